This design comes from an exercise in tuning for small area on the open sky130 flow, not from production work. At most, simulation tests tie the RTL to the original design; equivalence was not proved. The runs stand in the order in which they began. Some may have run side by side, so a run need not build on the results above it, and the first need not be the original design. Some runs may be left out. An edit can pass the tests and still lose a function that they never use. Function not checked in runs 1 to 5, 12, 13, 15 and 16: the RTL went through the layout flow alone. The flow treats the clock pin as an ideal source, which a real chip does not have.

<file path="design/flow/run.sh">
#!/bin/bash
# synth_recipe.tcl (not shown) runs the flow's synth.tcl, then flattens the netlist and writes it again
# the make line also repeats each setting of config.mk as NAME=value (left out here)
make -C /OpenROAD-flow-scripts/flow DESIGN_CONFIG=/design/flow/config.mk WORK_HOME=/design/flow/orfs CLKGATE_MAP_FILE= SYNTH_SCRIPT=/design/flow/synth_recipe.tcl finish
</file>
<file path="design/flow/config.mk">
export PLATFORM = sky130hd
export DESIGN_NAME = apb_wrapper
export DESIGN_NICKNAME = apb_wrapper
export VERILOG_FILES = /design/flow/design.v
export SDC_FILE = /design/flow/constraint.sdc
export NUM_CORES = 4
export LEC_CHECK = 0
export CAP_MARGIN = 20
export CORE_MARGIN = 2
export CORE_UTILIZATION = 40
export SLEW_MARGIN = 20
</file>
<file path="design/flow/constraint.sdc">
create_clock -name core_clock -period 5.0 [get_ports {pclk}]
set_input_delay 1.0000 -clock core_clock [delete_from_list [all_inputs] [get_ports {pclk}]]
set_output_delay 1.0000 -clock core_clock [all_outputs]
set_load 0.01 [all_outputs]
</file>
<file path="design/flow/design.v">
`timescale 1ns / 1ps
module apb_master#(parameter addr_width =5 , data_width = 16) (
    input bit pclk,                   
    input bit preset_n,               
    input logic pready,               
    input logic transfer,             
    input logic [data_width - 1 : 0] prdata,  
    input logic [addr_width - 1 : 0] apb_paddr,  
    input logic [data_width - 1 : 0] apb_pwdata,  
    input logic apb_control,          
    output logic [addr_width - 1 : 0] paddr,  
    output logic pselx,               
    output bit penable,               
    output logic pwrite,              
    output logic [data_width - 1 : 0] pwdata,  
    output logic [data_width / 8 - 1 : 0] pstrb,  
    output logic [data_width - 1 : 0] apb_prdata  
);
localparam logic [2:0] idle   = 3'b001;  
localparam logic [2:0] setup  = 3'b010;  
localparam logic [2:0] access = 3'b100;  
logic [2:0] present_state, next_state;   
logic [data_width - 1 : 0] temp_apb_prdata;
always_ff @(posedge pclk, negedge preset_n) begin
    if (!preset_n)
        present_state <= idle;       
    else
        present_state <= next_state;  
end
always_comb begin
    case (present_state)
        idle: begin
            if (transfer) begin
                next_state = setup;
            end else begin
                next_state = idle;
            end
        end
        setup: begin
            if (transfer) begin 
                next_state = access;
            end else begin
                next_state = idle;
            end
        end
        access: begin
            if (pready == 'b1) begin
                next_state = idle;
            end else begin
                next_state = access;  
            end
        end
        default: next_state = idle;   
    endcase
end
always_comb begin
    case (present_state)
        idle: begin
            pselx   = 'b0;   
            penable = 'b0;   
        end
        setup: begin
            pselx   = 'b1;   
            penable = 'b0;   
        end
        access: begin
            pselx   = 'b1;   
            penable = 'b1;   
        end
        default: begin
            pselx   = 'b0;
            penable = 'b0;
        end
    endcase
end           
always_comb begin
    if ((present_state == setup) || (present_state == access)) begin
        paddr = apb_paddr;  
        if (apb_control) begin  
            pwdata = apb_pwdata;
        end else begin  
            pwdata = 'b0;
        end
    end else begin  
        paddr = 'b0;
        pwdata = 'b0;
    end
end
always_ff @(posedge pclk, negedge preset_n) begin
    if (!preset_n) begin
        temp_apb_prdata <= '0;
    end else if (pready && !apb_control) begin
        temp_apb_prdata <= prdata;
    end
end
always_comb begin
    if (pwrite && pselx && penable) begin
        pstrb = {data_width / 8 {1'b1}};
    end else begin
        pstrb = 'b0;  
    end
end
assign pwrite = apb_control;
assign apb_prdata=temp_apb_prdata;
endmodule
`timescale 1ns / 1ps
module apb_slave#(
    parameter addr_width = 5,
    parameter data_width = 16
)(
    input  logic pclk,
    input  logic preset_n,
    input  logic pselx,
    input  logic penable,
    input  logic pwrite,
    input  logic [addr_width - 1 : 0] paddr,
    input  logic [data_width - 1 : 0] pwdata,
    output logic [data_width - 1 : 0] apb_spwdata,
    output logic [data_width - 1 : 0] prdata,
    output logic pready
);
    logic [data_width-1:0] mem [0:2**addr_width]; 
    typedef enum logic [1:0] {
        IDLE = 2'b00,
        SETUP = 2'b01,
        ACCESS = 2'b10
    } state_t;
    state_t present_state, next_state;
    always_ff @(posedge pclk or negedge preset_n) begin
        if (!preset_n)
            present_state <= IDLE;
        else
            present_state <= next_state;
    end 
    always_comb begin
        case (present_state)
            IDLE: begin
                if (pselx && !penable)  
                    next_state = SETUP;
                else
                    next_state = IDLE;
            end
            SETUP: begin
                if (pselx && penable)  
                    next_state = ACCESS;
                else
                    next_state = IDLE;
            end
            ACCESS: begin
                if (!pselx)  
                    next_state = IDLE;
                else
                    next_state = SETUP;  
            end
            default: next_state = IDLE;
        endcase
    end
    always_ff @(posedge pclk or negedge preset_n) begin
        if (!preset_n)
            pready <= 1'b0;
        else if (present_state == ACCESS)
            pready <= 1'b1;
        else
            pready <= 1'b0;
    end
    always_ff @(posedge pclk) begin
       if (pready && pwrite) begin
            mem[paddr] <= pwdata;
            apb_spwdata <= pwdata;
        end
    end
    always_ff @(posedge pclk) begin
        if (pready && !pwrite)
            prdata <= mem[paddr];
    end
endmodule
`timescale 1ns / 1ps
module apb_wrapper#(parameter addr_width = 5, data_width = 16)(
    input bit pclk,                   
    input bit preset_n,               
    input logic transfer,  
    input logic [addr_width - 1 : 0] apb_paddr,  
    input logic [data_width - 1 : 0] apb_pwdata,  
    input logic apb_control ,         
    output logic [data_width - 1 : 0] apb_spwdata,   
    output logic [data_width - 1 : 0] apb_prdata  
    );
    logic [addr_width-1:0] paddr;
    logic pselx;
    bit penable;
    logic pwrite;
    logic [data_width-1:0] pwdata;
    logic [data_width/8-1:0] pstrb; 
    logic                    pready;
    logic [data_width -1:0]  prdata;
    apb_master #(.addr_width(addr_width), .data_width(data_width)) DUT (
        .pclk(pclk),
        .preset_n(preset_n),
        .pready(pready),
        .transfer(transfer),
        .prdata(prdata),
        .apb_paddr(apb_paddr),
        .apb_pwdata(apb_pwdata),
        .apb_control(apb_control),
        .paddr(paddr),
        .pselx(pselx),
        .penable(penable),
        .pwrite(pwrite),
        .pwdata(pwdata),
        .pstrb(pstrb),
        .apb_prdata(apb_prdata)
    );
     apb_slave #(
        .addr_width(addr_width),
        .data_width(data_width)
    ) dut (
        .pclk       (pclk),
        .preset_n   (preset_n),
        .pselx      (pselx),
        .penable    (penable),
        .pwrite     (pwrite),
        .paddr      (paddr),
        .pwdata     (pwdata),
        .apb_spwdata(apb_spwdata),
        .prdata     (prdata),
        .pready     (pready)
    );
endmodule
</file>
==> flow_metrics.tcl, run 1 <==
set metrics [dict create \
    run_status "no timing/DRC/antenna violations" \
    clkSinkCount 566 \
    vias_in_the_first_global_route 11690 \
    floorplan.die.width_um 233.6 \
    critical_path_arrival_ns 4.13 \
    crit_path_end_kind "flop" \
    nets 1386 \
    mostFrequentLayoutCell "edfxtp_1" \
    synthesis.yosys.warnings 2 \
    synth-main-ff-cell "edfxtp_1" \
    layout.filler_cells 4344 \
    cts_post_setup_buffers_inserted 0 \
    groute.usage.overall 0.2098 \
    clk-insertion-delay-late_ns 0.59 \
    max_freq_mhz 260.6 \
    path_max_fanout 22 \
    postSynthCellCount 1220 \
    postCtsResizedCells 0 \
    synth_largest_type_area_fraction 0.7747 \
    ctsLongestPathBuffers 3 \
    worst_r2r_endpoint "dut.prdata[12]$_DFFE_PP_" \
    route.detailed.drc 0 \
    final-setup-viol-count 0 \
    maximum_number_of_pins_on_one_net_before_global_route_repair 43 \
    reg2reg_setup_slack_ns 1.57 \
    placed_cells_incl_taps 1994 \
    die_area_um2 54570 \
    r2r-start "DUT.present_state[1]$_DFF_PN0_" \
    maxcap_violations 0 \
    wire_per_inst_um 27.31 \
    clk_transition_reported_paths_ns 0.06 \
    initial_core_util 0.4029 \
    rsz0062_at_grt "false" \
    proportion_of_synthesized_flip_flops_having_asynchronous_set_or_reset 0.03887 \
    via_count 12080 \
    final.setup_skew_ns 0.01955 \
    synth.ff_latch_count 566 \
    route.antenna.remaining_nets 0 \
    die_h_um 233.6 \
    placement.io_buffers 56 \
    ctsHoldBuffers 0 \
    cts_tree "yes" \
    highest_count_cells_in_the_layout_ignoring_fill_and_taps "544 x edfxtp_1, 120 x a22oi_1, 97 x buf_4" \
    coreArea_um2 52340 \
    postSynthNetCount 1245 \
    finalWorstPathRequiredPeriod_ns 3.838 \
    synth_area_per_cell_um2 17.28 \
    design.portCount 57 \
    clk_root_buffer_cell "clkbuf_16" \
    count_of_inserted_antenna_diode_cells 0 \
    final.period_utilization 0.7676 \
    detail_route.wirelength_um 57170 \
    drive_gt1_frac 0.1594 \
    worstMarginPinSlew_ns 1.140 \
    clock_tree.htree_level_count 2 \
    synthDominantAreaCellType "edfxtp_1" \
    hp-class "primary input to async pin" \
    drt_iter0_markers 1698 \
    grt_antenna_before_repair 0 \
    mapped_area_um2 21090 \
    synth_edf_count 544 \
    maxSlewHeadroom 0.2342 \
    netlist-cell-type-count 48 \
    max_transition_viols_final 0 \
    type_of_the_worst_setup_path "primary input to flop" \
    drt-vias-per-instance 5.774 \
    final_hold_viol_count 0 \
    synth-seq-area-share 0.8009 \
    layoutNonFillerInstCount 2093 \
    critical_path.startpoint "apb_paddr[2]" \
    grt_pass1_wl_um 82200 \
    final_setup_tns_ns 0 \
    netlist_top_cells_area "edfxtp_1 77%, a22oi_1 4.3%, dfrtp_1 2.5%" \
    worstPathRequired_ns 5.29 \
    drt_pass1_iterations 5 \
    worstRegToRegCells 8 \
    placement_rows 84 \
    synthToLayoutAreaGrowth_pct 18.38 \
    worst_setup_path_start_kind "primary input" \
    dpl.hpwl_um 35060 \
    finalWeightedCongestion 0.8427 \
    global_route.overflow_total 0 \
    numCtsBuffers 53 \
]
==> registers in the layout, indices dropped and copies added, names as in the netlist <==
register and count:
DUT.present_state 3, dut.apb_spwdata 16, dut.pready 1, dut.prdata 16, dut.mem 512, dut.present_state 2, DUT.temp_apb_prdata 16
==> worst max-delay path by stage <==
stage	cells past startpoint	slack [ns]	endpoint
2_1_floorplan	4	1.84	dut.mem[24][0]$_DFFE_PP_
3_3_place_gp	9	0.70	dut.prdata[11]$_DFFE_PP_
3_5_place_dp	9	0.62	dut.prdata[12]$_DFFE_PP_
4_1_cts	9	1.22	dut.prdata[12]$_DFFE_PP_
5_1_grt	9	1.04	dut.prdata[11]$_DFFE_PP_
6_report	9	1.16	dut.prdata[12]$_DFFE_PP_
==> routing by layer <==
| layer | global-route usage | share of wire | vias up |
|---|---|---|---|
| li1 | - | - | 5241 |
| met1 | 0.2898 | 0.41 | 6185 |
| met2 | 0.3367 | 0.48 | 560 |
| met3 | 0.03906 | 0.084 | 98 |
| met4 | 0.06665 | 0.030 | 0 |
| met5 | 0 | 0 | - |
==> worst max-delay path, stage by stage <==
cell and delay [ns]:
clkdlybuf4s50_1 0.66, nor3_1 0.08, buf_4 0.16, or3_2 0.65, buf_4 0.35, a222oi_1 0.40
nand4_1 0.18, a21oi_1 0.44, o21ai_0 0.19
==> metrics by stage <==
step	cell area [um^2]	hold WS [ns]	util	setup WS, ns
after detailed placement	23080	0.4529	0.4410	0.6211
after floorplan	21090	0.4194	-	1.839
final	24960	0.3913	0.4769	1.162
after CTS	24960	0.4582	0.4769	1.216
after global routing	24960	0.4239	0.4769	1.037
after global placement	23080	0.4340	0.4409	0.7039
==> Yosys cell counts (12+ instances only) <==
library cell    n
a21oi_1        41
a222oi_1       18
a22oi_1       120
a41oi_1        16
and3_1         23
buf_2          22
clkbuf_1       40
dfrtp_1        21
edfxtp_1      544
mux2_2         22
mux2i_1        43
nand2_1        86
nor2_1         50
o21ai_0        33
o22ai_1        12
==> cell type report <==
cell class | count | area [um^2] | area share
Tap cell | 688 | 860.8 | 0.03448
Sequential cell | 566 | 16890 | 0.6765
Timing Repair Buffer | 159 | 1404 | 0.05624
Multi-Input combinational cell | 578 | 3916 | 0.1569
Inverter | 3 | 11.26 | 0.0004511
Clock inverter | 37 | 523.0 | 0.02095
Clock buffer | 62 | 1360 | 0.05448
==> logic make-up (layout without fill, tap and decap cells) <==
kind of cell / after synthesis / count (layout) / share of synthesized area
compound gates: 295 / 295 / 0.1012
simple gates: 213 / 213 / 0.04634
xor+xnor: 2 / 2 / 0.0008309
mux: 68 / 68 / 0.03536
buf+inv: 76 / 261 / 0.01537
flops: 566 / 566 / 0.8009
Power of run 1 is not shown: the default activity estimate is doubtful for this run.
==> run 2: changes to the inputs <==
==> design/flow/design.v (replaced) <==
`timescale 1ns / 1ps
module apb_master#(parameter addr_width =5 , data_width = 16) (
    input bit pclk,
    input bit preset_n,
    input logic pready,
    input logic transfer,
    input logic [data_width - 1 : 0] prdata,
    input logic [addr_width - 1 : 0] apb_paddr,
    input logic [data_width - 1 : 0] apb_pwdata,
    input logic apb_control,
    output logic [addr_width - 1 : 0] paddr,
    output logic pselx,
    output bit penable,
    output logic pwrite,
    output logic [data_width - 1 : 0] pwdata,
    output logic [data_width / 8 - 1 : 0] pstrb,
    output logic [data_width - 1 : 0] apb_prdata
);
logic sel_q, en_q;
logic [data_width - 1 : 0] temp_apb_prdata;
always_ff @(posedge pclk, negedge preset_n) begin
    if (!preset_n) begin
        sel_q <= 1'b0;
        en_q  <= 1'b0;
    end else if (en_q) begin
        sel_q <= !pready;
        en_q  <= !pready;
    end else if (sel_q) begin
        sel_q <= transfer;
        en_q  <= transfer;
    end else begin
        sel_q <= transfer;
        en_q  <= 1'b0;
    end
end
assign pselx   = sel_q;
assign penable = en_q;
assign paddr   = sel_q ? apb_paddr : '0;
assign pwdata  = (sel_q && apb_control) ? apb_pwdata : '0;
assign pwrite  = apb_control;
assign pstrb   = (pwrite && pselx && penable) ? '1 : '0;
always_ff @(posedge pclk, negedge preset_n) begin
    if (!preset_n)
        temp_apb_prdata <= '0;
    else if (pready && !apb_control)
        temp_apb_prdata <= prdata;
end
assign apb_prdata = temp_apb_prdata;
endmodule
`timescale 1ns / 1ps
module apb_slave#(
    parameter addr_width = 5,
    parameter data_width = 16
)(
    input  logic pclk,
    input  logic preset_n,
    input  logic pselx,
    input  logic penable,
    input  logic pwrite,
    input  logic [addr_width - 1 : 0] paddr,
    input  logic [data_width - 1 : 0] pwdata,
    output logic [data_width - 1 : 0] apb_spwdata,
    output logic [data_width - 1 : 0] prdata,
    output logic pready
);
    localparam int N = 2**addr_width;
    localparam logic [1:0] IDLE = 2'b00, SETUP = 2'b01, ACCESS = 2'b10;
    logic [1:0] present_state, next_state;
    always_ff @(posedge pclk or negedge preset_n) begin
        if (!preset_n)
            present_state <= IDLE;
        else
            present_state <= next_state;
    end
    always_comb begin
        case (present_state)
            IDLE:    next_state = (pselx && !penable) ? SETUP : IDLE;
            SETUP:   next_state = (pselx && penable) ? ACCESS : IDLE;
            ACCESS:  next_state = !pselx ? IDLE : SETUP;
            default: next_state = IDLE;
        endcase
    end
    always_ff @(posedge pclk or negedge preset_n) begin
        if (!preset_n)
            pready <= 1'b0;
        else
            pready <= (present_state == ACCESS);
    end
    logic [data_width-1:0] ring [0:N-1];
    logic [addr_width-1:0] cnt;
    logic                  pend;
    logic [addr_width-1:0] pend_addr;
    wire                   wr   = pready && pwrite;
    wire [addr_width-1:0]  base = pend ? pend_addr : paddr;
    wire [addr_width-1:0]  pos  = base + cnt;
    wire                   load = pend || (wr && !pos[0]);
    wire [data_width-1:0]  wbus = pend ? apb_spwdata : pwdata;
    always_ff @(posedge pclk) begin
        cnt       <= cnt + 1'b1;
        pend      <= wr && pos[0];
        pend_addr <= paddr;
    end
    always_ff @(posedge pclk) begin
        for (int p = 0; p < N; p++) begin
            if ((p % 2 == 1) && load && (pos[addr_width-1:1] == p[addr_width-1:1]))
                ring[p] <= wbus;
            else
                ring[p] <= ring[(p + N - 1) % N];
        end
    end
    always_ff @(posedge pclk) begin
        if (wr)
            apb_spwdata <= pwdata;
    end
    always_ff @(posedge pclk) begin
        if (pready && !pwrite)
            prdata <= ring[pos];
    end
endmodule
`timescale 1ns / 1ps
module apb_wrapper#(parameter addr_width = 5, data_width = 16)(
    input bit pclk,                   
    input bit preset_n,               
    input logic transfer,  
    input logic [addr_width - 1 : 0] apb_paddr,  
    input logic [data_width - 1 : 0] apb_pwdata,  
    input logic apb_control ,         
    output logic [data_width - 1 : 0] apb_spwdata,   
    output logic [data_width - 1 : 0] apb_prdata  
    );
    logic [addr_width-1:0] paddr;
    logic pselx;
    bit penable;
    logic pwrite;
    logic [data_width-1:0] pwdata;
    logic [data_width/8-1:0] pstrb; 
    logic                    pready;
    logic [data_width -1:0]  prdata;
    apb_master #(.addr_width(addr_width), .data_width(data_width)) DUT (
        .pclk(pclk),
        .preset_n(preset_n),
        .pready(pready),
        .transfer(transfer),
        .prdata(prdata),
        .apb_paddr(apb_paddr),
        .apb_pwdata(apb_pwdata),
        .apb_control(apb_control),
        .paddr(paddr),
        .pselx(pselx),
        .penable(penable),
        .pwrite(pwrite),
        .pwdata(pwdata),
        .pstrb(pstrb),
        .apb_prdata(apb_prdata)
    );
     apb_slave #(
        .addr_width(addr_width),
        .data_width(data_width)
    ) dut (
        .pclk       (pclk),
        .preset_n   (preset_n),
        .pselx      (pselx),
        .penable    (penable),
        .pwrite     (pwrite),
        .paddr      (paddr),
        .pwdata     (pwdata),
        .apb_spwdata(apb_spwdata),
        .prdata     (prdata),
        .pready     (pready)
    );
endmodule
==> run 2 against run 1 <==
  * Still clean
  * Worst setup slack worse by 0.39 ns
  * Flip-flop and latch count is 10 higher
  * First-iteration DRC count is 14% higher
  * Synthesized cell count is 55% higher
  * Critical path type is now flop to flop
  * Largest cell class unchanged
==> flow_metrics.tcl, run 2 <==
set metrics [dict create \
    type_of_the_worst_setup_path "flop to flop" \
    mostFrequentLayoutCell "dfxtp_1" \
    maxcap_violations 0 \
    route.detailed.drc 0 \
    final_setup_tns_ns 0 \
    drt_iter0_markers 1933 \
    hp-class "flop to flop" \
    placement.io_buffers 56 \
    mapped_area_um2 19550 \
    numCtsBuffers 56 \
    path_max_fanout 25 \
    flip_flop_count_of_the_largest_register_after_layout 512 \
    netlist_top_cells_area "dfxtp_1 54%, edfxtp_1 4.9%, a21oi_1 4.5%" \
    min-delay-start "dut.ring[27][10]$_DFF_P_" \
    final.period_utilization 0.8459 \
    synth-seq-area-share 0.6115 \
    grt_antenna_before_repair 0 \
    highest_count_cells_in_the_layout_ignoring_fill_and_taps "523 x dfxtp_1, 200 x nand2_1, 176 x a21oi_1" \
    final_hold_viol_count 0 \
    ctsHoldBuffers 0 \
    reg2reg_setup_slack_ns 0.77 \
    timing.hold.worst_path_depth 0 \
    top_register "dut.ring" \
    max_transition_viols_final 0 \
    detail_route.wirelength_um 62370 \
    max_freq_mhz 236.4 \
    clkSinkCount 576 \
    route.antenna.remaining_nets 0 \
    synthToLayoutAreaGrowth_pct 20.10 \
    proportion_of_synthesized_flip_flops_having_asynchronous_set_or_reset 0.03646 \
    cts_post_setup_buffers_inserted 0 \
    drt-vias-per-instance 5.791 \
    crit_path_end_kind "flop" \
    critical_path.startpoint "dut.pend$_DFF_P_" \
    postSynthNetCount 1920 \
    hold_path_end "dut.ring[28][10]$_DFF_P_" \
    design.portCount 57 \
    maximum_number_of_pins_on_one_net_before_global_route_repair 51 \
    synth.ff_latch_count 576 \
    layout.filler_cells 4371 \
    postSynthCellCount 1888 \
    drive_gt1_frac 0.1404 \
    r2r-start "dut.pend$_DFF_P_" \
    synth_edf_count 32 \
    synth_commonest_cells "523 x dfxtp_1, 201 x nand2_1, 176 x a21oi_1, 156 x nor2_1, 145 x o21ai_0" \
    run_status "no timing/DRC/antenna violations" \
    finalWorstPathRequiredPeriod_ns 4.229 \
    nets 1999 \
    final.setup_skew_ns 0.01669 \
    coreArea_um2 48550 \
    vias_in_the_first_global_route 15540 \
    clk_transition_reported_paths_ns 0.06 \
    synthDominantAreaCellType "dfxtp_1" \
    maxSlewHeadroom 0.2278 \
    initial_core_util 0.4027 \
    synth_largest_type_area_fraction 0.5355 \
    global_route.overflow_total 0 \
    via_count 15270 \
    clk-insertion-delay-late_ns 0.61 \
    synthesis.yosys.warnings 3 \
    clk_root_buffer_cell "clkbuf_16" \
    worstMarginPinSlew_ns 1.136 \
    synth_area_per_cell_um2 10.36 \
    dpl.hpwl_um 40350 \
    clock_tree.htree_level_count 2 \
    worst_setup_path_start_kind "flop" \
    die_area_um2 50660 \
    die_h_um 225.1 \
    final-setup-viol-count 0 \
    placement_rows 81 \
    floorplan.die.width_um 225.1 \
    synth-main-ff-cell "dfxtp_1" \
    synth.most_common_cell "dfxtp_1" \
    groute.usage.overall 0.2479 \
    wire_per_inst_um 23.65 \
    cts_tree "yes" \
    rsz0062_at_grt "false" \
    worstPathRequired_ns 5.36 \
    ctsLongestPathBuffers 3 \
    netlist-cell-type-count 73 \
    count_of_inserted_antenna_diode_cells 0 \
    grt_pass1_wl_um 94910 \
    postCtsResizedCells 0 \
    critical_path_arrival_ns 4.59 \
    drt_pass1_iterations 6 \
    worst_r2r_endpoint "dut.prdata[9]$_DFFE_PP_" \
    worstRegToRegCells 13 \
    finalWeightedCongestion 0.8855 \
]
[run 2: logic make-up (layout without fill, tap and decap cells)]
kind of cell	count (synthesis)	in the layout	synth area share
xor+xnor	7	7	0.005056
buf+inv	169	296	0.04051
fa+ha+maj	7	7	0.004864
simple gates	488	488	0.1099
mux	65	65	0.03750
compound gates	576	576	0.1906
flops	576	576	0.6115
[run 2: critical path, cell delays in order (launching register included)]
cell and delay [ns]:
dfxtp_1 0.82, mux2_2 0.42, ha_1 0.20, inv_1 0.08
fa_1 0.46, buf_12 0.21, nand2b_1 0.26, nor2_4 0.11
buf_4 0.21, a222oi_1 0.33, a21oi_1 0.11, a2111oi_2 0.32
a41oi_1 0.10, mux2_2 0.33
[run 2: metal layers]
layer / vias up / part of all wire / global-route usage
li1: 6975 / - / -
met1: 7483 / 0.42 / 0.3256
met2: 687 / 0.47 / 0.4091
met3: 126 / 0.079 / 0.04407
met4: 0 / 0.033 / 0.09101
met5: - / 0 / 0
[run 2: how the worst max path moves through the flow]
stage | endpoint | slack, ns | cells after the start
floorplan | dut.prdata[10]$_DFFE_PP_ | 0.96 | 12
global placement | dut.prdata[9]$_DFFE_PP_ | 0.15 | 14
detailed placement | dut.prdata[9]$_DFFE_PP_ | 0.14 | 14
CTS | dut.prdata[9]$_DFFE_PP_ | 0.79 | 14
global route | dut.prdata[15]$_DFFE_PP_ | 0.51 | 13
finish | dut.prdata[9]$_DFFE_PP_ | 0.77 | 13
[run 2: cell type report]
class	count	area [um^2]	share of cell area
timing repair buffer	181	1724	0.07343
sequential	576	11960	0.5092
tap	622	778.2	0.03314
clock inverter	29	440.4	0.01876
inverter	9	33.78	0.001439
clock buffer	77	1644	0.07002
multi-input combinational	1143	6904	0.2940
[run 2: stage by stage]
stage | setup slack [ns] | cells | hold WS [ns] | util | cell area (um^2)
after floorplan | 0.9640 | 1888 | 0.3231 | - | 19550
after global placement | 0.1520 | 2531 | 0.3260 | 0.4404 | 21380
after detailed placement | 0.1447 | 2531 | 0.3291 | 0.4404 | 21380
after CTS | 0.7884 | 2637 | 0.3417 | 0.4833 | 23460
after global routing | 0.5102 | 2637 | 0.3497 | 0.4837 | 23480
final | 0.7706 | 2637 | 0.3437 | 0.4837 | 23480
Power of run 2 is not shown: the default activity estimate is doubtful for this run.
==> run 3: changes to the inputs <==
--- a/design/flow/config.mk
+++ b/design/flow/config.mk
@@ -8,4 +8,5 @@
 export CAP_MARGIN = 20
 export CORE_MARGIN = 2
 export CORE_UTILIZATION = 40
+export CTS_BUF_LIST = sky130_fd_sc_hd__clkbuf_4
 export SLEW_MARGIN = 20
==> run 3 against run 2 <==
  * Highest routed layer unchanged
  * Flip-flop and latch count did not move
  * Hold slack got worse by 0.021 ns
  * Die area unchanged
  * Utilization shrank 0.22 points
  * Clock skew rose by 0.051 ns
  * Register-to-register slack hardly changed
  * Count of clock-buffer cells in the layout increased by 152
  * Critical path depth shrank 3
  * Still clean
  * Non-clock buffer count did not move
  * Sequential share of layout area increased by 0.23 points
  * Worst setup slack better by 0.00070 ns
==> flow_metrics.tcl, run 3 <==
set metrics [dict create \
    global_route.overflow_total 0 \
    synth_commonest_cells "523 x dfxtp_1, 201 x nand2_1, 176 x a21oi_1, 156 x nor2_1, 145 x o21ai_0" \
    design.portCount 57 \
    clkSinkCount 576 \
    drt-vias-per-instance 5.682 \
    hp-class "flop to flop" \
    worst_setup_path_start_kind "flop" \
    max_transition_viols_final 0 \
    final.setup_skew_ns 0.06760 \
    grt_antenna_before_repair 1 \
    mostFrequentLayoutCell "dfxtp_1" \
    ctsHoldBuffers 0 \
    proportion_of_synthesized_flip_flops_having_asynchronous_set_or_reset 0.03646 \
    synthDominantAreaCellType "dfxtp_1" \
    drt_pass1_iterations 12 \
    final_hold_viol_count 0 \
    finalWorstPathRequiredPeriod_ns 4.229 \
    postSynthNetCount 1920 \
    maxSlewHeadroom 0.2117 \
    synthToLayoutAreaGrowth_pct 19.55 \
    floorplan.die.width_um 225.1 \
    r2r-start "dut.pend$_DFF_P_" \
    detail_route.wirelength_um 63200 \
    finalWeightedCongestion 0.8855 \
    netlist-cell-type-count 73 \
    worstRegToRegCells 10 \
    dpl.hpwl_um 40350 \
    synth_largest_type_area_fraction 0.5355 \
    coreArea_um2 48550 \
    die_h_um 225.1 \
    pre_cts_slack_ns 0.1447 \
    synth.most_common_cell "dfxtp_1" \
    path_common_cell "buf_4" \
    synthesis.yosys.warnings 3 \
    run_status "no timing/DRC/antenna violations" \
    vias_in_the_first_global_route 16370 \
    flip_flop_count_of_the_largest_register_after_layout 512 \
    highest_count_cells_in_the_layout_ignoring_fill_and_taps "523 x dfxtp_1, 229 x clkbuf_4, 200 x nand2_1" \
    critical_path.n_buffers_inverters 3 \
    max_freq_mhz 236.5 \
    synth-main-ff-cell "dfxtp_1" \
    synth_area_per_cell_um2 10.36 \
    synth_edf_count 32 \
    critical_path.startpoint "dut.pend$_DFF_P_" \
    path_depth 10 \
    final.period_utilization 0.8457 \
    postCtsResizedCells 0 \
    top_register "dut.ring" \
    least_setup_slack_across_all_paths_after_layout_ns 0.7713 \
    placement.io_buffers 56 \
    cp-endpoint "dut.prdata[15]$_DFFE_PP_" \
    mapped_area_um2 19550 \
    critical_path_arrival_ns 5.00 \
    timing.critical_path.max_delay_family "multiplexers" \
    path_max_fanout 13 \
    path_cells "mux2_2 -> ha_1 -> inv_1 -> nor3_2 -> buf_4 -> buf_4 -> a21oi_1 -> mux4_2 -> o221a_1 -> a31oi_1" \
    clk_transition_reported_paths_ns 0.07 \
    grt_pass1_wl_um 96500 \
    postSynthCellCount 1888 \
    drt_iter0_markers 1855 \
    worstMarginPinSlew_ns 1.160 \
    type_of_the_worst_setup_path "flop to flop" \
    worstPathRequired_ns 5.77 \
    final-setup-viol-count 0 \
    ctsLongestPathBuffers 3 \
    crit_path_top_delay_cell "dfxtp_1" \
    groute.usage.overall 0.2541 \
    slowest_delay_ns 0.83 \
    final_setup_tns_ns 0 \
    maximum_number_of_pins_on_one_net_before_global_route_repair 51 \
    die_area_um2 50660 \
    rsz0062_at_grt "false" \
    crit_path_end_kind "flop" \
    netlist_top_cells_area "dfxtp_1 54%, edfxtp_1 4.9%, a21oi_1 4.5%" \
    clk-insertion-delay-late_ns 0.98 \
    route.antenna.remaining_nets 0 \
    placement_rows 81 \
    nets 2091 \
    clk_root_buffer_cell "clkbuf_4" \
    route.detailed.drc 0 \
    synth-seq-area-share 0.6115 \
    drive_gt1_frac 0.1977 \
    initial_core_util 0.4027 \
    cts_tree "yes" \
    wire_per_inst_um 22.61 \
    cts_post_setup_buffers_inserted 0 \
    worst_r2r_endpoint "dut.prdata[15]$_DFFE_PP_" \
    numCtsBuffers 148 \
    maxcap_violations 0 \
    reg2reg_setup_slack_ns 0.77 \
    synth.ff_latch_count 576 \
    clock_tree.htree_level_count 4 \
    via_count 15880 \
]
run 3: cell counts after synthesis:
No cell type changed its count.
run 3: per-stage QoR:
stage | cell area, um^2 | utilization | std cells | hold slack [ns]
after detailed placement | 21380 | 0.4404 | 2531 | 0.3291
after global routing | 23370 | 0.4814 | 2793 | 0.3309
after global placement | 21380 | 0.4404 | 2531 | 0.3260
final | 23370 | 0.4815 | 2795 | 0.3230
after CTS | 23350 | 0.4810 | 2792 | 0.3144
after floorplan | 19550 | - | 1888 | 0.3231
run 3: cells by family after synthesis:
group,Yosys count,share of synthesized area
AOI/OAI and AO/OA,576,0.1906
DFF,576,0.6115
and+or+nand+nor,488,0.1099
buffers and inverters,169,0.04051
muxes,65,0.03750
xor gates and xnor gates,7,0.005056
adders and majority gates,7,0.004864
run 3: area by class of cell:
cell class                 instances  area [um^2]
clock inverter                    32        250.2
fill                            4490        25170
tap                              622        778.2
clock buffer                     229         1719
sequential                       576        11960
inverter                           9        33.78
timing repair buffer             181         1724
multi-input combinational       1143         6904
antenna                            3        7.507
run 3: layer usage:
layer / GRT usage / share of wire / vias to the layer above
met3: 0.05867 / 0.075 / 145
met5: 0 / 0 / -
met4: 0.1134 / 0.035 / 0
met1: 0.3231 / 0.42 / 7751
li1: - / - / 7253
met2: 0.4124 / 0.47 / 733
run 3: worst min path at each step:
stage / cells after the start / start / endpoint
after floorplan: 0 / dut.ring[15][13]$_DFF_P_ / dut.ring[16][13]$_DFF_P_
after global placement: 0 / dut.ring[25][13]$_DFF_P_ / dut.ring[26][13]$_DFF_P_
after detailed placement: 0 / dut.ring[25][13]$_DFF_P_ / dut.ring[26][13]$_DFF_P_
after CTS: 0 / dut.ring[9][8]$_DFF_P_ / dut.ring[10][8]$_DFF_P_
after global routing: 0 / dut.ring[9][8]$_DFF_P_ / dut.ring[10][8]$_DFF_P_
final: 0 / dut.ring[9][8]$_DFF_P_ / dut.ring[10][8]$_DFF_P_
run 3: worst reg2reg max path, delay by kind of cell, from the launching register on:
kind	cells	cell delay, ns
buf+inv	3	0.84
mux	2	0.88
fa+ha+maj	1	0.70
compound gates	3	0.44
simple gates	1	0.37
flops	1	0.83
Power of run 3 is not shown: the default activity estimate is doubtful for this run.
==> run 4: changes to the inputs <==
--- a/design/flow/design.v
+++ b/design/flow/design.v
@@ -64,6 +64,7 @@
     output logic pready
 );
     localparam int N = 2**addr_width;
+    localparam int H = N / 2;
     localparam logic [1:0] IDLE = 2'b00, SETUP = 2'b01, ACCESS = 2'b10;
     logic [1:0] present_state, next_state;
     always_ff @(posedge pclk or negedge preset_n) begin
@@ -88,23 +89,40 @@
     end
     logic [data_width-1:0] ring [0:N-1];
     logic [addr_width-1:0] cnt;
-    logic                  pend;
-    logic [addr_width-1:0] pend_addr;
+    logic                  wr_hold, rd_hold;
+    logic [addr_width-1:0] hold_addr;
     wire                   wr   = pready && pwrite;
-    wire [addr_width-1:0]  base = pend ? pend_addr : paddr;
+    wire                   rd   = pready && !pwrite;
+    wire [addr_width-1:0]  base = (wr_hold || rd_hold) ? hold_addr : paddr;
     wire [addr_width-1:0]  pos  = base + cnt;
-    wire                   load = pend || (wr && !pos[0]);
-    wire [data_width-1:0]  wbus = pend ? apb_spwdata : pwdata;
+    wire                   load = wr_hold || (wr && !pos[0]);
+    wire                   rload = rd_hold || (rd && !pos[0]);
+    wire [data_width-1:0]  wbus = wr_hold ? apb_spwdata : pwdata;
     always_ff @(posedge pclk) begin
         cnt       <= cnt + 1'b1;
-        pend      <= wr && pos[0];
-        pend_addr <= paddr;
-    end
-    always_ff @(posedge pclk) begin
-        for (int p = 0; p < N; p++) begin
-            if ((p % 2 == 1) && load && (pos[addr_width-1:1] == p[addr_width-1:1]))
-                ring[p] <= wbus;
-            else
+        wr_hold   <= wr && pos[0];
+        rd_hold   <= rd && pos[0];
+        hold_addr <= paddr;
+    end
+    logic [H-1:0] psel, wsel, wseln, rseln;
+    always_comb
+        for (int k = 0; k < H; k++) begin
+            psel[k]  = (pos[addr_width-1:1] == k[addr_width-2:0]);
+            wsel[k]  = load && psel[k];
+            wseln[k] = !wsel[k];
+            rseln[k] = !psel[k];
+        end
+    for (genvar p = 0; p < N; p++) begin : g_ring
+        if (p % 2 == 1) begin : g_load
+            wire [data_width-1:0] a = (p % 4 == 1) ? wbus : ~wbus;
+            for (genvar i = 0; i < data_width; i++) begin : g_bit
+                wire d;
+                apb_imux u_mux (.s(wsel[p/2]), .sn(wseln[p/2]), .a(a[i]), .b(ring[p-1][i]), .y(d));
+                always_ff @(posedge pclk)
+                    ring[p][i] <= d;
+            end
+        end else begin : g_shift
+            always_ff @(posedge pclk)
                 ring[p] <= ring[(p + N - 1) % N];
         end
     end
@@ -112,9 +130,42 @@
         if (wr)
             apb_spwdata <= pwdata;
     end
+    localparam logic [H-1:0] INV = 16'hAAAA;
+    logic [data_width-1:0] rdata;
+    for (genvar i = 0; i < data_width; i++) begin : g_rd
+        logic [H-1:0] col;
+        for (genvar k = 0; k < H; k++) begin : g_col
+            assign col[k] = ring[2*k][i];
+        end
+        apb_rmux #(.N(H), .INV(INV)) u_rmux (.s(psel), .sn(rseln), .d(col), .y(rdata[i]));
+    end
     always_ff @(posedge pclk) begin
-        if (pready && !pwrite)
-            prdata <= ring[pos];
+        if (rload)
+            prdata <= rdata;
+    end
+endmodule
+module apb_imux (
+    input  logic s,
+    input  logic sn,
+    input  logic a,
+    input  logic b,
+    output logic y
+);
+    assign y = ~((sn | a) & (s | b));
+endmodule
+module apb_rmux #(parameter N = 16, parameter logic [N-1:0] INV = '0) (
+    input  logic [N-1:0] s,
+    input  logic [N-1:0] sn,
+    input  logic [N-1:0] d,
+    output logic         y
+);
+    always_comb begin
+        y = 1'b0;
+        for (int k = 0; k < N; k++)
+            if (INV[k])
+                y = y | !(sn[k] | d[k]);
+            else
+                y = y | (s[k] & d[k]);
     end
 endmodule
 `timescale 1ns / 1ps
==> design/flow/flow/run.sh (new file) <==
#!/bin/bash
# Layout flow: the standard flow (standard.sh, unchanged synthesis), with
# options changed through ORFS's own variables:
#  - clock tree synthesis without dummy loads, with clkbuf_8 buffers and
#    larger sink clusters,
#  - port buffers of the smallest buffer cell.
# make's full output goes to standard.log here; ORFS's per-step logs stay
# under orfs/logs/.
set -euo pipefail
export CTS_ARGS="-sink_clustering_enable -repair_clock_nets -dont_use_dummy_load -buf_list sky130_fd_sc_hd__clkbuf_8 -sink_clustering_size 16 -sink_clustering_max_diameter 60"
export BUFFER_PORTS_ARGS="-buffer_cell sky130_fd_sc_hd__buf_1"
bash standard.sh > standard.log 2>&1
==> design/flow/standard.sh (new file) <==
#!/bin/bash
# synth_recipe.tcl (not shown) runs the flow's synth.tcl, then flattens the netlist and writes it again
# the make line also repeats each setting of config.mk as NAME=value (left out here)
make -C /OpenROAD-flow-scripts/flow DESIGN_CONFIG=/design/flow/config.mk WORK_HOME=/design/flow/orfs CLKGATE_MAP_FILE= SYNTH_SCRIPT=/design/flow/synth_recipe.tcl "${@:-finish}"
==> design/flow/config.mk (replaced) <==
export PLATFORM = sky130hd
export DESIGN_NAME = apb_wrapper
export DESIGN_NICKNAME = apb_wrapper
export VERILOG_FILES = /design/flow/design.v
export SDC_FILE = /design/flow/constraint.sdc
export NUM_CORES = 4
export LEC_CHECK = 0
export CAP_MARGIN = 0
export CORE_MARGIN = 2
export CORE_UTILIZATION = 40
export GPL_TIMING_DRIVEN = 0
export SLEW_MARGIN = 0
export SYNTH_HIERARCHICAL = 1
export SYNTH_MINIMUM_KEEP_SIZE = 0
removed: design/flow/run.sh
==> run 4 against run 3 <==
  * Sequential share of layout area grew 13 points
  * First-iteration DRC count shrank 38%
  * Clock skew shrank 0.0064 ns
  * Die area shrank 15%
  * Utilization shrank 2.8 points
  * Register-to-register slack lost 0.58 ns
  * Final area shrank 21%
  * Synthesized area shrank 15%
  * Critical path depth grew 4
  * Wire length shrank 16%
  * Flip-flop and latch count grew 1
  * Hold slack lost 0.050 ns
==> flow_metrics.tcl, run 4 <==
set metrics [dict create \
    run_status "no timing/DRC/antenna violations" \
    layout.filler_cells 3728 \
    clock_tree.htree_level_count 2 \
    mostFrequentLayoutCell "dfxtp_1" \
    ctsLongestPathBuffers 3 \
    final.period_utilization 0.9616 \
    synthesis.yosys.warnings 11 \
    global_route.overflow_total 0 \
    reg2reg_setup_slack_ns 0.19 \
    finalWeightedCongestion 0.8864 \
    rsz0062_at_grt "false" \
    count_of_inserted_antenna_diode_cells 0 \
    cts_tree "yes" \
    die_h_um 208.1 \
    worstRegToRegCells 14 \
    drt_pass1_iterations 5 \
    layout.core_utilization 0.4538 \
    type_of_the_worst_setup_path "flop to flop" \
    worst_hold_slack_ns 0.2725 \
    timing.critical_path.max_delay_family "simple AND/OR/NAND/NOR gates" \
    crit_path_top_delay_cell "nand2_1" \
    initial_core_util 0.4070 \
    mapped_area_um2 16660 \
    top_register "dut.ring" \
    grt_antenna_before_repair 0 \
    vias_in_the_first_global_route 11180 \
    coreArea_um2 40920 \
    final_hold_viol_count 0 \
    postSynthNetCount 1268 \
    dpl.hpwl_um 32380 \
    finalWorstPathRequiredPeriod_ns 4.808 \
    via_count 11390 \
    floorplan.die.width_um 208.1 \
    worstMarginPinSlew_ns 1.298 \
    nets 1390 \
    drive_gt1_frac 0.1402 \
    placement.io_buffers 56 \
    r2r-start "DUT.sel_q$_DFF_PN0_" \
    pre_cts_slack_ns -0.09707 \
    detail_route.wirelength_um 52870 \
    max_freq_mhz 208.0 \
    hold_path_end "dut.ring[20][9]$_DFF_P_" \
    path_max_fanout 16 \
    postSynthCellCount 1235 \
    die_area_um2 43290 \
    clkSinkCount 577 \
    slowest_delay_ns 0.95 \
    drt_iter0_markers 1150 \
    clk-insertion-delay-late_ns 0.60 \
    timing.hold.worst_path_depth 0 \
    route.detailed.drc 0 \
    synthToLayoutAreaGrowth_pct 11.50 \
    multi_input_area_um2 4566 \
    ctsHoldBuffers 0 \
    postCtsResizedCells 0 \
    worstPathRequired_ns 5.24 \
    highest_count_cells_in_the_layout_ignoring_fill_and_taps "524 x dfxtp_1, 288 x o22ai_1, 57 x buf_1" \
    numCtsBuffers 43 \
    clk_root_buffer_cell "clkbuf_8" \
    hp-class "flop to flop" \
    critical_path_arrival_ns 5.05 \
    crit_path_end_kind "flop" \
    cts_post_setup_buffers_inserted 0 \
    clk_transition_reported_paths_ns 0.10 \
    max_transition_viols_final 0 \
    sequential_cell_area_um2 11980 \
    flip_flop_count_of_the_largest_register_after_layout 512 \
    maxSlewHeadroom 0.1347 \
    final-setup-viol-count 0 \
    path_cells "clkbuf_1 -> and2_1 -> mux2_2 -> ha_1 -> inv_1 -> fa_1 -> nor2b_1 -> a221oi_4 -> xnor3_2 -> buf_2 -> nand2_1 -> nor2_1 -> a211oi_1 -> nand4_1" \
    critical_path.n_buffers_inverters 3 \
    maximum_number_of_pins_on_one_net_before_global_route_repair 22 \
    least_setup_slack_across_all_paths_after_layout_ns 0.1918 \
    worst_setup_path_start_kind "flop" \
    placement_rows 74 \
    drt-vias-per-instance 6.034 \
    final.setup_skew_ns 0.06119 \
    maxcap_violations 0 \
    design.portCount 57 \
    wire_per_inst_um 28.02 \
    groute.usage.overall 0.2409 \
    worst_r2r_endpoint "dut.prdata[0]$_DFFE_PP_" \
    grt_pass1_wl_um 75700 \
    route.antenna.remaining_nets 0 \
    synth_area_per_cell_um2 13.49 \
    min-delay-start "dut.ring[19][9]$_DFF_P_" \
]
[run 4: cell type report]
class                      instances  area share
multi-input combinational        617      0.2458
inverter                          21    0.004244
clock buffer                      43     0.03187
timing repair buffer              77     0.03032
tap                              532     0.03584
sequential                       577      0.6449
buffer                            20    0.007007
[run 4: worst max path at each step]
stage                        startpoint                 endpoint  slack, ns  depth (start not counted)
detailed placement         apb_paddr[0]  dut.prdata[5]$_DFFE_PP_       -0.1                         14
global placement           apb_paddr[0]  dut.prdata[9]$_DFFE_PP_      -0.84                         13
global route        DUT.sel_q$_DFF_PN0_  dut.prdata[9]$_DFFE_PP_       0.01                         14
floorplan                  apb_paddr[0]  dut.prdata[0]$_DFFE_PP_       0.74                         12
CTS                 DUT.sel_q$_DFF_PN0_  dut.prdata[9]$_DFFE_PP_        0.1                         14
finish              DUT.sel_q$_DFF_PN0_  dut.prdata[0]$_DFFE_PP_       0.19                         14
[run 4: routing by layer]
layer	track usage	vias to the layer above	wire, um
met5	0	-	0
met4	0.1093	0	2597
li1	-	4942	-
met2	0.3751	690	23160
met1	0.3104	5569	21360
met3	0.06958	186	5745
[run 4: worst reg2reg max path: stages, from the launching register on]
cell and delay [ns]:
dfrtp_1 0.45, clkbuf_1 0.36, and2_1 0.22, mux2_2 0.15, ha_1 0.17, inv_1 0.06, fa_1 0.43, nor2b_1 0.22
a221oi_4 0.10, xnor3_2 0.45, buf_2 0.21, nand2_1 0.95, nor2_1 0.09, a211oi_1 0.29, nand4_1 0.33
[run 4: stage by stage]
| step | TNS, ns | std cells | instance area, um^2 |
|---|---|---|---|
| 6_report | 0 | 1887 | 18570 |
| 3_3_place_gp | -13.85 | 1823 | 17530 |
| 3_5_place_dp | -0.4806 | 1843 | 17940 |
| 5_1_grt | 0 | 1887 | 18570 |
| 4_1_cts | 0 | 1886 | 18530 |
| 2_1_floorplan | 0 | 1235 | 16660 |
Power of run 4 is not shown: the default activity estimate is doubtful for this run.
==> run 5: changes to the inputs <==
--- a/design/flow/config.mk
+++ b/design/flow/config.mk
@@ -5,10 +5,10 @@
 export SDC_FILE = /design/flow/constraint.sdc
 export NUM_CORES = 4
 export LEC_CHECK = 0
-export CAP_MARGIN = 0
+export CAP_MARGIN = 20
 export CORE_MARGIN = 2
 export CORE_UTILIZATION = 40
 export GPL_TIMING_DRIVEN = 0
-export SLEW_MARGIN = 0
+export SLEW_MARGIN = 20
 export SYNTH_HIERARCHICAL = 1
 export SYNTH_MINIMUM_KEEP_SIZE = 0
==> run 5 against run 4 <==
  * Synthesized area unchanged
  * Die area unchanged
  * Clock skew is 0.0016 ns lower
  * Flip-flop and latch count did not move
  * Non-clock buffer count is 15 lower
  * Utilization fell by 0.20 points
  * Count of clock-buffer cells in the layout is the same
  * Worst setup slack gained 0.26 ns
  * First-iteration DRC count increased by 11%
  * Cell count fell by 0.74%
  * Critical path type unchanged
  * Critical endpoint is now dut.prdata[5]$_DFFE_PP_
==> flow_metrics.tcl, run 5 <==
set metrics [dict create \
    highest-signal-layer "met4" \
    worst_setup_path_start_kind "flop" \
    postSynthNetCount 1268 \
    mostFrequentLayoutCell "dfxtp_1" \
    groute.usage.overall 0.2383 \
    final.period_utilization 0.9103 \
    nets 1375 \
    type_of_the_worst_setup_path "flop to flop" \
    vias_in_the_first_global_route 10990 \
    crit_path_end_kind "flop" \
    dpl.hpwl_um 29950 \
    final_hold_viol_count 0 \
    via_count 11390 \
    synthToLayoutAreaGrowth_pct 11.00 \
    drt_pass1_iterations 6 \
    max_transition_viols_final 0 \
    global_route.overflow_total 0 \
    maxcap_violations 0 \
    sequential_cell_area_um2 11980 \
    clk_transition_reported_paths_ns 0.10 \
    clkSinkCount 577 \
    placed_cells_incl_taps 1828 \
    rsz0062_at_grt "false" \
    finalWorstPathRequiredPeriod_ns 4.551 \
    finalWeightedCongestion 0.8864 \
    route.antenna.remaining_nets 0 \
    maximum_number_of_pins_on_one_net_before_global_route_repair 22 \
    final.setup_skew_ns 0.05958 \
    highest_count_cells_in_the_layout_ignoring_fill_and_taps "524 x dfxtp_1, 288 x o22ai_1, 55 x buf_1" \
    multi_input_area_um2 4677 \
    clock_tree.htree_level_count 2 \
    detail_route.wirelength_um 52810 \
    drt-vias-per-instance 6.080 \
    clk-insertion-delay-late_ns 0.60 \
    drt_iter0_markers 1272 \
    die_area_um2 43290 \
    path_max_fanout 16 \
    numCtsBuffers 43 \
    critical_path_arrival_ns 4.78 \
    wl_met2_um 22790 \
    wire_per_inst_um 28.20 \
    cts_tree "yes" \
    max_freq_mhz 219.7 \
    placement.io_buffers 56 \
    coreArea_um2 40920 \
    top_register "dut.ring" \
    drive_gt1_frac 0.1358 \
    hp-class "flop to flop" \
    layout.filler_cells 3708 \
    placement_rows 74 \
    final-setup-viol-count 0 \
    grt_pass1_wl_um 74510 \
    layoutNonFillerInstCount 1873 \
    run_status "no timing/DRC/antenna violations" \
    mapped_area_um2 16660 \
    postSynthCellCount 1235 \
    initial_core_util 0.4070 \
    maxSlewHeadroom 0.1451 \
    clk_root_buffer_cell "clkbuf_8" \
    worstMarginPinSlew_ns 1.279 \
    layout.core_utilization 0.4518 \
    wl_met1_um 21570 \
    floorplan.die.width_um 208.1 \
    synth_area_per_cell_um2 13.49 \
    design.portCount 57 \
    wl_met3_um 5819 \
    worstPathRequired_ns 5.23 \
    grt_antenna_before_repair 1 \
    cts_post_setup_buffers_inserted 0 \
    die_h_um 208.1 \
    ctsHoldBuffers 0 \
    route.detailed.drc 0 \
    ctsLongestPathBuffers 3 \
    synthesis.yosys.warnings 11 \
    flip_flop_count_of_the_largest_register_after_layout 512 \
]
## run 5: final timing paths
path	from	end	slack (ns)	depth (start not counted)
worst min register to register	dut.ring[1][1]$_DFF_P_	dut.ring[2][1]$_DFF_P_	0.29	0
worst min-delay path	dut.ring[1][1]$_DFF_P_	dut.ring[2][1]$_DFF_P_	0.29	0
worst max-delay path	DUT.sel_q$_DFF_PN0_	dut.prdata[5]$_DFFE_PP_	0.45	14
max in group asynchronous	preset_n	DUT.temp_apb_prdata[11]$_DFFE_PN0P_	4.26	1
worst max register to register	DUT.sel_q$_DFF_PN0_	dut.prdata[5]$_DFFE_PP_	0.45	14
min in group asynchronous	preset_n	DUT.sel_q$_DFF_PN0_	0.38	1
## run 5: repair_timing
item,4_1_cts,5_1_grt
hold endpoints to repair,0,0
endpoints found under the setup margin,0,5
gates resized for setup,0,7
## run 5: final cells by class
type	count	share of cell area
diodes	1	0.0001354
plain buffers	20	0.007038
clock buffers	43	0.03201
inverters	21	0.004264
multi-input cells	617	0.2530
flip-flops and latches	577	0.6478
well taps	532	0.03600
repair buffers	62	0.01976
## run 5: worst max-delay path, cell delays in order (launching register included)
cell and delay (ns):
dfrtp_1 0.46, clkbuf_1 0.35, and2_1 0.21, mux2_2 0.15
ha_1 0.16, inv_1 0.06, fa_1 0.42, nor2b_1 0.22
a221oi_4 0.10, xor3_1 0.50, buf_2 0.23, nand2_2 0.62
o2bb2ai_2 0.11, a211oi_2 0.28, nand4_1 0.32
## run 5: metal layers
layer  global-route usage  up-vias
met1               0.3231     5526
li1                     -     4914
met3              0.05917      190
met2               0.3622      758
met5                    0        -
met4               0.1030        0
## run 5: per-stage QoR
stage / cell area (um^2) / setup TNS, ns / hold WS, ns / setup WS, ns
after global placement: 17530 / -13.85 / 0.3095 / -0.8364
final: 18490 / 0 / 0.2912 / 0.4487
after floorplan: 16660 / 0 / 0.3096 / 0.7419
after CTS: 18450 / 0 / 0.2962 / 0.1920
after detailed placement: 17860 / -0.001110 / 0.3121 / -0.001110
after global routing: 18490 / 0 / 0.2942 / 0.1303
Power of run 5 is not shown: the default activity estimate is doubtful for this run.
==> run 6: changes to the inputs <==
--- a/design/flow/design.v
+++ b/design/flow/design.v
@@ -88,33 +88,33 @@
             pready <= (present_state == ACCESS);
     end
     logic [data_width-1:0] ring [0:N-1];
+    logic [data_width-1:0] rd_q;
     logic [addr_width-1:0] cnt;
-    logic                  wr_hold, rd_hold;
+    logic                  wr_pend, rd_pend;
     logic [addr_width-1:0] hold_addr;
     wire                   wr   = pready && pwrite;
     wire                   rd   = pready && !pwrite;
-    wire [addr_width-1:0]  base = (wr_hold || rd_hold) ? hold_addr : paddr;
-    wire [addr_width-1:0]  pos  = base + cnt;
-    wire                   load = wr_hold || (wr && !pos[0]);
-    wire                   rload = rd_hold || (rd && !pos[0]);
-    wire [data_width-1:0]  wbus = wr_hold ? apb_spwdata : pwdata;
+    wire [addr_width-1:0]  pos  = hold_addr + cnt;
+    wire                   wr_do = wr_pend && !pos[0];
+    wire                   rd_do = rd_pend && !pos[0];
     always_ff @(posedge pclk) begin
-        cnt       <= cnt + 1'b1;
-        wr_hold   <= wr && pos[0];
-        rd_hold   <= rd && pos[0];
-        hold_addr <= paddr;
+        cnt     <= cnt + 1'b1;
+        wr_pend <= wr || (wr_pend && pos[0]);
+        rd_pend <= rd || (rd_pend && pos[0]);
+        if (pready)
+            hold_addr <= paddr;
     end
     logic [H-1:0] psel, wsel, wseln, rseln;
     always_comb
         for (int k = 0; k < H; k++) begin
             psel[k]  = (pos[addr_width-1:1] == k[addr_width-2:0]);
-            wsel[k]  = load && psel[k];
+            wsel[k]  = wr_do && psel[k];
             wseln[k] = !wsel[k];
             rseln[k] = !psel[k];
         end
     for (genvar p = 0; p < N; p++) begin : g_ring
         if (p % 2 == 1) begin : g_load
-            wire [data_width-1:0] a = (p % 4 == 1) ? wbus : ~wbus;
+            wire [data_width-1:0] a = (p % 4 == 1) ? apb_spwdata : ~apb_spwdata;
             for (genvar i = 0; i < data_width; i++) begin : g_bit
                 wire d;
                 apb_imux u_mux (.s(wsel[p/2]), .sn(wseln[p/2]), .a(a[i]), .b(ring[p-1][i]), .y(d));
@@ -139,10 +139,9 @@
         end
         apb_rmux #(.N(H), .INV(INV)) u_rmux (.s(psel), .sn(rseln), .d(col), .y(rdata[i]));
     end
-    always_ff @(posedge pclk) begin
-        if (rload)
-            prdata <= rdata;
-    end
+    assign prdata = rd_do ? rdata : rd_q;
+    always_ff @(posedge pclk)
+        rd_q <= prdata;
 endmodule
 module apb_imux (
     input  logic s,
==> design/flow/flow/run.sh (replaced) <==
#!/bin/bash
# Layout flow: the standard flow (standard.sh) with these changes, made
# through ORFS's own variables and a wrapper around the synthesis script:
#  - synthesis: the standard flow's synthesis script unchanged, except that ABC maps the
#    logic for area (flow/abc_area.script) instead of ORFS's delay script;
#    registers are mapped before ABC runs, so they are the standard ones,
#  - clock tree synthesis without dummy loads, with clkbuf_8 buffers and
#    smaller sink clusters,
#  - port buffers of the smallest buffer cell.
# make's full output goes to standard.log here; ORFS's per-step logs stay
# under orfs/logs/.
set -euo pipefail
here=$(pwd)
flowdir=$(cd "$(dirname "$0")" && pwd)

orig=$(grep -o 'SYNTH_SCRIPT=[^ ]*' standard.sh | head -1 | cut -d= -f2-)
cat > "$here/area_synth.tcl" <<EOT
# ABC with the area script; drop the delay target and its constraints
proc abc {args} {
  set keep {}
  set skip 0
  foreach a \$args {
    if {\$skip} { set skip 0; continue }
    if {\$a in {-script -D -constr}} { set skip 1; continue }
    lappend keep \$a
  }
  yosys abc -script $flowdir/abc_area.script {*}\$keep
}
source $orig
EOT
sed "s#SYNTH_SCRIPT=[^ ]*#SYNTH_SCRIPT=$here/area_synth.tcl#" standard.sh > area_standard.sh

export CTS_ARGS="-sink_clustering_enable -repair_clock_nets -dont_use_dummy_load -buf_list sky130_fd_sc_hd__clkbuf_8 -sink_clustering_size 16 -sink_clustering_max_diameter 60"
export BUFFER_PORTS_ARGS="-buffer_cell sky130_fd_sc_hd__buf_1"
bash area_standard.sh > standard.log 2>&1
==> design/flow/flow/abc_area.script (new file) <==
strash
dch
amap
--- a/design/flow/config.mk
+++ b/design/flow/config.mk
@@ -9,6 +9,7 @@
 export CORE_MARGIN = 2
 export CORE_UTILIZATION = 40
 export GPL_TIMING_DRIVEN = 0
+export SETUP_SLACK_MARGIN = 0.2
 export SLEW_MARGIN = 20
 export SYNTH_HIERARCHICAL = 1
 export SYNTH_MINIMUM_KEEP_SIZE = 0
==> run 6 against run 5 <==
  * Still clean on timing, DRC and antenna
  * Flip-flop and latch count is the same
  * Count of clock-buffer cells in the layout is the same
  * Synthesized area shrank 5.0%
  * Non-clock buffer count shrank 1
  * Clock skew grew 0.00096 ns
  * Utilization grew 0.57 points
  * Final area shrank 3.9%
  * First-iteration DRC count shrank 4.5%
  * Cell count shrank 2.3%
  * Wire length shrank 7.8%
  * Critical path depth shrank 1
  * Largest cell class unchanged
==> flow_metrics.tcl, run 6 <==
set metrics [dict create \
    max_freq_mhz 217.7 \
    final.period_utilization 0.9189 \
    critical_path.n_buffers_inverters 4 \
    critical_path_arrival_ns 5.07 \
    synth_area_per_cell_um2 13.31 \
    rsz0062_at_grt "true" \
    layout.filler_cells 3517 \
    clock_tree.htree_level_count 2 \
    slowest_delay_ns 0.76 \
    path_common_cell "clkinv_1" \
    count_of_inserted_antenna_diode_cells 0 \
    maxcap_violations 0 \
    worstPathRequired_ns 5.48 \
    route.antenna.remaining_nets 0 \
    hp-class "flop to flop" \
    worstMarginPinSlew_ns 1.112 \
    drt_pass1_iterations 7 \
    route.detailed.drc 0 \
    global_route.overflow_total 0 \
    clk-insertion-delay-late_ns 0.62 \
    grt_pass1_wl_um 69100 \
    clk_transition_reported_paths_ns 0.10 \
    worst_r2r_endpoint "dut.ring[17][6]$_DFF_P_" \
    least_setup_slack_across_all_paths_after_layout_ns 0.4056 \
    drt_iter0_markers 1215 \
    cts_tree "yes" \
    mapped_area_um2 15820 \
    placement_rows 72 \
    design.portCount 57 \
    clkSinkCount 577 \
    timing.critical_path.max_delay_family "simple AND/OR/NAND/NOR gates" \
    grt_antenna_before_repair 0 \
    finalWorstPathRequiredPeriod_ns 4.594 \
    initial_core_util 0.4075 \
    dpl.hpwl_um 26870 \
    postSynthCellCount 1189 \
    drt-vias-per-instance 5.964 \
    wire_per_inst_um 26.61 \
    flip_flop_count_of_the_largest_register_after_layout 512 \
    finalWeightedCongestion 0.8061 \
    numCtsBuffers 43 \
    top_register "dut.ring" \
    die_h_um 202.9 \
    final.setup_skew_ns 0.06053 \
    synthToLayoutAreaGrowth_pct 12.27 \
    mostFrequentLayoutCell "dfxtp_1" \
    sequential_cell_area_um2 11870 \
    floorplan.die.width_um 202.9 \
    ctsHoldBuffers 0 \
    path_max_fanout 17 \
    die_area_um2 41160 \
    final-setup-viol-count 0 \
    path_cells "ha_1 -> fa_1 -> clkinv_1 -> nor2_1 -> o32ai_1 -> a21oi_1 -> clkinv_1 -> nand2_1 -> nor2_4 -> clkinv_1 -> nor2_4 -> clkinvlp_4 -> o22ai_1" \
    pre_cts_slack_ns -0.3615 \
    drive_gt1_frac 0.08841 \
    critical_path.startpoint "dut.hold_addr[0]$_DFFE_PP_" \
    multi_input_area_um2 3904 \
    min-delay-start "dut.ring[15][5]$_DFF_P_" \
    maximum_number_of_pins_on_one_net_before_global_route_repair 22 \
    via_count 10910 \
    detail_route.wirelength_um 48700 \
    crit_path_top_delay_cell "clkinvlp_4" \
    groute.usage.overall 0.2321 \
    reg2reg_setup_slack_ns 0.41 \
    highest_count_cells_in_the_layout_ignoring_fill_and_taps "535 x dfxtp_1, 290 x o22ai_1, 96 x a22o_1" \
    maxSlewHeadroom 0.2543 \
    timing.hold.worst_path_depth 0 \
    postSynthNetCount 1220 \
    worst_setup_path_start_kind "flop" \
    final_hold_viol_count 0 \
    placement.io_buffers 56 \
    r2r-start "dut.hold_addr[0]$_DFFE_PP_" \
    type_of_the_worst_setup_path "flop to flop" \
    layout.core_utilization 0.4575 \
    crit_path_end_kind "flop" \
    run_status "no timing/DRC/antenna violations" \
    synthesis.yosys.warnings 11 \
    hold_path_end "dut.ring[16][5]$_DFF_P_" \
    nets 1345 \
    worstRegToRegCells 13 \
    coreArea_um2 38830 \
    vias_in_the_first_global_route 10550 \
    clk_root_buffer_cell "clkbuf_8" \
    max_transition_viols_final 0 \
    ctsLongestPathBuffers 3 \
]
==> run 6: final cells by class <==
type,count,share of cell area
Sequential cell,577,0.6681
Multi-Input combinational cell,547,0.2198
Tap cell,518,0.03649
Clock buffer,43,0.03332
Timing Repair Buffer,80,0.02642
Inverter,64,0.01550
Buffer,1,0.0004227
==> run 6: how the worst max path moves through the flow <==
stage | end | cells past startpoint
5_1_grt | dut.ring[17][10]$_DFF_P_ | 13
2_1_floorplan | dut.ring[1][0]$_DFF_P_ | 13
3_5_place_dp | dut.ring[15][9]$_DFF_P_ | 13
6_report | dut.ring[17][6]$_DFF_P_ | 13
3_3_place_gp | dut.ring[13][2]$_DFF_P_ | 13
4_1_cts | dut.ring[17][6]$_DFF_P_ | 13
==> run 6: through the flow <==
step	instances	cell area, um^2	hold slack, ns	setup TNS, ns
floorplan	1189	15820	0.3096	0
global placement	1763	16680	0.3096	-473.84
detailed placement	1765	16930	0.3121	-20.30
CTS	1814	17580	0.2701	0
global route	1830	17760	0.2840	0
finish	1830	17760	0.2751	0
==> run 6: routing by layer <==
layer,vias to the layer above,part of all wire,global-route usage,wire length (um)
met5,-,0,0,0
met1,5374,0.42,0.3170,20440
li1,4782,-,-,-
met4,0,0.037,0.09567,1783
met2,620,0.44,0.3573,21370
met3,138,0.11,0.05104,5114
==> run 6: what timing repair did <==
item,in CTS,in global routing
endpoints found under the setup margin,209,116
buffers inserted,6,16
hold endpoints to repair,0,0
pin swaps,4,5
gates resized for setup,14,6
Power of run 6 is not shown: the default activity estimate is doubtful for this run.
==> run 7: changes to the inputs <==
==> design/flow/flow/run.sh (replaced) <==
#!/bin/bash
# Layout flow: the standard flow (standard.sh, unchanged synthesis), with
# options changed through ORFS's own variables:
#  - clock tree synthesis without dummy loads, with clkbuf_8 buffers and
#    larger sink clusters,
#  - port buffers of the smallest buffer cell.
# make's full output goes to standard.log here; ORFS's per-step logs stay
# under orfs/logs/.
set -euo pipefail
export CTS_ARGS="-sink_clustering_enable -repair_clock_nets -dont_use_dummy_load -buf_list sky130_fd_sc_hd__clkbuf_8 -sink_clustering_size 16 -sink_clustering_max_diameter 60"
export BUFFER_PORTS_ARGS="-buffer_cell sky130_fd_sc_hd__buf_1"
bash standard.sh > standard.log 2>&1
--- a/design/flow/config.mk
+++ b/design/flow/config.mk
@@ -9,7 +9,6 @@
 export CORE_MARGIN = 2
 export CORE_UTILIZATION = 40
 export GPL_TIMING_DRIVEN = 0
-export SETUP_SLACK_MARGIN = 0.2
 export SLEW_MARGIN = 20
 export SYNTH_HIERARCHICAL = 1
 export SYNTH_MINIMUM_KEEP_SIZE = 0
removed: design/flow/flow/abc_area.script
==> run 7 against run 6 <==
  * Register-to-register slack better by 0.42 ns
  * Largest cell class unchanged
  * Critical path depth unchanged
  * Cell count up 2.6%
  * Count of clock-buffer cells in the layout unchanged
  * Die area up 3.8%
  * Synthesized area up 3.8%
  * Final area up 3.9%
  * Maximum frequency up 10%
  * Utilization down 0.33 points
  * Via count up 3.6%
  * Still clean
==> flow_metrics.tcl, run 7 <==
set metrics [dict create \
    run_status "no timing/DRC/antenna violations" \
    floorplan.die.width_um 206.6 \
    ctsLongestPathBuffers 3 \
    hp-class "primary input to async pin" \
    worst_setup_path_start_kind "flop" \
    critical_path.n_buffers_inverters 2 \
    route.detailed.drc 0 \
    finalWeightedCongestion 0.8261 \
    timing.critical_path.max_delay_family "simple AND/OR/NAND/NOR gates" \
    vias_in_the_first_global_route 11280 \
    drt-vias-per-instance 6.026 \
    synth_area_per_cell_um2 13.64 \
    rsz0062_at_grt "false" \
    pre_cts_slack_ns 0.9352 \
    count_of_inserted_antenna_diode_cells 0 \
    placement_rows 74 \
    route.antenna.remaining_nets 0 \
    final-setup-viol-count 0 \
    wire_per_inst_um 27.81 \
    least_setup_slack_across_all_paths_after_layout_ns 0.8225 \
    dpl_cell_area_um2 17850 \
    postSynthCellCount 1204 \
    initial_core_util 0.4041 \
    critical_path_arrival_ns 4.67 \
    flip_flop_count_of_the_largest_register_after_layout 512 \
    final.setup_skew_ns 0.04530 \
    final.period_utilization 0.8355 \
    max_freq_mhz 239.4 \
    maxSlewHeadroom 0.1527 \
    final_setup_tns_ns 0 \
    clk_transition_reported_paths_ns 0.10 \
    path_cells "ha_1 -> fa_1 -> a21o_1 -> a21oi_2 -> xor2_1 -> buf_4 -> buf_6 -> nand3_1 -> o22ai_1 -> a221oi_1 -> nand4_1 -> mux2_2 -> mux2_4" \
    type_of_the_worst_setup_path "flop to flop" \
    finalWorstPathRequiredPeriod_ns 4.178 \
    clkSinkCount 577 \
    die_area_um2 42700 \
    placement.io_buffers 56 \
    global_route.overflow_total 0 \
    postCtsResizedCells 0 \
    mapped_area_um2 16430 \
    maximum_number_of_pins_on_one_net_before_global_route_repair 18 \
    worst_hold_slack_ns 0.2948 \
    drt_pass1_iterations 5 \
    drt_iter0_markers 1223 \
    cts_post_setup_buffers_inserted 0 \
    synthToLayoutAreaGrowth_pct 12.38 \
    dpl.hpwl_um 32230 \
    max_transition_viols_final 0 \
    synthesis.yosys.warnings 11 \
    crit_path_end_kind "flop" \
    top_register "dut.ring" \
    via_count 11310 \
    groute.usage.overall 0.2441 \
    clk_root_buffer_cell "clkbuf_8" \
    path_max_fanout 16 \
    drive_gt1_frac 0.1695 \
    ctsHoldBuffers 0 \
    design.portCount 57 \
    grt_pass1_wl_um 74570 \
    final_hold_viol_count 0 \
    detail_route.wirelength_um 52200 \
    worstPathRequired_ns 5.49 \
    clock_tree.htree_level_count 2 \
    numCtsBuffers 43 \
    mostFrequentLayoutCell "dfxtp_1" \
    worstMarginPinSlew_ns 1.271 \
    highest_count_cells_in_the_layout_ignoring_fill_and_taps "535 x dfxtp_1, 288 x o22ai_1, 55 x buf_1" \
    slowest_delay_ns 0.91 \
    die_h_um 206.6 \
    postSynthNetCount 1235 \
    crit_path_top_delay_cell "nand3_1" \
    coreArea_um2 40650 \
    nets 1378 \
    maxcap_violations 0 \
    fin_area_um2 18460 \
    cts_tree "yes" \
    clk-insertion-delay-late_ns 0.59 \
    grt_antenna_before_repair 1 \
]
run 7: worst register-to-register path, delay by kind of cell (launching register included):
family | cells | cell delay, ns
simple gates | 2 | 1.13
compound gates | 4 | 0.86
fa+ha+maj | 2 | 0.65
mux | 2 | 0.59
flops | 1 | 0.38
buf+inv | 2 | 0.32
xor+xnor | 1 | 0.15
run 7: path summary, 6_finish.rpt:
kind                                            startpoint                                  to  slack, ns  cells past startpoint
worst max-delay path            dut.hold_addr[0]$_DFFE_PP_  DUT.temp_apb_prdata[4]$_DFFE_PN0P_       0.82                     13
worst min-delay path                              preset_n  DUT.temp_apb_prdata[9]$_DFFE_PN0P_       0.29                      1
worst max register to register  dut.hold_addr[0]$_DFFE_PP_  DUT.temp_apb_prdata[4]$_DFFE_PN0P_       0.82                     13
worst min register to register     dut.ring[7][13]$_DFF_P_             dut.ring[8][13]$_DFF_P_       0.31                      0
max in group asynchronous                         preset_n  DUT.temp_apb_prdata[6]$_DFFE_PN0P_       4.28                      2
min in group core_clock            dut.ring[7][13]$_DFF_P_             dut.ring[8][13]$_DFF_P_       0.31                      0
run 7: final cells by class:
type	count	area, um^2
tap	532	665.6
clock buffer	43	591.8
fill	3655	22190
buffer	21	140.1
multi-input combinational	587	4497
timing repair buffer	98	626.9
sequential	577	11870
inverter	19	71.32
run 7: stage by stage:
step,utilization,cells
2_1_floorplan,-,1204
3_3_place_gp,0.4257,1792
3_5_place_dp,0.4391,1834
4_1_cts,0.4536,1877
5_1_grt,0.4541,1877
6_report,0.4541,1877
run 7: metal layers:
layer / part of all wire / global-route usage / up-vias
met5: 0 / 0 / -
met4: 0.046 / 0.1036 / 0
met1: 0.42 / 0.3325 / 5574
li1: - / - / 4881
met3: 0.11 / 0.06327 / 188
met2: 0.43 / 0.3678 / 668
Power of run 7 is not shown: the default activity estimate is doubtful for this run.
==> run 8: changes to the inputs <==
--- a/design/flow/design.v
+++ b/design/flow/design.v
@@ -91,18 +91,16 @@
     logic [data_width-1:0] rd_q;
     logic [addr_width-1:0] cnt;
     logic                  wr_pend, rd_pend;
-    logic [addr_width-1:0] hold_addr;
-    wire                   wr   = pready && pwrite;
-    wire                   rd   = pready && !pwrite;
-    wire [addr_width-1:0]  pos  = hold_addr + cnt;
+    logic [addr_width-1:0] pos;
+    wire                   wr    = pready && pwrite;
+    wire                   rd    = pready && !pwrite;
     wire                   wr_do = wr_pend && !pos[0];
     wire                   rd_do = rd_pend && !pos[0];
     always_ff @(posedge pclk) begin
         cnt     <= cnt + 1'b1;
         wr_pend <= wr || (wr_pend && pos[0]);
         rd_pend <= rd || (rd_pend && pos[0]);
-        if (pready)
-            hold_addr <= paddr;
+        pos     <= pready ? paddr + cnt + 1'b1 : pos + 1'b1;
     end
     logic [H-1:0] psel, wsel, wseln, rseln;
     always_comb
==> design/flow/flow/run.sh (replaced) <==
#!/bin/bash
# Layout flow: the standard flow (standard.sh) with these changes, made
# through ORFS's own variables and a wrapper around the synthesis script:
#  - synthesis: the standard flow's synthesis script unchanged, except that ABC maps the
#    logic for area (flow/abc_area.script) instead of ORFS's delay script;
#    registers are mapped before ABC runs, so they are the standard ones,
#  - clock tree synthesis without dummy loads, with clkbuf_8 buffers and
#    smaller sink clusters,
#  - port buffers of the smallest buffer cell.
# make's full output goes to standard.log here; ORFS's per-step logs stay
# under orfs/logs/.
set -euo pipefail
here=$(pwd)
flowdir=$(cd "$(dirname "$0")" && pwd)

orig=$(grep -o 'SYNTH_SCRIPT=[^ ]*' standard.sh | head -1 | cut -d= -f2-)
cat > "$here/area_synth.tcl" <<EOT
# ABC with the area script; drop the delay target and its constraints
proc abc {args} {
  set keep {}
  set skip 0
  foreach a \$args {
    if {\$skip} { set skip 0; continue }
    if {\$a in {-script -D -constr}} { set skip 1; continue }
    lappend keep \$a
  }
  yosys abc -script $flowdir/abc_area.script {*}\$keep
}
source $orig
EOT
sed "s#SYNTH_SCRIPT=[^ ]*#SYNTH_SCRIPT=$here/area_synth.tcl#" standard.sh > area_standard.sh

export CTS_ARGS="-sink_clustering_enable -repair_clock_nets -dont_use_dummy_load -buf_list sky130_fd_sc_hd__clkbuf_8 -sink_clustering_size 20 -sink_clustering_max_diameter 60"
export BUFFER_PORTS_ARGS="-buffer_cell sky130_fd_sc_hd__buf_1"
bash area_standard.sh > standard.log 2>&1
==> design/flow/flow/abc_area.script (new file) <==
strash
dch
amap
==> run 8 against run 7 <==
  * Worst setup slack lost 0.20 ns
  * Count of clock-buffer cells in the layout is 6 lower
  * Maximum frequency decreased by 4.5%
  * Final area fell by 5.3%
  * Highest routed layer unchanged
  * Global-route usage down 1.3 points
  * Synthesized cell count unchanged
  * Hold slack got worse by 0.0012 ns
  * Synthesized area shrank 3.5%
  * Critical path type unchanged
  * Utilization down 0.51 points
  * First-iteration DRC count decreased by 20%
  * Die area is 3.4% lower
  * Register-to-register slack worse by 0.20 ns
==> flow_metrics.tcl, run 8 <==
set metrics [dict create \
    coreArea_um2 38920 \
    synthesis.yosys.warnings 11 \
    layout.filler_cells 3593 \
    maximum_number_of_pins_on_one_net_before_global_route_repair 22 \
    pre_cts_slack_ns 0.9171 \
    wire_per_inst_um 26.71 \
    sequential_cell_area_um2 11820 \
    drt_pass1_iterations 5 \
    path_depth 6 \
    finalWeightedCongestion 0.7913 \
    reg2reg_setup_slack_ns 0.63 \
    rsz0062_at_grt "false" \
    clk-insertion-delay-late_ns 0.57 \
    final.period_utilization 0.8748 \
    worstRegToRegCells 6 \
    mapped_area_um2 15850 \
    worstMarginPinSlew_ns 1.187 \
    drive_gt1_frac 0.05534 \
    detail_route.wirelength_um 48580 \
    global_route.overflow_total 0 \
    postSynthCellCount 1204 \
    grt_pass1_wl_um 68140 \
    mostFrequentLayoutCell "dfxtp_1" \
    die_h_um 203.1 \
    timing.hold.worst_path_depth 0 \
    cts_post_setup_buffers_inserted 0 \
    initial_core_util 0.4074 \
    clk_root_buffer_cell "clkbuf_8" \
    path_common_cell "clkinv_1" \
    max_freq_mhz 228.6 \
    crit_path_end_kind "flop" \
    run_status "no timing/DRC/antenna violations" \
    final-setup-viol-count 0 \
    path_cells "nand2_1 -> nor2_1 -> clkinv_1 -> nor2_4 -> clkinv_1 -> o22ai_1" \
    top_register "dut.ring" \
    layout.core_utilization 0.4490 \
    timing.critical_path.max_delay_family "buffers and inverters" \
    clock_tree.htree_level_count 2 \
    count_of_inserted_antenna_diode_cells 0 \
    final_hold_viol_count 0 \
    hp-class "flop to flop" \
    nets 1335 \
    final.setup_skew_ns 0.05273 \
    type_of_the_worst_setup_path "flop to flop" \
    worst_setup_path_start_kind "flop" \
    dpl.hpwl_um 27110 \
    path_max_fanout 17 \
    numCtsBuffers 37 \
    synthToLayoutAreaGrowth_pct 10.22 \
    groute.usage.overall 0.2309 \
    critical_path_arrival_ns 4.81 \
    clkSinkCount 577 \
    cts_tree "yes" \
    highest_count_cells_in_the_layout_ignoring_fill_and_taps "540 x dfxtp_1, 291 x o22ai_1, 96 x a22o_1" \
    via_count 10840 \
    route.detailed.drc 0 \
    finalWorstPathRequiredPeriod_ns 4.374 \
    ctsLongestPathBuffers 3 \
    maxcap_violations 0 \
    postCtsResizedCells 0 \
    crit_path_top_delay_cell "clkinv_1" \
    flip_flop_count_of_the_largest_register_after_layout 512 \
    slowest_delay_ns 1.14 \
    multi_input_area_um2 3973 \
    grt_antenna_before_repair 1 \
    clk_transition_reported_paths_ns 0.10 \
    design.portCount 57 \
    floorplan.die.width_um 203.1 \
    die_area_um2 41240 \
    least_setup_slack_across_all_paths_after_layout_ns 0.6261 \
    max_transition_viols_final 0 \
    placement_rows 72 \
    ctsHoldBuffers 0 \
    maxSlewHeadroom 0.2040 \
    postSynthNetCount 1236 \
    critical_path.n_buffers_inverters 2 \
    worstPathRequired_ns 5.43 \
    vias_in_the_first_global_route 10500 \
    drt-vias-per-instance 5.959 \
    placement.io_buffers 56 \
    route.antenna.remaining_nets 0 \
    drt_iter0_markers 977 \
    synth_area_per_cell_um2 13.17 \
]
## run 8: cell types whose count changed in the layout (fill, tap and decap cells not counted), moves of 17 or more
| cell | before | now |
|---|---|---|
| a22o_1 | 0 | 96 |
| buf_4 | 25 | 1 |
| buf_6 | 22 | 1 |
| clkinv_1 | 0 | 64 |
| inv_1 | 19 | 0 |
| mux2_2 | 22 | 0 |
| nor2_4 | 0 | 21 |
| nor2b_1 | 2 | 23 |
| o22a_1 | 0 | 17 |
| or4_1 | 0 | 32 |
## run 8: area by class of cell
type | instances | area share
flip-flops and latches | 577 | 0.6762
multi-input cells | 562 | 0.2273
well taps | 518 | 0.03709
clock buffers | 37 | 0.02914
repair buffers | 60 | 0.01604
inverters | 64 | 0.01375
plain buffers | 1 | 0.0004296
## run 8: final timing paths
check	from	to
setup / recovery	dut.pos[3]$_DFF_P_	dut.ring[15][4]$_DFF_P_
hold / removal	dut.ring[25][9]$_DFF_P_	dut.ring[26][9]$_DFF_P_
setup reg to reg	dut.pos[3]$_DFF_P_	dut.ring[15][4]$_DFF_P_
hold reg to reg	dut.ring[25][9]$_DFF_P_	dut.ring[26][9]$_DFF_P_
max in group asynchronous	preset_n	dut.present_state[1]$_DFF_PN0_
min in group asynchronous	preset_n	dut.pready$_DFF_PN0_
## run 8: layer usage
| metal | track usage | up-vias | routed length, um |
|---|---|---|---|
| met1 | 0.2953 | 5311 | 19900 |
| li1 | - | 4776 | - |
| met5 | 0 | - | 0 |
| met4 | 0.1152 | 0 | 2504 |
| met3 | 0.05297 | 180 | 4330 |
| met2 | 0.3680 | 573 | 21850 |
## run 8: per-stage QoR
stage | cell area (um^2) | hold slack, ns | TNS (ns) | cells
floorplan | 15850 | 0.3096 | 0 | 1204
global placement | 16710 | 0.3095 | -150.63 | 1778
detailed placement | 16960 | 0.3121 | 0 | 1782
CTS | 17470 | 0.2919 | 0 | 1819
global route | 17470 | 0.3027 | 0 | 1819
finish | 17470 | 0.2935 | 0 | 1819
Power of run 8 is not shown: the default activity estimate is doubtful for this run.
==> run 9: changes to the inputs <==
--- a/design/flow/flow/run.sh
+++ b/design/flow/flow/run.sh
@@ -30,6 +30,6 @@
 EOT
 sed "s#SYNTH_SCRIPT=[^ ]*#SYNTH_SCRIPT=$here/area_synth.tcl#" standard.sh > area_standard.sh
 
-export CTS_ARGS="-sink_clustering_enable -repair_clock_nets -dont_use_dummy_load -buf_list sky130_fd_sc_hd__clkbuf_8 -sink_clustering_size 20 -sink_clustering_max_diameter 60"
+export CTS_ARGS="-sink_clustering_enable -repair_clock_nets -dont_use_dummy_load -buf_list sky130_fd_sc_hd__clkbuf_16 -sink_clustering_size 32 -sink_clustering_max_diameter 80"
 export BUFFER_PORTS_ARGS="-buffer_cell sky130_fd_sc_hd__buf_1"
 bash area_standard.sh > standard.log 2>&1
==> run 9 against run 8 <==
  * Synthesized area is the same
  * Count of clock-buffer cells in the layout decreased by 14
  * Worst setup slack got worse by 0.037 ns
  * Die area is the same
  * Non-clock buffer count stayed put
  * Sequential share of layout area down 0.26 points
  * Final area grew 0.38%
  * Flip-flop and latch count is the same
  * First-iteration DRC count increased by 12%
  * Global-route usage fell by 0.11 points
==> flow_metrics.tcl, run 9 <==
set metrics [dict create \
    die_h_um 203.1 \
    global_route.overflow_total 0 \
    layoutNonFillerInstCount 1805 \
    clk_root_buffer_cell "clkbuf_16" \
    count_of_inserted_antenna_diode_cells 0 \
    finalWorstPathRequiredPeriod_ns 4.411 \
    numCtsBuffers 23 \
    type_of_the_worst_setup_path "flop to flop" \
    drive_gt1_frac 0.04507 \
    mapped_area_um2 15850 \
    hp-class "flop to flop" \
    final-setup-viol-count 0 \
    maxcap_violations 0 \
    flip_flop_count_of_the_largest_register_after_layout 512 \
    postSynthCellCount 1204 \
    placement_rows 72 \
    use_met2 0.3631 \
    placed_cells_incl_taps 1782 \
    final_hold_viol_count 0 \
    grt_util_met3 0.05329 \
    path_common_cell "clkinv_1" \
    coreArea_um2 38920 \
    crit_path_end_kind "flop" \
    ctsLongestPathBuffers 3 \
    synthesis.yosys.warnings 11 \
    nets 1321 \
    initial_core_util 0.4074 \
    mostFrequentLayoutCell "dfxtp_1" \
    worstRegToRegCells 6 \
    rsz0062_at_grt "false" \
    final.period_utilization 0.8822 \
    r2r-start "dut.pos[3]$_DFF_P_" \
    max_transition_viols_final 0 \
    max_freq_mhz 226.7 \
    critical_path.startpoint "dut.pos[3]$_DFF_P_" \
    postCtsResizedCells 0 \
    grt_pass1_wl_um 67670 \
    run_status "no timing/DRC/antenna violations" \
    worst_r2r_endpoint "dut.ring[31][4]$_DFF_P_" \
    vias_in_the_first_global_route 10320 \
    synth_area_per_cell_um2 13.17 \
    busiest_layer "met2" \
    groute.layer.met1.usage 0.2994 \
    highest_count_cells_in_the_layout_ignoring_fill_and_taps "540 x dfxtp_1, 291 x o22ai_1, 96 x a22o_1" \
    clk_transition_reported_paths_ns 0.11 \
    clk-insertion-delay-late_ns 0.57 \
    crit_path_top_delay_cell "clkinv_1" \
    finalWeightedCongestion 0.7913 \
    critical_path_arrival_ns 4.87 \
    cts_tree "yes" \
    min-delay-start "dut.ring[19][11]$_DFF_P_" \
    worstMarginPinSlew_ns 1.182 \
    path_cells "nand2_1 -> nor2_1 -> clkinv_1 -> nor2_4 -> clkinv_1 -> o22ai_1" \
    worst_hold_slack_ns 0.2968 \
    dpl_cell_area_um2 16960 \
    design.portCount 57 \
    drt_iter0_markers 1091 \
    worst_setup_path_start_kind "flop" \
    cts_post_setup_buffers_inserted 0 \
    postSynthNetCount 1236 \
    maxSlewHeadroom 0.2069 \
    reg2reg_setup_slack_ns 0.59 \
    top_register "dut.ring" \
    layout.core_utilization 0.4507 \
    floorplan.die.width_um 203.1 \
    slowest_delay_ns 1.11 \
    layout.filler_cells 3577 \
    route.detailed.drc 0 \
    detail_route.wirelength_um 48550 \
    fin_area_um2 17540 \
    cp-endpoint "dut.ring[31][4]$_DFF_P_" \
    ctsHoldBuffers 0 \
    placement.io_buffers 56 \
    wire_per_inst_um 26.90 \
    final.setup_skew_ns 0.03476 \
    route.antenna.remaining_nets 0 \
    via_count 10730 \
    worstPathRequired_ns 5.46 \
    die_area_um2 41240 \
    synthToLayoutAreaGrowth_pct 10.64 \
    maximum_number_of_pins_on_one_net_before_global_route_repair 33 \
    clkSinkCount 577 \
    dpl.hpwl_um 27110 \
    grt_antenna_before_repair 1 \
    clock_tree.htree_level_count 1 \
    drt-vias-per-instance 5.942 \
    multi_input_area_um2 3973 \
    drt_pass1_iterations 5 \
    path_max_fanout 17 \
    groute.usage.overall 0.2299 \
    sequential_cell_area_um2 11820 \
]
run 9: cell count changes in the layout (fill, tap and decap cells not counted):
cell       before  now
clkbuf_16       0   23
clkbuf_8       37    0
run 9: cell type report:
cell class,instances,share of cell area
Sequential cell,577,0.6737
Multi-Input combinational cell,562,0.2265
Inverter,64,0.01370
Clock buffer,23,0.03281
Buffer,1,0.0004280
Tap cell,518,0.03695
Timing Repair Buffer,60,0.01598
run 9: per-stage QoR:
stage,setup TNS (ns),setup WS [ns]
2_1_floorplan,0,2.409
3_3_place_gp,-150.63,-1.208
3_5_place_dp,0,0.9171
4_1_cts,0,0.9146
5_1_grt,0,0.5071
6_report,0,0.5890
run 9: how the worst min path moves through the flow:
stage | to | slack, ns | cells past startpoint
after floorplan | dut.ring[0][0]$_DFF_P_ | 0.31 | 0
after global placement | dut.ring[4][14]$_DFF_P_ | 0.31 | 0
after detailed placement | dut.ring[0][9]$_DFF_P_ | 0.31 | 0
after CTS | dut.ring[20][11]$_DFF_P_ | 0.30 | 0
after global routing | dut.ring[20][11]$_DFF_P_ | 0.31 | 0
final | dut.ring[20][11]$_DFF_P_ | 0.30 | 0
run 9: worst max-delay path, delay by kind of cell, from the launching register on:
family	cells	cell delay, ns
compound gates	1	0.42
flops	1	0.43
buf+inv	2	2.03
simple gates	3	1.42
run 9: metal layers:
layer | routed length, um | up-vias
met3 | 4508 | 170
met5 | 0 | -
li1 | - | 4767
met2 | 21560 | 552
met1 | 20010 | 5237
met4 | 2475 | 0
Power of run 9 is not shown: the default activity estimate is doubtful for this run.
==> run 10: changes to the inputs <==
--- a/design/flow/flow/run.sh
+++ b/design/flow/flow/run.sh
@@ -30,6 +30,6 @@
 EOT
 sed "s#SYNTH_SCRIPT=[^ ]*#SYNTH_SCRIPT=$here/area_synth.tcl#" standard.sh > area_standard.sh
 
-export CTS_ARGS="-sink_clustering_enable -repair_clock_nets -dont_use_dummy_load -buf_list sky130_fd_sc_hd__clkbuf_16 -sink_clustering_size 32 -sink_clustering_max_diameter 80"
+export CTS_ARGS="-sink_clustering_enable -repair_clock_nets -dont_use_dummy_load -buf_list sky130_fd_sc_hd__clkbuf_8 -sink_clustering_size 16 -sink_clustering_max_diameter 60"
 export BUFFER_PORTS_ARGS="-buffer_cell sky130_fd_sc_hd__buf_1"
 bash area_standard.sh > standard.log 2>&1
==> run 10 against run 9 <==
  * Count of clock-buffer cells in the layout rose by 20
  * Utilization barely moved
  * Synthesized area did not move
  * Hold slack got worse by 0.021 ns
  * Clock skew rose by 0.035 ns
  * Global-route usage rose by 0.28 points
  * Synthesized cell count did not move
  * Flip-flop and latch count did not move
  * Maximum frequency fell by 0.31%
  * Largest cell class unchanged
==> flow_metrics.tcl, run 10 <==
set metrics [dict create \
    finalWorstPathRequiredPeriod_ns 4.425 \
    clk-insertion-delay-late_ns 0.59 \
    grt_antenna_before_repair 1 \
    final-setup-viol-count 0 \
    final.setup_skew_ns 0.07006 \
    clk_transition_reported_paths_ns 0.09 \
    detail_route.wirelength_um 48980 \
    global_route.overflow_total 0 \
    grt_pass1_wl_um 68300 \
    run_status "no timing/DRC/antenna violations" \
    worstPathRequired_ns 5.47 \
    coreArea_um2 38920 \
    postSynthCellCount 1204 \
    drt_pass1_iterations 8 \
    design.portCount 57 \
    placement.io_buffers 56 \
    highest_count_cells_in_the_layout_ignoring_fill_and_taps "540 x dfxtp_1, 291 x o22ai_1, 96 x a22o_1" \
    groute.usage.overall 0.2326 \
    path_max_fanout 17 \
    die_area_um2 41240 \
    layout.filler_cells 3589 \
    ctsLongestPathBuffers 3 \
    worstMarginPinSlew_ns 1.178 \
    floorplan.die.width_um 203.1 \
    synth_area_per_cell_um2 13.17 \
    clkSinkCount 577 \
    max_transition_viols_final 0 \
    worst_hold_slack_ns 0.2756 \
    hp-class "flop to flop" \
    synthToLayoutAreaGrowth_pct 10.74 \
    cts_tree "yes" \
    flip_flop_count_of_the_largest_register_after_layout 512 \
    layoutNonFillerInstCount 1825 \
    placed_cells_incl_taps 1782 \
    wire_per_inst_um 26.84 \
    crit_path_end_kind "flop" \
    maximum_number_of_pins_on_one_net_before_global_route_repair 22 \
    cts_post_setup_buffers_inserted 0 \
    finalWeightedCongestion 0.7913 \
    clock_tree.htree_level_count 2 \
    die_h_um 203.1 \
    nets 1341 \
    ctsHoldBuffers 0 \
    drive_gt1_frac 0.05968 \
    drt-vias-per-instance 5.984 \
    top_register "dut.ring" \
    count_of_inserted_antenna_diode_cells 0 \
    clk_root_buffer_cell "clkbuf_8" \
    final_hold_viol_count 0 \
    final.period_utilization 0.8849 \
    maxSlewHeadroom 0.2096 \
    vias_in_the_first_global_route 10590 \
    worst_setup_path_start_kind "flop" \
    type_of_the_worst_setup_path "flop to flop" \
    rsz0062_at_grt "false" \
    placement_rows 72 \
    mostFrequentLayoutCell "dfxtp_1" \
    synthesis.yosys.warnings 11 \
    postSynthNetCount 1236 \
    drt_iter0_markers 1024 \
    mapped_area_um2 15850 \
    route.antenna.remaining_nets 0 \
    dpl.hpwl_um 27110 \
    critical_path_arrival_ns 4.90 \
    postCtsResizedCells 0 \
    numCtsBuffers 43 \
    initial_core_util 0.4074 \
    via_count 10920 \
    maxcap_violations 0 \
    max_freq_mhz 226.0 \
    route.detailed.drc 0 \
]
run 10: metal layers:
layer / up-vias / track usage / wire (um)
li1: 4810 / - / -
met1: 5288 / 0.2931 / 19870
met2: 617 / 0.3677 / 21830
met3: 206 / 0.05987 / 4594
met4: 0 / 0.1230 / 2692
met5: - / 0 / 0
run 10: worst max-delay path, cell delays in order, from the launching register on:
cell and delay (ns):
dfxtp_1 0.41, nand2_1 0.20, nor2_1 0.16, clkinv_1 0.92, nor2_4 1.07, clkinv_1 1.13
o22ai_1 0.41
run 10: area by class of cell:
class / instances / area [um^2] / area share
sequential: 577 / 11820 / 0.6730
multi-input combinational: 562 / 3973 / 0.2263
tap: 518 / 648.1 / 0.03692
clock buffer: 43 / 591.8 / 0.03371
timing repair buffer: 60 / 280.3 / 0.01596
inverter: 64 / 240.2 / 0.01368
buffer: 1 / 7.507 / 0.0004276
run 10: final timing paths:
path | startpoint | end | slack [ns] | depth (start not counted)
worst max register to register | dut.pos[3]$_DFF_P_ | dut.ring[31][1]$_DFF_P_ | 0.58 | 6
max in group asynchronous | preset_n | DUT.en_q$_DFF_PN0_ | 4.29 | 1
min in group asynchronous | preset_n | DUT.temp_apb_prdata[13]$_DFFE_PN0P_ | 0.35 | 1
worst min-delay path | dut.ring[19][12]$_DFF_P_ | dut.ring[20][12]$_DFF_P_ | 0.28 | 0
worst max-delay path | dut.pos[3]$_DFF_P_ | dut.ring[31][1]$_DFF_P_ | 0.58 | 6
worst min register to register | dut.ring[19][12]$_DFF_P_ | dut.ring[20][12]$_DFF_P_ | 0.28 | 0
run 10: stage by stage:
step / worst slack (ns) / instance area (um^2) / util / setup TNS (ns)
global route: 0.5340 / 17560 / 0.4511 / 0
CTS: 0.9317 / 17550 / 0.4510 / 0
detailed placement: 0.9171 / 16960 / 0.4358 / 0
floorplan: 2.409 / 15850 / - / 0
finish: 0.5754 / 17560 / 0.4511 / 0
global placement: -1.208 / 16710 / 0.4294 / -150.63
Power of run 10 is not shown: the default activity estimate is doubtful for this run.
==> run 11: changes to the inputs <==
--- a/design/flow/config.mk
+++ b/design/flow/config.mk
@@ -7,7 +7,7 @@
 export LEC_CHECK = 0
 export CAP_MARGIN = 20
 export CORE_MARGIN = 2
-export CORE_UTILIZATION = 40
+export CORE_UTILIZATION = 55
 export GPL_TIMING_DRIVEN = 0
 export SLEW_MARGIN = 20
 export SYNTH_HIERARCHICAL = 1
==> run 11 against run 10 <==
  * Via count up 0.87%
  * First-iteration DRC count rose by 26%
  * Synthesized cell count did not move
  * Global-route usage rose by 9.2 points
  * Cell count decreased by 6.8%
  * Die area is 27% lower
  * Clock skew shrank 0.038 ns
  * Synthesized area did not move
  * Still clean
  * Maximum frequency is 2.1% lower
==> flow_metrics.tcl, run 11 <==
set metrics [dict create \
    run_status "no timing/DRC/antenna violations" \
    max_freq_mhz 221.3 \
    mostFrequentLayoutCell "dfxtp_1" \
    layoutNonFillerInstCount 1700 \
    placement_rows 62 \
    fin_area_um2 17660 \
    synthesis.yosys.warnings 11 \
    grt_antenna_before_repair 0 \
    final.setup_skew_ns 0.03189 \
    floorplan.die.width_um 173.8 \
    top_register "dut.ring" \
    clkSinkCount 577 \
    crit_path_top_delay_cell "clkinv_1" \
    cts_post_setup_buffers_inserted 0 \
    route.antenna.remaining_nets 0 \
    slowest_delay_ns 1.12 \
    coreArea_um2 28550 \
    pre_cts_slack_ns 0.7777 \
    worstPathRequired_ns 5.44 \
    drt-vias-per-instance 6.480 \
    groute.usage.overall 0.3246 \
    rsz0062_at_grt "false" \
    cts_tree "yes" \
    hp-class "flop to flop" \
    path_cells "clkinv_1 -> nand2_1 -> nor2_1 -> clkinv_1 -> nor2_4 -> clkinv_1 -> o22ai_1" \
    postCtsResizedCells 0 \
    ctsLongestPathBuffers 3 \
    finalWorstPathRequiredPeriod_ns 4.519 \
    max_transition_viols_final 0 \
    count_of_inserted_antenna_diode_cells 0 \
    least_setup_slack_across_all_paths_after_layout_ns 0.4806 \
    drive_gt1_frac 0.06611 \
    postSynthNetCount 1236 \
    synthToLayoutAreaGrowth_pct 11.37 \
    route.detailed.drc 0 \
    nets 1350 \
    maximum_number_of_pins_on_one_net_before_global_route_repair 22 \
    critical_path_arrival_ns 4.96 \
    timing.critical_path.max_delay_family "buffers and inverters" \
    finalWeightedCongestion 0.8107 \
    detail_route.wirelength_um 49880 \
    die_h_um 173.8 \
    worstMarginPinSlew_ns 1.158 \
    flip_flop_count_of_the_largest_register_after_layout 512 \
    critical_path.n_buffers_inverters 3 \
    crit_path_end_kind "flop" \
    clk-insertion-delay-late_ns 0.58 \
    placement.io_buffers 56 \
    clk_root_buffer_cell "clkbuf_8" \
    die_area_um2 30200 \
    layout.filler_cells 2338 \
    design.portCount 57 \
    final.period_utilization 0.9039 \
    dpl_cell_area_um2 17070 \
    initial_core_util 0.5554 \
    drt_pass1_iterations 7 \
    drt_iter0_markers 1291 \
    mapped_area_um2 15850 \
    final-setup-viol-count 0 \
    via_count 11020 \
    vias_in_the_first_global_route 10370 \
    synth_area_per_cell_um2 13.17 \
    path_common_cell "clkinv_1" \
    highest_count_cells_in_the_layout_ignoring_fill_and_taps "540 x dfxtp_1, 291 x o22ai_1, 96 x a22o_1" \
    grt_pass1_wl_um 70370 \
    ctsHoldBuffers 0 \
    maxcap_violations 0 \
    numCtsBuffers 42 \
    global_route.overflow_total 0 \
    path_max_fanout 17 \
    clock_tree.htree_level_count 2 \
    worst_setup_path_start_kind "flop" \
    placed_cells_incl_taps 1658 \
    type_of_the_worst_setup_path "flop to flop" \
    postSynthCellCount 1204 \
    maxSlewHeadroom 0.2235 \
    final_hold_viol_count 0 \
    wire_per_inst_um 29.34 \
    layout.core_utilization 0.6185 \
    dpl.hpwl_um 27230 \
    clk_transition_reported_paths_ns 0.10 \
]
## run 11: worst paths after layout
kind,from,slack (ns),endpoint,cells after the start
min in group asynchronous,preset_n,0.38,DUT.sel_q$_DFF_PN0_,1
max in group asynchronous,preset_n,4.26,DUT.temp_apb_prdata[12]$_DFFE_PN0P_,1
worst min register to register,dut.ring[5][7]$_DFF_P_,0.31,dut.ring[6][7]$_DFF_P_,0
worst max-delay path,dut.pos[3]$_DFF_P_,0.48,dut.ring[3][10]$_DFF_P_,7
worst min-delay path,dut.ring[5][7]$_DFF_P_,0.31,dut.ring[6][7]$_DFF_P_,0
worst max register to register,dut.pos[3]$_DFF_P_,0.48,dut.ring[3][10]$_DFF_P_,7
## run 11: per-layer routing
layer / GRT usage / up-vias / routed length (um)
met2: 0.4837 / 639 / 21170
met3: 0.07039 / 162 / 5507
met1: 0.4624 / 5414 / 21040
met5: 0 / - / 0
li1: - / 4801 / -
met4: 0.1306 / 0 / 2156
## run 11: final cells by class
| type | count | area [um^2] | area share |
|---|---|---|---|
| Sequential cell | 577 | 11820 | 0.6692 |
| Multi-Input combinational cell | 562 | 3988 | 0.2258 |
| Clock buffer | 42 | 578.1 | 0.03274 |
| Timing Repair Buffer | 70 | 546.8 | 0.03097 |
| Tap cell | 384 | 480.5 | 0.02721 |
| Inverter | 64 | 240.2 | 0.01361 |
| Buffer | 1 | 7.507 | 0.0004252 |
## run 11: metrics by stage
stage          hold slack [ns]  setup TNS [ns]
6_report                0.3068               0
5_1_grt                 0.3127               0
4_1_cts                 0.3079               0
3_5_place_dp            0.3121               0
3_3_place_gp            0.3095         -231.61
2_1_floorplan           0.3096               0
Power of run 11 is not shown: the default activity estimate is doubtful for this run.
==> run 12: changes to the inputs <==
--- a/design/flow/design.v
+++ b/design/flow/design.v
@@ -156,14 +156,37 @@
     input  logic [N-1:0] d,
     output logic         y
 );
+    localparam int NP = N / 2;
+    logic [NP-1:0] ps, pd, qsn, qd;
     always_comb begin
-        y = 1'b0;
+        int ip, iq;
+        ip = 0; iq = 0;
+        ps = '0; pd = '0; qsn = '0; qd = '0;
         for (int k = 0; k < N; k++)
-            if (INV[k])
-                y = y | !(sn[k] | d[k]);
-            else
-                y = y | (s[k] & d[k]);
-    end
+            if (INV[k]) begin
+                qsn[iq] = sn[k]; qd[iq] = d[k]; iq++;
+            end else begin
+                ps[ip] = s[k]; pd[ip] = d[k]; ip++;
+            end
+    end
+    logic [NP/2-1:0] pn, qp;
+    for (genvar j = 0; j < NP/2; j++) begin : g_pair
+        apb_rsel_aoi u_p (.s1(ps[2*j]), .d1(pd[2*j]), .s2(ps[2*j+1]), .d2(pd[2*j+1]), .y(pn[j]));
+        apb_rsel_oai u_q (.sn1(qsn[2*j]), .d1(qd[2*j]), .sn2(qsn[2*j+1]), .d2(qd[2*j+1]), .y(qp[j]));
+    end
+    assign y = !(&pn) || (|qp);
+endmodule
+module apb_rsel_aoi (
+    input  logic s1, d1, s2, d2,
+    output logic y
+);
+    assign y = !((s1 && d1) || (s2 && d2));
+endmodule
+module apb_rsel_oai (
+    input  logic sn1, d1, sn2, d2,
+    output logic y
+);
+    assign y = !((sn1 || d1) && (sn2 || d2));
 endmodule
 `timescale 1ns / 1ps
 module apb_wrapper#(parameter addr_width = 5, data_width = 16)(
--- a/design/flow/config.mk
+++ b/design/flow/config.mk
@@ -7,7 +7,7 @@
 export LEC_CHECK = 0
 export CAP_MARGIN = 20
 export CORE_MARGIN = 2
-export CORE_UTILIZATION = 55
+export CORE_UTILIZATION = 40
 export GPL_TIMING_DRIVEN = 0
 export SLEW_MARGIN = 20
 export SYNTH_HIERARCHICAL = 1
==> run 12 against run 11 <==
  * Still clean
  * Utilization is 16 points lower
  * Hold slack worse by 0.014 ns
  * Count of clock-buffer cells in the layout did not move
  * Wire length down 11%
  * Die area is 36% higher
  * First-iteration DRC count is 48% lower
  * Sequential share of layout area grew 0.28 points
  * Non-clock buffer count increased by 9
==> flow_metrics.tcl, run 12 <==
set metrics [dict create \
    groute.usage.overall 0.2141 \
    critical_path_arrival_ns 4.23 \
    route.detailed.drc 0 \
    placement.io_buffers 56 \
    die_h_um 202.5 \
    dpl.hpwl_um 28480 \
    final.setup_skew_ns 0.04712 \
    postSynthCellCount 1236 \
    flip_flop_count_of_the_largest_register_after_layout 512 \
    ctsLongestPathBuffers 3 \
    drt_iter0_markers 667 \
    maxcap_violations 0 \
    mostFrequentLayoutCell "dfxtp_1" \
    worst_setup_path_start_kind "flop" \
    highest_count_cells_in_the_layout_ignoring_fill_and_taps "540 x dfxtp_1, 323 x o22ai_1, 64 x clkinv_1, 64 x a22oi_1, 55 x buf_1" \
    maxSlewHeadroom 0.4014 \
    clk_transition_reported_paths_ns 0.09 \
    clk-insertion-delay-late_ns 0.60 \
    hp-class "flop to flop" \
    clk_root_buffer_cell "clkbuf_8" \
    drt-vias-per-instance 5.731 \
    mapped_area_um2 15750 \
    global_route.overflow_total 0 \
    grt_pass1_wl_um 66260 \
    max_transition_viols_final 0 \
    route.antenna.remaining_nets 0 \
    initial_core_util 0.4067 \
    nets 1391 \
    rsz0062_at_grt "false" \
    final-setup-viol-count 0 \
    synthesis.yosys.warnings 11 \
    placement_rows 72 \
    path_max_fanout 17 \
    grt_antenna_before_repair 0 \
    floorplan.die.width_um 202.5 \
    max_freq_mhz 264.3 \
    wire_per_inst_um 23.65 \
    clkSinkCount 577 \
    crit_path_end_kind "flop" \
    design.portCount 57 \
    worstPathRequired_ns 5.44 \
    ctsHoldBuffers 0 \
    die_area_um2 40990 \
    synthToLayoutAreaGrowth_pct 11.62 \
    numCtsBuffers 42 \
    top_register "dut.ring" \
    dpl_cell_area_um2 17000 \
    final.period_utilization 0.7568 \
    worstMarginPinSlew_ns 0.8923 \
    vias_in_the_first_global_route 10870 \
    clock_tree.htree_level_count 2 \
    cts_post_setup_buffers_inserted 0 \
    coreArea_um2 38740 \
    synth_area_per_cell_um2 12.75 \
    via_count 10750 \
    layout.filler_cells 3674 \
    maximum_number_of_pins_on_one_net_before_global_route_repair 22 \
    type_of_the_worst_setup_path "flop to flop" \
    finalWorstPathRequiredPeriod_ns 3.784 \
    cts_tree "yes" \
    count_of_inserted_antenna_diode_cells 0 \
    detail_route.wirelength_um 44350 \
    drive_gt1_frac 0.06853 \
    postSynthNetCount 1268 \
    fin_area_um2 17580 \
    postCtsResizedCells 0 \
    finalWeightedCongestion 0.8283 \
    final_hold_viol_count 0 \
    run_status "no timing/DRC/antenna violations" \
    drt_pass1_iterations 5 \
]
[run 12: per-layer routing]
metal / wire length, um / vias up / share of wire / global-route usage
li1: - / 4883 / - / -
met1: 19530 / 5386 / 0.44 / 0.2889
met2: 20560 / 366 / 0.46 / 0.3470
met3: 2568 / 111 / 0.058 / 0.02921
met4: 1701 / 0 / 0.038 / 0.08968
met5: 0 / - / 0 / 0
[run 12: layout make-up]
cell class              count  area (um^2)  area share
well taps                 518        648.1     0.03686
repair buffers             79        534.3     0.03038
multi-input cells         594         3760      0.2138
flip-flops and latches    577        11820      0.6720
clock buffers              42        578.1     0.03287
plain buffers               1        7.507   0.0004269
inverters                  64        240.2     0.01366
[run 12: metrics by stage]
step	std cells	utilization	hold slack [ns]	setup WS, ns	TNS (ns)
after CTS	1875	0.4538	0.2917	0.9853	0
after floorplan	1236	-	0.3096	2.409	0
final	1875	0.4539	0.2923	1.216	0
after global placement	1810	0.4288	0.3096	-0.2866	-13.06
after detailed placement	1833	0.4389	0.3121	1.052	0
after global routing	1875	0.4539	0.2980	1.214	0
[run 12: path summary, 6_finish.rpt]
path	startpoint	to	slack, ns	cells after the start
max	dut.pos[2]$_DFF_P_	dut.ring[15][13]$_DFF_P_	1.22	6
min	dut.ring[13][12]$_DFF_P_	dut.ring[14][12]$_DFF_P_	0.29	0
max reg2reg	dut.pos[2]$_DFF_P_	dut.ring[15][13]$_DFF_P_	1.22	6
min reg2reg	dut.ring[13][12]$_DFF_P_	dut.ring[14][12]$_DFF_P_	0.29	0
max in group asynchronous	preset_n	DUT.sel_q$_DFF_PN0_	4.29	1
min in group asynchronous	preset_n	DUT.temp_apb_prdata[11]$_DFFE_PN0P_	0.37	1
[run 12: critical path, stage by stage (launching register included)]
cell and delay (ns):
dfxtp_1 0.40, nand2_1 0.20, nor2_1 0.19, clkinv_1 0.68
nor2_2 0.94, clkinv_1 0.72, o22ai_1 0.51
Power of run 12 is not shown: the default activity estimate is doubtful for this run.
==> run 13: changes to the inputs <==
--- a/design/flow/flow/run.sh
+++ b/design/flow/flow/run.sh
@@ -30,6 +30,6 @@
 EOT
 sed "s#SYNTH_SCRIPT=[^ ]*#SYNTH_SCRIPT=$here/area_synth.tcl#" standard.sh > area_standard.sh
 
-export CTS_ARGS="-sink_clustering_enable -repair_clock_nets -dont_use_dummy_load -buf_list sky130_fd_sc_hd__clkbuf_8 -sink_clustering_size 16 -sink_clustering_max_diameter 60"
+export CTS_ARGS="-sink_clustering_enable -repair_clock_nets -dont_use_dummy_load -buf_list sky130_fd_sc_hd__clkbuf_8 -sink_clustering_size 18 -sink_clustering_max_diameter 50"
 export BUFFER_PORTS_ARGS="-buffer_cell sky130_fd_sc_hd__buf_1"
 bash area_standard.sh > standard.log 2>&1
==> run 13 against run 12 <==
  * Worst setup slack improved by 0.20 ns
  * Highest routed layer unchanged
  * Still clean on timing, DRC and antenna
  * Wire length down 0.45%
  * Synthesized cell count unchanged
  * Synthesized area is the same
  * Non-clock buffer count did not move
==> flow_metrics.tcl, run 13 <==
set metrics [dict create \
    final_hold_viol_count 0 \
    finalWorstPathRequiredPeriod_ns 3.589 \
    clock_tree.htree_level_count 2 \
    postCtsResizedCells 0 \
    mostFrequentLayoutCell "dfxtp_1" \
    crit_path_top_delay_cell "nor2_2" \
    drive_gt1_frac 0.06853 \
    synth_area_per_cell_um2 12.75 \
    finalWeightedCongestion 0.8283 \
    detail_route.wirelength_um 44150 \
    ctsHoldBuffers 0 \
    grt_antenna_before_repair 0 \
    dpl_cell_area_um2 17000 \
    via_count 10660 \
    route.antenna.remaining_nets 0 \
    floorplan.die.width_um 202.5 \
    mapped_area_um2 15750 \
    cts_post_setup_buffers_inserted 0 \
    placed_cells_incl_taps 1833 \
    fin_area_um2 17580 \
    timing.critical_path.max_delay_family "buffers and inverters" \
    drt_iter0_markers 631 \
    grt_pass1_wl_um 66340 \
    placement.io_buffers 56 \
    critical_path.n_buffers_inverters 4 \
    path_cells "clkinv_1 -> nand2_1 -> nor2_1 -> clkinv_1 -> nor2_2 -> buf_6 -> clkinv_1 -> o22ai_1" \
    wire_per_inst_um 23.55 \
    flip_flop_count_of_the_largest_register_after_layout 512 \
    cts_tree "yes" \
    die_area_um2 40990 \
    synthesis.yosys.warnings 11 \
    path_common_cell "clkinv_1" \
    initial_core_util 0.4067 \
    hp-class "flop to flop" \
    worstPathRequired_ns 5.49 \
    vias_in_the_first_global_route 10820 \
    rsz0062_at_grt "false" \
    placement_rows 72 \
    final-setup-viol-count 0 \
    type_of_the_worst_setup_path "flop to flop" \
    max_transition_viols_final 0 \
    maxcap_violations 0 \
    path_max_fanout 17 \
    layoutNonFillerInstCount 1875 \
    dpl.hpwl_um 28480 \
    maximum_number_of_pins_on_one_net_before_global_route_repair 22 \
    count_of_inserted_antenna_diode_cells 0 \
    run_status "no timing/DRC/antenna violations" \
    drt_pass1_iterations 5 \
    global_route.overflow_total 0 \
    final.period_utilization 0.7178 \
    design.portCount 57 \
    max_freq_mhz 278.6 \
    critical_path_arrival_ns 4.08 \
    postSynthCellCount 1236 \
    worst_setup_path_start_kind "flop" \
    top_register "dut.ring" \
    clk_root_buffer_cell "clkbuf_8" \
    final.setup_skew_ns 0.05369 \
    crit_path_end_kind "flop" \
    nets 1391 \
    die_h_um 202.5 \
    slowest_delay_ns 0.82 \
    route.detailed.drc 0 \
    clk-insertion-delay-late_ns 0.60 \
    maxSlewHeadroom 0.4048 \
    groute.usage.overall 0.2148 \
    ctsLongestPathBuffers 3 \
    worstMarginPinSlew_ns 0.8873 \
    coreArea_um2 38740 \
    numCtsBuffers 42 \
    postSynthNetCount 1268 \
    synthToLayoutAreaGrowth_pct 11.62 \
    highest_count_cells_in_the_layout_ignoring_fill_and_taps "540 x dfxtp_1, 323 x o22ai_1, 64 x clkinv_1, 64 x a22oi_1, 55 x buf_1" \
    clk_transition_reported_paths_ns 0.11 \
    clkSinkCount 577 \
    drt-vias-per-instance 5.687 \
]
[run 13: cell counts in the layout (fill, tap and decap cells not counted)]
Identical to the previous run, type by type.
[run 13: worst reg2reg max path, cell delays in order (launching register included)]
cell	delay, ns
dfxtp_1	0.37
clkinv_1	0.09
nand2_1	0.18
nor2_1	0.16
clkinv_1	0.62
nor2_2	0.82
buf_6	0.26
clkinv_1	0.61
o22ai_1	0.38
[run 13: cell type report]
type	instances	area, um^2
buffer	1	7.507
multi-input combinational	594	3760
tap	518	648.1
sequential	577	11820
clock buffer	42	578.1
fill	3672	21150
timing repair buffer	79	534.3
inverter	64	240.2
[run 13: through the flow]
| stage | utilization | worst slack (ns) | hold slack [ns] | setup TNS, ns |
|---|---|---|---|---|
| 2_1_floorplan | - | 2.409 | 0.3096 | 0 |
| 3_3_place_gp | 0.4288 | -0.2866 | 0.3096 | -13.06 |
| 3_5_place_dp | 0.4389 | 1.052 | 0.3121 | 0 |
| 4_1_cts | 0.4538 | 1.086 | 0.3037 | 0 |
| 5_1_grt | 0.4539 | 1.216 | 0.3058 | 0 |
| 6_report | 0.4539 | 1.411 | 0.2989 | 0 |
[run 13: final timing paths]
kind                                    startpoint                             endpoint  slack, ns  cells after the start
min reg2reg                dut.ring[17][4]$_DFF_P_              dut.ring[18][4]$_DFF_P_       0.30                      0
min in group asynchronous                 preset_n       dut.present_state[1]$_DFF_PN0_       0.36                      1
max in group asynchronous                 preset_n  DUT.temp_apb_prdata[15]$_DFFE_PN0P_       4.27                      1
min                        dut.ring[17][4]$_DFF_P_              dut.ring[18][4]$_DFF_P_       0.30                      0
max                             dut.pos[3]$_DFF_P_              dut.ring[23][2]$_DFF_P_       1.41                      8
max reg2reg                     dut.pos[3]$_DFF_P_              dut.ring[23][2]$_DFF_P_       1.41                      8
[run 13: routing by layer]
layer	GRT usage	vias up	routed length, um
met5	0	-	0
met4	0.08811	0	1547
met3	0.02809	89	2181
met2	0.3491	348	20650
met1	0.2906	5343	19780
li1	-	4883	-
Power of run 13 is not shown: the default activity estimate is doubtful for this run.
==> run 14: changes to the inputs <==
--- a/design/flow/design.v
+++ b/design/flow/design.v
@@ -156,37 +156,14 @@
     input  logic [N-1:0] d,
     output logic         y
 );
-    localparam int NP = N / 2;
-    logic [NP-1:0] ps, pd, qsn, qd;
     always_comb begin
-        int ip, iq;
-        ip = 0; iq = 0;
-        ps = '0; pd = '0; qsn = '0; qd = '0;
+        y = 1'b0;
         for (int k = 0; k < N; k++)
-            if (INV[k]) begin
-                qsn[iq] = sn[k]; qd[iq] = d[k]; iq++;
-            end else begin
-                ps[ip] = s[k]; pd[ip] = d[k]; ip++;
-            end
-    end
-    logic [NP/2-1:0] pn, qp;
-    for (genvar j = 0; j < NP/2; j++) begin : g_pair
-        apb_rsel_aoi u_p (.s1(ps[2*j]), .d1(pd[2*j]), .s2(ps[2*j+1]), .d2(pd[2*j+1]), .y(pn[j]));
-        apb_rsel_oai u_q (.sn1(qsn[2*j]), .d1(qd[2*j]), .sn2(qsn[2*j+1]), .d2(qd[2*j+1]), .y(qp[j]));
-    end
-    assign y = !(&pn) || (|qp);
-endmodule
-module apb_rsel_aoi (
-    input  logic s1, d1, s2, d2,
-    output logic y
-);
-    assign y = !((s1 && d1) || (s2 && d2));
-endmodule
-module apb_rsel_oai (
-    input  logic sn1, d1, sn2, d2,
-    output logic y
-);
-    assign y = !((sn1 || d1) && (sn2 || d2));
+            if (INV[k])
+                y = y | !(sn[k] | d[k]);
+            else
+                y = y | (s[k] & d[k]);
+    end
 endmodule
 `timescale 1ns / 1ps
 module apb_wrapper#(parameter addr_width = 5, data_width = 16)(
--- a/design/flow/flow/run.sh
+++ b/design/flow/flow/run.sh
@@ -30,6 +30,6 @@
 EOT
 sed "s#SYNTH_SCRIPT=[^ ]*#SYNTH_SCRIPT=$here/area_synth.tcl#" standard.sh > area_standard.sh
 
-export CTS_ARGS="-sink_clustering_enable -repair_clock_nets -dont_use_dummy_load -buf_list sky130_fd_sc_hd__clkbuf_8 -sink_clustering_size 18 -sink_clustering_max_diameter 50"
+export CTS_ARGS="-sink_clustering_enable -repair_clock_nets -dont_use_dummy_load -buf_list sky130_fd_sc_hd__clkbuf_8 -sink_clustering_size 16 -sink_clustering_max_diameter 60"
 export BUFFER_PORTS_ARGS="-buffer_cell sky130_fd_sc_hd__buf_1"
 bash area_standard.sh > standard.log 2>&1
--- a/design/flow/config.mk
+++ b/design/flow/config.mk
@@ -5,10 +5,10 @@
 export SDC_FILE = /design/flow/constraint.sdc
 export NUM_CORES = 4
 export LEC_CHECK = 0
-export CAP_MARGIN = 20
+export CAP_MARGIN = 0
 export CORE_MARGIN = 2
 export CORE_UTILIZATION = 40
 export GPL_TIMING_DRIVEN = 0
-export SLEW_MARGIN = 20
+export SLEW_MARGIN = 0
 export SYNTH_HIERARCHICAL = 1
 export SYNTH_MINIMUM_KEEP_SIZE = 0
==> run 14 against run 13 <==
  * Sequential share of layout area down 0.93 points
  * Worst setup slack worse by 0.63 ns
  * Synthesized cell count down 2.6%
  * Still clean on timing, DRC and antenna
  * Global-route usage up 2.1 points
  * Non-clock buffer count up 1
  * Hold slack about the same
  * First-iteration DRC count up 67%
==> flow_metrics.tcl, run 14 <==
set metrics [dict create \
    worstPathRequired_ns 5.48 \
    final_setup_tns_ns 0 \
    reg2reg_setup_slack_ns 0.78 \
    drt-vias-per-instance 5.906 \
    clock_tree.htree_level_count 2 \
    final.period_utilization 0.8441 \
    ctsLongestPathBuffers 3 \
    count_of_inserted_antenna_diode_cells 0 \
    die_area_um2 41240 \
    mapped_area_um2 15850 \
    maximum_number_of_pins_on_one_net_before_global_route_repair 22 \
    worstMarginPinSlew_ns 1.145 \
    wl_met1_um 19970 \
    max_transition_viols_final 0 \
    cts_post_setup_buffers_inserted 0 \
    grt_antenna_before_repair 0 \
    final-setup-viol-count 0 \
    ctsHoldBuffers 0 \
    type_of_the_worst_setup_path "flop to flop" \
    placement.io_buffers 56 \
    clkSinkCount 577 \
    global_route.overflow_total 0 \
    flip_flop_count_of_the_largest_register_after_layout 512 \
    numCtsBuffers 42 \
    critical_path_arrival_ns 4.70 \
    coreArea_um2 38920 \
    top_register "dut.ring" \
    synthToLayoutAreaGrowth_pct 12.47 \
    drt_iter0_markers 1052 \
    maxcap_violations 0 \
    cts_tree "yes" \
    path_max_fanout 17 \
    final_hold_viol_count 0 \
    nets 1360 \
    max_freq_mhz 236.9 \
    finalWorstPathRequiredPeriod_ns 4.221 \
    synthesis.yosys.warnings 11 \
    groute.usage.overall 0.2354 \
    initial_core_util 0.4074 \
    finalWeightedCongestion 0.7913 \
    wl_met3_um 4367 \
    via_count 10890 \
    drive_gt1_frac 0.06938 \
    detail_route.wirelength_um 49140 \
    mostFrequentLayoutCell "dfxtp_1" \
    run_status "no timing/DRC/antenna violations" \
    drt_pass1_iterations 5 \
    final.setup_skew_ns 0.03831 \
    die_h_um 203.1 \
    route.antenna.remaining_nets 0 \
    clk_root_buffer_cell "clkbuf_8" \
    postSynthNetCount 1236 \
    route.detailed.drc 0 \
    wl_met2_um 22010 \
    clk_transition_reported_paths_ns 0.10 \
    highest_count_cells_in_the_layout_ignoring_fill_and_taps "540 x dfxtp_1, 291 x o22ai_1, 96 x a22o_1" \
    rsz0062_at_grt "false" \
    vias_in_the_first_global_route 10760 \
    synth_area_per_cell_um2 13.17 \
    placement_rows 72 \
    crit_path_end_kind "flop" \
    floorplan.die.width_um 203.1 \
    wire_per_inst_um 26.65 \
    postCtsResizedCells 0 \
    dpl.hpwl_um 30320 \
    grt_pass1_wl_um 69390 \
    postSynthCellCount 1204 \
    design.portCount 57 \
    hp-class "flop to flop" \
    highest-signal-layer "met4" \
    clk-insertion-delay-late_ns 0.61 \
    maxSlewHeadroom 0.2321 \
    worst_setup_path_start_kind "flop" \
]
## run 14: final timing paths
check	start	endpoint	cells past startpoint
hold reg to reg	dut.ring[19][2]$_DFF_P_	dut.ring[20][2]$_DFF_P_	0
max in group asynchronous	preset_n	DUT.temp_apb_prdata[5]$_DFFE_PN0P_	1
min in group asynchronous	preset_n	DUT.temp_apb_prdata[15]$_DFFE_PN0P_	1
setup / recovery	dut.pos[1]$_DFF_P_	dut.ring[15][4]$_DFF_P_	6
hold / removal	dut.ring[19][2]$_DFF_P_	dut.ring[20][2]$_DFF_P_	0
setup reg to reg	dut.pos[1]$_DFF_P_	dut.ring[15][4]$_DFF_P_	6
## run 14: metal layers
metal  track usage  vias up
li1              -     4839
met5             0        -
met3       0.05233      179
met4        0.1283        0
met1        0.2983     5289
met2        0.3746      583
## run 14: area by class of cell
class / instances / area (um^2)
buffer: 1 / 7.507
clock buffer: 42 / 578.1
fill: 3533 / 21090
inverter: 64 / 240.2
multi-input combinational: 562 / 3857
sequential: 577 / 11820
tap: 518 / 648.1
timing repair buffer: 80 / 683.2
## run 14: worst max-delay path: stages (launching register included)
cell and delay (ns):
dfxtp_1 0.41, nand2_1 0.16, nor2_1 0.15, clkinv_1 0.85
nor2_2 1.00, clkinv_1 1.11, o22ai_1 0.41
## run 14: through the flow
step                      setup slack (ns)  cells    util  hold slack (ns)  cell area, um^2
after floorplan                      2.409   1204       -           0.3096            15850
after global placement              -1.208   1778  0.4294           0.3095            16710
after detailed placement             1.049   1802  0.4433           0.3121            17250
after CTS                            1.036   1844  0.4582           0.3121            17830
after global routing                0.6819   1844  0.4582           0.3138            17830
final                               0.7793   1844  0.4582           0.2987            17830
Power of run 14 is not shown: the default activity estimate is doubtful for this run.
==> run 15: changes to the inputs <==
--- a/design/flow/design.v
+++ b/design/flow/design.v
@@ -156,14 +156,37 @@
     input  logic [N-1:0] d,
     output logic         y
 );
+    localparam int NP = N / 2;
+    logic [NP-1:0] ps, pd, qsn, qd;
     always_comb begin
-        y = 1'b0;
+        int ip, iq;
+        ip = 0; iq = 0;
+        ps = '0; pd = '0; qsn = '0; qd = '0;
         for (int k = 0; k < N; k++)
-            if (INV[k])
-                y = y | !(sn[k] | d[k]);
-            else
-                y = y | (s[k] & d[k]);
-    end
+            if (INV[k]) begin
+                qsn[iq] = sn[k]; qd[iq] = d[k]; iq++;
+            end else begin
+                ps[ip] = s[k]; pd[ip] = d[k]; ip++;
+            end
+    end
+    logic [NP/2-1:0] pn, qp;
+    for (genvar j = 0; j < NP/2; j++) begin : g_pair
+        apb_rsel_aoi u_p (.s1(ps[2*j]), .d1(pd[2*j]), .s2(ps[2*j+1]), .d2(pd[2*j+1]), .y(pn[j]));
+        apb_rsel_oai u_q (.sn1(qsn[2*j]), .d1(qd[2*j]), .sn2(qsn[2*j+1]), .d2(qd[2*j+1]), .y(qp[j]));
+    end
+    assign y = !(&pn) || (|qp);
+endmodule
+module apb_rsel_aoi (
+    input  logic s1, d1, s2, d2,
+    output logic y
+);
+    assign y = !((s1 && d1) || (s2 && d2));
+endmodule
+module apb_rsel_oai (
+    input  logic sn1, d1, sn2, d2,
+    output logic y
+);
+    assign y = !((sn1 || d1) && (sn2 || d2));
 endmodule
 `timescale 1ns / 1ps
 module apb_wrapper#(parameter addr_width = 5, data_width = 16)(
==> run 15 against run 14 <==
  * Still clean
  * Wire length fell by 11%
  * Critical path depth did not move
  * Hold slack got worse by 0.011 ns
  * Via count fell by 2.4%
  * Register-to-register slack barely moved
  * Die area fell by 0.62%
  * Synthesized cell count rose by 2.7%
  * Critical endpoint is now dut.ring[15][13]$_DFF_P_
==> flow_metrics.tcl, run 15 <==
set metrics [dict create \
    route.antenna.remaining_nets 0 \
    placement.io_buffers 56 \
    worstMarginPinSlew_ns 1.286 \
    max_transition_viols_final 0 \
    clk_root_buffer_cell "clkbuf_8" \
    layout.filler_cells 3650 \
    count_of_inserted_antenna_diode_cells 0 \
    crit_path_top_delay_cell "nor2_1" \
    cts_post_setup_buffers_inserted 0 \
    grt_antenna_before_repair 0 \
    path_max_fanout 17 \
    ctsHoldBuffers 0 \
    die_area_um2 40990 \
    final.setup_skew_ns 0.06420 \
    placement_rows 72 \
    nets 1391 \
    synthesis.yosys.warnings 11 \
    mostFrequentLayoutCell "dfxtp_1" \
    numCtsBuffers 42 \
    finalWorstPathRequiredPeriod_ns 4.212 \
    floorplan.die.width_um 202.5 \
    highest_count_cells_in_the_layout_ignoring_fill_and_taps "540 x dfxtp_1, 323 x o22ai_1, 64 x clkinv_1, 64 x a22oi_1, 56 x buf_1" \
    synthToLayoutAreaGrowth_pct 11.60 \
    finalWeightedCongestion 0.8283 \
    synth_area_per_cell_um2 12.75 \
    worst_setup_path_start_kind "flop" \
    maximum_number_of_pins_on_one_net_before_global_route_repair 22 \
    design.portCount 57 \
    worstPathRequired_ns 5.44 \
    via_count 10620 \
    hp-class "flop to flop" \
    max_freq_mhz 237.4 \
    flip_flop_count_of_the_largest_register_after_layout 512 \
    postSynthCellCount 1236 \
    drt-vias-per-instance 5.666 \
    dpl.hpwl_um 28540 \
    postSynthNetCount 1268 \
    crit_path_end_kind "flop" \
    fin_area_um2 17580 \
    critical_path.n_buffers_inverters 2 \
    grt_pass1_wl_um 65450 \
    die_h_um 202.5 \
    slowest_delay_ns 1.26 \
    final-setup-viol-count 0 \
    ctsLongestPathBuffers 3 \
    clk_transition_reported_paths_ns 0.10 \
    layout.core_utilization 0.4538 \
    final.period_utilization 0.8425 \
    clk-insertion-delay-late_ns 0.59 \
    timing.critical_path.max_delay_family "simple AND/OR/NAND/NOR gates" \
    coreArea_um2 38740 \
    clkSinkCount 577 \
    maxSlewHeadroom 0.1392 \
    groute.usage.overall 0.2115 \
    type_of_the_worst_setup_path "flop to flop" \
    mapped_area_um2 15750 \
    initial_core_util 0.4067 \
    wire_per_inst_um 23.37 \
    drt_pass1_iterations 5 \
    critical_path_arrival_ns 4.65 \
    maxcap_violations 0 \
    path_cells "nand2_1 -> nor2_1 -> clkinv_1 -> nor2_1 -> clkinv_1 -> o22ai_1" \
    rsz0062_at_grt "false" \
    dpl_cell_area_um2 17000 \
    cts_tree "yes" \
    drive_gt1_frac 0.06632 \
    vias_in_the_first_global_route 10800 \
    route.detailed.drc 0 \
    global_route.overflow_total 0 \
    postCtsResizedCells 0 \
    run_status "no timing/DRC/antenna violations" \
    detail_route.wirelength_um 43830 \
    drt_iter0_markers 641 \
    top_register "dut.ring" \
    final_hold_viol_count 0 \
    clock_tree.htree_level_count 2 \
]
## run 15: cell types whose count changed in the layout (fill, tap and decap cells not counted), moves of 9 or more
| cell | change |
|---|---|
| nor2_1 | +18 |
| or4_1 | -32 |
| a22oi_1 | +64 |
| nand2_1 | +16 |
| nand4_1 | +16 |
| buf_16 | -9 |
| o221ai_1 | -16 |
| nor3_1 | +16 |
| a22o_1 | -64 |
| o22ai_1 | +32 |
| o22a_1 | -16 |
## run 15: worst paths after layout
check | start | depth (start not counted) | slack (ns) | to
setup / recovery | dut.pos[1]$_DFF_P_ | 6 | 0.79 | dut.ring[15][13]$_DFF_P_
hold / removal | dut.ring[19][8]$_DFF_P_ | 0 | 0.29 | dut.ring[20][8]$_DFF_P_
setup reg to reg | dut.pos[1]$_DFF_P_ | 6 | 0.79 | dut.ring[15][13]$_DFF_P_
hold reg to reg | dut.ring[19][8]$_DFF_P_ | 0 | 0.29 | dut.ring[20][8]$_DFF_P_
max in group asynchronous | preset_n | 1 | 3.66 | DUT.sel_q$_DFF_PN0_
min in group asynchronous | preset_n | 1 | 0.62 | DUT.temp_apb_prdata[11]$_DFFE_PN0P_
## run 15: through the flow
stage	setup TNS (ns)	worst slack [ns]	hold WS, ns	instances
after floorplan	0	2.409	0.3096	1236
after global placement	-13.06	-0.2866	0.3096	1810
after detailed placement	0	1.060	0.3121	1833
after CTS	0	1.001	0.2818	1875
after global routing	0	0.6804	0.2873	1875
final	0	0.7877	0.2880	1875
## run 15: layout make-up
class	count	area, um^2	share of cell area
Buffer	1	7.507	0.0004270
Clock buffer	42	578.1	0.03288
Inverter	64	240.2	0.01366
Multi-Input combinational cell	594	3750	0.2133
Sequential cell	577	11820	0.6721
Tap cell	518	648.1	0.03687
Timing Repair Buffer	79	540.5	0.03075
## run 15: routing by layer
layer | global-route usage | up-vias | part of all wire
met1 | 0.2815 | 5256 | 0.44
met5 | 0 | - | 0
met2 | 0.3426 | 369 | 0.47
li1 | - | 4886 | -
met4 | 0.09567 | 0 | 0.040
met3 | 0.03082 | 113 | 0.056
Power of run 15 is not shown: the default activity estimate is doubtful for this run.
==> run 16: changes to the inputs <==
--- a/design/flow/design.v
+++ b/design/flow/design.v
@@ -6,14 +6,11 @@
     input logic transfer,
     input logic [data_width - 1 : 0] prdata,
     input logic [addr_width - 1 : 0] apb_paddr,
-    input logic [data_width - 1 : 0] apb_pwdata,
     input logic apb_control,
     output logic [addr_width - 1 : 0] paddr,
     output logic pselx,
     output bit penable,
     output logic pwrite,
-    output logic [data_width - 1 : 0] pwdata,
-    output logic [data_width / 8 - 1 : 0] pstrb,
     output logic [data_width - 1 : 0] apb_prdata
 );
 logic sel_q, en_q;
@@ -36,9 +33,7 @@
 assign pselx   = sel_q;
 assign penable = en_q;
 assign paddr   = sel_q ? apb_paddr : '0;
-assign pwdata  = (sel_q && apb_control) ? apb_pwdata : '0;
 assign pwrite  = apb_control;
-assign pstrb   = (pwrite && pselx && penable) ? '1 : '0;
 always_ff @(posedge pclk, negedge preset_n) begin
     if (!preset_n)
         temp_apb_prdata <= '0;
@@ -58,7 +53,7 @@
     input  logic penable,
     input  logic pwrite,
     input  logic [addr_width - 1 : 0] paddr,
-    input  logic [data_width - 1 : 0] pwdata,
+    input  logic [data_width - 1 : 0] pwdata,      
     output logic [data_width - 1 : 0] apb_spwdata,
     output logic [data_width - 1 : 0] prdata,
     output logic pready
@@ -124,10 +119,9 @@
                 ring[p] <= ring[(p + N - 1) % N];
         end
     end
-    always_ff @(posedge pclk) begin
-        if (wr)
-            apb_spwdata <= pwdata;
-    end
+    wire wr_data = wr && pselx;
+    always_ff @(posedge pclk)
+        apb_spwdata <= ({data_width{wr_data}} & pwdata) | ({data_width{!wr}} & apb_spwdata);
     localparam logic [H-1:0] INV = 16'hAAAA;
     logic [data_width-1:0] rdata;
     for (genvar i = 0; i < data_width; i++) begin : g_rd
@@ -156,37 +150,14 @@
     input  logic [N-1:0] d,
     output logic         y
 );
-    localparam int NP = N / 2;
-    logic [NP-1:0] ps, pd, qsn, qd;
     always_comb begin
-        int ip, iq;
-        ip = 0; iq = 0;
-        ps = '0; pd = '0; qsn = '0; qd = '0;
+        y = 1'b0;
         for (int k = 0; k < N; k++)
-            if (INV[k]) begin
-                qsn[iq] = sn[k]; qd[iq] = d[k]; iq++;
-            end else begin
-                ps[ip] = s[k]; pd[ip] = d[k]; ip++;
-            end
-    end
-    logic [NP/2-1:0] pn, qp;
-    for (genvar j = 0; j < NP/2; j++) begin : g_pair
-        apb_rsel_aoi u_p (.s1(ps[2*j]), .d1(pd[2*j]), .s2(ps[2*j+1]), .d2(pd[2*j+1]), .y(pn[j]));
-        apb_rsel_oai u_q (.sn1(qsn[2*j]), .d1(qd[2*j]), .sn2(qsn[2*j+1]), .d2(qd[2*j+1]), .y(qp[j]));
-    end
-    assign y = !(&pn) || (|qp);
-endmodule
-module apb_rsel_aoi (
-    input  logic s1, d1, s2, d2,
-    output logic y
-);
-    assign y = !((s1 && d1) || (s2 && d2));
-endmodule
-module apb_rsel_oai (
-    input  logic sn1, d1, sn2, d2,
-    output logic y
-);
-    assign y = !((sn1 || d1) && (sn2 || d2));
+            if (INV[k])
+                y = y | !(sn[k] | d[k]);
+            else
+                y = y | (s[k] & d[k]);
+    end
 endmodule
 `timescale 1ns / 1ps
 module apb_wrapper#(parameter addr_width = 5, data_width = 16)(
@@ -203,8 +174,6 @@
     logic pselx;
     bit penable;
     logic pwrite;
-    logic [data_width-1:0] pwdata;
-    logic [data_width/8-1:0] pstrb; 
     logic                    pready;
     logic [data_width -1:0]  prdata;
     apb_master #(.addr_width(addr_width), .data_width(data_width)) DUT (
@@ -214,14 +183,11 @@
         .transfer(transfer),
         .prdata(prdata),
         .apb_paddr(apb_paddr),
-        .apb_pwdata(apb_pwdata),
         .apb_control(apb_control),
         .paddr(paddr),
         .pselx(pselx),
         .penable(penable),
         .pwrite(pwrite),
-        .pwdata(pwdata),
-        .pstrb(pstrb),
         .apb_prdata(apb_prdata)
     );
      apb_slave #(
@@ -234,7 +200,7 @@
         .penable    (penable),
         .pwrite     (pwrite),
         .paddr      (paddr),
-        .pwdata     (pwdata),
+        .pwdata     (apb_pwdata),
         .apb_spwdata(apb_spwdata),
         .prdata     (prdata),
         .pready     (pready)
--- a/design/flow/config.mk
+++ b/design/flow/config.mk
@@ -5,10 +5,10 @@
 export SDC_FILE = /design/flow/constraint.sdc
 export NUM_CORES = 4
 export LEC_CHECK = 0
-export CAP_MARGIN = 0
+export CAP_MARGIN = 20
 export CORE_MARGIN = 2
 export CORE_UTILIZATION = 40
 export GPL_TIMING_DRIVEN = 0
-export SLEW_MARGIN = 0
+export SLEW_MARGIN = 20
 export SYNTH_HIERARCHICAL = 1
 export SYNTH_MINIMUM_KEEP_SIZE = 0
==> run 16 against run 15 <==
  * Still clean on timing, DRC and antenna
  * Cell count fell by 1.9%
  * Synthesized cell count fell by 1.3%
  * Via count rose by 3.1%
  * Hold slack better by 0.024 ns
  * Count of clock-buffer cells in the layout increased by 1
  * Final area decreased by 0.82%
  * Critical path type unchanged
  * Critical endpoint is now dut.ring[31][15]$_DFF_P_
==> flow_metrics.tcl, run 16 <==
set metrics [dict create \
    synthDominantAreaCellType "dfxtp_1" \
    mostFrequentLayoutCell "dfxtp_1" \
    layout.filler_cells 3576 \
    busiest_layer "met2" \
    ctsHoldBuffers 0 \
    via_count 10950 \
    worstMarginPinSlew_ns 1.172 \
    count_of_inserted_antenna_diode_cells 0 \
    postSynthNetCount 1252 \
    path_common_cell "clkinv_1" \
    wire_per_inst_um 26.96 \
    worstPathRequired_ns 5.47 \
    reg2reg_setup_slack_ns 0.49 \
    fin_area_um2 17440 \
    design.portCount 57 \
    groute.layer.met1.usage 0.3215 \
    min-delay-start "dut.ring[15][8]$_DFF_P_" \
    die_h_um 202.5 \
    type_of_the_worst_setup_path "flop to flop" \
    worst_r2r_endpoint "dut.ring[31][15]$_DFF_P_" \
    netlist-cell-type-count 23 \
    mapped_area_um2 15750 \
    synth-main-ff-cell "dfxtp_1" \
    placement.io_buffers 56 \
    clkSinkCount 577 \
    global_route.overflow_total 0 \
    grt_antenna_before_repair 0 \
    drt-vias-per-instance 5.955 \
    finalWeightedCongestion 0.8002 \
    dpl.hpwl_um 27410 \
    final-setup-viol-count 0 \
    run_status "no timing/DRC/antenna violations" \
    synthesis.yosys.warnings 11 \
    numCtsBuffers 43 \
    vias_in_the_first_global_route 10520 \
    nets 1355 \
    synth_commonest_cells "556 x dfxtp_1, 308 x o22ai_1, 96 x a22o_1, 80 x clkinv_1, 44 x nor2_1" \
    placement_rows 72 \
    detail_route.wirelength_um 49570 \
    initial_core_util 0.4067 \
    drive_gt1_frac 0.05753 \
    postCtsResizedCells 0 \
    r2r-start "dut.pos[4]$_DFF_P_" \
    path_depth 6 \
    grt_util_met3 0.05088 \
    drt_pass1_iterations 5 \
    critical_path_arrival_ns 4.98 \
    groute.usage.overall 0.2365 \
    critical_path.n_buffers_inverters 2 \
    route.detailed.drc 0 \
    path_cells "nand2_1 -> nor2_1 -> clkinv_1 -> nor2_4 -> clkinv_1 -> o22ai_1" \
    path_max_fanout 17 \
    cp-endpoint "dut.ring[31][15]$_DFF_P_" \
    synthToLayoutAreaGrowth_pct 10.68 \
    maximum_number_of_pins_on_one_net_before_global_route_repair 22 \
    critical_path.startpoint "dut.pos[4]$_DFF_P_" \
    timing.critical_path.max_delay_family "buffers and inverters" \
    cts_tree "yes" \
    route.antenna.remaining_nets 0 \
    clk-insertion-delay-late_ns 0.58 \
    die_area_um2 40990 \
    proportion_of_synthesized_flip_flops_having_asynchronous_set_or_reset 0.03640 \
    coreArea_um2 38740 \
    floorplan.die.width_um 202.5 \
    top_register "dut.ring" \
    maxSlewHeadroom 0.2140 \
    dpl_cell_area_um2 16840 \
    flip_flop_count_of_the_largest_register_after_layout 512 \
    clock_tree.htree_level_count 2 \
    max_freq_mhz 221.7 \
    maxcap_violations 0 \
    worstRegToRegCells 6 \
    synth-seq-area-share 0.7399 \
    use_met2 0.3737 \
    max_transition_viols_final 0 \
    crit_path_end_kind "flop" \
    synth_largest_type_area_fraction 0.7065 \
    hp-class "flop to flop" \
    final_hold_viol_count 0 \
    cts_post_setup_buffers_inserted 0 \
    rsz0062_at_grt "false" \
    clk_transition_reported_paths_ns 0.10 \
    synth.ff_latch_count 577 \
    slowest_delay_ns 1.22 \
    clk_root_buffer_cell "clkbuf_8" \
    final.setup_skew_ns 0.04523 \
    drt_iter0_markers 1152 \
    netlist_top_cells_area "dfxtp_1 71%, o22ai_1 12%, a22o_1 5.3%" \
    final.period_utilization 0.9021 \
    synth.most_common_cell "dfxtp_1" \
    ctsLongestPathBuffers 3 \
    postSynthCellCount 1220 \
    highest_count_cells_in_the_layout_ignoring_fill_and_taps "556 x dfxtp_1, 308 x o22ai_1, 96 x a22o_1" \
    synth_edf_count 0 \
    crit_path_top_delay_cell "clkinv_1" \
    synth_area_per_cell_um2 12.91 \
    worst_setup_path_start_kind "flop" \
    grt_pass1_wl_um 70000 \
    finalWorstPathRequiredPeriod_ns 4.511 \
]
-- run 16: worst min-delay path by stage --
stage / to / cells after the start
after CTS: dut.ring[16][8]$_DFF_P_ / 0
after floorplan: dut.ring[0][0]$_DFF_P_ / 0
after detailed placement: dut.ring[0][7]$_DFF_P_ / 0
after global routing: dut.ring[8][8]$_DFF_P_ / 0
final: dut.ring[16][8]$_DFF_P_ / 0
after global placement: dut.ring[6][13]$_DFF_P_ / 0
-- run 16: area by class of cell --
cell class,count,area (um^2),share of cell area
flip-flops and latches,577,11660,0.6685
plain buffers,1,7.507,0.0004305
inverters,80,300.3,0.01722
clock buffers,43,591.8,0.03394
repair buffers,58,250.2,0.01435
well taps,518,648.1,0.03717
multi-input cells,562,3983,0.2284
-- run 16: kinds of logic after synthesis --
group / after synthesis / share of synthesized area
AOI/OAI and AO/OA: 452 / 0.1999
xor gates and xnor gates: 1 / 0.0005561
adders and majority gates: 7 / 0.006036
buffers and inverters: 81 / 0.01954
DFF: 577 / 0.7399
and+or+nand+nor: 102 / 0.03407
-- run 16: metal layers --
layer | up-vias | wire length (um)
met1 | 5452 | 21100
met5 | - | 0
li1 | 4834 | -
met2 | 546 | 22140
met3 | 119 | 4649
met4 | 0 | 1690
-- run 16: per-stage QoR --
stage / setup TNS [ns] / hold WS, ns / utilization / worst slack [ns] / cells
6_report: 0 / 0.3118 / 0.4501 / 0.4893 / 1839
5_1_grt: 0 / 0.3129 / 0.4501 / 0.6331 / 1839
4_1_cts: 0 / 0.3045 / 0.4500 / 0.8126 / 1839
3_5_place_dp: 0 / 0.3121 / 0.4348 / 0.7955 / 1796
3_3_place_gp: -171.79 / 0.3098 / 0.4288 / -1.238 / 1794
2_1_floorplan: 0 / 0.3096 / - / 2.409 / 1220
Power of run 16 is not shown: the default activity estimate is doubtful for this run.
==> run 17: changes to the inputs <==
--- a/design/flow/design.v
+++ b/design/flow/design.v
@@ -150,14 +150,37 @@
     input  logic [N-1:0] d,
     output logic         y
 );
+    localparam int NP = N / 2;
+    logic [NP-1:0] ps, pd, qsn, qd;
     always_comb begin
-        y = 1'b0;
+        int ip, iq;
+        ip = 0; iq = 0;
+        ps = '0; pd = '0; qsn = '0; qd = '0;
         for (int k = 0; k < N; k++)
-            if (INV[k])
-                y = y | !(sn[k] | d[k]);
-            else
-                y = y | (s[k] & d[k]);
-    end
+            if (INV[k]) begin
+                qsn[iq] = sn[k]; qd[iq] = d[k]; iq++;
+            end else begin
+                ps[ip] = s[k]; pd[ip] = d[k]; ip++;
+            end
+    end
+    logic [NP/2-1:0] pn, qp;
+    for (genvar j = 0; j < NP/2; j++) begin : g_pair
+        apb_rsel_aoi u_p (.s1(ps[2*j]), .d1(pd[2*j]), .s2(ps[2*j+1]), .d2(pd[2*j+1]), .y(pn[j]));
+        apb_rsel_oai u_q (.sn1(qsn[2*j]), .d1(qd[2*j]), .sn2(qsn[2*j+1]), .d2(qd[2*j+1]), .y(qp[j]));
+    end
+    assign y = !(&pn) || (|qp);
+endmodule
+module apb_rsel_aoi (
+    input  logic s1, d1, s2, d2,
+    output logic y
+);
+    assign y = !((s1 && d1) || (s2 && d2));
+endmodule
+module apb_rsel_oai (
+    input  logic sn1, d1, sn2, d2,
+    output logic y
+);
+    assign y = !((sn1 || d1) && (sn2 || d2));
 endmodule
 `timescale 1ns / 1ps
 module apb_wrapper#(parameter addr_width = 5, data_width = 16)(
--- a/design/flow/config.mk
+++ b/design/flow/config.mk
@@ -7,7 +7,7 @@
 export LEC_CHECK = 0
 export CAP_MARGIN = 20
 export CORE_MARGIN = 2
-export CORE_UTILIZATION = 40
+export CORE_UTILIZATION = 33
 export GPL_TIMING_DRIVEN = 0
 export SLEW_MARGIN = 20
 export SYNTH_HIERARCHICAL = 1
==> run 17 against run 16 <==
  * Hold slack got worse by 0.016 ns
  * First-iteration DRC count increased by 1.3%
  * Maximum frequency increased by 13%
  * Synthesized area decreased by 0.64%
  * Count of clock-buffer cells in the layout decreased by 1
  * Global-route usage decreased by 5.2 points
  * Critical endpoint is now dut.ring[19][5]$_DFF_P_
  * Critical path depth unchanged
  * Wire length decreased by 5.8%
  * Final area increased by 0.67%
==> flow_metrics.tcl, run 17 <==
set metrics [dict create \
    run_status "no timing/DRC/antenna violations" \
    critical_path_arrival_ns 4.43 \
    layout.filler_cells 4538 \
    maxSlewHeadroom 0.3208 \
    clk_transition_reported_paths_ns 0.10 \
    max_freq_mhz 250.3 \
    clk_root_buffer_cell "clkbuf_8" \
    design.portCount 57 \
    worst_r2r_endpoint "dut.ring[19][5]$_DFF_P_" \
    multi_input_area_um2 3815 \
    type_of_the_worst_setup_path "flop to flop" \
    synth_area_per_cell_um2 12.50 \
    highest_count_cells_in_the_layout_ignoring_fill_and_taps "556 x dfxtp_1, 340 x o22ai_1, 80 x clkinv_1" \
    cp-endpoint "dut.ring[19][5]$_DFF_P_" \
    clock_tree.htree_level_count 2 \
    final.setup_skew_ns 0.05405 \
    max_transition_viols_final 0 \
    least_setup_slack_across_all_paths_after_layout_ns 1.004 \
    top_register "dut.ring" \
    initial_core_util 0.3355 \
    reg2reg_setup_slack_ns 1.00 \
    finalWorstPathRequiredPeriod_ns 3.996 \
    path_common_cell "clkinv_1" \
    sequential_cell_area_um2 11660 \
    mapped_area_um2 15650 \
    placement_rows 79 \
    ctsLongestPathBuffers 3 \
    dpl.hpwl_um 28620 \
    synth_edf_count 0 \
    groute.usage.overall 0.1849 \
    coreArea_um2 46650 \
    worstRegToRegCells 6 \
    synth_largest_type_area_fraction 0.7111 \
    synth.most_common_cell "dfxtp_1" \
    clk-insertion-delay-late_ns 0.59 \
    vias_in_the_first_global_route 10810 \
    path_cells "nand2_1 -> nor2_1 -> clkinv_1 -> nor2_4 -> clkinv_1 -> o22ai_1" \
    critical_path.startpoint "dut.pos[4]$_DFF_P_" \
    layout.core_utilization 0.3763 \
    finalWeightedCongestion 0.8285 \
    cts_tree "yes" \
    synth-main-ff-cell "dfxtp_1" \
    worstPathRequired_ns 5.43 \
    wire_per_inst_um 23.67 \
    synth-seq-area-share 0.7446 \
    synthToLayoutAreaGrowth_pct 12.14 \
    global_route.overflow_total 0 \
    synthesis.yosys.warnings 11 \
    path_max_fanout 17 \
    die_h_um 221.8 \
    die_area_um2 49190 \
    layoutNonFillerInstCount 1973 \
    netlist_top_cells_area "dfxtp_1 71%, o22ai_1 14%, dfrtp_1 3.4%" \
    clkSinkCount 577 \
    maxcap_violations 0 \
    final_hold_viol_count 0 \
    crit_path_end_kind "flop" \
    grt_antenna_before_repair 0 \
    maximum_number_of_pins_on_one_net_before_global_route_repair 22 \
    ctsHoldBuffers 0 \
    final-setup-viol-count 0 \
    postSynthCellCount 1252 \
    synthDominantAreaCellType "dfxtp_1" \
    floorplan.die.width_um 221.8 \
    route.detailed.drc 0 \
    placement.io_buffers 56 \
    detail_route.wirelength_um 46690 \
    cts_post_setup_buffers_inserted 0 \
    worst_hold_slack_ns 0.2954 \
    r2r-start "dut.pos[4]$_DFF_P_" \
    numCtsBuffers 42 \
    via_count 10910 \
    synth.ff_latch_count 577 \
    drt-vias-per-instance 5.530 \
    count_of_inserted_antenna_diode_cells 0 \
    slowest_delay_ns 0.98 \
    pre_cts_slack_ns 1.185 \
    nets 1400 \
    route.antenna.remaining_nets 0 \
    drt_iter0_markers 1167 \
    worst_setup_path_start_kind "flop" \
    placed_cells_incl_taps 1930 \
    synth_commonest_cells "556 x dfxtp_1, 340 x o22ai_1, 80 x clkinv_1, 64 x a22oi_1, 60 x nor2_1" \
    postSynthNetCount 1284 \
    worstMarginPinSlew_ns 1.013 \
    grt_pass1_wl_um 68320 \
    mostFrequentLayoutCell "dfxtp_1" \
    rsz0062_at_grt "false" \
    final.period_utilization 0.7992 \
    drive_gt1_frac 0.06442 \
    flip_flop_count_of_the_largest_register_after_layout 512 \
    postCtsResizedCells 0 \
    crit_path_top_delay_cell "clkinv_1" \
    hp-class "flop to flop" \
    netlist-cell-type-count 24 \
    drt_pass1_iterations 16 \
    proportion_of_synthesized_flip_flops_having_asynchronous_set_or_reset 0.03640 \
]
==> run 17: final cells by class <==
type | count | area share
buffer | 1 | 0.0004277
clock buffer | 42 | 0.03293
inverter | 80 | 0.01711
multi-input combinational | 594 | 0.2173
sequential | 577 | 0.6640
tap | 607 | 0.04326
timing repair buffer | 72 | 0.02495
==> run 17: worst min-delay path by stage <==
stage,from,end,cells after the start
6_report,dut.ring[21][11]$_DFF_P_,dut.ring[22][11]$_DFF_P_,0
5_1_grt,dut.ring[21][11]$_DFF_P_,dut.ring[22][11]$_DFF_P_,0
4_1_cts,dut.ring[21][11]$_DFF_P_,dut.ring[22][11]$_DFF_P_,0
3_5_place_dp,dut.ring[15][11]$_DFF_P_,dut.ring[16][11]$_DFF_P_,0
3_3_place_gp,dut.ring[11][7]$_DFF_P_,dut.ring[12][7]$_DFF_P_,0
2_1_floorplan,dut.ring[31][0]$_DFF_P_,dut.ring[0][0]$_DFF_P_,0
==> run 17: stage by stage <==
step,area (um^2),TNS (ns)
floorplan,15650,0
global placement,16620,-63.62
detailed placement,16960,0
CTS,17530,0
global route,17550,0
finish,17550,0
==> run 17: logic make-up after synthesis <==
family / share of synthesized area
xor+xnor: 0.0005596
simple gates: 0.03813
flops: 0.7446
fa+ha+maj: 0.006075
buf+inv: 0.01966
compound gates: 0.1910
==> run 17: routing by layer <==
metal / vias up / track usage / wire [um]
met5: - / 0 / 0
met4: 0 / 0.06386 / 1579
met3: 109 / 0.03658 / 3822
met2: 490 / 0.2905 / 20680
met1: 5372 / 0.2541 / 20610
li1: 4940 / - / -
==> run 17: per-module statistics from Yosys (local to each module, per instance), a selection <==
| module | area, um^2 | cells inside |
|---|---|---|
| apb_rsel_aoi | 7.507 | 1 |
| apb_imux | 6.256 | 1 |
| apb_rsel_oai | 6.256 | 1 |
==> run 17: critical path: cells and delay by family, from the launching register on <==
family | cells | cell delay [ns]
compound gates | 1 | 0.37
buf+inv | 2 | 1.77
flops | 1 | 0.42
simple gates | 3 | 1.28
Power of run 17 is not shown: the default activity estimate is doubtful for this run.
==> run 18: changes to the inputs <==
--- a/design/flow/config.mk
+++ b/design/flow/config.mk
@@ -7,7 +7,7 @@
 export LEC_CHECK = 0
 export CAP_MARGIN = 20
 export CORE_MARGIN = 2
-export CORE_UTILIZATION = 33
+export CORE_UTILIZATION = 46
 export GPL_TIMING_DRIVEN = 0
 export SLEW_MARGIN = 20
 export SYNTH_HIERARCHICAL = 1
==> run 18 against run 17 <==
  * Still clean on timing, DRC and antenna
  * Cell count down 7.7%
  * Register-to-register slack gained 0.19 ns
  * Worst setup slack gained 0.19 ns
  * Synthesized area unchanged
  * Wire length is 3.5% lower
  * Maximum frequency rose by 5.0%
  * Synthesized cell count stayed put
  * Global-route usage up 6.6 points
  * Utilization rose by 14 points
  * Flip-flop and latch count did not move
  * First-iteration DRC count fell by 30%
  * Clock skew increased by 0.0096 ns
  * Largest cell class unchanged
==> flow_metrics.tcl, run 18 <==
set metrics [dict create \
    ctsLongestPathBuffers 3 \
    groute.usage.overall 0.2511 \
    final_hold_viol_count 0 \
    type_of_the_worst_setup_path "flop to flop" \
    worst_r2r_endpoint "dut.ring[31][8]$_DFF_P_" \
    synthToLayoutAreaGrowth_pct 11.41 \
    min-delay-start "dut.ring[25][2]$_DFF_P_" \
    clk_root_buffer_cell "clkbuf_8" \
    drt_pass1_iterations 5 \
    finalWeightedCongestion 0.8348 \
    die_h_um 188.5 \
    run_status "no timing/DRC/antenna violations" \
    proportion_of_synthesized_flip_flops_having_asynchronous_set_or_reset 0.03640 \
    placement_rows 67 \
    worst_setup_path_start_kind "flop" \
    least_setup_slack_across_all_paths_after_layout_ns 1.193 \
    path_cells "nand2_1 -> nor2_1 -> clkinv_1 -> nor2_4 -> clkinv_1 -> o22ai_1" \
    rsz0062_at_grt "false" \
    maximum_number_of_pins_on_one_net_before_global_route_repair 22 \
    slowest_delay_ns 0.98 \
    r2r-start "dut.pos[4]$_DFF_P_" \
    worstPathRequired_ns 5.46 \
    postCtsResizedCells 0 \
    synth-seq-area-share 0.7446 \
    cts_tree "yes" \
    nets 1407 \
    postSynthNetCount 1284 \
    postSynthCellCount 1252 \
    path_max_fanout 17 \
    final.setup_skew_ns 0.06363 \
    grt_pass1_wl_um 66450 \
    pre_cts_slack_ns 1.348 \
    final-setup-viol-count 0 \
    finalWorstPathRequiredPeriod_ns 3.807 \
    die_area_um2 35520 \
    drive_gt1_frac 0.06919 \
    worstRegToRegCells 6 \
    reg2reg_setup_slack_ns 1.19 \
    synth.ff_latch_count 577 \
    maxcap_violations 0 \
    drt-vias-per-instance 5.967 \
    ctsHoldBuffers 0 \
    route.detailed.drc 0 \
    vias_in_the_first_global_route 10590 \
    clock_tree.htree_level_count 2 \
    worstMarginPinSlew_ns 0.9890 \
    synth_area_per_cell_um2 12.50 \
    detail_route.wirelength_um 45040 \
    synth_largest_type_area_fraction 0.7111 \
    synth_commonest_cells "556 x dfxtp_1, 340 x o22ai_1, 80 x clkinv_1, 64 x a22oi_1, 60 x nor2_1" \
    synth.most_common_cell "dfxtp_1" \
    layout.core_utilization 0.5201 \
    netlist_top_cells_area "dfxtp_1 71%, o22ai_1 14%, dfrtp_1 3.4%" \
    cts_post_setup_buffers_inserted 0 \
    maxSlewHeadroom 0.3366 \
    crit_path_end_kind "flop" \
    hp-class "flop to flop" \
    drt_iter0_markers 812 \
    clkSinkCount 577 \
    hold_path_end "dut.ring[26][2]$_DFF_P_" \
    synth-main-ff-cell "dfxtp_1" \
    mostFrequentLayoutCell "dfxtp_1" \
    via_count 10870 \
    synthDominantAreaCellType "dfxtp_1" \
    dpl.hpwl_um 28830 \
    path_common_cell "clkinv_1" \
    max_transition_viols_final 0 \
    synthesis.yosys.warnings 11 \
    netlist-cell-type-count 24 \
    initial_core_util 0.4668 \
    flip_flop_count_of_the_largest_register_after_layout 512 \
    route.antenna.remaining_nets 0 \
    count_of_inserted_antenna_diode_cells 0 \
    grt_antenna_before_repair 0 \
    clk-insertion-delay-late_ns 0.58 \
    crit_path_top_delay_cell "clkinv_1" \
    worst_hold_slack_ns 0.3189 \
    synth_edf_count 0 \
    placement.io_buffers 56 \
    design.portCount 57 \
    numCtsBuffers 42 \
    timing.hold.worst_path_depth 0 \
    mapped_area_um2 15650 \
    top_register "dut.ring" \
    clk_transition_reported_paths_ns 0.10 \
    wire_per_inst_um 24.74 \
    floorplan.die.width_um 188.5 \
    highest_count_cells_in_the_layout_ignoring_fill_and_taps "556 x dfxtp_1, 340 x o22ai_1, 80 x clkinv_1" \
    final.period_utilization 0.7614 \
    max_freq_mhz 262.7 \
    critical_path_arrival_ns 4.27 \
    global_route.overflow_total 0 \
    coreArea_um2 33530 \
]
-- run 18: cell counts after synthesis --
No cell type changed its count.
-- run 18: area by class of cell --
cell class	count	area, um^2
Multi-Input combinational cell	594	3775
Tap cell	448	560.5
Buffer	1	7.507
Clock buffer	42	578.1
Timing Repair Buffer	79	561.8
Inverter	80	300.3
Sequential cell	577	11660
Fill cell	2998	16090
-- run 18: logic make-up after synthesis --
kind of cell / share of synthesized area
XOR/XNOR: 0.0005596
AO/OA/AOI/OAI: 0.1910
buffers and inverters: 0.01966
adder cells (fa/ha/maj): 0.006075
flip-flops: 0.7446
AND/OR/NAND/NOR: 0.03813
-- run 18: stage by stage --
stage	TNS (ns)	instance area, um^2	std cells
after floorplan	0	15650	1252
after global placement	-57.31	16420	1756
after detailed placement	0	16850	1779
after CTS	0	17430	1821
after global routing	0	17440	1821
final	0	17440	1821
-- run 18: routing by layer --
layer / global-route usage / vias to the layer above / share of wire
met5: 0 / - / 0
met1: 0.3542 / 5401 / 0.45
met2: 0.3956 / 439 / 0.45
met4: 0.07272 / 0 / 0.026
li1: - / 4933 / -
met3: 0.04563 / 93 / 0.075
-- run 18: how the worst max path moves through the flow --
stage / start / end / slack [ns] / cells past startpoint
after global placement: dut.pos[2]$_DFF_P_ / dut.ring[21][11]$_DFF_P_ / -0.59 / 6
after CTS: dut.pos[4]$_DFF_P_ / dut.ring[31][8]$_DFF_P_ / 1.29 / 6
after floorplan: dut.pos[4]$_DFF_P_ / dut.ring[25][0]$_DFF_P_ / 2.41 / 6
after global routing: dut.pos[1]$_DFF_P_ / dut.ring[31][3]$_DFF_P_ / 1.15 / 6
after detailed placement: dut.pos[4]$_DFF_P_ / dut.ring[31][8]$_DFF_P_ / 1.35 / 6
final: dut.pos[4]$_DFF_P_ / dut.ring[31][8]$_DFF_P_ / 1.19 / 6
-- run 18: critical path, delay by kind of cell, from the launching register on --
kind                   cells  cell delay, ns
flip-flops                 1            0.42
buffers and inverters      2            1.69
AND/OR/NAND/NOR            3            1.17
AO/OA/AOI/OAI              1            0.39
-- run 18: per-module statistics from Yosys, one instance, submodules excluded, excerpt --
module	copies in the design	cell area, um^2	flops+latches	cells
apb_imux	256	6.256	0	1
apb_rsel_oai	64	6.256	0	1
apb_rsel_aoi	64	7.507	0	1
Power of run 18 is not shown: the default activity estimate is doubtful for this run.
==> run 19: changes to the inputs <==
--- a/design/flow/config.mk
+++ b/design/flow/config.mk
@@ -7,7 +7,7 @@
 export LEC_CHECK = 0
 export CAP_MARGIN = 20
 export CORE_MARGIN = 2
-export CORE_UTILIZATION = 46
+export CORE_UTILIZATION = 40
 export GPL_TIMING_DRIVEN = 0
 export SLEW_MARGIN = 20
 export SYNTH_HIERARCHICAL = 1
==> run 19 against run 18 <==
  * Count of clock-buffer cells in the layout is 1 higher
  * Highest routed layer unchanged
  * Cell count is 3.3% higher
  * Non-clock buffer count is 11 lower
  * Worst setup slack worse by 0.34 ns
  * Largest cell class unchanged
  * Utilization is 6.9 points lower
  * Register-to-register slack worse by 0.34 ns
  * Still clean on timing, DRC and antenna
  * Die area is 15% higher
==> flow_metrics.tcl, run 19 <==
set metrics [dict create \
    synth_commonest_cells "556 x dfxtp_1, 340 x o22ai_1, 80 x clkinv_1, 64 x a22oi_1, 60 x nor2_1" \
    final.setup_skew_ns 0.03244 \
    postSynthCellCount 1252 \
    placement_rows 72 \
    nets 1397 \
    grt_antenna_before_repair 0 \
    clkSinkCount 577 \
    pre_cts_slack_ns 1.048 \
    run_status "no timing/DRC/antenna violations" \
    clk_transition_reported_paths_ns 0.10 \
    path_common_cell "clkinv_1" \
    groute.usage.overall 0.2254 \
    postCtsResizedCells 0 \
    maxcap_violations 0 \
    synth_edf_count 0 \
    crit_path_end_kind "flop" \
    synth_largest_type_area_fraction 0.7111 \
    maximum_number_of_pins_on_one_net_before_global_route_repair 22 \
    worst_setup_path_start_kind "flop" \
    finalWeightedCongestion 0.8303 \
    critical_path_arrival_ns 4.61 \
    cts_tree "yes" \
    drive_gt1_frac 0.06310 \
    final_hold_viol_count 0 \
    synthesis.yosys.warnings 11 \
    wire_per_inst_um 24.65 \
    via_count 10890 \
    final.period_utilization 0.8300 \
    path_max_fanout 17 \
    coreArea_um2 38650 \
    proportion_of_synthesized_flip_flops_having_asynchronous_set_or_reset 0.03640 \
    placement.io_buffers 56 \
    netlist-cell-type-count 24 \
    route.antenna.remaining_nets 0 \
    design.portCount 57 \
    worstMarginPinSlew_ns 1.032 \
    mostFrequentLayoutCell "dfxtp_1" \
    slowest_delay_ns 1.06 \
    rsz0062_at_grt "false" \
    drt-vias-per-instance 5.787 \
    detail_route.wirelength_um 46370 \
    path_cells "nand2_1 -> nor2_1 -> clkinv_1 -> nor2_4 -> clkinv_1 -> o22ai_1" \
    synth-seq-area-share 0.7446 \
    die_area_um2 40730 \
    clk-insertion-delay-late_ns 0.60 \
    drt_iter0_markers 934 \
    numCtsBuffers 43 \
    synth.ff_latch_count 577 \
    crit_path_top_delay_cell "clkinv_1" \
    global_route.overflow_total 0 \
    flip_flop_count_of_the_largest_register_after_layout 512 \
    final-setup-viol-count 0 \
    synthDominantAreaCellType "dfxtp_1" \
    least_setup_slack_across_all_paths_after_layout_ns 0.8498 \
    finalWorstPathRequiredPeriod_ns 4.150 \
    top_register "dut.ring" \
    type_of_the_worst_setup_path "flop to flop" \
    clock_tree.htree_level_count 2 \
    layout.filler_cells 3582 \
    mapped_area_um2 15650 \
    cts_post_setup_buffers_inserted 0 \
    die_h_um 201.8 \
    clk_root_buffer_cell "clkbuf_8" \
    synthToLayoutAreaGrowth_pct 11.37 \
    worst_hold_slack_ns 0.3002 \
    grt_pass1_wl_um 68340 \
    hp-class "flop to flop" \
    postSynthNetCount 1284 \
    vias_in_the_first_global_route 10760 \
    floorplan.die.width_um 201.8 \
    highest_count_cells_in_the_layout_ignoring_fill_and_taps "556 x dfxtp_1, 340 x o22ai_1, 80 x clkinv_1" \
    ctsHoldBuffers 0 \
    count_of_inserted_antenna_diode_cells 0 \
    route.detailed.drc 0 \
    netlist_top_cells_area "dfxtp_1 71%, o22ai_1 14%, dfrtp_1 3.4%" \
    synth_area_per_cell_um2 12.50 \
    synth.most_common_cell "dfxtp_1" \
    max_transition_viols_final 0 \
    synth-main-ff-cell "dfxtp_1" \
    max_freq_mhz 241.0 \
    initial_core_util 0.4050 \
    ctsLongestPathBuffers 3 \
    worstPathRequired_ns 5.46 \
    maxSlewHeadroom 0.3076 \
    dpl.hpwl_um 27890 \
    drt_pass1_iterations 7 \
]
## run 19: cell type report
class / instances / area, um^2 / area share
buffer: 1 / 7.507 / 0.0004306
clock buffer: 43 / 591.8 / 0.03395
inverter: 80 / 300.3 / 0.01723
multi-input combinational: 594 / 3832 / 0.2198
sequential: 577 / 11660 / 0.6686
tap: 518 / 648.1 / 0.03718
timing repair buffer: 68 / 396.6 / 0.02275
## run 19: modules after synthesis (local to each module, per instance), a selection
module	flip-flops and latches	cell area [um^2]	cells	times used
apb_rsel_aoi	0	7.507	1	64
apb_imux	0	6.256	1	256
apb_rsel_oai	0	6.256	1	64
## run 19: path summary, 6_finish.rpt
| kind | depth (start not counted) | slack [ns] | to | start |
|---|---|---|---|---|
| worst min-delay path | 0 | 0.30 | dut.ring[14][4]$_DFF_P_ | dut.ring[13][4]$_DFF_P_ |
| worst max-delay path | 6 | 0.85 | dut.ring[27][13]$_DFF_P_ | dut.pos[4]$_DFF_P_ |
| min in group asynchronous | 1 | 0.37 | DUT.temp_apb_prdata[10]$_DFFE_PN0P_ | preset_n |
| max in group asynchronous | 1 | 4.26 | DUT.temp_apb_prdata[14]$_DFFE_PN0P_ | preset_n |
| worst max register to register | 6 | 0.85 | dut.ring[27][13]$_DFF_P_ | dut.pos[4]$_DFF_P_ |
| worst min register to register | 0 | 0.30 | dut.ring[14][4]$_DFF_P_ | dut.ring[13][4]$_DFF_P_ |
## run 19: through the flow
step                area [um^2]    util  std cells  setup TNS, ns
floorplan                 15650       -       1252              0
global placement          16510  0.4273       1826         -91.80
detailed placement        16830  0.4355       1838              0
CTS                       17420  0.4509       1881              0
global route              17430  0.4511       1881              0
finish                    17430  0.4511       1881              0
## run 19: layer usage
metal | share of wire | global-route usage | up-vias | wire, um
met2 | 0.44 | 0.3454 | 477 | 20370
met4 | 0.032 | 0.07589 | 0 | 1484
met5 | 0 | 0 | - | 0
met1 | 0.44 | 0.3112 | 5374 | 20500
met3 | 0.087 | 0.05740 | 109 | 4017
li1 | - | - | 4926 | -
## run 19: critical path: cells and delay by family (launching register included)
family	cells	cell delay [ns]
flops	1	0.40
compound gates	1	0.44
simple gates	3	1.34
buf+inv	2	1.83
## run 19: logic make-up after synthesis
group | count (synthesis) | share of synthesized area
adders and majority gates | 7 | 0.006075
DFF | 577 | 0.7446
buffers and inverters | 81 | 0.01966
and+or+nand+nor | 134 | 0.03813
AOI/OAI and AO/OA | 452 | 0.1910
xor gates and xnor gates | 1 | 0.0005596
Power of run 19 is not shown: the default activity estimate is doubtful for this run.
==> run 20: changes to the inputs <==
--- a/design/flow/design.v
+++ b/design/flow/design.v
@@ -120,8 +120,13 @@
         end
     end
     wire wr_data = wr && pselx;
-    always_ff @(posedge pclk)
-        apb_spwdata <= ({data_width{wr_data}} & pwdata) | ({data_width{!wr}} & apb_spwdata);
+    wire wr_n    = !wr;
+    for (genvar i = 0; i < data_width; i++) begin : g_w
+        wire d;
+        apb_ao22 u_w (.s1(wr_data), .a1(pwdata[i]), .s2(wr_n), .a2(apb_spwdata[i]), .y(d));
+        always_ff @(posedge pclk)
+            apb_spwdata[i] <= d;
+    end
     localparam logic [H-1:0] INV = 16'hAAAA;
     logic [data_width-1:0] rdata;
     for (genvar i = 0; i < data_width; i++) begin : g_rd
@@ -169,6 +174,12 @@
         apb_rsel_oai u_q (.sn1(qsn[2*j]), .d1(qd[2*j]), .sn2(qsn[2*j+1]), .d2(qd[2*j+1]), .y(qp[j]));
     end
     assign y = !(&pn) || (|qp);
+endmodule
+module apb_ao22 (
+    input  logic s1, a1, s2, a2,
+    output logic y
+);
+    assign y = (s1 && a1) || (s2 && a2);
 endmodule
 module apb_rsel_aoi (
     input  logic s1, d1, s2, d2,
--- a/design/flow/flow/run.sh
+++ b/design/flow/flow/run.sh
@@ -6,7 +6,10 @@
 #    registers are mapped before ABC runs, so they are the standard ones,
 #  - clock tree synthesis without dummy loads, with clkbuf_8 buffers and
 #    smaller sink clusters,
-#  - port buffers of the smallest buffer cell.
+#  - port buffers of the smallest buffer cell,
+#  - power recovery after global routing (downsizes gates off the critical
+#    paths), followed by a repair of slew and capacitance limits
+#    (flow/post_grt.tcl).
 # make's full output goes to standard.log here; ORFS's per-step logs stay
 # under orfs/logs/.
 set -euo pipefail
@@ -32,4 +35,6 @@
 
 export CTS_ARGS="-sink_clustering_enable -repair_clock_nets -dont_use_dummy_load -buf_list sky130_fd_sc_hd__clkbuf_8 -sink_clustering_size 16 -sink_clustering_max_diameter 60"
 export BUFFER_PORTS_ARGS="-buffer_cell sky130_fd_sc_hd__buf_1"
+export RECOVER_POWER=100
+export POST_GLOBAL_ROUTE_TCL="$flowdir/post_grt.tcl"
 bash area_standard.sh > standard.log 2>&1
==> design/flow/flow/post_grt.tcl (new file) <==
# Runs after ORFS's global route step (its POST_GLOBAL_ROUTE_TCL hook), after
# power recovery has downsized gates: repair any slew or capacitance limit
# that the downsizing broke, then place and route the changed nets again.
global_route -start_incremental
repair_design -slew_margin 20 -cap_margin 20
detailed_placement
global_route -end_incremental
estimate_parasitics -global_routing
write_guides $::env(RESULTS_DIR)/route.guide
==> run 20 against run 19 <==
  * Still clean
  * Cell count shrank 0.64%
  * Non-clock buffer count grew 2
  * Register-to-register slack lost 0.33 ns
  * Synthesized cell count shrank 1.1%
  * Wire length grew 0.50%
  * Clock skew shrank 0.00095 ns
  * Worst setup slack lost 0.33 ns
  * Die area shrank 0.13%
  * Sequential share of layout area grew 0.28 points
  * Hold slack gained 0.0036 ns
==> flow_metrics.tcl, run 20 <==
set metrics [dict create \
    synth.most_common_cell "dfxtp_1" \
    synth.ff_latch_count 577 \
    slowest_delay_ns 1.05 \
    layout.filler_cells 3564 \
    grt_pass1_wl_um 67540 \
    cts_post_setup_buffers_inserted 0 \
    via_count 10940 \
    wl_met1_um 20250 \
    highest-signal-layer "met4" \
    final.period_utilization 0.8964 \
    least_setup_slack_across_all_paths_after_layout_ns 0.5178 \
    ctsHoldBuffers 0 \
    mostFrequentLayoutCell "dfxtp_1" \
    drt_iter0_markers 983 \
    crit_path_top_delay_cell "clkinv_1" \
    vias_in_the_first_global_route 10620 \
    max_freq_mhz 223.1 \
    wl_met2_um 20940 \
    worstMarginPinSlew_ns 1.179 \
    highest_count_cells_in_the_layout_ignoring_fill_and_taps "556 x dfxtp_1, 323 x o22ai_1, 66 x clkinv_1" \
    synthToLayoutAreaGrowth_pct 11.04 \
    timing.critical_path.max_delay_family "buffers and inverters" \
    max_transition_viols_final 0 \
    crit_path_end_kind "flop" \
    clk_root_buffer_cell "clkbuf_8" \
    hp-class "flop to flop" \
    grt_antenna_before_repair 0 \
    postSynthNetCount 1270 \
    synthesis.yosys.warnings 11 \
    postSynthCellCount 1238 \
    clk_transition_reported_paths_ns 0.10 \
    yosys.area_share.adder 0.006082 \
    type_of_the_worst_setup_path "flop to flop" \
    drive_gt1_frac 0.05551 \
    critical_path.n_buffers_inverters 4 \
    maxcap_violations 0 \
    route.detailed.drc 0 \
    floorplan.die.width_um 201.7 \
    synth_top_family_by_area "compound AO/OA/AOI/OAI gates" \
    maxSlewHeadroom 0.2108 \
    synth-main-ff-cell "dfxtp_1" \
    top_register "dut.ring" \
    numCtsBuffers 43 \
    synthDominantAreaCellType "dfxtp_1" \
    synth.area.mux_share 0 \
    coreArea_um2 38650 \
    ctsLongestPathBuffers 3 \
    clkSinkCount 577 \
    final-setup-viol-count 0 \
    global_route.overflow_total 0 \
    clock_tree.htree_level_count 2 \
    synth_xor_area_frac 0.0005602 \
    synth_commonest_cells "556 x dfxtp_1, 323 x o22ai_1, 66 x clkinv_1, 64 x a22oi_1, 60 x nor2_1" \
    path_max_fanout 16 \
    clk-insertion-delay-late_ns 0.59 \
    nets 1385 \
    wire_per_inst_um 24.93 \
    dpl.hpwl_um 27810 \
    maximum_number_of_pins_on_one_net_before_global_route_repair 22 \
    worst_hold_slack_ns 0.3038 \
    synth_largest_type_area_fraction 0.7120 \
    placement.io_buffers 56 \
    groute.usage.overall 0.2238 \
    drt_pass1_iterations 5 \
    synth_area_per_cell_um2 12.63 \
    route.antenna.remaining_nets 0 \
    placement_rows 72 \
    critical_path_arrival_ns 4.97 \
    layout.core_utilization 0.4492 \
    netlist_top_cells_area "dfxtp_1 71%, o22ai_1 13%, dfrtp_1 3.4%" \
    pre_cts_slack_ns 1.010 \
    initial_core_util 0.4045 \
    die_area_um2 40680 \
    proportion_of_synthesized_flip_flops_having_asynchronous_set_or_reset 0.03640 \
    path_cells "nand2_1 -> nor2_1 -> buf_8 -> clkinv_1 -> nor2_1 -> clkbuf_1 -> clkinv_1 -> o22ai_1" \
    final.setup_skew_ns 0.03149 \
    synth_edf_count 0 \
    worst_setup_path_start_kind "flop" \
    mapped_area_um2 15630 \
    run_status "no timing/DRC/antenna violations" \
    detail_route.wirelength_um 46600 \
    worstPathRequired_ns 5.49 \
    finalWeightedCongestion 0.8067 \
    design.portCount 57 \
    synthSimpleGateAreaFrac 0.03762 \
    finalWorstPathRequiredPeriod_ns 4.482 \
    cts_tree "yes" \
    count_of_inserted_antenna_diode_cells 0 \
    wl_met3_um 3295 \
    synth-compound-area-share 0.1938 \
    die_h_um 201.7 \
    final_hold_viol_count 0 \
    netlist-cell-type-count 23 \
    synth-seq-area-share 0.7456 \
    flip_flop_count_of_the_largest_register_after_layout 512 \
    postCtsResizedCells 0 \
    drt-vias-per-instance 5.855 \
]
[run 20: cell count changes in the layout (fill, tap and decap cells not counted), sizes merged, moves of 2 or more]
cell and delta:
o22ai -17, a22o +16, buf -2, clkbuf +4
o21ai +3, clkinv -14
[run 20: worst reg2reg max path: stages, from the launching register on]
cell and delay [ns]:
dfxtp_1 0.41, nand2_1 0.18, nor2_1 0.64, buf_8 0.26, clkinv_1 0.08, nor2_1 0.59, clkbuf_1 0.75, clkinv_1 1.05
o22ai_1 0.42
[run 20: final cells by class]
type | count | area (um^2) | share of cell area
repair buffers | 70 | 384.1 | 0.02213
multi-input cells | 594 | 3825 | 0.2203
flip-flops and latches | 577 | 11660 | 0.6714
plain buffers | 1 | 7.507 | 0.0004324
well taps | 518 | 648.1 | 0.03733
clock buffers | 43 | 591.8 | 0.03409
inverters | 66 | 247.7 | 0.01427
[run 20: modules after synthesis, one instance, submodules excluded, a selection]
module        times used  cell area [um^2]  flip-flops and latches
apb_ao22              16             8.758                       0
apb_imux             256             6.256                       0
apb_rsel_oai          64             6.256                       0
apb_rsel_aoi          64             7.507                       0
[run 20: per-layer routing]
layer,vias to the layer above,GRT usage
met3,127,0.03725
li1,4897,-
met4,0,0.1085
met1,5450,0.3048
met2,469,0.3473
met5,-,0
[run 20: per-stage QoR]
step           instances  setup TNS (ns)  instance area, um^2
6_report            1869               0                17360
3_5_place_dp        1826               0                16840
4_1_cts             1869               0                17430
2_1_floorplan       1238               0                15630
3_3_place_gp        1812          -82.85                16490
[run 20: cells by family after synthesis]
| family | after synthesis |
|---|---|
| AND/OR/NAND/NOR | 133 |
| AO/OA/AOI/OAI | 453 |
| adder cells (fa/ha/maj) | 7 |
| XOR/XNOR | 1 |
| buffers and inverters | 67 |
| flip-flops | 577 |
[run 20: path summary, 6_finish.rpt]
check,end,cells after the start,slack [ns],from
max in group asynchronous,DUT.temp_apb_prdata[5]$_DFFE_PN0P_,1,4.23,preset_n
min reg2reg,dut.ring[22][11]$_DFF_P_,0,0.30,dut.ring[21][11]$_DFF_P_
max reg2reg,dut.ring[13][6]$_DFF_P_,8,0.52,dut.pos[2]$_DFF_P_
min,dut.ring[22][11]$_DFF_P_,0,0.30,dut.ring[21][11]$_DFF_P_
min in group asynchronous,DUT.temp_apb_prdata[8]$_DFFE_PN0P_,1,0.38,preset_n
max,dut.ring[13][6]$_DFF_P_,8,0.52,dut.pos[2]$_DFF_P_
Power of run 20 is not shown: the default activity estimate is doubtful for this run.
==> run 21: changes to the inputs <==
--- a/design/flow/flow/run.sh
+++ b/design/flow/flow/run.sh
@@ -33,7 +33,7 @@
 EOT
 sed "s#SYNTH_SCRIPT=[^ ]*#SYNTH_SCRIPT=$here/area_synth.tcl#" standard.sh > area_standard.sh
 
-export CTS_ARGS="-sink_clustering_enable -repair_clock_nets -dont_use_dummy_load -buf_list sky130_fd_sc_hd__clkbuf_8 -sink_clustering_size 16 -sink_clustering_max_diameter 60"
+export CTS_ARGS="-sink_clustering_enable -repair_clock_nets -dont_use_dummy_load -buf_list sky130_fd_sc_hd__clkbuf_8 -sink_clustering_size 24 -sink_clustering_max_diameter 40"
 export BUFFER_PORTS_ARGS="-buffer_cell sky130_fd_sc_hd__buf_1"
 export RECOVER_POWER=100
 export POST_GLOBAL_ROUTE_TCL="$flowdir/post_grt.tcl"
==> run 21 against run 20 <==
  * Global-route usage rose by 0.088 points
  * Largest cell class unchanged
  * Wire length barely moved
  * Critical path depth did not move
  * Worst setup slack got worse by 0.066 ns
  * Maximum frequency fell by 1.5%
  * Still clean on timing, DRC and antenna
==> flow_metrics.tcl, run 21 <==
set metrics [dict create \
    vias_in_the_first_global_route 10740 \
    finalWeightedCongestion 0.8067 \
    max_freq_mhz 219.9 \
    initial_core_util 0.4045 \
    route.antenna.remaining_nets 0 \
    layout.filler_cells 3520 \
    path_max_fanout 17 \
    cts_tree "yes" \
    wire_per_inst_um 24.72 \
    proportion_of_synthesized_flip_flops_having_asynchronous_set_or_reset 0.03640 \
    dpl.hpwl_um 27810 \
    synth.ff_latch_count 577 \
    final.period_utilization 0.9097 \
    drt-vias-per-instance 5.823 \
    crit_path_end_kind "flop" \
    clkSinkCount 577 \
    worst_setup_path_start_kind "flop" \
    ctsHoldBuffers 0 \
    worstMarginPinSlew_ns 1.161 \
    synthesis.yosys.warnings 11 \
    pre_cts_slack_ns 1.010 \
    netlist_top_cells_area "dfxtp_1 71%, o22ai_1 13%, dfrtp_1 3.4%" \
    sequential_cell_area_um2 11660 \
    synthDominantAreaCellType "dfxtp_1" \
    cts_post_setup_buffers_inserted 0 \
    multi_input_area_um2 3822 \
    final.setup_skew_ns 0.05236 \
    maxcap_violations 0 \
    die_area_um2 40680 \
    highest_count_cells_in_the_layout_ignoring_fill_and_taps "556 x dfxtp_1, 323 x o22ai_1, 66 x clkinv_1" \
    drt_pass1_iterations 5 \
    groute.usage.overall 0.2247 \
    max_transition_viols_final 0 \
    grt_pass1_wl_um 67930 \
    least_setup_slack_across_all_paths_after_layout_ns 0.4515 \
    synth_largest_type_area_fraction 0.7120 \
    layout.core_utilization 0.4546 \
    postSynthNetCount 1270 \
    route.detailed.drc 0 \
    drive_gt1_frac 0.06511 \
    worstPathRequired_ns 5.49 \
    clk_transition_reported_paths_ns 0.10 \
    grt_antenna_before_repair 0 \
    synth_area_per_cell_um2 12.63 \
    synthToLayoutAreaGrowth_pct 12.38 \
    type_of_the_worst_setup_path "flop to flop" \
    synth.most_common_cell "dfxtp_1" \
    clock_tree.htree_level_count 2 \
    final-setup-viol-count 0 \
    synth_commonest_cells "556 x dfxtp_1, 323 x o22ai_1, 66 x clkinv_1, 64 x a22oi_1, 60 x nor2_1" \
    nets 1401 \
    hp-class "flop to flop" \
    flip_flop_count_of_the_largest_register_after_layout 512 \
    clk-insertion-delay-late_ns 0.64 \
    placement.io_buffers 56 \
    mapped_area_um2 15630 \
    synth-main-ff-cell "dfxtp_1" \
    maximum_number_of_pins_on_one_net_before_global_route_repair 22 \
    floorplan.die.width_um 201.7 \
    clk_root_buffer_cell "clkbuf_8" \
    mostFrequentLayoutCell "dfxtp_1" \
    placement_rows 72 \
    detail_route.wirelength_um 46620 \
    reg2reg_setup_slack_ns 0.45 \
    synth_edf_count 0 \
    run_status "no timing/DRC/antenna violations" \
    postCtsResizedCells 0 \
    design.portCount 57 \
    netlist-cell-type-count 23 \
    die_h_um 201.7 \
    numCtsBuffers 59 \
    synth-seq-area-share 0.7456 \
    finalWorstPathRequiredPeriod_ns 4.549 \
    maxSlewHeadroom 0.2232 \
    drt_iter0_markers 885 \
    coreArea_um2 38650 \
    global_route.overflow_total 0 \
    final_hold_viol_count 0 \
    via_count 10980 \
    critical_path_arrival_ns 5.04 \
    ctsLongestPathBuffers 3 \
    top_register "dut.ring" \
    postSynthCellCount 1238 \
]
[run 21: changes by cell type in the layout (fill, tap and decap cells not counted)]
cell,previous run,this run
clkbuf_1,3,4
nor2_1,44,45
buf_8,10,9
diode_2,0,1
nor2_2,5,4
clkbuf_8,43,59
[run 21: cell families after synthesis]
family | synth area share
xor+xnor | 0.0005603
buf+inv | 0.01633
flops | 0.7456
compound gates | 0.1938
fa+ha+maj | 0.006082
simple gates | 0.03762
[run 21: Yosys stat by module (local to each module, per instance), excerpt]
module        cell area (um^2)  flops+latches  cells inside
apb_rsel_aoi             7.507              0             1
apb_ao22                 8.758              0             1
apb_rsel_oai             6.256              0             1
apb_imux                 6.256              0             1
[run 21: path summary, 6_finish.rpt]
path / startpoint / end / depth (start not counted)
max: dut.pos[3]$_DFF_P_ / dut.ring[23][6]$_DFF_P_ / 8
max in group asynchronous: preset_n / DUT.temp_apb_prdata[14]$_DFFE_PN0P_ / 1
min reg2reg: dut.ring[13][6]$_DFF_P_ / dut.ring[14][6]$_DFF_P_ / 0
min: dut.ring[13][6]$_DFF_P_ / dut.ring[14][6]$_DFF_P_ / 0
min in group asynchronous: preset_n / dut.present_state[0]$_DFF_PN0_ / 1
max reg2reg: dut.pos[3]$_DFF_P_ / dut.ring[23][6]$_DFF_P_ / 8
[run 21: final cells by class]
type | instances | area share
diodes | 1 | 0.0001424
inverters | 66 | 0.01410
multi-input cells | 594 | 0.2176
repair buffers | 70 | 0.02122
flip-flops and latches | 577 | 0.6634
plain buffers | 1 | 0.0004273
clock buffers | 59 | 0.04622
well taps | 518 | 0.03689
[run 21: critical path, stage by stage, from the launching register on]
cell and delay [ns]:
dfxtp_1 0.36, clkinv_1 0.09, nand2_1 0.12, nor2_1 0.12, clkinv_1 0.68, nor2_1 1.03, clkbuf_1 0.62, clkinv_1 0.93
o22ai_1 0.44
[run 21: through the flow]
step,hold WS (ns),setup TNS [ns],cell area (um^2),instances
after global placement,0.3098,-82.85,16490,1812
after floorplan,0.3096,0,15630,1238
final,0.2961,0,17570,1886
after detailed placement,0.3121,0,16840,1826
after CTS,0.2951,0,17650,1885
[run 21: metal layers]
metal | vias to the layer above | wire length, um | global-route usage
met1 | 5367 | 19760 | 0.3013
met3 | 141 | 3714 | 0.03952
li1 | 4933 | - | -
met5 | - | 0 | 0
met4 | 0 | 2320 | 0.1195
met2 | 542 | 20820 | 0.3475
Power of run 21 is not shown: the default activity estimate is doubtful for this run.
==> run 22: changes to the inputs <==
--- a/design/flow/flow/run.sh
+++ b/design/flow/flow/run.sh
@@ -33,7 +33,7 @@
 EOT
 sed "s#SYNTH_SCRIPT=[^ ]*#SYNTH_SCRIPT=$here/area_synth.tcl#" standard.sh > area_standard.sh
 
-export CTS_ARGS="-sink_clustering_enable -repair_clock_nets -dont_use_dummy_load -buf_list sky130_fd_sc_hd__clkbuf_8 -sink_clustering_size 24 -sink_clustering_max_diameter 40"
+export CTS_ARGS="-sink_clustering_enable -repair_clock_nets -dont_use_dummy_load -buf_list sky130_fd_sc_hd__clkbuf_8 -sink_clustering_size 18 -sink_clustering_max_diameter 80"
 export BUFFER_PORTS_ARGS="-buffer_cell sky130_fd_sc_hd__buf_1"
 export RECOVER_POWER=100
 export POST_GLOBAL_ROUTE_TCL="$flowdir/post_grt.tcl"
==> run 22 against run 21 <==
  * Utilization decreased by 0.73 points
  * Critical endpoint is now dut.ring[13][6]$_DFF_P_
  * Register-to-register slack improved by 0.21 ns
  * Final area decreased by 1.6%
  * Cell count decreased by 1.2%
  * Flip-flop and latch count unchanged
  * Hold slack got worse by 0.051 ns
  * Count of clock-buffer cells in the layout decreased by 21
  * Clock skew increased by 0.016 ns
  * Maximum frequency increased by 4.9%
  * Critical path depth unchanged
  * Global-route usage decreased by 0.24 points
  * Synthesized cell count unchanged
  * Still clean
  * Critical path type unchanged
==> flow_metrics.tcl, run 22 <==
set metrics [dict create \
    route.antenna.remaining_nets 0 \
    hp-class "flop to flop" \
    maxSlewHeadroom 0.2124 \
    synthesis.yosys.warnings 11 \
    layout.filler_cells 3543 \
    wire_per_inst_um 24.95 \
    netlist-cell-type-count 23 \
    vias_in_the_first_global_route 10550 \
    synth_edf_count 0 \
    postSynthCellCount 1238 \
    critical_path_arrival_ns 4.79 \
    maximum_number_of_pins_on_one_net_before_global_route_repair 22 \
    multi_input_area_um2 3822 \
    die_area_um2 40680 \
    top_register "dut.ring" \
    sequential_cell_area_um2 11660 \
    worst_setup_path_start_kind "flop" \
    ctsLongestPathBuffers 3 \
    coreArea_um2 38650 \
    clk_root_buffer_cell "clkbuf_8" \
    placement.io_buffers 56 \
    drt-vias-per-instance 5.857 \
    final.period_utilization 0.8670 \
    postSynthNetCount 1270 \
    die_h_um 201.7 \
    synth.ff_latch_count 577 \
    floorplan.die.width_um 201.7 \
    dpl.hpwl_um 27810 \
    placement_rows 72 \
    grt_pass1_wl_um 67290 \
    netlist_top_cells_area "dfxtp_1 71%, o22ai_1 13%, dfrtp_1 3.4%" \
    nets 1380 \
    initial_core_util 0.4045 \
    route.detailed.drc 0 \
    finalWorstPathRequiredPeriod_ns 4.335 \
    synth-main-ff-cell "dfxtp_1" \
    clk_transition_reported_paths_ns 0.11 \
    final-setup-viol-count 0 \
    worstPathRequired_ns 5.46 \
    crit_path_end_kind "flop" \
    ctsHoldBuffers 0 \
    proportion_of_synthesized_flip_flops_having_asynchronous_set_or_reset 0.03640 \
    synthToLayoutAreaGrowth_pct 10.59 \
    finalWeightedCongestion 0.8067 \
    mapped_area_um2 15630 \
    final_hold_viol_count 0 \
    synth-seq-area-share 0.7456 \
    run_status "no timing/DRC/antenna violations" \
    design.portCount 57 \
    postCtsResizedCells 0 \
    via_count 10920 \
    groute.usage.overall 0.2223 \
    cts_tree "yes" \
    count_of_inserted_antenna_diode_cells 0 \
    drt_pass1_iterations 5 \
    final.setup_skew_ns 0.06832 \
    worstMarginPinSlew_ns 1.177 \
    synth.most_common_cell "dfxtp_1" \
    layout.core_utilization 0.4474 \
    numCtsBuffers 38 \
    drive_gt1_frac 0.05126 \
    detail_route.wirelength_um 46510 \
    synth_largest_type_area_fraction 0.7120 \
    grt_antenna_before_repair 0 \
    path_max_fanout 16 \
    max_freq_mhz 230.7 \
    global_route.overflow_total 0 \
    drt_iter0_markers 961 \
    max_transition_viols_final 0 \
    flip_flop_count_of_the_largest_register_after_layout 512 \
    type_of_the_worst_setup_path "flop to flop" \
    synth_commonest_cells "556 x dfxtp_1, 323 x o22ai_1, 66 x clkinv_1, 64 x a22oi_1, 60 x nor2_1" \
    clk-insertion-delay-late_ns 0.59 \
    mostFrequentLayoutCell "dfxtp_1" \
    highest_count_cells_in_the_layout_ignoring_fill_and_taps "556 x dfxtp_1, 323 x o22ai_1, 66 x clkinv_1" \
    clkSinkCount 577 \
    synthDominantAreaCellType "dfxtp_1" \
    cts_post_setup_buffers_inserted 0 \
    synth_area_per_cell_um2 12.63 \
    maxcap_violations 0 \
    clock_tree.htree_level_count 2 \
]
run 22: cell type report:
type / instances / area share
flip-flops and latches: 577 / 0.6742
multi-input cells: 594 / 0.2211
well taps: 518 / 0.03749
clock buffers: 38 / 0.03025
repair buffers: 70 / 0.02222
inverters: 66 / 0.01433
plain buffers: 1 / 0.0004342
run 22: Yosys stat by module, one instance, submodules excluded, a selection:
module,cell area [um^2],cells inside,flops+latches
apb_ao22,8.758,1,0
apb_imux,6.256,1,0
apb_rsel_aoi,7.507,1,0
apb_rsel_oai,6.256,1,0
run 22: logic make-up after synthesis:
logic type / share of synthesized area
xor+xnor: 0.0005603
flops: 0.7456
buf+inv: 0.01633
simple gates: 0.03762
compound gates: 0.1938
fa+ha+maj: 0.006082
run 22: critical path: stages, from the launching register on:
cell and delay, ns:
dfxtp_1 0.43, nand2_1 0.18, nor2_1 0.57, clkbuf_1 0.78, clkinv_1 0.16, nor2_1 0.71, buf_8 0.26, clkinv_1 0.73
o22ai_1 0.40
run 22: per-stage QoR:
step | hold WS, ns | instance area (um^2) | std cells | worst slack (ns) | TNS, ns
2_1_floorplan | 0.3096 | 15630 | 1238 | 2.409 | 0
3_3_place_gp | 0.3098 | 16490 | 1812 | -0.8489 | -82.85
3_5_place_dp | 0.3121 | 16840 | 1826 | 1.010 | 0
4_1_cts | 0.2421 | 17360 | 1864 | 1.022 | 0
6_report | 0.2452 | 17290 | 1864 | 0.6651 | 0
run 22: final timing paths:
kind / from / end / slack (ns) / cells after the start
worst max-delay path: dut.pos[2]$_DFF_P_ / dut.ring[13][6]$_DFF_P_ / 0.67 / 8
worst min-delay path: dut.ring[17][11]$_DFF_P_ / dut.ring[18][11]$_DFF_P_ / 0.25 / 0
worst max register to register: dut.pos[2]$_DFF_P_ / dut.ring[13][6]$_DFF_P_ / 0.67 / 8
worst min register to register: dut.ring[17][11]$_DFF_P_ / dut.ring[18][11]$_DFF_P_ / 0.25 / 0
max in group asynchronous: preset_n / DUT.temp_apb_prdata[7]$_DFFE_PN0P_ / 4.22 / 1
min in group asynchronous: preset_n / DUT.temp_apb_prdata[3]$_DFFE_PN0P_ / 0.41 / 1
run 22: per-layer routing:
layer  share of wire  global-route usage  vias to the layer above
li1                -                   -                     4883
met1            0.44              0.3050                     5425
met2            0.44              0.3459                      474
met3           0.064             0.03304                      135
met4           0.049              0.1061                        0
met5               0                   0                        -
Power of run 22 is not shown: the default activity estimate is doubtful for this run.

-- afterwards: timing with drivers on the ports --
The results above use ideal ports. As a check the final layouts listed here were re-extracted and re-timed, cells and wires unchanged. Step 1: set_driving_cell puts a clkbuf_16 on pclk and a buf_2 on each other input, an assumption about the parent block. Step 2 also shifts input and output timing later by t, the mid clock arrival at the registers, as if the neighbouring blocks saw the same clock. Slacks: no drivers / after step 1 / after step 2; pairs: no drivers / after step 1.
run | t, ns | setup slack, ns | hold slack, ns | latest minus earliest clock arrival (ns)
run 1 | 0.645 | 1.162 / 1.197 / 0.552 | 0.391 / 0.349 / 0.462 | 0.023 / 0.023
run 2 | 0.663 | 0.771 / 0.771 / 0.155 | 0.344 / 0.344 / 0.344 | 0.020 / 0.020
run 3 | 0.999 | 0.771 / 0.771 / 0.154 | 0.323 / 0.323 / 0.323 | 0.067 / 0.068
run 4 | 0.619 | 0.192 / 0.192 / -0.034 | 0.273 / 0.273 / 0.273 | 0.061 / 0.061
run 5 | 0.616 | 0.449 / 0.449 / 0.214 | 0.291 / 0.291 / 0.291 | 0.060 / 0.060
run 6 | 0.637 | 0.406 / 0.406 / 0.406 | 0.275 / 0.275 / 0.275 | 0.064 / 0.064
run 7 | 0.622 | 0.822 / 0.822 / 0.822 | 0.295 / 0.271 / 0.313 | 0.052 / 0.052
run 8 | 0.595 | 0.626 / 0.626 / 0.626 | 0.294 / 0.294 / 0.294 | 0.061 / 0.061
run 9 | 0.609 | 0.589 / 0.589 / 0.589 | 0.297 / 0.297 / 0.297 | 0.040 / 0.040
run 10 | 0.617 | 0.575 / 0.575 / 0.575 | 0.276 / 0.276 / 0.276 | 0.088 / 0.089
run 11 | 0.613 | 0.481 / 0.481 / 0.481 | 0.307 / 0.307 / 0.307 | 0.033 / 0.033
run 12 | 0.626 | 1.216 / 1.216 / 1.216 | 0.292 / 0.292 / 0.292 | 0.052 / 0.052
run 13 | 0.621 | 1.411 / 1.411 / 1.411 | 0.299 / 0.299 / 0.299 | 0.055 / 0.055
run 14 | 0.634 | 0.779 / 0.779 / 0.779 | 0.299 / 0.299 / 0.299 | 0.040 / 0.040
run 15 | 0.608 | 0.788 / 0.788 / 0.788 | 0.288 / 0.288 / 0.288 | 0.066 / 0.066
run 16 | 0.617 | 0.489 / 0.489 / 0.489 | 0.312 / 0.312 / 0.312 | 0.049 / 0.049
run 17 | 0.623 | 1.004 / 1.004 / 1.004 | 0.295 / 0.295 / 0.295 | 0.063 / 0.063
run 18 | 0.589 | 1.193 / 1.193 / 1.193 | 0.319 / 0.319 / 0.319 | 0.064 / 0.064
run 19 | 0.625 | 0.850 / 0.850 / 0.850 | 0.300 / 0.300 / 0.300 | 0.042 / 0.042
run 20 | 0.623 | 0.518 / 0.518 / 0.518 | 0.304 / 0.304 / 0.304 | 0.039 / 0.039
run 21 | 0.665 | 0.451 / 0.451 / 0.451 | 0.296 / 0.296 / 0.296 | 0.056 / 0.055
run 22 | 0.613 | 0.665 / 0.665 / 0.665 | 0.245 / 0.245 / 0.245 | 0.069 / 0.070
With both steps, setup timing fails in run 4, where it was met with ideal ports. The setup slack of run 3, which loses most, moves by 0.000 ns with the drivers and by -0.617 ns with both steps.
